Context: an optimization exercise on an open-source flow, tuned for a short achievable clock period and few clock cycles. The choices shown serve that exercise and are no tape-out recipe.
RTL that was checked went through simulation tests only; none was proved equivalent to the original.
The runs stand in the order in which they began. Some may have run side by side, so a run need not build on the results above it, and the first need not be the original design.
The series may have gaps, and a smaller design here may also do less where the tests do not look.
For run 2, only the layout was checked, not whether the RTL still works.
Power figures rest on the tool's default switching activity, not on a simulated workload.

<file path="design/flow/config.mk">
export PLATFORM = sky130hd
export DESIGN_NAME = RV32I
export DESIGN_NICKNAME = RV32I
export VERILOG_FILES = /design/flow/design.v
export SDC_FILE = /design/flow/constraint.sdc
export NUM_CORES = 4
export LEC_CHECK = 0
export CAP_MARGIN = 20
export CORE_MARGIN = 2
export CORE_UTILIZATION = 40
export SLEW_MARGIN = 20
</file>
<file path="design/flow/constraint.sdc">
create_clock -name core_clock -period 9.0 [get_ports {clk}]
set_input_delay 1.8000 -clock core_clock [delete_from_list [all_inputs] [get_ports {clk}]]
set_output_delay 1.8000 -clock core_clock [all_outputs]
set_load 0.01 [all_outputs]
</file>
<file path="design/flow/design.v">
module addr(in_a,in_b,out);
input[31:0] in_a,in_b;
output[31:0] out;
assign out = in_a+in_b;
endmodule
module alu(SrcA,SrcB,ALUResult,zero,ALUControl);
input[31:0] SrcA,SrcB;
input[3:0] ALUControl;
output zero;
output reg[31:0] ALUResult;
always @(*) begin
	case(ALUControl)
	0: ALUResult = SrcA+SrcB;
	1: ALUResult = SrcA-SrcB;
	2: ALUResult = SrcA&SrcB;
	3: ALUResult = SrcA|SrcB;
	4: ALUResult = SrcA<<SrcB[4:0];
	5: ALUResult = ($signed(SrcA)<$signed(SrcB));
	6: ALUResult = SrcA>>SrcB[4:0];
	7: ALUResult = SrcA>>>SrcB[4:0];
	8: ALUResult = SrcA^SrcB;
    9: ALUResult = (SrcB<SrcA)?1:0;
    10: ALUResult = SrcB<<12;
    default: ALUResult = 0;
    endcase
end
assign zero = ((SrcA-SrcB)==0)?1:0;
endmodule
module alu_decoder(ALUOp,funct,ALUControl);
input[1:0] ALUOp;
input[4:0] funct;  
output reg[3:0] ALUControl;
always @(*) begin
	case(ALUOp)
	0: ALUControl = 4'b0000;  
	1: ALUControl = 4'b0001;  
	2: begin
		case(funct[2:0]) 
		0:ALUControl=(funct[4]&funct[3])?4'b0001:4'b0000;  
		1:ALUControl=4'b0100;
		2:ALUControl=4'b0101;
		3:ALUControl=4'b1001;
		4:ALUControl=4'b1000;
		5:ALUControl=funct[4]?4'b0111:4'b0110;
		6:ALUControl=4'b0011;
		7:ALUControl=4'b0010;
		default:ALUControl=0;
		endcase
	end
	3: ALUControl = 4'b1010;
	default:ALUControl=0;
	endcase
end
endmodule
module main_decoder(opcode,funct3,Branch,Jump,ResultSrc,MemWrite,ALUSrc,ImmSrc,MemStrobe,RegWrite,ALUOp,transEn,lui_en,store_done);
input[6:0] opcode;
input[2:0] funct3;
output reg Branch,Jump,MemWrite,ALUSrc,RegWrite,transEn,lui_en,store_done;
output reg[1:0] ResultSrc,ALUOp,MemStrobe;
output reg[2:0] ImmSrc;
always @(*) begin
    MemStrobe = 0;
    transEn = 0;
    lui_en = 0;
    store_done = 0;
	case(opcode)
    7'b0000011:begin
        {RegWrite,ImmSrc,ALUSrc,MemWrite,ResultSrc,Branch,ALUOp,Jump} = 12'b1_000_1_0_01_0_00_0;  
        case(funct3)
        0: MemStrobe = 2'b01;
        1: MemStrobe = 2'b10;
        default: MemStrobe = 2'b11;
        endcase
        transEn = 1;
    end
    7'b0100011:begin
        {RegWrite,ImmSrc,ALUSrc,MemWrite,ResultSrc,Branch,ALUOp,Jump} = 12'b0_001_1_1_00_0_00_0;  
         case(funct3)
        0: MemStrobe = 2'b01;
        1: MemStrobe = 2'b10;
        default: MemStrobe = 2'b11;
        endcase
        transEn = 1;
        store_done = 1;
    end
    7'b0110011:{RegWrite,ImmSrc,ALUSrc,MemWrite,ResultSrc,Branch,ALUOp,Jump} = 12'b1_000_0_0_00_0_10_0;  
    7'b1100011:{RegWrite,ImmSrc,ALUSrc,MemWrite,ResultSrc,Branch,ALUOp,Jump} = 12'b0_010_0_0_00_1_01_0;  
    7'b0010011:{RegWrite,ImmSrc,ALUSrc,MemWrite,ResultSrc,Branch,ALUOp,Jump} = 12'b1_000_1_0_00_0_10_0;  
    7'b1101111:{RegWrite,ImmSrc,ALUSrc,MemWrite,ResultSrc,Branch,ALUOp,Jump} = 12'b1_011_0_0_10_0_00_1;  
    7'b0110111:{RegWrite,ImmSrc,ALUSrc,MemWrite,ResultSrc,Branch,ALUOp,Jump,lui_en} = 13'b1_100_1_0_00_0_11_0_1;  
    default:{RegWrite,ImmSrc,ALUSrc,MemWrite,ResultSrc,Branch,ALUOp,Jump} = 0;
    endcase
end
endmodule
module control_unit(opcode,funct,RegWrite,ResultSrc,MemWrite,Jump,Branch,ALUControl,ALUSrc,ImmSrc,MemStrobe,transEn,lui_en,store_done);
input[6:0] opcode;
input[4:0] funct;
output RegWrite,MemWrite,Jump,Branch,ALUSrc,transEn,lui_en,store_done;
output[1:0] ResultSrc,MemStrobe;
output[2:0] ImmSrc;
output[3:0] ALUControl;
wire[1:0] ALUOp;
main_decoder main_dec(opcode,funct[2:0],Branch,Jump,ResultSrc,MemWrite,ALUSrc,ImmSrc,MemStrobe,RegWrite,ALUOp,transEn,lui_en,store_done);
alu_decoder alu_dec(ALUOp,funct,ALUControl);
endmodule
module hazard_unit(Rs1E,Rs2E,Rs1D,Rs2D,RdE,RdM,RdW,RegWriteM,RegWriteW,ResultSrc0,PCSrcE,FlushE,FlushD,StallD,StallF,ForwardAE,ForwardBE);
input[4:0] Rs1E,Rs2E,Rs1D,Rs2D,RdE,RdM,RdW;
input RegWriteM,RegWriteW,ResultSrc0,PCSrcE;
output reg[1:0] ForwardAE,ForwardBE;
output reg FlushE,FlushD,StallD,StallF;
reg lwStall;
always @(*) begin
	if((Rs1E==RdM) && RegWriteM && (Rs1E!=0)) ForwardAE=2'b10;
	else if((Rs1E==RdW) && RegWriteW && (Rs1E!=0)) ForwardAE=2'b01;
	else ForwardAE=2'b00;
	if((Rs2E==RdM) && RegWriteM && (Rs2E!=0)) ForwardBE=2'b10;
	else if((Rs2E==RdW) && RegWriteW && (Rs2E!=0)) ForwardBE=2'b01;
	else ForwardBE=2'b00;
	lwStall = ((Rs1D==RdE)||(Rs2D==RdE)) && ResultSrc0;
    {FlushE,FlushD,StallD,StallF} = {lwStall|PCSrcE,
    	                             PCSrcE,
    	                             lwStall,
    	                             lwStall};
end
endmodule
module imm_extend(imm,ImmSrc,ImmExt);
input[24:0] imm;
input[2:0] ImmSrc;
output reg[31:0] ImmExt;
always @(*) begin
	case(ImmSrc)
	0: ImmExt = {{20{imm[24]}},imm[24:13]};  
	1: ImmExt = {{20{imm[24]}},imm[24:18],imm[4:0]};  
	2: ImmExt = {{20{imm[24]}},imm[0],imm[23:18],imm[4:1],1'b0};  
	3: ImmExt = {{12{imm[24]}},imm[12:5],imm[13],imm[23:14],1'b0};  
	4: ImmExt = {{7{1'b0}},imm[24:0]};  
	default: ImmExt=0;
	endcase
end
endmodule
module pc(pc_current,pc_nxt,clk,rst,StallF);
input clk,rst,StallF;
input[31:0] pc_current;
output reg[31:0] pc_nxt;
always @(posedge clk or posedge rst) begin
	if (rst) pc_nxt<=0;
	else if(StallF==0) pc_nxt<=pc_current;	
end
endmodule
module register_file(clk,A1,A2,A3,WD3,RD1,RD2,rst,WE1);
input clk,rst,WE1;
input[4:0] A1,A2,A3;
input[31:0] WD3;
output[31:0] RD1,RD2;
reg[31:0] reg_file[1:31];
always @(negedge clk) begin
	if(WE1 && (A3!=0)) reg_file[A3]<=WD3;
end
assign RD1 = (A1==0) ? 32'd0 : reg_file[A1];
assign RD2 = (A2==0) ? 32'd0 : reg_file[A2];
endmodule
module IF_DEC_Reg(InstrF,InstrD,PCF,PCD,PCPlus4F,PCPlus4D,clk,rst,StallD,FlushD);
input[31:0] InstrF,PCF,PCPlus4F;
input clk,rst,StallD,FlushD;
output reg[31:0] InstrD,PCD,PCPlus4D;
always @(posedge clk or posedge rst) begin
	if (rst) begin
        InstrD<=0;
        PCD<=0;
        PCPlus4D<=0;
	end
	else if (FlushD) begin
        InstrD<=0;
        PCD<=0;
        PCPlus4D<=0;
	end
	else if(StallD==0) begin
		InstrD<=InstrF;
		PCD<=PCF;
		PCPlus4D<=PCPlus4F;
	end
end
endmodule
module DEC_EX_Reg(
	input clk,rst,RegWriteD,MemWriteD,JumpD,BranchD,ALUSrcD,FlushE,transEnD,StallE,lui_enD,store_doneD,
    input[1:0] ResultSrcD,ImmSrcD,MemStrobeD,
    input[3:0] ALUControlD,
    input[31:0] RD1D,RD2D,PCD,ImmExtD,PCPlus4D,
    input[4:0] RdD,Rs1D,Rs2D,
    output reg RegWriteE,MemWriteE,JumpE,BranchE,ALUSrcE,transEnE,lui_enE,store_doneE,
    output reg[1:0] ResultSrcE,ImmSrcE,MemStrobeE,
    output reg[3:0] ALUControlE,
    output reg[31:0] RD1E,RD2E,PCE,ImmExtE,PCPlus4E,
	output reg[4:0] RdE,Rs1E,Rs2E
	);
always @(posedge clk or posedge rst) begin
	if (rst) begin
		RegWriteE<=0;
		MemWriteE<=0;
		transEnE<=0;
		JumpE<=0;
		BranchE<=0;
		ALUSrcE<=0;
		ResultSrcE<=0;
		ImmSrcE<=0;
		lui_enE<=0;
		store_doneE<=0;
		MemStrobeE<=0;
		ALUControlE<=0;
		RD1E<=0;
		RD2E<=0;
		PCE<=0;
		ImmExtE<=0;
		PCPlus4E<=0;
		RdE<=0;
		Rs1E<=0;
		Rs2E<=0;
	end
	else if (FlushE) begin
		RegWriteE<=0;
		MemWriteE<=0;
		transEnE<=0;
		JumpE<=0;
		BranchE<=0;
		ALUSrcE<=0;
		ResultSrcE<=0;
		ImmSrcE<=0;
		lui_enE<=0;
		store_doneE<=0;
		MemStrobeE<=0;
		ALUControlE<=0;
		RD1E<=0;
		RD2E<=0;
		PCE<=0;
		ImmExtE<=0;
		PCPlus4E<=0;
		RdE<=0;
		Rs1E<=0;
		Rs2E<=0;
	end
	else if(StallE==0) begin
		RegWriteE<=RegWriteD;
		MemWriteE<=MemWriteD;
		transEnE<=transEnD;
		JumpE<=JumpD;
		BranchE<=BranchD;
		ALUSrcE<=ALUSrcD;
		ResultSrcE<=ResultSrcD;
		ImmSrcE<=ImmSrcD;
		lui_enE<=lui_enD;
		store_doneE<=store_doneD;
		MemStrobeE<=MemStrobeD;
		ALUControlE<=ALUControlD;
		RD1E<=RD1D;
		RD2E<=RD2D;
		PCE<=PCD;
		ImmExtE<=ImmExtD;
		PCPlus4E<=PCPlus4D;
		RdE<=RdD;
		Rs1E<=Rs1D;
		Rs2E<=Rs2D;
	end
end
endmodule
module EX_MEM_Reg(
	input clk,rst,RegWriteE,MemWriteE,transEnE,StallM,lui_enE,store_doneE,
	input[1:0] ResultSrcE,MemStrobeE,
	input[31:0] ALUResultE,WriteDataE,
	input[4:0] RdE,
	input[31:0] PCPlus4E,
	output reg RegWriteM,MemWriteM,transEnM,lui_enM,store_doneM,
	output reg[1:0] ResultSrcM,MemStrobeM,
	output reg[31:0] ALUResultM,WriteDataM,PCPlus4M,
	output reg[4:0] RdM
	);
always @(posedge clk or posedge rst) begin
	if (rst) begin
		RegWriteM<=0;
		MemWriteM<=0;
		transEnM<=0;
		ResultSrcM<=0;
		MemStrobeM<=0;
		ALUResultM<=0;
		lui_enM<=0;
		store_doneM<=0;
		WriteDataM<=0;
		RdM<=0;
		PCPlus4M<=0;
	end
	else if(StallM==0) begin
		RegWriteM<=RegWriteE;
		MemWriteM<=MemWriteE;
		transEnM<=transEnE;
		lui_enM<=lui_enE;
		store_doneM<=store_doneE;
		ResultSrcM<=ResultSrcE;
		MemStrobeM<=MemStrobeE;
		ALUResultM<=ALUResultE;
		WriteDataM<=WriteDataE;
		RdM<=RdE;
		PCPlus4M<=PCPlus4E;
	end
end
endmodule
module MEM_WB_Reg(
	input clk,rst,RegWriteM,MemWriteM,transEnM,StallW,lui_enM,store_doneM,
	input[1:0] ResultSrcM,MemStrobeM,
	input[3:0] peripheral_load,
	input[4:0] RdM,
	input[31:0] ALUResultM,ReadDataM,PCPlus4M,WriteDataM,
	output reg RegWriteW,Wr_En,transEn,lui_enW,store_doneW,
	output reg[1:0] ResultSrcW,MemStrobeW,
	output reg[4:0] RdW,
	output reg[31:0] ALUResultW,ReadDataW,PCPlus4W,WriteDataW
	);
always @(posedge clk or posedge rst) begin
	if (rst) begin
		RegWriteW<=0;
		Wr_En<=0;
		transEn<=0;
		ResultSrcW<=0;
		MemStrobeW<=0;
		lui_enW<=0;
		store_doneW<=0;
		RdW<=0;
		ALUResultW<=0;
		WriteDataW<=0;
		ReadDataW<=0;
		PCPlus4W<=0;
	end
	else if(StallW==0) begin
		RegWriteW<=RegWriteM;
		Wr_En<=MemWriteM;
		if(peripheral_load==2) transEn<=transEnM;
		else transEn<=0;
		ResultSrcW<=ResultSrcM;
		lui_enW<=lui_enM;
		store_doneW<=store_doneM;
		MemStrobeW<=MemStrobeM;
		RdW<=RdM;
		ALUResultW<=ALUResultM;
		WriteDataW<=WriteDataM;
		ReadDataW<=ReadDataM;
		PCPlus4W<=PCPlus4M;
	end
end
endmodule
module RV32I(clk,rst,imem_addr,imem_rdata,dmem_addr,dmem_wdata,dmem_size,dmem_we,dmem_rdata);
input clk,rst;
input[31:0] imem_rdata,dmem_rdata;
output[31:0] imem_addr,dmem_addr,dmem_wdata;
output[1:0] dmem_size;
output dmem_we;
wire[31:0] pc_current,pc_nxt,ImmExtD,ImmExtE,ALUResultE,ALUResultM,ALUResultW,PCTargetE,WriteDataM,ReadDataM,ReadDataW;
wire[31:0] PCPlus4F,InstF,InstD,PCD,PCPlus4D,RD1D,RD2D,RD1E,RD2E,PCE,PCPlus4E,PCPlus4M,PCPlus4W,SrcBE1,SrcBE2,SrcAE,ResultW;
wire[31:0] WriteDataW;
wire[24:0] instDImm_out;
wire ZeroE,PCSrcE,BranchCond,FlushE,FlushD,StallD,StallF;
wire RegWriteD,MemWriteD,JumpD,BranchD,ALUSrcD,transEnD,lui_enD,store_doneD;
wire RegWriteE,MemWriteE,JumpE,BranchE,ALUSrcE,transEnE,store_doneE,opcode5E,opcode5M;
wire RegWriteM,MemWriteM,transEnM,store_doneM;
wire RegWriteW,Wr_EnW,transEnW,opcode5W,store_doneW;
wire[4:0] RdE,RdM,RdW,Rs1E,Rs2E;
wire[1:0] ResultSrcD,MemStrobeD,ResultSrcE,ResultSrcM,ResultSrcW,ImmSrcE,MemStrobeE,MemStrobeM,MemStrobeW,ForwardAE,ForwardBE;
wire[2:0] ImmSrcD;
wire[3:0] ALUControlD,ALUControlE;
hazard_unit HU(
	Rs1E,Rs2E,InstD[19:15],InstD[24:20],
	RdE,RdM,RdW,RegWriteM,RegWriteW,ResultSrcE[0],
	PCSrcE,FlushE,FlushD,StallD,StallF,ForwardAE,ForwardBE);
pc PC(pc_current,pc_nxt,clk,rst,StallF);
assign imem_addr = pc_nxt;
assign InstF = imem_rdata;
IF_DEC_Reg FD_Reg(InstF,InstD,pc_nxt,PCD,PCPlus4F,PCPlus4D,clk,rst,StallD,FlushD);
addr PCPlus4(pc_nxt,4,PCPlus4F);
control_unit CU(
	InstD[6:0],{InstD[30],InstD[5],InstD[14:12]},
	RegWriteD,ResultSrcD,MemWriteD,JumpD,BranchD,ALUControlD,ALUSrcD,ImmSrcD,MemStrobeD,transEnD,lui_enD,store_doneD
	);
register_file RF(clk,InstD[19:15],InstD[24:20],RdW,ResultW,RD1D,RD2D,rst,RegWriteW);
assign instDImm_out = lui_enD?{{5{1'b0}},InstD[31:12]}:InstD[31:7];
imm_extend ImmExt(instDImm_out,ImmSrcD,ImmExtD);
DEC_EX_Reg DE_Reg(
	 clk,rst,RegWriteD,MemWriteD,JumpD,BranchD,ALUSrcD,FlushE,transEnD,1'b0,InstD[5],store_doneD,
     ResultSrcD,ImmSrcD[1:0],MemStrobeD,
     ALUControlD,
     RD1D,RD2D,PCD,ImmExtD,PCPlus4D,
     InstD[11:7],InstD[19:15],InstD[24:20],
     RegWriteE,MemWriteE,JumpE,BranchE,ALUSrcE,transEnE,opcode5E,store_doneE,
     ResultSrcE,ImmSrcE,MemStrobeE,
     ALUControlE,
     RD1E,RD2E,PCE,ImmExtE,PCPlus4E,
	 RdE,Rs1E,Rs2E
	);
assign SrcBE1 = (ForwardBE==2)?ALUResultM:(ForwardBE==1)?ResultW:RD2E;
assign SrcBE2 = ALUSrcE?ImmExtE:SrcBE1;
assign SrcAE = (ForwardAE==2)?ALUResultM:(ForwardAE==1)?ResultW:RD1E;
alu ALU(SrcAE,SrcBE2,ALUResultE,ZeroE,ALUControlE);
addr JMPADDER(PCE,ImmExtE,PCTargetE);
and(BranchCond,ZeroE,BranchE);
or(PCSrcE,JumpE,BranchCond);
assign pc_current = PCSrcE?PCTargetE:PCPlus4F;
EX_MEM_Reg EM_Reg(
	 clk,rst,RegWriteE,MemWriteE,transEnE,1'b0,opcode5E,store_doneE,
	 ResultSrcE,MemStrobeE,
	 ALUResultE,SrcBE1,RdE,PCPlus4E,
     RegWriteM,MemWriteM,transEnM,opcode5M,store_doneM,
	 ResultSrcM,MemStrobeM,
	 ALUResultM,WriteDataM,PCPlus4M,
	 RdM
	);
assign dmem_addr  = ALUResultM;
assign dmem_wdata = WriteDataM;
assign dmem_size  = MemStrobeM;
assign dmem_we    = MemWriteM;
assign ReadDataM = (MemStrobeM == 2'b01) ? {{24{dmem_rdata[7]}}, dmem_rdata[7:0]} :
                   (MemStrobeM == 2'b10) ? {{16{dmem_rdata[15]}}, dmem_rdata[15:0]} :
                   dmem_rdata;
MEM_WB_Reg MW_Reg(
	clk,rst,RegWriteM,MemWriteM,transEnM,1'b0,opcode5M,store_doneM,
	ResultSrcM,MemStrobeM,
	ALUResultM[31:28],
	RdM,
	ALUResultM,ReadDataM,PCPlus4M,WriteDataM,
	RegWriteW,Wr_EnW,transEnW,opcode5W,store_doneW,
	ResultSrcW,MemStrobeW,
	RdW,
	ALUResultW,ReadDataW,PCPlus4W,WriteDataW
	);
assign ResultW = (ResultSrcW==0)?ALUResultW:(ResultSrcW==1)?ReadDataW:(ResultSrcW==2)?PCPlus4W:0;
endmodule
</file>
<file path="design/flow/run.sh">
#!/bin/bash
# synth_recipe.tcl (not shown) runs the flow's synth.tcl, then flattens the netlist and writes it again
# the make line also repeats each setting of config.mk as NAME=value (left out here)
make -C /OpenROAD-flow-scripts/flow DESIGN_CONFIG=/design/flow/config.mk WORK_HOME=/design/flow/orfs CLKGATE_MAP_FILE= SYNTH_SCRIPT=/design/flow/synth_recipe.tcl finish
</file>
==> results of run 1 <==
## worst max-delay path: stages (launching register included)
cell and delay (ns):
dfrtp_2 0.59, nor2b_4 0.52, nand2_1 0.44, o21ai_2 0.18, buf_4 0.35, mux2i_1 0.15, o21ai_1 0.68, mux2i_1 0.36
inv_1 0.13, ha_1 0.36, clkinv_1 0.25, nand4_1 0.19, a21boi_0 0.66, o32ai_1 0.23, xnor2_1 0.23, nor4_1 0.46
nand4_1 0.36, nor4_4 0.49, or2_4 0.46, buf_4 0.28, a21oi_1 0.07, a221o_1 0.26
## metrics by stage
stage	power, mW	cells	hold WS (ns)	setup slack (ns)
floorplan	12.2	5382	0.331	0.206
finish	22.5	9175	0.345	1.15
detailed placement	14.3	7859	0.335	1.40
global placement	14.3	7859	0.333	1.04
global route	23.6	9172	0.351	0.946
CTS	22.6	9158	0.345	1.36
## layer usage
layer	GRT usage (%)	wire, um
met3	6.10	20800
met1	34.6	102000
met2	43.4	129000
met5	0	11
met4	17.7	16200
## synthesized netlist by cell type (all sizes together) (7+ instances only)
cell | n | share of area (%)
nand2 | 402 | 2.0
a22oi | 91 | 0.90
o21a | 22 | 0.22
a221o | 18 | 0.24
a211o | 7 | 0.081
a21o | 44 | 0.43
mux4 | 581 | 17
edfxtp | 992 | 39
and3 | 15 | 0.12
a21oi | 283 | 1.9
xnor2 | 73 | 0.84
o21bai | 18 | 0.18
o22ai | 28 | 0.23
nand3 | 61 | 0.40
xor2 | 39 | 0.45
clkbuf | 269 | 1.3
nor2b | 26 | 0.21
o31ai | 13 | 0.13
nor3 | 88 | 0.59
a31oi | 24 | 0.20
o2111ai | 8 | 0.092
ha | 129 | 2.1
o221ai | 31 | 0.37
nand4 | 30 | 0.25
nand2b | 27 | 0.22
nand3b | 7 | 0.069
or4 | 7 | 0.069
o21ai | 204 | 1.3
or2 | 13 | 0.11
a211oi | 57 | 0.56
dfrtp | 515 | 17
mux2i | 324 | 4.3
nor2 | 372 | 1.9
and2 | 90 | 0.74
a221oi | 35 | 0.41
o211ai | 33 | 0.33
mux2 | 38 | 0.56
buf | 118 | 0.76
or3 | 19 | 0.16
nor4 | 25 | 0.24
inv | 118 | 0.58
## cell families (layout without fill, tap and decap cells)
family / Yosys count / after routing / synth area share (%)
other: 0 / 17 / 0
buffers and inverters: 509 / 1790 / 2.69
flip-flops: 1507 / 1507 / 56.2
AND/OR/NAND/NOR: 1203 / 1203 / 7.27
XOR/XNOR: 112 / 112 / 1.29
AO/OA/AOI/OAI: 976 / 976 / 8.32
multiplexers: 943 / 943 / 22.1
adder cells (fa/ha/maj): 132 / 132 / 2.20
## cell type report
cell class,instances,area [um^2],share of cell area [%]
diodes,17,42.5,0.0468
clock buffers,181,4270,4.70
flip-flops and latches,1507,42700,47.0
multi-input cells,3366,31700,34.9
repair buffers,369,3460,3.80
inverters,121,458,0.504
clock inverters,1119,5120,5.63
well taps,2495,3120,3.43
## worst min-delay path by stage
stage                    startpoint                   end  slack [ns]  cells after the start
2_1_floorplan  DE_Reg.MemStrobeE[0]  EM_Reg.MemStrobeM[0]        0.33                      0
3_3_place_gp    EM_Reg.PCPlus4M[23]   MW_Reg.PCPlus4W[23]        0.33                      0
3_5_place_dp     DE_Reg.PCPlus4E[7]    EM_Reg.PCPlus4M[7]        0.33                      0
4_1_cts        EM_Reg.ResultSrcM[1]  MW_Reg.ResultSrcW[1]        0.34                      0
5_1_grt         EM_Reg.PCPlus4M[28]   MW_Reg.PCPlus4W[28]        0.35                      0
6_report        DE_Reg.PCPlus4E[16]   EM_Reg.PCPlus4M[16]        0.34                      0
## report_power, final
part           internal, mW  leakage, nW  switching (mW)
clock network          4.71         8.08            4.12
logic                  1.63         13.1            2.96
registers              8.52         15.3           0.581
total                  14.9         36.5            7.66
==> summary.txt, run 1 <==
Timing
  – Final Slew Violations: 0
  – Final Hold Vio Count: 0
  – Final setup vio count: 0
  – Max Freq: 127 MHz
  – RSZ-0062 raised after global routing: false
  – Max_slew headroom: 26.9%
  – Slew @ Worst Pin: about 1.1 ns
  – Tcrit/Tclk final: 87.2%
  – Setup TNS: 0 ns
  – Clock Skew: 0.0543 ns
  – Tmin final: 7.85 ns

Layout
  – Layout fillers: 16,700
  – Register with the most flip-flops: RF.reg_file
  – Final net count: 6,721
  – Share of layout cells above drive strength 1: 18.3%
  – Final Cell Area: 90,900 um^2
  – Most common cell after layout, fill and taps aside: inv_1
  – Area grow syn2layout: 19.7%
  – Commonest non-fill, non-tap cells in the layout: inv_1 (1,130), edfxtp_1 (992), mux4_2 (581)
  – Final core utilization: 48.3%
  – Max reg flops: 992

Setup path
  – R2R Setup Slk: between 1 and 1.5 ns
  – Setup crit start: MW_Reg.ResultSrcW[1]
  – Reg2reg start: MW_Reg.ResultSrcW[1]
  – Worst endpoint data arrival time: ~8.6 ns
  – Worst Setup End Kind: flip-flop
  – Reg2Reg Depth: 21
  – Worst path required time: 9.70 ns
  – Critical path launch point type: flip-flop
  – R2R Path End: PC.pc_nxt[31]
  – Setup CP Type: reg -> reg
  – Critical path endpoint: PC.pc_nxt[31]
  – Max FO, Critical Path: 33

Global routing
  – Total gr overflow: 0
  – First-pass GRT wire length: 383,000 um
  – Largest net degree at the start of global routing: approximately 160
  – Vias in the first global route: 56,000
  – Total Routing Usage GR: 27.6%
  – Initial antenna violation count: 7

Synth
  – Seq cells post-synth: 1,507
  – Post-synth EDFFs: 992
  – Synth Instances: 5,382
  – Yosys warnings: 11
  – Synth cell types: 92
  – Prevailing post-synth register cell: edfxtp_1
  – Avg Inst Size Synth: 14.1 um^2
  – Synthesized Nets: 5,580
  – Synth async-reset ratio: about a third
  – Cell Area, Synth: ~76,000 um^2
  – Sequential area share after synthesis: between 50% and 60%

Floorplan
  – Die Width: 440 um
  – Initial Utilization: roughly two fifths
  – DIE AREA: 193,000 um^2
  – Rows: between 150 and 200
  – Core Footprint: 188,000 um^2
  – I/O pin count: 165
  – Die extent in y: 440 um

Route
  – DRC: 0
  – Vias per inst: 5.93
  – Vias: between 50,000 and 60,000
  – Avg WL per Cell: about 29 um
  – Routed WL: 268,000 um
  – Initial DRC count: roughly 6,600
  – 1st-pass router iterations: 7
  – Routed Antenna Nets: 0

Clocking
  – CTS tree: done
  – CTS Hold Bufs: 0
  – Clk sinks: 1,507
  – Clock root buffer: clkbuf_16
  – Inserted Clock Buffers: 166
  – Post-CTS resize count: 0
  – Post-CTS Setup Bufs: 0
  – Clock Latency Late Sink: 0.82 ns
  – Worst-case clock buffer depth: 3
  – H-tree level count: 4
  – Clk pin slew, worst setup/hold paths: 0.06 ns

Flow run
  – Maxcap violations: 0

Place
  – Final GP Congestion: 1.02
  – Placed Instance Area: 81,500 um^2
  – DPL Wire Length: 177,000 um
  – IO buf count: 164

Pwr
  – PD cells: 248 nW/um^2
  – Max VDD drop: 0.000207 V
  – Static Leak: 36.5 nW

Outcome
  – Status: timing/DRC/antenna clean

Worst hold path
  – Hold Path Class: reg -> reg
Testbench counts, summed over its fixed seeds: cycles 29,373.
==> inputs of run 2 (changes only) <==
==> design/flow/design.v (replaced) <==
module RV32I(clk,rst,imem_addr,imem_rdata,dmem_addr,dmem_wdata,dmem_size,dmem_we,dmem_rdata);
input clk,rst;
input[31:0] imem_rdata,dmem_rdata;
output[31:0] imem_addr,dmem_addr,dmem_wdata;
output[1:0] dmem_size;
output dmem_we;
reg [31:0] pc_f;
reg        v_d;
reg [31:0] ir_d, pc_d;
reg        rw_e, st_e, ld_e, br_e;
reg [4:0]  rd_e;
reg [2:0]  f3_e;
reg [31:0] opa_e, opb_e, sd_e, tgt_e;
reg        fa_m, fa_w, fb_m, fb_w, fs_m, fs_w;
reg        s_add, s_sub, s_sll, s_slt, s_sltu, s_xor, s_srl, s_or, s_and;
reg        rw_m, ld_m, we_m;
reg [4:0]  rd_m;
reg [2:0]  f3_m;
reg [1:0]  size_m;
reg [31:0] res_m, sd_m;
reg        rw_w;
reg [4:0]  rd_w;
reg [31:0] res_w;
reg [31:0] rf [1:31];
wire [6:0] op  = ir_d[6:0];
wire [2:0] f3  = ir_d[14:12];
wire [4:0] rs1 = ir_d[19:15];
wire [4:0] rs2 = ir_d[24:20];
wire [4:0] rd  = ir_d[11:7];
wire is_r   = op == 7'b0110011;
wire is_i   = op == 7'b0010011;
wire is_ld  = op == 7'b0000011;
wire is_st  = op == 7'b0100011;
wire is_br  = op == 7'b1100011;
wire is_jal = op == 7'b1101111;
wire is_lui = op == 7'b0110111;
wire br_same = is_br & (rs1 == rs2);
wire br_cond = is_br & ~br_same;
wire use1 = is_r | is_i | is_ld | is_st | br_cond;
wire use2 = is_r | br_cond;
wire rw_d = (is_r | is_i | is_ld | is_jal | is_lui) & (rd != 5'd0);
wire [31:0] imm_i = {{20{ir_d[31]}}, ir_d[31:20]};
wire [31:0] imm_s = {{20{ir_d[31]}}, ir_d[31:25], ir_d[11:7]};
wire [31:0] imm_b = {{19{ir_d[31]}}, ir_d[31], ir_d[7], ir_d[30:25], ir_d[11:8], 1'b0};
wire [31:0] imm_j = {{11{ir_d[31]}}, ir_d[31], ir_d[19:12], ir_d[20], ir_d[30:21], 1'b0};
wire [31:0] imm_u = {ir_d[31:12], 12'b0};
wire [31:0] tgt_d = pc_d + (is_jal ? imm_j : imm_b);
wire [31:0] rf1 = (rs1 == 5'd0) ? 32'd0 : rf[rs1];
wire [31:0] rf2 = (rs2 == 5'd0) ? 32'd0 : rf[rs2];
wire [31:0] rv1 = (rw_w && rd_w == rs1) ? res_w : rf1;
wire [31:0] rv2 = (rw_w && rd_w == rs2) ? res_w : rf2;
wire [31:0] opa_d = is_jal ? pc_d : is_lui ? 32'd0 : rv1;
wire [31:0] opb_d = is_jal ? 32'd4 : is_lui ? imm_u : is_st ? imm_s :
                    (is_i | is_ld) ? imm_i : rv2;
wire alu_rr = is_r | is_i;
wire d_add  = is_ld | is_st | is_jal | is_lui | (alu_rr & f3 == 3'd0 & ~(is_r & ir_d[30]));
wire d_sub  = is_r & f3 == 3'd0 & ir_d[30];
wire d_fa_m = use1 & rw_e & (rd_e == rs1);
wire d_fa_w = use1 & rw_m & (rd_m == rs1);
wire d_fb_m = use2 & rw_e & (rd_e == rs2);
wire d_fb_w = use2 & rw_m & (rd_m == rs2);
wire d_fs_m = is_st & rw_e & (rd_e == rs2);
wire d_fs_w = is_st & rw_m & (rd_m == rs2);
wire redir_e;
wire stall   = v_d & ld_e & rw_e & ((use1 & rd_e == rs1) | (use2 & rd_e == rs2));
wire redir_d = v_d & (is_jal | br_same) & ~redir_e;
wire bubble  = redir_e | stall | ~v_d;
assign imem_addr = pc_f;
always @(posedge clk or posedge rst) begin
	if (rst) begin
		pc_f <= 32'd0;
		v_d  <= 1'b0;
	end else if (redir_e) begin
		pc_f <= tgt_e;
		v_d  <= 1'b0;
	end else if (!stall) begin
		pc_f <= redir_d ? tgt_d : pc_f + 32'd4;
		v_d  <= ~redir_d;
	end
end
always @(posedge clk) begin
	if (!stall) begin
		ir_d <= imem_rdata;
		pc_d <= pc_f;
	end
end
always @(posedge clk or posedge rst) begin
	if (rst) begin
		rw_e <= 1'b0; st_e <= 1'b0; ld_e <= 1'b0; br_e <= 1'b0;
	end else begin
		rw_e <= ~bubble & rw_d;
		st_e <= ~bubble & is_st;
		ld_e <= ~bubble & is_ld;
		br_e <= ~bubble & br_cond;
	end
end
always @(posedge clk) begin
	rd_e  <= rd;
	f3_e  <= f3;
	opa_e <= opa_d;
	opb_e <= opb_d;
	sd_e  <= rv2;
	tgt_e <= tgt_d;
	fa_m  <= d_fa_m;
	fa_w  <= ~d_fa_m & d_fa_w;
	fb_m  <= d_fb_m;
	fb_w  <= ~d_fb_m & d_fb_w;
	fs_m  <= d_fs_m;
	fs_w  <= ~d_fs_m & d_fs_w;
	s_add  <= d_add;
	s_sub  <= d_sub;
	s_sll  <= alu_rr & f3 == 3'd1;
	s_slt  <= alu_rr & f3 == 3'd2;
	s_sltu <= alu_rr & f3 == 3'd3;
	s_xor  <= alu_rr & f3 == 3'd4;
	s_srl  <= alu_rr & f3 == 3'd5;
	s_or   <= alu_rr & f3 == 3'd6;
	s_and  <= alu_rr & f3 == 3'd7;
end
wire [31:0] resm_fin;
wire [31:0] A  = fa_m ? res_m : fa_w ? res_w : opa_e;
wire [31:0] B  = fb_m ? res_m : fb_w ? res_w : opb_e;
wire [31:0] SD = fs_m ? resm_fin : fs_w ? res_w : sd_e;
assign redir_e = br_e & (A == B);
wire [31:0] sum  = A + B;
wire [31:0] diff = A - B;
wire        lt   = $signed(A) < $signed(B);
wire        ltu  = B < A;
wire [31:0] shl  = A << B[4:0];
wire [31:0] shr  = A >> B[4:0];
wire [31:0] res_e = ({32{s_add}}  & sum)  |
                    ({32{s_sub}}  & diff) |
                    ({32{s_sll}}  & shl)  |
                    ({32{s_slt}}  & {31'd0, lt})  |
                    ({32{s_sltu}} & {31'd0, ltu}) |
                    ({32{s_xor}}  & (A ^ B)) |
                    ({32{s_srl}}  & shr)  |
                    ({32{s_or}}   & (A | B)) |
                    ({32{s_and}}  & (A & B));
always @(posedge clk or posedge rst) begin
	if (rst) begin
		rw_m <= 1'b0; ld_m <= 1'b0; we_m <= 1'b0;
	end else begin
		rw_m <= rw_e;
		ld_m <= ld_e;
		we_m <= st_e;
	end
end
always @(posedge clk) begin
	rd_m  <= rd_e;
	f3_m  <= f3_e;
	size_m <= (f3_e == 3'd0) ? 2'd1 : (f3_e == 3'd1) ? 2'd2 : 2'd3;
	res_m <= res_e;
	sd_m  <= SD;
end
assign dmem_addr  = res_m;
assign dmem_wdata = sd_m;
assign dmem_size  = size_m;
assign dmem_we    = we_m;
wire [31:0] ldv = (f3_m == 3'd0) ? {{24{dmem_rdata[7]}}, dmem_rdata[7:0]} :
                  (f3_m == 3'd1) ? {{16{dmem_rdata[15]}}, dmem_rdata[15:0]} :
                  dmem_rdata;
assign resm_fin = ld_m ? ldv : res_m;
always @(posedge clk or posedge rst) begin
	if (rst) rw_w <= 1'b0;
	else     rw_w <= rw_m;
end
always @(posedge clk) begin
	rd_w  <= rd_m;
	res_w <= resm_fin;
end
always @(posedge clk) begin
	if (rw_w) rf[rd_w] <= res_w;
end
endmodule
--- a/design/flow/config.mk
+++ b/design/flow/config.mk
@@ -5,7 +5,9 @@
 export SDC_FILE = /design/flow/constraint.sdc
 export NUM_CORES = 4
 export LEC_CHECK = 0
+export ABC_CLOCK_PERIOD_IN_PS = 2500
 export CAP_MARGIN = 20
 export CORE_MARGIN = 2
 export CORE_UTILIZATION = 40
+export SETUP_SLACK_MARGIN = 5
 export SLEW_MARGIN = 20
==> run 2 against run 1 <==
  * Still clean on timing, DRC and antenna
  * Non-clock buffer count is 39 higher
  * Sequential power down 14%
  * Routed wire length shrank 6.3%
  * Final cell count down 16%
  * Global-route usage down 0.19 points
  * Register-to-register slack improved by 3.8 ns
  * Synthesized cell count shrank 5.6%
  * Die area shrank 7.7%
  * Via count decreased by 10%
  * Largest power group unchanged
==> summary.txt, run 2 <==
Route
  – 1st-pass router iterations: 6
  – Vias per inst: 6.34
  – Initial DRC count: between 6,000 and 7,000
  – Vias: 48,900
  – Routed Antenna Nets: 0
  – Routed WL: 251,000 um
  – Avg WL per Cell: 32.5 um
  – DRC: 0

Pwr
  – Static Leak: 28.0 nW
  – PD cells: 216 nW/um^2
  – Max VDD drop: 0.000144 V

Synth
  – Sequential area share after synthesis: 54.5%
  – Synth async-reset ratio: 2.99%
  – Top cells by count, synth: edfxtp_1 (1,056), mux4_2 (559), nand2_1 (409), nor2_1 (371), a21oi_1 (327)
  – Seq cells post-synth: roughly 1,400
  – Synth cell types: 107
  – Most common cell in the netlist: edfxtp_1
  – Largest area contributor in the netlist: edfxtp_1
  – Leading post-synthesis cells by cell area: edfxtp_1 (45%), mux4_2 (18%), dfxtp_1 (7.8%), mux2i_1 (4.3%), ha_1 (2.5%)
  – Synthesized Nets: 5,288
  – Avg Inst Size Synth: 13.8 um^2
  – Synth Instances: 5,079
  – Prevailing post-synth register cell: edfxtp_1
  – Yosys warnings: 1
  – Post-synth EDFFs: around 1,100
  – Cell Area, Synth: 70,100 um^2
  – Area share of the largest cell type after synthesis: 45.2%

Floorplan
  – DIE AREA: 179,000 um^2
  – I/O pin count: 165
  – Die Width: about 420 um
  – Initial Utilization: 40.3%
  – Rows: 153
  – Core Footprint: 174,000 um^2
  – Die extent in y: 423 um

Place
  – Final GP Congestion: 0.970
  – IO buf count: 164
  – Placement Setup Slack: 3.76 ns
  – DPL Wire Length: 159,000 um
  – Placed Instance Area: 74,400 um^2

Clocking
  – CTS Hold Bufs: 0
  – Clock root buffer: clkbuf_16
  – H-tree level count: 4
  – Worst-case clock buffer depth: 3
  – CTS tree: done
  – Inserted Clock Buffers: 151
  – Clk pin slew, worst setup/hold paths: approximately 0.06 ns
  – Clk sinks: 1,369
  – Clock Latency Late Sink: 0.82 ns

Timing
  – Tcrit/Tclk final: 45.4%
  – Tmin final: 4.08 ns
  – Final Slew Violations: 0
  – Worst setup margin: 4.92 ns
  – Clock Skew: 0.0442 ns
  – Final setup vio count: 0
  – Setup TNS: 0 ns
  – Max Freq: 245 MHz
  – Slew @ Worst Pin: 1.13 ns
  – Max_slew headroom: 25.0%
  – RSZ-0062 raised after global routing: true
  – Hold slack: between 0.3 and 0.4 ns
  – Final Hold Vio Count: 0

Layout
  – Most common cell after layout, fill and taps aside: edfxtp_1
  – Share of layout cells above drive strength 1: 24.2%
  – Final Cell Area: 81,400 um^2
  – Max reg flops: 992
  – Area grow syn2layout: 16.2%
  – Register with the most flip-flops: rf
  – Final core utilization: 46.8%
  – Final net count: 5,482
  – Commonest non-fill, non-tap cells in the layout: edfxtp_1 (1,056), mux4_2 (559), nand2_1 (405)

Setup path
  – Reg2reg start: ir_d[4]
  – Slowest cell on crit path: edfxtp_1
  – Worst Setup End Kind: flip-flop
  – CP max stage delay: 0.46 ns
  – Critical-path cell list: nor2b_2 -> nand4_1 -> nor2_4 -> buf_8 -> mux2_4 -> ha_4 -> fa_2 -> a21oi_2 -> o211ai_1 -> o2111ai_2 -> a31o_4 -> a211oi_4 -> o41ai_4 -> buf_6 -> o21ai_2 -> or3_1 -> a21oi_2 -> o32a_1
  – Setup crit start: ir_d[4]
  – Max FO, Critical Path: 5
  – Setup CP Type: reg -> reg
  – Critical path launch point type: flip-flop
  – Worst path required time: around 10 ns
  – Worst endpoint data arrival time: just under 5 ns
  – CP dominant cell by count: a21oi_2

Worst hold path
  – Hold Path Class: reg -> reg
  – HP Start: st_e

Flow run
  – Maxcap violations: 0

Global routing
  – First-pass GRT wire length: roughly 350,000 um
  – Total gr overflow: 0
  – Total Routing Usage GR: 27.4%
  – Initial antenna violation count: 12
  – Vias in the first global route: roughly 48,000
  – Largest net degree at the start of global routing: 127

Outcome
  – Status: timing/DRC/antenna clean
-- run 2: cell count changes after synthesis, moves of 64 or more --
cell | previous run | this run
edfxtp_1 | 992 | 1056
and2_1 | 90 | 14
a22oi_1 | 91 | 12
clkbuf_1 | 269 | 190
dfxtp_1 | 0 | 272
buf_2 | 40 | 113
dfrtp_1 | 515 | 41
-- run 2: worst paths after layout --
kind | endpoint | slack [ns] | cells after the start
worst max-delay path | pc_f[31] | 4.92 | 18
worst min-delay path | we_m | 0.34 | 0
worst max register to register | pc_f[31] | 4.92 | 18
worst min register to register | we_m | 0.34 | 0
max in group asynchronous | rw_m | 7.06 | 3
min in group asynchronous | pc_f[1] | 1.48 | 3
-- run 2: power breakdown --
group          internal (mW)  total, mW  leakage (nW)  switching (mW)
sequential              7.38       7.83          12.5           0.451
combinational           1.40       3.62          13.1            2.22
clock                   3.47       6.10          2.37            2.63
total                   12.2       17.6          28.0            5.30
-- run 2: cell families after synthesis --
group           count (synthesis)  share of synthesized area, %
buf+inv                       502                          3.10
xor+xnor                       69                         0.862
flops                        1369                          54.5
compound gates               1096                          9.99
fa+ha+maj                     143                          2.59
mux                           884                          22.7
simple gates                 1016                          6.28
-- run 2: layout make-up --
| type | count | area (um^2) |
|---|---|---|
| Clock inverter | 75 | 726 |
| Clock buffer | 196 | 4100 |
| Antenna cell | 3 | 7.51 |
| Sequential cell | 1369 | 38300 |
| Fill cell | 15100 | 92600 |
| Timing Repair inverter | 2 | 17.5 |
| Tap cell | 2325 | 2910 |
| Multi-Input combinational cell | 3211 | 30900 |
| Timing Repair Buffer | 408 | 4010 |
| Inverter | 130 | 517 |
-- run 2: repair_timing --
action                                  4_1_cts  5_1_grt
buffers inserted                             65       41
pin swaps                                    42       49
gates resized for setup                     132      101
endpoints found under the setup margin      129       56
gates cloned                                  9        2
-- run 2: metal layers --
layer,vias up,share of wire [%],global-route usage [%]
met2,2767,47,44.1
met4,8,6.0,14.1
met1,25200,38,35.5
li1,20300,-,-
met5,-,0.023,0
met3,608,8.9,5.05
-- run 2: per-stage QoR --
stage / power, mW / cells
6_report: 17.6 / 7719
5_1_grt: 18.1 / 7717
4_1_cts: 17.4 / 7673
3_3_place_gp: 11.1 / 7327
3_5_place_dp: 11.1 / 7328
2_1_floorplan: 9.72 / 5079
-- run 2: worst max-delay path: cells and delay by family, from the launching register on --
kind                     cells  cell delay, ns
AND/OR/NAND/NOR              4            0.84
adder cells (fa/ha/maj)      2            0.53
multiplexers                 1            0.32
flip-flops                   1            0.46
AO/OA/AOI/OAI                9            1.51
buffers and inverters        2            0.34
==> inputs of run 3 (changes only) <==
--- a/design/flow/design.v
+++ b/design/flow/design.v
@@ -5,8 +5,13 @@
 output[1:0] dmem_size;
 output dmem_we;
 reg [31:0] pc_f;
-reg        v_d;
+reg        v_d, p_d;
 reg [31:0] ir_d, pc_d;
+localparam NB = 8;
+reg [NB-1:0] bv;
+reg [29:0]   btag [0:NB-1];
+reg [31:0]   btgt [0:NB-1];
+reg [2:0]    bptr;
 reg        rw_e, st_e, ld_e, br_e;
 reg [4:0]  rd_e;
 reg [2:0]  f3_e;
@@ -63,19 +68,50 @@
 wire d_fs_w = is_st & rw_m & (rd_m == rs2);
 wire redir_e;
 wire stall   = v_d & ld_e & rw_e & ((use1 & rd_e == rs1) | (use2 & rd_e == rs2));
-wire redir_d = v_d & (is_jal | br_same) & ~redir_e;
+wire jmp_d   = is_jal | br_same;
+wire redir_d = v_d & (jmp_d ^ p_d) & ~redir_e;
+wire learn_d = v_d & jmp_d & ~p_d & ~redir_e;
 wire bubble  = redir_e | stall | ~v_d;
 assign imem_addr = pc_f;
+reg [NB-1:0] bhit;
+reg [31:0]   bt_f;
+integer k;
+always @(*) begin
+	bt_f = 32'd0;
+	for (k = 0; k < NB; k = k + 1) begin
+		bhit[k] = bv[k] & (btag[k] == pc_f[31:2]);
+		bt_f = bt_f | ({32{bhit[k]}} & btgt[k]);
+	end
+end
+wire hit_f = |bhit;
 always @(posedge clk or posedge rst) begin
 	if (rst) begin
 		pc_f <= 32'd0;
 		v_d  <= 1'b0;
+		p_d  <= 1'b0;
 	end else if (redir_e) begin
 		pc_f <= tgt_e;
 		v_d  <= 1'b0;
+		p_d  <= 1'b0;
 	end else if (!stall) begin
-		pc_f <= redir_d ? tgt_d : pc_f + 32'd4;
+		pc_f <= redir_d ? (jmp_d ? tgt_d : pc_d + 32'd4) : hit_f ? bt_f : pc_f + 32'd4;
 		v_d  <= ~redir_d;
+		p_d  <= ~redir_d & hit_f;
+	end
+end
+always @(posedge clk or posedge rst) begin
+	if (rst) begin
+		bv   <= {NB{1'b0}};
+		bptr <= 3'd0;
+	end else if (learn_d) begin
+		bv[bptr] <= 1'b1;
+		bptr     <= bptr + 3'd1;
+	end
+end
+always @(posedge clk) begin
+	if (learn_d) begin
+		btag[bptr] <= pc_d[31:2];
+		btgt[bptr] <= tgt_d;
 	end
 end
 always @(posedge clk) begin
==> run 3 against run 2 <==
  * Synthesized cell count rose by 25%
  * First-iteration DRC count rose by 34%
  * Sequential share of layout area rose by 3.3 points
  * Core utilization rose by 0.69 points
  * Critical path type unchanged
  * Global-route usage rose by 0.79 points
  * Routed wire length rose by 32%
  * Register-to-register slack got worse by 0.31 ns
==> summary.txt, run 3 <==
Setup path
  – R2R Setup Slk: 4.60 ns
  – CP max stage delay: 0.41 ns
  – Reg2Reg Depth: 17
  – Worst Setup End Kind: flip-flop
  – Worst path required time: 9.53 ns
  – Reg2reg start: ir_d[4]
  – CP top delay family: compound AO/OA/AOI/OAI gates
  – R2R Path End: btgt[3][31]
  – Max FO, Critical Path: 5
  – Worst endpoint data arrival time: 4.92 ns
  – Worst path bufs/invs: 1
  – Slowest cell on crit path: edfxtp_1
  – Critical path launch point type: flip-flop
  – Critical-path cell list: nand2b_4 -> or2_4 -> nor2_4 -> mux2_4 -> ha_4 -> fa_2 -> a211oi_2 -> o21a_1 -> nor2_2 -> a221o_1 -> a211oi_4 -> buf_6 -> o31ai_4 -> a211o_1 -> a21oi_2 -> xor2_2 -> xnor2_2
  – Setup CP Type: reg -> reg

Floorplan
  – Die extent in y: 479 um
  – Rows: ~170
  – I/O pin count: 165
  – Core Footprint: 224,000 um^2
  – DIE AREA: 229,000 um^2
  – Die Width: 479 um
  – Initial Utilization: between 40% and 50%

Layout
  – FF+latch area: 53,600 um^2
  – Area grow syn2layout: 18.1%
  – Share of layout cells above drive strength 1: 23.8%
  – Commonest non-fill, non-tap cells in the layout: edfxtp_1 (1,552), mux4_2 (555), nand2_1 (417)
  – Layout fillers: 19,200
  – Max reg flops: 992
  – Register with the most flip-flops: rf
  – Multi-input combinational cell area: approximately 36,000 um^2
  – Final net count: around 6,900
  – Most common cell after layout, fill and taps aside: edfxtp_1
  – Largest regs: rf: 992 flops, btgt: 256 flops, btag: 240 flops

Place
  – Final GP Congestion: a little under 1
  – IO buf count: approximately 160
  – DPL Wire Length: 203,000 um

Clocking
  – CTS tree: done
  – H-tree level count: 4
  – Worst-case clock buffer depth: 3
  – Inserted Clock Buffers: 193
  – Clk pin slew, worst setup/hold paths: ~0.06 ns
  – CTS Hold Bufs: 0
  – Clock Latency Late Sink: roughly 0.86 ns
  – Clk sinks: 1,877
  – Clock root buffer: clkbuf_16

Timing
  – Slew @ Worst Pin: 1.24 ns
  – Final Hold Vio Count: 0
  – RSZ-0062 raised after global routing: true
  – Final setup vio count: 0
  – Max Freq: 227 MHz
  – Tmin final: roughly 4.4 ns
  – Final Slew Violations: 0
  – Hold slack: 0.355 ns
  – Max_slew headroom: 17.3%
  – Setup TNS: 0 ns
  – Tcrit/Tclk final: 48.9%
  – Clock Skew: 0.0869 ns

Synth
  – Area share of the largest cell type after synthesis: 51.6%
  – Synth Instances: 6,343
  – Sequential area share after synthesis: 59.1%
  – Seq cells post-synth: 1,877
  – Cell Area, Synth: 90,200 um^2
  – Synth async-reset ratio: 2.82%
  – Synthesized Nets: approximately 6,600
  – Avg Inst Size Synth: 14.2 um^2
  – Synth cell types: 92
  – Leading post-synthesis cells by cell area: edfxtp_1 (52%), mux4_2 (14%), dfxtp_1 (6.0%), mux2i_1 (3.4%), xnor2_1 (2.4%)
  – Top cells by count, synth: edfxtp_1 (1,552), mux4_2 (555), nor2_1 (428), nand2_1 (422), a21oi_1 (347)
  – Most common cell in the netlist: edfxtp_1
  – Post-synth EDFFs: between 1,500 and 2,000
  – Prevailing post-synth register cell: edfxtp_1
  – Yosys warnings: 1
  – Largest area contributor in the netlist: edfxtp_1

Route
  – Initial DRC count: about 8,800
  – Routed Antenna Nets: 0
  – Vias per inst: 6.33
  – Vias: between 60,000 and 70,000
  – Avg WL per Cell: 33.8 um
  – DRC: 0
  – Routed WL: 332,000 um
  – 1st-pass router iterations: 9

Global routing
  – Initial antenna violation count: 28
  – Largest net degree at the start of global routing: 122
  – First-pass GRT wire length: 460,000 um
  – Total gr overflow: 0
  – Vias in the first global route: approximately 60,000
  – Total Routing Usage GR: 28.2%

Worst hold path
  – Worst Hold Depth: 0
  – HP Start: st_e
  – Worst hold endpoint: we_m
  – Hold Path Class: reg -> reg

Pwr
  – Max VDD drop: 0.000184 V
  – Static Leak: 36.5 nW
  – PD cells: roughly 220 nW/um^2

Flow run
  – Maxcap violations: 0

Outcome
  – Status: timing/DRC/antenna clean
[run 3: cell types whose count changed after synthesis, moves of 57 or more]
| cell | change |
|---|---|
| edfxtp_1 | +496 |
| xnor2_1 | +218 |
| clkbuf_1 | +91 |
| xor2_1 | +83 |
| a222oi_1 | +64 |
| nand4_1 | +60 |
| nor2_1 | +57 |
[run 3: worst reg2reg max path, cell delays in order, from the launching register on]
cell,delay (ns)
edfxtp_1,0.41
nand2b_4,0.18
or2_4,0.25
nor2_4,0.14
mux2_4,0.33
ha_4,0.17
fa_2,0.37
a211oi_2,0.23
o21a_1,0.19
nor2_2,0.06
a221o_1,0.40
a211oi_4,0.22
buf_6,0.17
o31ai_4,0.07
a211o_1,0.25
a21oi_2,0.17
xor2_2,0.29
xnor2_2,0.17
[run 3: layout make-up]
| type | count | share of cell area, % |
|---|---|---|
| Antenna cell | 2 | 0.00470 |
| Clock inverter | 112 | 0.984 |
| Clock buffer | 248 | 4.96 |
| Timing Repair inverter | 1 | 0.00822 |
| Sequential cell | 1877 | 50.3 |
| Tap cell | 2992 | 3.51 |
| Multi-Input combinational cell | 3891 | 34.2 |
| Timing Repair Buffer | 568 | 5.56 |
| Inverter | 130 | 0.481 |
[run 3: worst max-delay path by stage]
stage	from	end	slack (ns)	cells past startpoint
floorplan	fb_w	btag[5][0]	4.40	17
global placement	fa_w	btgt[3][0]	3.23	12
detailed placement	fa_w	btgt[3][0]	3.13	12
CTS	ir_d[4]	btgt[7][31]	4.56	17
global route	ir_d[4]	btgt[2][31]	4.50	17
finish	ir_d[4]	btgt[3][31]	4.60	17
[run 3: per-stage QoR]
step           power (mW)  setup slack, ns  area (um^2)  cells  util, %
2_1_floorplan        12.7             4.40        90800   6343        -
4_1_cts              22.8             4.56       105000   9743     46.9
6_report             23.0             4.60       107000   9821     47.5
5_1_grt              23.7             4.50       107000   9819     47.5
3_5_place_dp         14.4             3.13        96000   9237     42.8
3_3_place_gp         14.4             3.23        95900   9236     42.7
[run 3: routing by layer]
metal  GRT usage (%)  wire [um]  vias up  share of wire (%)
met2            43.9     150000     3846                 45
met3            6.42      36500      814                 11
met5               0         34        -              0.010
li1                -          -    25500                  -
met1            37.9     127000    32000                 38
met4            12.4      17700        6                5.3
[run 3: power by group]
group | internal, mW | total, mW | leakage (nW) | switching [mW]
sequential | 10.0 | 10.6 | 17.5 | 0.516
clock | 4.47 | 8.01 | 3.07 | 3.55
combinational | 1.68 | 4.45 | 16.0 | 2.77
[run 3: kinds of logic (layout without fill, tap and decap cells)]
kind of cell             Yosys count  after routing  synth area share [%]
flip-flops                      1877           1877                  59.1
AO/OA/AOI/OAI                   1213           1213                  8.68
adder cells (fa/ha/maj)          147            147                  2.06
buffers and inverters            581           1059                  2.60
XOR/XNOR                         370            372                  3.59
other                              0              2                     0
AND/OR/NAND/NOR                 1271           1275                  6.39
multiplexers                     884            884                  17.5
[run 3: repair_timing]
| action | CTS | global route |
|---|---|---|
| cloned | 21 | 3 |
| endpoints found under the setup margin | 788 | 467 |
| pin swaps | 60 | 80 |
| resized for setup | 314 | 115 |
| buffers inserted | 125 | 72 |
Testbench counts for the RTL of run 3, summed over its fixed seeds: cycles 26,761.
==> inputs of run 4 (changes only) <==
--- a/design/flow/design.v
+++ b/design/flow/design.v
@@ -16,7 +16,7 @@
 reg [4:0]  rd_e;
 reg [2:0]  f3_e;
 reg [31:0] opa_e, opb_e, sd_e, tgt_e;
-reg        fa_m, fa_w, fb_m, fb_w, fs_m, fs_w;
+reg        fs_e;
 reg        s_add, s_sub, s_sll, s_slt, s_sltu, s_xor, s_srl, s_or, s_and;
 reg        rw_m, ld_m, we_m;
 reg [4:0]  rd_m;
@@ -49,28 +49,32 @@
 wire [31:0] imm_b = {{19{ir_d[31]}}, ir_d[31], ir_d[7], ir_d[30:25], ir_d[11:8], 1'b0};
 wire [31:0] imm_j = {{11{ir_d[31]}}, ir_d[31], ir_d[19:12], ir_d[20], ir_d[30:21], 1'b0};
 wire [31:0] imm_u = {ir_d[31:12], 12'b0};
-wire [31:0] tgt_d = pc_d + (is_jal ? imm_j : imm_b);
+wire [31:0] tgt_j = pc_d + imm_j;
+wire [31:0] tgt_b = pc_d + imm_b;
+wire [31:0] tgt_d = is_jal ? tgt_j : tgt_b;
 wire [31:0] rf1 = (rs1 == 5'd0) ? 32'd0 : rf[rs1];
 wire [31:0] rf2 = (rs2 == 5'd0) ? 32'd0 : rf[rs2];
 wire [31:0] rv1 = (rw_w && rd_w == rs1) ? res_w : rf1;
 wire [31:0] rv2 = (rw_w && rd_w == rs2) ? res_w : rf2;
-wire [31:0] opa_d = is_jal ? pc_d : is_lui ? 32'd0 : rv1;
+wire [31:0] res_e, resm_fin;
+wire f1e = rw_e & (rd_e == rs1);
+wire f1m = ~f1e & rw_m & (rd_m == rs1);
+wire f2e = rw_e & (rd_e == rs2);
+wire f2m = ~f2e & rw_m & (rd_m == rs2);
+wire [31:0] src1 = f1e ? res_e : f1m ? resm_fin : rv1;
+wire [31:0] src2 = f2e ? res_e : f2m ? resm_fin : rv2;
+wire [31:0] opa_d = is_jal ? pc_d : is_lui ? 32'd0 : src1;
 wire [31:0] opb_d = is_jal ? 32'd4 : is_lui ? imm_u : is_st ? imm_s :
-                    (is_i | is_ld) ? imm_i : rv2;
+                    (is_i | is_ld) ? imm_i : src2;
 wire alu_rr = is_r | is_i;
 wire d_add  = is_ld | is_st | is_jal | is_lui | (alu_rr & f3 == 3'd0 & ~(is_r & ir_d[30]));
 wire d_sub  = is_r & f3 == 3'd0 & ir_d[30];
-wire d_fa_m = use1 & rw_e & (rd_e == rs1);
-wire d_fa_w = use1 & rw_m & (rd_m == rs1);
-wire d_fb_m = use2 & rw_e & (rd_e == rs2);
-wire d_fb_w = use2 & rw_m & (rd_m == rs2);
-wire d_fs_m = is_st & rw_e & (rd_e == rs2);
-wire d_fs_w = is_st & rw_m & (rd_m == rs2);
+wire d_fs = is_st & ld_e & rw_e & (rd_e == rs2);
 wire redir_e;
 wire stall   = v_d & ld_e & rw_e & ((use1 & rd_e == rs1) | (use2 & rd_e == rs2));
 wire jmp_d   = is_jal | br_same;
 wire redir_d = v_d & (jmp_d ^ p_d) & ~redir_e;
-wire learn_d = v_d & jmp_d & ~p_d & ~redir_e;
+wire learn_d = v_d & jmp_d & ~p_d;
 wire bubble  = redir_e | stall | ~v_d;
 assign imem_addr = pc_f;
 reg [NB-1:0] bhit;
@@ -135,14 +139,9 @@
 	f3_e  <= f3;
 	opa_e <= opa_d;
 	opb_e <= opb_d;
-	sd_e  <= rv2;
-	tgt_e <= tgt_d;
-	fa_m  <= d_fa_m;
-	fa_w  <= ~d_fa_m & d_fa_w;
-	fb_m  <= d_fb_m;
-	fb_w  <= ~d_fb_m & d_fb_w;
-	fs_m  <= d_fs_m;
-	fs_w  <= ~d_fs_m & d_fs_w;
+	sd_e  <= src2;
+	tgt_e <= tgt_b;
+	fs_e  <= d_fs;
 	s_add  <= d_add;
 	s_sub  <= d_sub;
 	s_sll  <= alu_rr & f3 == 3'd1;
@@ -153,10 +152,8 @@
 	s_or   <= alu_rr & f3 == 3'd6;
 	s_and  <= alu_rr & f3 == 3'd7;
 end
-wire [31:0] resm_fin;
-wire [31:0] A  = fa_m ? res_m : fa_w ? res_w : opa_e;
-wire [31:0] B  = fb_m ? res_m : fb_w ? res_w : opb_e;
-wire [31:0] SD = fs_m ? resm_fin : fs_w ? res_w : sd_e;
+wire [31:0] A  = opa_e;
+wire [31:0] B  = opb_e;
 assign redir_e = br_e & (A == B);
 wire [31:0] sum  = A + B;
 wire [31:0] diff = A - B;
@@ -164,7 +161,7 @@
 wire        ltu  = B < A;
 wire [31:0] shl  = A << B[4:0];
 wire [31:0] shr  = A >> B[4:0];
-wire [31:0] res_e = ({32{s_add}}  & sum)  |
+assign res_e = ({32{s_add}}  & sum)  |
                     ({32{s_sub}}  & diff) |
                     ({32{s_sll}}  & shl)  |
                     ({32{s_slt}}  & {31'd0, lt})  |
@@ -187,7 +184,6 @@
 	f3_m  <= f3_e;
 	size_m <= (f3_e == 3'd0) ? 2'd1 : (f3_e == 3'd1) ? 2'd2 : 2'd3;
 	res_m <= res_e;
-	sd_m  <= SD;
 end
 assign dmem_addr  = res_m;
 assign dmem_wdata = sd_m;
@@ -197,6 +193,10 @@
                   (f3_m == 3'd1) ? {{16{dmem_rdata[15]}}, dmem_rdata[15:0]} :
                   dmem_rdata;
 assign resm_fin = ld_m ? ldv : res_m;
+always @(posedge clk) begin
+	if (fs_e) sd_m <= resm_fin;
+	else      sd_m <= sd_e;
+end
 always @(posedge clk or posedge rst) begin
 	if (rst) rw_w <= 1'b0;
 	else     rw_w <= rw_m;
==> design/flow/flow/run.sh (new file) <==
#!/bin/bash
set -euo pipefail
bash standard.sh SETUP_SLACK_MARGIN=6 finish > make_finish.log 2>&1
==> design/flow/standard.sh (new file) <==
#!/bin/bash
# synth_recipe.tcl (not shown) runs the flow's synth.tcl, then flattens the netlist and writes it again
# the make line also repeats each setting of config.mk as NAME=value (left out here)
make -C /OpenROAD-flow-scripts/flow DESIGN_CONFIG=/design/flow/config.mk WORK_HOME=/design/flow/orfs CLKGATE_MAP_FILE= SYNTH_SCRIPT=/design/flow/synth_recipe.tcl "${@:-finish}"
--- a/design/flow/config.mk
+++ b/design/flow/config.mk
@@ -9,5 +9,4 @@
 export CAP_MARGIN = 20
 export CORE_MARGIN = 2
 export CORE_UTILIZATION = 40
-export SETUP_SLACK_MARGIN = 5
 export SLEW_MARGIN = 20
removed: design/flow/run.sh
==> run 4 against run 3 <==
  * Register-to-register slack gained 0.81 ns
  * First-iteration DRC count rose by 18%
  * Critical path depth decreased by 4
  * Synthesized cell count grew 0.35%
  * Cell area increased by 11%
  * Fmax grew 23%
  * Clock power grew 2.6%
  * Clock skew fell by 0.0085 ns
  * Largest power group unchanged
==> summary.txt, run 4 <==
Timing
  – Final setup vio count: 0
  – Final Slew Violations: 0
  – Tmin final: approximately 3.6 ns
  – Max_slew headroom: 19.4%
  – Setup TNS: 0 ns
  – Clock Skew: about 0.08 ns
  – Slew @ Worst Pin: 1.20 ns
  – Hold slack: 0.346 ns
  – RSZ-0062 raised after global routing: true
  – Max Freq: ~280 MHz
  – Tcrit/Tclk final: 39.9%
  – Final Hold Vio Count: 0

Global routing
  – Vias in the first global route: 64,600
  – First-pass GRT wire length: 505,000 um
  – Total gr overflow: 0
  – Initial antenna violation count: 28
  – Total Routing Usage GR: 30.9%
  – Largest net degree at the start of global routing: 57

Floorplan
  – Die extent in y: 482 um
  – Initial Utilization: 40.2%
  – Die Width: 482 um
  – I/O pin count: 165
  – DIE AREA: 233,000 um^2
  – Core Footprint: approximately 230,000 um^2
  – Rows: 175

Setup path
  – Max FO, Critical Path: 6
  – CP max stage delay: about 0.55 ns
  – Reg2Reg Depth: 13
  – CP top delay family: multiplexers
  – Critical path launch point type: flip-flop
  – Worst path required time: 9.72 ns
  – Worst endpoint data arrival time: 4.31 ns
  – Worst Setup End Kind: flip-flop
  – Crit path depth: 13
  – Slowest cell on crit path: mux4_2
  – Critical-path cell list: buf_12 -> buf_8 -> buf_16 -> buf_4 -> mux4_2 -> mux2i_2 -> mux2i_2 -> mux2_4 -> a221o_1 -> a22o_1 -> mux2_4 -> a21oi_2 -> o21ai_2
  – Worst path bufs/invs: 4
  – Setup CP Type: reg -> reg

Synth
  – Avg Inst Size Synth: 14.4 um^2
  – Sequential area share after synthesis: 58.2%
  – Area share of the largest cell type after synthesis: between 50% and 60%
  – Largest area contributor in the netlist: edfxtp_1
  – Seq cells post-synth: 1,872
  – Synthesized Nets: 6,591
  – Prevailing post-synth register cell: edfxtp_1
  – Most common cell in the netlist: edfxtp_1
  – Top cells by count, synth: edfxtp_1 (1,552), mux4_2 (618), a21oi_1 (430), nor2_1 (407), nand2_1 (300)
  – Leading post-synthesis cells by cell area: edfxtp_1 (51%), mux4_2 (15%), dfxtp_1 (5.8%), xnor2_1 (2.7%), a21oi_1 (2.4%)
  – Cell Area, Synth: 91,500 um^2
  – Post-synth EDFFs: 1,552
  – Synth Instances: around 6,400
  – Synth cell types: between 90 and 100
  – Synth async-reset ratio: 2.83%
  – Yosys warnings: 1

Route
  – Avg WL per Cell: about 36 um
  – 1st-pass router iterations: 7
  – DRC: 0
  – Routed WL: 374,000 um
  – Vias per inst: 6.51
  – Vias: 67,700
  – Initial DRC count: 10,400
  – Routed Antenna Nets: 0

Clocking
  – Clk sinks: 1,872
  – Inserted Clock Buffers: 201
  – Clk pin slew, worst setup/hold paths: about 0.070 ns
  – H-tree level count: 4
  – Clock root buffer: clkbuf_16
  – Worst-case clock buffer depth: 3
  – CTS tree: done
  – Clock Latency Late Sink: 0.89 ns

Pwr
  – PD cells: 214 nW/um^2
  – Clk pwr share: 32.4%
  – Comb pwr share: 26.0%
  – Max VDD drop: 0.000259 V
  – Sequential share of power: 41.6%
  – Sw Share: 31.2%
  – Static Leak: 41.3 nW
  – Cell Int Power: 17.4 mW
  – P_sw: between 7 and 8 mW

Layout
  – Final Cell Area: between 100,000 and 150,000 um^2
  – Layout fillers: 18,300
  – Max reg flops: 992
  – Area grow syn2layout: 29.2%
  – Final net count: 7,431
  – Commonest non-fill, non-tap cells in the layout: edfxtp_1 (1,552), mux4_2 (618), buf_4 (524)
  – Final std cells w/o fill: 10,400
  – Most common cell after layout, fill and taps aside: edfxtp_1
  – Multi-input combinational cell area: approximately 40,000 um^2
  – FF+latch area: 53,600 um^2
  – Largest regs: rf: 992 flops, btgt: 256 flops, btag: 240 flops
  – Share of layout cells above drive strength 1: 37.7%
  – Register with the most flip-flops: rf

Worst hold path
  – Worst Hold Depth: 0
  – Hold Path Class: reg -> reg

Outcome
  – Status: timing/DRC/antenna clean

Place
  – Final GP Congestion: 0.972
  – IO buf count: 164
  – Placed cells: 9,280
  – Placed Instance Area: approximately 98,000 um^2
  – DPL Wire Length: between 200,000 and 250,000 um

Flow run
  – Maxcap violations: 0
[run 4: cell types whose count changed after synthesis, moves of 25 or more]
cell	before	now
inv_1	127	158
nand2_1	422	300
o21ai_1	39	14
mux4_2	555	618
xnor2_1	248	286
mux2i_1	308	180
o22ai_1	44	13
a21oi_1	347	430
[run 4: worst paths after layout]
| check | end | startpoint | slack, ns |
|---|---|---|---|
| worst max-delay path | opb_e[2] | opb_e[0] | 5.41 |
| min in group asynchronous | bv[6] | rst | 1.56 |
| max in group asynchronous | pc_f[19] | rst | 6.69 |
| worst min register to register | f3_m[0] | f3_e[0] | 0.35 |
| worst min-delay path | f3_m[0] | f3_e[0] | 0.35 |
| worst max register to register | opb_e[2] | opb_e[0] | 5.41 |
[run 4: final cells by class]
class / count / share of cell area, %
clock inverter: 115 / 0.980
clock buffer: 260 / 4.50
timing repair buffer: 1079 / 10.9
tap: 3009 / 3.18
timing repair inverter: 3 / 0.0286
antenna: 14 / 0.0296
inverter: 161 / 0.602
multi-input combinational: 3887 / 34.4
sequential: 1872 / 45.3
[run 4: per-layer routing]
layer / part of all wire (%) / GRT usage (%)
met4: 8.4 / 19.2
met5: 0.015 / 0
met2: 45 / 48.1
met3: 11 / 7.47
met1: 35 / 38.8
[run 4: kinds of logic (layout without fill, tap and decap cells)]
group,count (synthesis),after routing,synth area share [%]
buffers and inverters,610,1618,2.73
muxes,828,829,17.5
DFF,1872,1872,58.2
AOI/OAI and AO/OA,1320,1321,9.48
adders and majority gates,160,160,2.22
xor gates and xnor gates,407,407,3.89
and+or+nand+nor,1168,1170,5.92
other,0,14,0
[run 4: timing repair]
action,in CTS,in global routing
resized for setup,1535,452
hold buffers,0,0
endpoints found under the setup margin,1069,901
buffers inserted,454,184
pin swaps,170,256
cloned,62,31
[run 4: worst reg2reg max path, stage by stage (launching register included)]
cell and delay (ns):
dfxtp_4 0.46, buf_12 0.15, buf_8 0.12, buf_16 0.12, buf_4 0.11, mux4_2 0.55
mux2i_2 0.25, mux2i_2 0.13, mux2_4 0.29, a221o_1 0.42, a22o_1 0.33, mux2_4 0.28
a21oi_2 0.13, o21ai_2 0.10
[run 4: metrics by stage]
step | setup slack, ns | utilization (%) | power (mW)
2_1_floorplan | 5.12 | - | 13.2
3_3_place_gp | 4.09 | 42.8 | 15.1
3_5_place_dp | 4.14 | 42.9 | 15.1
4_1_cts | 5.49 | 50.2 | 24.6
5_1_grt | 5.38 | 52.0 | 25.9
6_report | 5.41 | 52.0 | 25.3
[run 4: power by group through the flow]
stage,Sequential (mW),Clock [mW],Combinational (mW)
global route,10.5,8.63,6.76
CTS,10.5,8.26,5.83
finish,10.5,8.22,6.58
global placement,10.8,0,4.27
detailed placement,10.8,0,4.28
floorplan,10.5,0,2.70
Testbench counts for the RTL of run 4, summed over its fixed seeds: cycles 26,761.
==> inputs of run 5 (changes only) <==
==> design/flow/design.v (replaced) <==
module ks_add32(a, b, cin, s, cout);
input [31:0] a, b;
input cin;
output [31:0] s;
output cout;
wire [31:0] g [0:5];
wire [31:0] p [0:5];
wire [31:0] p0 = a ^ b;
assign g[0] = {a[31:1] & b[31:1], (a[0] & b[0]) | (p0[0] & cin)};
assign p[0] = p0;
genvar l, i;
generate
	for (l = 0; l < 5; l = l + 1) begin : lvl
		for (i = 0; i < 32; i = i + 1) begin : bt
			if (i >= (1 << l)) begin : m
				assign g[l+1][i] = g[l][i] | (p[l][i] & g[l][i - (1 << l)]);
				assign p[l+1][i] = p[l][i] & p[l][i - (1 << l)];
			end else begin : k
				assign g[l+1][i] = g[l][i];
				assign p[l+1][i] = p[l][i];
			end
		end
	end
endgenerate
assign s = p0 ^ {g[5][30:0], cin};
assign cout = g[5][31];
endmodule
module RV32I(clk,rst,imem_addr,imem_rdata,dmem_addr,dmem_wdata,dmem_size,dmem_we,dmem_rdata);
input clk,rst;
input[31:0] imem_rdata,dmem_rdata;
output[31:0] imem_addr,dmem_addr,dmem_wdata;
output[1:0] dmem_size;
output dmem_we;
reg [31:0] pc_f;
reg        v_d, t_d;    
reg        x_d;         
reg [31:0] ir_d, pc_d;
reg [31:13] hi_inc_b, hi_dec_b;    
reg [31:21] hi_inc_j, hi_dec_j;    
reg        rw_e, st_e, ld_e, br_e, jmp_e;
reg [4:0]  rd_e;
reg [2:0]  f3_e;
reg [31:0] opa_e, opb_e, sd_e, tgt_e;
reg        fs_e;
reg        s_add, s_sub, s_sll, s_slt, s_sltu, s_xor, s_srl, s_or, s_and;
reg        rw_m, ld_m, we_m;
reg [4:0]  rd_m;
reg        lb_m, lh_m;    
reg [1:0]  size_m;
reg [31:0] res_m, sd_m;
reg        rw_w;
reg [4:0]  rd_w;
reg [31:0] res_w;
reg [31:0] rf [1:31];
wire [6:0] op  = ir_d[6:0];
wire [2:0] f3  = ir_d[14:12];
wire [4:0] rs1 = ir_d[19:15];
wire [4:0] rs2 = ir_d[24:20];
wire [4:0] rd  = ir_d[11:7];
wire is_r   = op == 7'b0110011;
wire is_i   = op == 7'b0010011;
wire is_ld  = op == 7'b0000011;
wire is_st  = op == 7'b0100011;
wire is_br  = op == 7'b1100011;
wire is_jal = op == 7'b1101111;
wire is_lui = op == 7'b0110111;
wire br_same = is_br & (rs1 == rs2);
wire br_cond = is_br & ~br_same;
wire use1 = is_r | is_i | is_ld | is_st | br_cond;
wire use2 = is_r | br_cond;
wire rw_d = (is_r | is_i | is_ld | is_jal | is_lui) & (rd != 5'd0);
wire [31:0] imm_i = {{20{ir_d[31]}}, ir_d[31:20]};
wire [31:0] imm_s = {{20{ir_d[31]}}, ir_d[31:25], ir_d[11:7]};
wire [31:0] imm_b = {{19{ir_d[31]}}, ir_d[31], ir_d[7], ir_d[30:25], ir_d[11:8], 1'b0};
wire [31:0] imm_j = {{11{ir_d[31]}}, ir_d[31], ir_d[19:12], ir_d[20], ir_d[30:21], 1'b0};
wire [31:0] imm_u = {ir_d[31:12], 12'b0};
wire [13:0] lo_b = {1'b0, pc_d[12:0]} + {1'b0, imm_b[12:0]};
wire [21:0] lo_j = {1'b0, pc_d[20:0]} + {1'b0, imm_j[20:0]};
wire [31:13] hi_b = (lo_b[13] == ir_d[31]) ? pc_d[31:13] : lo_b[13] ? hi_inc_b : hi_dec_b;
wire [31:21] hi_j = (lo_j[21] == ir_d[31]) ? pc_d[31:21] : lo_j[21] ? hi_inc_j : hi_dec_j;
wire [31:0] tgt_b = {hi_b, lo_b[12:0]};
wire [31:0] tgt_j = {hi_j, lo_j[20:0]};
wire [31:0] tgt_d = is_jal ? tgt_j : tgt_b;
wire [31:0] rf1 = (rs1 == 5'd0) ? 32'd0 : rf[rs1];
wire [31:0] rf2 = (rs2 == 5'd0) ? 32'd0 : rf[rs2];
wire [31:0] rv1 = (rw_w && rd_w == rs1) ? res_w : rf1;
wire [31:0] rv2 = (rw_w && rd_w == rs2) ? res_w : rf2;
wire [31:0] res_e, ldv;
wire f1e = rw_e & (rd_e == rs1);
wire f1m = rw_m & (rd_m == rs1);
wire f2e = rw_e & (rd_e == rs2);
wire f2m = rw_m & (rd_m == rs2);
wire a_reg = ~(is_jal | is_lui);
wire b_reg = ~(is_jal | is_lui | is_st | is_i | is_ld);
wire [31:0] opa_r = is_jal ? pc_d : is_lui ? 32'd0 : rv1;
wire [31:0] opb_r = is_jal ? 32'd4 : is_lui ? imm_u : is_st ? imm_s :
                    (is_i | is_ld) ? imm_i : rv2;
wire ae = a_reg & f1e;
wire al = a_reg & ~f1e & f1m & ld_m;
wire am = a_reg & ~f1e & f1m & ~ld_m;
wire ar = ~(ae | al | am);
wire be = b_reg & f2e;
wire bl = b_reg & ~f2e & f2m & ld_m;
wire bm = b_reg & ~f2e & f2m & ~ld_m;
wire br = ~(be | bl | bm);
wire se = f2e;
wire sl = ~f2e & f2m & ld_m;
wire sm = ~f2e & f2m & ~ld_m;
wire sr = ~(se | sl | sm);
wire [31:0] opa_d = ({32{ae}} & res_e) | ({32{al}} & ldv) | ({32{am}} & res_m) | ({32{ar}} & opa_r);
wire [31:0] opb_d = ({32{be}} & res_e) | ({32{bl}} & ldv) | ({32{bm}} & res_m) | ({32{br}} & opb_r);
wire [31:0] sd_d  = ({32{se}} & res_e) | ({32{sl}} & ldv) | ({32{sm}} & res_m) | ({32{sr}} & rv2);
wire alu_rr = is_r | is_i;
wire d_add  = is_ld | is_st | is_jal | is_lui | (alu_rr & f3 == 3'd0 & ~(is_r & ir_d[30]));
wire d_sub  = is_r & f3 == 3'd0 & ir_d[30];
wire d_fs = is_st & ld_e & rw_e & (rd_e == rs2);
wire redir_e;
wire stall   = v_d & ld_e & rw_e & ((use1 & rd_e == rs1) | (use2 & rd_e == rs2));
wire jmp_d   = is_jal | br_same;
wire jfix_d  = jmp_d & (~t_d | x_d);    
wire bubble  = redir_e | stall | ~v_d;
assign imem_addr = pc_f;
wire [31:0] ins    = imem_rdata;
wire        f_jal  = ins[6:0] == 7'b1101111;
wire        take_f = f_jal | (ins[6:0] == 7'b1100011 & ins[19:15] == ins[24:20]);
wire [12:0] lo_jf  = {1'b0, pc_f[11:0]} + {1'b0, ins[20], ins[30:21], 1'b0};
wire [12:0] lo_bf  = {1'b0, pc_f[11:0]} + {1'b0, ins[7], ins[30:25], ins[11:8], 1'b0};
wire        far_f  = f_jal ? (lo_jf[12] != ins[31]) | (ins[19:12] != {8{ins[31]}})
                           : (lo_bf[12] != ins[31]);
wire [31:0] tgt_f  = {pc_f[31:12], f_jal ? lo_jf[11:0] : lo_bf[11:0]};
always @(posedge clk or posedge rst) begin
	if (rst) begin
		pc_f <= 32'd0;
		v_d  <= 1'b0;
		t_d  <= 1'b0;
		x_d  <= 1'b0;
	end else if (redir_e) begin
		pc_f <= tgt_e;
		v_d  <= 1'b0;
		t_d  <= 1'b0;
		x_d  <= 1'b0;
	end else if (!stall) begin
		pc_f <= take_f ? tgt_f : pc_f + 32'd4;
		v_d  <= 1'b1;
		t_d  <= take_f;
		x_d  <= far_f;
	end
end
always @(posedge clk) begin
	if (!stall) begin
		ir_d <= imem_rdata;
		pc_d <= pc_f;
		hi_inc_b <= pc_f[31:13] + 19'd1;
		hi_dec_b <= pc_f[31:13] - 19'd1;
		hi_inc_j <= pc_f[31:21] + 11'd1;
		hi_dec_j <= pc_f[31:21] - 11'd1;
	end
end
always @(posedge clk or posedge rst) begin
	if (rst) begin
		rw_e <= 1'b0; st_e <= 1'b0; ld_e <= 1'b0; br_e <= 1'b0; jmp_e <= 1'b0;
	end else begin
		rw_e <= ~bubble & rw_d;
		st_e <= ~bubble & is_st;
		ld_e <= ~bubble & is_ld;
		br_e <= ~bubble & br_cond;
		jmp_e <= ~bubble & jfix_d;
	end
end
always @(posedge clk) begin
	rd_e  <= rd;
	f3_e  <= f3;
	opa_e <= opa_d;
	opb_e <= opb_d;
	sd_e  <= sd_d;
	tgt_e <= tgt_d;
	fs_e  <= d_fs;
	s_add  <= d_add;
	s_sub  <= d_sub;
	s_sll  <= alu_rr & f3 == 3'd1;
	s_slt  <= alu_rr & f3 == 3'd2;
	s_sltu <= alu_rr & f3 == 3'd3;
	s_xor  <= alu_rr & f3 == 3'd4;
	s_srl  <= alu_rr & f3 == 3'd5;
	s_or   <= alu_rr & f3 == 3'd6;
	s_and  <= alu_rr & f3 == 3'd7;
end
wire [31:0] A  = opa_e;
wire [31:0] B  = opb_e;
wire        eq   = A == B;
assign redir_e = (br_e & eq) | jmp_e;
wire [31:0] sum, diff;
wire        c_sum, c_diff;
ks_add32 ADD(A, B, 1'b0, sum, c_sum);
ks_add32 SUB(A, ~B, 1'b1, diff, c_diff);
wire        lt   = (A[31] ^ B[31]) ? A[31] : ~c_diff;
wire        ltu  = c_diff & ~eq;
wire [31:0] shl  = A << B[4:0];
wire [31:0] shr  = A >> B[4:0];
assign res_e = ({32{s_add}}  & sum)  |
                    ({32{s_sub}}  & diff) |
                    ({32{s_sll}}  & shl)  |
                    ({32{s_slt}}  & {31'd0, lt})  |
                    ({32{s_sltu}} & {31'd0, ltu}) |
                    ({32{s_xor}}  & (A ^ B)) |
                    ({32{s_srl}}  & shr)  |
                    ({32{s_or}}   & (A | B)) |
                    ({32{s_and}}  & (A & B));
always @(posedge clk or posedge rst) begin
	if (rst) begin
		rw_m <= 1'b0; ld_m <= 1'b0; we_m <= 1'b0;
	end else begin
		rw_m <= rw_e;
		ld_m <= ld_e;
		we_m <= st_e;
	end
end
always @(posedge clk) begin
	rd_m  <= rd_e;
	lb_m  <= f3_e == 3'd0;
	lh_m  <= f3_e == 3'd1;
	size_m <= (f3_e == 3'd0) ? 2'd1 : (f3_e == 3'd1) ? 2'd2 : 2'd3;
	res_m <= res_e;
end
assign dmem_addr  = res_m;
assign dmem_wdata = sd_m;
assign dmem_size  = size_m;
assign dmem_we    = we_m;
assign ldv[7:0]   = dmem_rdata[7:0];
assign ldv[15:8]  = lb_m ? {8{dmem_rdata[7]}} : dmem_rdata[15:8];
assign ldv[31:16] = lb_m ? {16{dmem_rdata[7]}} : lh_m ? {16{dmem_rdata[15]}} : dmem_rdata[31:16];
wire [31:0] resm_fin = ld_m ? ldv : res_m;
always @(posedge clk) begin
	if (fs_e) sd_m <= ldv;
	else      sd_m <= sd_e;
end
always @(posedge clk or posedge rst) begin
	if (rst) rw_w <= 1'b0;
	else     rw_w <= rw_m;
end
always @(posedge clk) begin
	rd_w  <= rd_m;
	res_w <= resm_fin;
end
always @(posedge clk) begin
	if (rw_w) rf[rd_w] <= res_w;
end
endmodule
==> design/flow/flow/run.sh (replaced) <==
#!/bin/bash
set -euo pipefail
bash standard.sh SETUP_SLACK_MARGIN=6 "BUFFER_PORTS_ARGS=-buffer_cell sky130_fd_sc_hd__buf_8" finish > make_finish.log 2>&1
==> run 5 against run 4 <==
  * Power down 21%
  * Clock skew down 0.043 ns
  * Core utilization down 1.6 points
  * Register-to-register slack better by 0.15 ns
  * Sequential share of layout area down 2.2 points
  * Critical path depth unchanged
  * Synthesized cell count down 15%
  * Still clean on timing, DRC and antenna
  * Routed wire length down 22%
  * Final cell count down 19%
==> summary.txt, run 5 <==
Setup path
  – Reg2reg start: opa_e[10]
  – R2R Setup Slk: approximately 5.6 ns
  – Max FO, Critical Path: 7
  – Worst endpoint data arrival time: 4.12 ns
  – R2R Path End: opb_e[21]
  – Critical-path cell list: buf_4 -> ha_1 -> nor2_1 -> a221oi_1 -> nor3_1 -> o22ai_4 -> buf_12 -> o311a_4 -> buf_6 -> nor3_2 -> a21oi_2 -> o221a_4 -> o211ai_1
  – Critical path launch point type: flip-flop
  – CP max stage delay: between 0.5 and 0.6 ns
  – Reg2Reg Depth: 13
  – Setup CP Type: reg -> reg
  – Worst path required time: 9.69 ns
  – Worst Setup End Kind: flip-flop
  – Slowest cell on crit path: nor3_1

Clocking
  – CTS Hold Bufs: 0
  – CTS tree: done
  – Worst-case clock buffer depth: 3
  – Clk sinks: 1,424
  – Inserted Clock Buffers: 152
  – Clock Latency Late Sink: 0.82 ns
  – Clock root buffer: clkbuf_16
  – H-tree level count: 4
  – Clk pin slew, worst setup/hold paths: 0.07 ns

Route
  – Avg WL per Cell: around 34 um
  – Routed Antenna Nets: 0
  – 1st-pass router iterations: 9
  – DRC: 0
  – Highest metal used: met5
  – Metal-1 WL: 108,000 um
  – Met3 wire len: 28,100 um
  – Routed WL: 291,000 um
  – Initial DRC count: between 7,000 and 8,000
  – Routed met2 length: between 100,000 and 150,000 um
  – Vias: 54,500
  – Vias per inst: 6.45

Synth
  – Top cells by count, synth: edfxtp_1 (1,114), mux4_2 (604), nand2_1 (400), a21oi_1 (315), nor2_1 (315)
  – Post-synth EDFFs: around 1,100
  – Synth cell types: 97
  – Yosys warnings: 2
  – Cell Area, Synth: between 70,000 and 80,000 um^2
  – Avg Inst Size Synth: 13.8 um^2
  – Seq cells post-synth: 1,424
  – Synth async-reset ratio: under 10%
  – Most common cell in the netlist: edfxtp_1
  – Leading post-synthesis cells by cell area: edfxtp_1 (45%), mux4_2 (18%), dfxtp_1 (7.2%), mux2i_1 (3.0%), ha_1 (2.4%)
  – Area share of the largest cell type after synthesis: 45.0%
  – Sequential area share after synthesis: a little over half
  – Synthesized Nets: 5,597
  – Synth Instances: between 5,000 and 6,000
  – Prevailing post-synth register cell: edfxtp_1
  – Largest area contributor in the netlist: edfxtp_1

Global routing
  – Total Routing Usage GR: 29.6%
  – First-pass GRT wire length: 400,000 um
  – Largest net degree at the start of global routing: 80
  – Initial antenna violation count: 13
  – Total gr overflow: 0
  – Vias in the first global route: 52,500

Floorplan
  – DIE AREA: 189,000 um^2
  – I/O pin count: around 170
  – Initial Utilization: 40.2%
  – Core Footprint: 185,000 um^2
  – Rows: 158
  – Die extent in y: ~440 um
  – Die Width: around 440 um

Place
  – Final GP Congestion: between 0.9 and 1
  – IO buf count: 164
  – DPL Wire Length: roughly 170,000 um

Timing
  – Setup TNS: 0 ns
  – Tmin final: 3.43 ns
  – Tcrit/Tclk final: 38.2%
  – Max_slew headroom: 24.7%
  – Final Slew Violations: 0
  – Slew @ Worst Pin: around 1.1 ns
  – RSZ-0062 raised after global routing: true
  – Max Freq: roughly 290 MHz
  – Clock Skew: 0.0356 ns
  – Final Hold Vio Count: 0
  – Final setup vio count: 0

Layout
  – Layout fillers: 15,600
  – Final core utilization: 50.4%
  – Max reg flops: 992
  – Final net count: around 6,100
  – Area grow syn2layout: 25.4%
  – Share of layout cells above drive strength 1: 38.6%
  – Most common cell after layout, fill and taps aside: edfxtp_1
  – Commonest non-fill, non-tap cells in the layout: edfxtp_1 (1,114), mux4_2 (604), nand2_1 (370)
  – Register with the most flip-flops: rf

Worst hold path
  – Hold Path Class: reg -> reg
  – HP Start: rd_e[3]
  – Worst Hold Depth: 0
  – Worst hold endpoint: rd_m[3]

Pwr
  – PD cells: 213 nW/um^2
  – Static Leak: 32.9 nW
  – Max VDD drop: 0.000151 V

Outcome
  – Status: timing/DRC/antenna clean

Flow run
  – Maxcap violations: 0
[run 5: cell count changes after synthesis, sizes merged, moves of 36 or more]
cell    change
a21oi     -113
xor2       -36
mux2       +60
nand4      -68
mux2i      +42
a222oi     -36
edfxtp    -438
a211oi     -71
nor2       -90
xnor2     -224
nand2     +100
[run 5: worst max path at each step]
stage | cells after the start | to | from
finish | 13 | opb_e[21] | opa_e[10]
global route | 13 | opb_e[21] | opa_e[10]
CTS | 12 | opa_e[27] | opb_e[9]
detailed placement | 12 | pc_f[4] | opa_e[17]
global placement | 12 | pc_f[4] | opa_e[17]
floorplan | 9 | pc_f[6] | ir_d[15]
[run 5: repair_timing]
action                                  CTS  global route
pin swaps                               121           135
gates resized for setup                 648           316
cloned                                   37            19
buffers inserted                        226           141
endpoints found under the setup margin  486           341
[run 5: worst max-delay path, delay by kind of cell, from the launching register on]
kind,cells,cell delay (ns)
flip-flops,1,0.37
buffers and inverters,3,0.50
AND/OR/NAND/NOR,3,0.79
AO/OA/AOI/OAI,6,1.38
adder cells (fa/ha/maj),1,0.27
[run 5: logic make-up (layout without fill, tap and decap cells)]
logic type / after synthesis / in the layout / synth area share [%]
flip-flops: 1424 / 1424 / 53.6
other: 0 / 5 / 0
adder cells (fa/ha/maj): 150 / 150 / 2.58
AO/OA/AOI/OAI: 1088 / 1088 / 9.64
buffers and inverters: 567 / 1155 / 3.10
XOR/XNOR: 147 / 147 / 1.73
multiplexers: 916 / 916 / 22.6
AND/OR/NAND/NOR: 1089 / 1092 / 6.68
[run 5: through the flow]
| stage | hold WS, ns | total power [mW] | setup WS (ns) | std cells | area, um^2 |
|---|---|---|---|---|---|
| after floorplan | 0.331 | 10.7 | 5.32 | 5381 | 75200 |
| after detailed placement | 0.381 | 12.3 | 3.83 | 7753 | 80200 |
| after CTS | 0.394 | 19.4 | 5.58 | 8292 | 90400 |
| after global routing | 0.400 | 20.5 | 5.50 | 8454 | 93200 |
| after global placement | 0.381 | 12.3 | 3.84 | 7753 | 80200 |
| final | 0.397 | 19.9 | 5.57 | 8457 | 93200 |
[run 5: metal layers]
layer / vias to the layer above / GRT usage [%]
met5: - / 0
met4: 2 / 16.5
met3: 775 / 5.17
met2: 3395 / 47.0
met1: 28000 / 38.5
li1: 22300 / -
[run 5: report_power, final]
| part | total [mW] | internal, mW | switching (mW) | leakage [nW] |
|---|---|---|---|---|
| Combinational | 5.29 | 2.40 | 2.90 | 17.4 |
| Sequential | 8.28 | 7.66 | 0.617 | 13.1 |
| Clock | 6.31 | 3.57 | 2.74 | 2.38 |
[run 5: cell type report]
type	count	area (um^2)	share of cell area (%)
Timing Repair Buffer	708	8630	9.25
Clock buffer	212	4200	4.50
Sequential cell	1424	40200	43.2
Clock inverter	64	723	0.776
Timing Repair inverter	4	35.0	0.0376
Inverter	167	698	0.749
Tap cell	2480	3100	3.33
Antenna cell	5	12.5	0.0134
Multi-Input combinational cell	3393	35600	38.2
Testbench counts for the RTL of run 5, summed over its fixed seeds: cycles 26,042.
==> inputs of run 6 (changes only) <==
--- a/design/flow/config.mk
+++ b/design/flow/config.mk
@@ -8,5 +8,5 @@
 export ABC_CLOCK_PERIOD_IN_PS = 2500
 export CAP_MARGIN = 20
 export CORE_MARGIN = 2
-export CORE_UTILIZATION = 40
+export CORE_UTILIZATION = 65
 export SLEW_MARGIN = 20
==> run 6 against run 5 <==
  * Still clean
  * Global-route usage increased by 23 points
  * Combinational power increased by 7.9%
  * Final cell count decreased by 11%
  * Cell area increased by 0.29%
  * Critical path type unchanged
  * Highest routed layer unchanged
==> summary.txt, run 6 <==
Synth
  – Area share of the largest cell type after synthesis: approximately 45%
  – Synth Instances: 5,381
  – Largest area contributor in the netlist: edfxtp_1
  – Yosys warnings: 2
  – Prevailing post-synth register cell: edfxtp_1
  – Cell Area, Synth: around 74,000 um^2
  – Sequential area share after synthesis: 53.6%
  – Synthesized Nets: between 5,000 and 6,000
  – Synth async-reset ratio: 3.09%
  – Synth cell types: 97
  – Post-synth EDFFs: 1,114
  – Avg Inst Size Synth: 13.8 um^2
  – Leading post-synthesis cells by cell area: edfxtp_1 (45%), mux4_2 (18%), dfxtp_1 (7.2%), mux2i_1 (3.0%), ha_1 (2.4%)
  – Seq cells post-synth: about 1,400
  – Top cells by count, synth: edfxtp_1 (1,114), mux4_2 (604), nand2_1 (400), a21oi_1 (315), nor2_1 (315)
  – Most common cell in the netlist: edfxtp_1

Layout
  – Register with the most flip-flops: rf
  – Most common cell after layout, fill and taps aside: edfxtp_1
  – Commonest non-fill, non-tap cells in the layout: edfxtp_1 (1,114), mux4_2 (604), buf_4 (411)
  – Final net count: ~6,100
  – Max reg flops: 992
  – FF+latch area: 40,200 um^2
  – Area grow syn2layout: 25.7%
  – Multi-input combinational cell area: 35,900 um^2
  – Final std cells w/o fill: 7,565
  – Layout fillers: 5,651
  – Share of layout cells above drive strength 1: 40.3%

Global routing
  – Largest net degree at the start of global routing: 71
  – Total Routing Usage GR: a little over half
  – First-pass GRT wire length: 430,000 um
  – Initial antenna violation count: 24
  – Total gr overflow: 0
  – Vias in the first global route: about 58,000

Floorplan
  – Rows: 124
  – Core Footprint: 114,000 um^2
  – I/O pin count: 165
  – Die Width: 342 um
  – Initial Utilization: 65.3%
  – DIE AREA: 117,000 um^2
  – Die extent in y: 342 um

Worst hold path
  – HP Start: st_e
  – Worst Hold Depth: 0
  – Worst hold endpoint: we_m
  – Hold Path Class: reg -> reg

Setup path
  – Critical-path cell list: buf_12 -> bufbuf_16 -> mux4_2 -> mux4_2 -> mux2_2 -> a222oi_1 -> o221ai_1
  – Worst path required time: 9.61 ns
  – CP top delay family: multiplexers
  – Worst Setup End Kind: flip-flop
  – CP max stage delay: between 1 and 1.5 ns
  – Worst endpoint data arrival time: approximately 4.4 ns
  – Setup CP Type: reg -> reg
  – CP dominant cell by count: mux4_2
  – R2R Path End: opa_e[23]
  – Reg2Reg Depth: 7
  – Max FO, Critical Path: 6
  – Worst path bufs/invs: 2
  – Critical path launch point type: flip-flop
  – Slowest cell on crit path: a222oi_1
  – R2R Setup Slk: 5.23 ns

Clocking
  – Clk pin slew, worst setup/hold paths: about 0.070 ns
  – CTS Hold Bufs: 0
  – Inserted Clock Buffers: 146
  – Clock Latency Late Sink: 0.85 ns
  – Clk sinks: 1,424
  – Worst-case clock buffer depth: 3
  – Clock root buffer: clkbuf_16
  – H-tree level count: 4
  – CTS tree: done

Pwr
  – Final Power: between 20 and 25 mW
  – Max VDD drop: 0.000218 V
  – Static Leak: 33.5 nW
  – PD cells: 220 nW/um^2

Timing
  – Slew @ Worst Pin: ~1.4 ns
  – Max Freq: between 200 and 300 MHz
  – Tmin final: about 3.8 ns
  – Max_slew headroom: 8.64%
  – Final Hold Vio Count: 0
  – Clock Skew: 0.0904 ns
  – RSZ-0062 raised after global routing: true
  – Final Slew Violations: 0
  – Setup TNS: 0 ns
  – Final setup vio count: 0
  – Tcrit/Tclk final: 41.9%

Route
  – DRC: 0
  – Routed WL: 329,000 um
  – Vias: approximately 63,000
  – Avg WL per Cell: 43.5 um
  – Initial DRC count: between 10,000 and 15,000
  – Vias per inst: 8.32
  – 1st-pass router iterations: 15
  – Routed Antenna Nets: 0

Place
  – DPL Wire Length: 168,000 um
  – IO buf count: 164
  – Placed cells: 6,770
  – Final GP Congestion: 1.05

Outcome
  – Status: timing/DRC/antenna clean

Flow run
  – Maxcap violations: 0
run 6: cell counts after synthesis:
No cell type changed its count.
run 6: where the power goes:
group | total [mW] | leakage (nW) | switching (mW) | internal, mW
Sequential | 8.35 | 13.1 | 0.691 | 7.66
Clock | 6.48 | 2.34 | 2.92 | 3.56
Combinational | 5.71 | 18.1 | 3.17 | 2.54
Total | 20.5 | 33.5 | 6.78 | 13.8
run 6: cell families after synthesis:
logic type                 count (synthesis)  share of synthesized area [%]
xor gates and xnor gates                 147                           1.73
DFF                                     1424                           53.6
buffers and inverters                    567                           3.10
AOI/OAI and AO/OA                       1088                           9.64
and+or+nand+nor                         1089                           6.68
muxes                                    916                           22.6
adders and majority gates                150                           2.58
run 6: timing repair:
item,in CTS,in global routing
cloned,49,21
gates resized for setup,679,347
pin swaps,109,175
endpoints found under the setup margin,407,488
setup buffers,239,213
run 6: worst max-delay path by stage:
stage | endpoint | slack [ns] | cells after the start
2_1_floorplan | pc_f[6] | 5.32 | 9
3_3_place_gp | opb_e[5] | 4.07 | 12
3_5_place_dp | opa_e[27] | 3.99 | 12
4_1_cts | opa_e[27] | 5.55 | 15
5_1_grt | opa_e[6] | 5.32 | 11
6_report | opa_e[23] | 5.23 | 7
run 6: per-layer routing:
layer / vias to the layer above / part of all wire [%] / track usage (%)
li1: 22400 / - / -
met1: 30000 / 29 / 61.0
met2: 7835 / 42 / 75.9
met3: 2664 / 18 / 24.9
met4: 36 / 12 / 40.1
met5: - / 0.15 / 0.858
run 6: layout make-up:
type	count	area share, %
clock buffer	187	4.21
timing repair buffer	789	10.4
multi-input combinational	3395	38.4
clock inverter	75	1.01
sequential	1424	43.0
timing repair inverter	5	0.0522
tap	1512	2.02
antenna	11	0.0294
inverter	167	0.752
run 6: through the flow:
stage | hold WS (ns) | setup slack [ns] | utilization [%] | cell area (um^2)
CTS | 0.372 | 5.55 | 78.8 | 89800
detailed placement | 0.346 | 3.99 | 69.3 | 78900
global placement | 0.360 | 4.07 | 69.3 | 78900
finish | 0.372 | 5.23 | 82.1 | 93500
floorplan | 0.331 | 5.32 | - | 75200
global route | 0.397 | 5.32 | 82.1 | 93500
==> inputs of run 7 (changes only) <==
--- a/design/flow/design.v
+++ b/design/flow/design.v
@@ -24,6 +24,24 @@
 endgenerate
 assign s = p0 ^ {g[5][30:0], cin};
 assign cout = g[5][31];
+endmodule
+module alu_pick(sel, sum, diff, shl, lt, ltu, x, shr, o, n, s1, v1, s2, v2, s3, v3, y);
+input [8:0] sel;
+input [31:0] sum, diff, shl, x, shr, o, n;
+input lt, ltu;
+input s1, s2, s3;
+input [31:0] v1, v2, v3;
+output [31:0] y;
+assign y = ({32{sel[0]}} & sum)  |
+           ({32{sel[1]}} & diff) |
+           ({32{sel[2]}} & shl)  |
+           ({32{sel[3]}} & {31'd0, lt})  |
+           ({32{sel[4]}} & {31'd0, ltu}) |
+           ({32{sel[5]}} & x)    |
+           ({32{sel[6]}} & shr)  |
+           ({32{sel[7]}} & o)    |
+           ({32{sel[8]}} & n)    |
+           ({32{s1}} & v1) | ({32{s2}} & v2) | ({32{s3}} & v3);
 endmodule
 module RV32I(clk,rst,imem_addr,imem_rdata,dmem_addr,dmem_wdata,dmem_size,dmem_we,dmem_rdata);
 input clk,rst;
@@ -80,7 +98,7 @@
 wire [31:21] hi_j = (lo_j[21] == ir_d[31]) ? pc_d[31:21] : lo_j[21] ? hi_inc_j : hi_dec_j;
 wire [31:0] tgt_b = {hi_b, lo_b[12:0]};
 wire [31:0] tgt_j = {hi_j, lo_j[20:0]};
-wire [31:0] tgt_d = is_jal ? tgt_j : tgt_b;
+wire [31:0] tgt_d = ({32{is_jal}} & tgt_j) | ({32{~is_jal}} & tgt_b);
 wire [31:0] rf1 = (rs1 == 5'd0) ? 32'd0 : rf[rs1];
 wire [31:0] rf2 = (rs2 == 5'd0) ? 32'd0 : rf[rs2];
 wire [31:0] rv1 = (rw_w && rd_w == rs1) ? res_w : rf1;
@@ -107,9 +125,13 @@
 wire sl = ~f2e & f2m & ld_m;
 wire sm = ~f2e & f2m & ~ld_m;
 wire sr = ~(se | sl | sm);
-wire [31:0] opa_d = ({32{ae}} & res_e) | ({32{al}} & ldv) | ({32{am}} & res_m) | ({32{ar}} & opa_r);
-wire [31:0] opb_d = ({32{be}} & res_e) | ({32{bl}} & ldv) | ({32{bm}} & res_m) | ({32{br}} & opb_r);
-wire [31:0] sd_d  = ({32{se}} & res_e) | ({32{sl}} & ldv) | ({32{sm}} & res_m) | ({32{sr}} & rv2);
+wire [8:0]  s_vec;
+wire [31:0] sum, diff, shl, shr, u_x, u_o, u_n;
+wire        lt, ltu;
+wire [31:0] opa_d, opb_d, sd_d;
+alu_pick PA({9{ae}} & s_vec, sum, diff, shl, lt, ltu, u_x, shr, u_o, u_n, al, ldv, am, res_m, ar, opa_r, opa_d);
+alu_pick PB({9{be}} & s_vec, sum, diff, shl, lt, ltu, u_x, shr, u_o, u_n, bl, ldv, bm, res_m, br, opb_r, opb_d);
+alu_pick PS({9{se}} & s_vec, sum, diff, shl, lt, ltu, u_x, shr, u_o, u_n, sl, ldv, sm, res_m, sr, rv2, sd_d);
 wire alu_rr = is_r | is_i;
 wire d_add  = is_ld | is_st | is_jal | is_lui | (alu_rr & f3 == 3'd0 & ~(is_r & ir_d[30]));
 wire d_sub  = is_r & f3 == 3'd0 & ir_d[30];
@@ -127,7 +149,9 @@
 wire [12:0] lo_bf  = {1'b0, pc_f[11:0]} + {1'b0, ins[7], ins[30:25], ins[11:8], 1'b0};
 wire        far_f  = f_jal ? (lo_jf[12] != ins[31]) | (ins[19:12] != {8{ins[31]}})
                            : (lo_bf[12] != ins[31]);
-wire [31:0] tgt_f  = {pc_f[31:12], f_jal ? lo_jf[11:0] : lo_bf[11:0]};
+wire [31:0] tgt_f  = {pc_f[31:12], ({12{f_jal}} & lo_jf[11:0]) | ({12{~f_jal}} & lo_bf[11:0])};
+wire [31:0] pc4_f  = pc_f + 32'd4;
+wire [31:0] npc_f  = ({32{take_f}} & tgt_f) | ({32{~take_f}} & pc4_f);
 always @(posedge clk or posedge rst) begin
 	if (rst) begin
 		pc_f <= 32'd0;
@@ -140,7 +164,7 @@
 		t_d  <= 1'b0;
 		x_d  <= 1'b0;
 	end else if (!stall) begin
-		pc_f <= take_f ? tgt_f : pc_f + 32'd4;
+		pc_f <= npc_f;
 		v_d  <= 1'b1;
 		t_d  <= take_f;
 		x_d  <= far_f;
@@ -189,23 +213,18 @@
 wire [31:0] B  = opb_e;
 wire        eq   = A == B;
 assign redir_e = (br_e & eq) | jmp_e;
-wire [31:0] sum, diff;
 wire        c_sum, c_diff;
 ks_add32 ADD(A, B, 1'b0, sum, c_sum);
 ks_add32 SUB(A, ~B, 1'b1, diff, c_diff);
-wire        lt   = (A[31] ^ B[31]) ? A[31] : ~c_diff;
-wire        ltu  = c_diff & ~eq;
-wire [31:0] shl  = A << B[4:0];
-wire [31:0] shr  = A >> B[4:0];
-assign res_e = ({32{s_add}}  & sum)  |
-                    ({32{s_sub}}  & diff) |
-                    ({32{s_sll}}  & shl)  |
-                    ({32{s_slt}}  & {31'd0, lt})  |
-                    ({32{s_sltu}} & {31'd0, ltu}) |
-                    ({32{s_xor}}  & (A ^ B)) |
-                    ({32{s_srl}}  & shr)  |
-                    ({32{s_or}}   & (A | B)) |
-                    ({32{s_and}}  & (A & B));
+assign lt   = (A[31] ^ B[31]) ? A[31] : ~c_diff;
+assign ltu  = c_diff & ~eq;
+assign shl  = A << B[4:0];
+assign shr  = A >> B[4:0];
+assign u_x  = A ^ B;
+assign u_o  = A | B;
+assign u_n  = A & B;
+assign s_vec = {s_and, s_or, s_srl, s_xor, s_sltu, s_slt, s_sll, s_sub, s_add};
+alu_pick PR(s_vec, sum, diff, shl, lt, ltu, u_x, shr, u_o, u_n, 1'b0, 32'd0, 1'b0, 32'd0, 1'b0, 32'd0, res_e);
 always @(posedge clk or posedge rst) begin
 	if (rst) begin
 		rw_m <= 1'b0; ld_m <= 1'b0; we_m <= 1'b0;
--- a/design/flow/config.mk
+++ b/design/flow/config.mk
@@ -8,5 +8,5 @@
 export ABC_CLOCK_PERIOD_IN_PS = 2500
 export CAP_MARGIN = 20
 export CORE_MARGIN = 2
-export CORE_UTILIZATION = 65
+export CORE_UTILIZATION = 40
 export SLEW_MARGIN = 20
==> run 7 against run 6 <==
  * Still clean on timing, DRC and antenna
  * Clock skew fell by 0.041 ns
  * Cell area rose by 4.6%
  * Hold slack improved by 0.027 ns
  * Core utilization fell by 29 points
  * Final cell count rose by 16%
  * Register-to-register slack improved by 0.33 ns
  * Count of clock-buffer cells in the layout rose by 23
  * Sequential share of layout area fell by 1.9 points
  * Area after synthesis rose by 0.87%
  * Sequential power fell by 6.0%
  * Largest cell class unchanged
  * Largest power group unchanged
  * Highest routed layer unchanged
==> summary.txt, run 7 <==
Outcome
  – Status: timing/DRC/antenna clean

Layout
  – Commonest non-fill, non-tap cells in the layout: edfxtp_1 (1,114), mux4_2 (599), buf_4 (476)
  – Layout fillers: between 15,000 and 20,000
  – Max reg flops: 992
  – Register with the most flip-flops: rf
  – Final std cells w/o fill: 8,757
  – Share of layout cells above drive strength 1: between 40% and 50%
  – Most common cell after layout, fill and taps aside: edfxtp_1
  – Final net count: 6,359
  – Area grow syn2layout: 30.4%
  – Final core utilization: 52.7%

Synth
  – Seq cells post-synth: 1,424
  – Synthesized Nets: 5,693
  – Post-synth EDFFs: 1,114
  – Top cells by count, synth: edfxtp_1 (1,114), mux4_2 (598), nor2_1 (351), nand2_1 (344), a21oi_1 (343)
  – Yosys warnings: 2
  – Largest area contributor in the netlist: edfxtp_1
  – Synth async-reset ratio: just over 3%
  – Prevailing post-synth register cell: edfxtp_1
  – Avg Inst Size Synth: approximately 14 um^2
  – Most common cell in the netlist: edfxtp_1
  – Synth Instances: 5,476
  – Sequential area share after synthesis: 53.2%
  – Synth cell types: 97
  – Area share of the largest cell type after synthesis: between 40% and 50%
  – Cell Area, Synth: between 70,000 and 80,000 um^2
  – Leading post-synthesis cells by cell area: edfxtp_1 (45%), mux4_2 (18%), dfxtp_1 (7.1%), mux2i_1 (2.6%), ha_1 (2.4%)

Setup path
  – Worst path required time: ~9.6 ns
  – Max FO, Critical Path: 10
  – R2R Path End: opa_e[16]
  – Setup CP Type: reg -> reg
  – Reg2Reg Depth: 9
  – Worst Setup End Kind: flip-flop
  – CP max stage delay: about 0.76 ns
  – R2R Setup Slk: between 5 and 6 ns
  – Worst endpoint data arrival time: 4.06 ns
  – Critical path launch point type: flip-flop
  – Critical-path cell list: buf_12 -> buf_12 -> buf_16 -> buf_12 -> mux4_2 -> mux4_2 -> mux2_4 -> a222oi_1 -> o221ai_1
  – Slowest cell on crit path: a222oi_1
  – CP dominant cell by count: buf_12

Global routing
  – Total gr overflow: 0
  – Total Routing Usage GR: 31.8%
  – Vias in the first global route: 55,600
  – First-pass GRT wire length: 430,000 um
  – Initial antenna violation count: 18
  – Largest net degree at the start of global routing: 83

Floorplan
  – Initial Utilization: 40.4%
  – Die Width: 437 um
  – DIE AREA: 191,000 um^2
  – I/O pin count: 165
  – Core Footprint: ~190,000 um^2
  – Die extent in y: 437 um
  – Rows: 158

Route
  – Vias per inst: 6.59
  – 1st-pass router iterations: 9
  – Avg WL per Cell: around 36 um
  – Routed WL: between 300,000 and 400,000 um
  – Routed Antenna Nets: 0
  – Initial DRC count: around 8,400
  – Vias: 57,700
  – DRC: 0

Clocking
  – Clk pin slew, worst setup/hold paths: ~0.060 ns
  – Clock root buffer: clkbuf_16
  – Worst-case clock buffer depth: 3
  – Clock Latency Late Sink: 0.83 ns
  – Clk sinks: between 1,000 and 1,500
  – Inserted Clock Buffers: 157
  – H-tree level count: 4
  – CTS tree: done

Pwr
  – Final Power: roughly 20 mW
  – Max VDD drop: around 0.00019 V
  – Static Leak: 34.9 nW
  – PD cells: 207 nW/um^2

Place
  – Final GP Congestion: 1.06
  – Placed cells: 7,835
  – IO buf count: 164
  – DPL Wire Length: 184,000 um

Worst hold path
  – HP Start: rd_e[2]
  – Hold Path Class: reg -> reg
  – Worst Hold Depth: 0
  – Worst hold endpoint: rd_m[2]

Timing
  – Final Hold Vio Count: 0
  – Tmin final: 3.44 ns
  – Final setup vio count: 0
  – Max Freq: 291 MHz
  – Hold slack: 0.399 ns
  – Slew @ Worst Pin: 1.13 ns
  – Final Slew Violations: 0
  – Tcrit/Tclk final: 38.2%
  – RSZ-0062 raised after global routing: true
  – Max_slew headroom: 24.6%
  – Setup TNS: 0 ns
  – Clock Skew: 0.0491 ns

Flow run
  – Maxcap violations: 0
-- run 7: cell count changes after synthesis, moves of 14 or more --
cell / previous run / this run
a211oi_1: 39 / 71
a21oi_1: 315 / 343
a31oi_1: 32 / 49
mux2_2: 87 / 130
mux2i_1: 222 / 195
nand2_1: 400 / 344
nand3_1: 72 / 90
nand3b_1: 8 / 22
nor2_1: 315 / 351
o21ai_0: 253 / 233
xnor2_1: 62 / 125
xor2_1: 85 / 56
-- run 7: cell type report --
class	instances	area [um^2]	area share (%)
clock inverter	78	843	0.862
timing repair buffer	922	11500	11.7
tap	2480	3100	3.17
sequential	1424	40200	41.1
inverter	161	712	0.728
clock buffer	210	4280	4.37
timing repair inverter	3	28.8	0.0294
multi-input combinational	3473	37100	38.0
antenna	6	15.0	0.0153
-- run 7: metal layers --
layer  up-vias  part of all wire (%)  global-route usage (%)
met2      3914                    46                    49.7
met4        10                   8.1                    20.3
li1      23100                     -                       -
met3      1046                    11                    8.51
met5         -                 0.022                       0
met1     29700                    35                    39.0
-- run 7: power breakdown --
| group | leakage, nW | internal (mW) | total (mW) | switching, mW |
|---|---|---|---|---|
| sequential | 13.2 | 7.42 | 7.85 | 0.426 |
| combinational | 19.2 | 2.74 | 5.95 | 3.20 |
| clock | 2.50 | 3.69 | 6.49 | 2.80 |
| total | 34.9 | 13.9 | 20.3 | 6.43 |
-- run 7: cells by family after synthesis --
group | after synthesis | share of synthesized area (%)
flip-flops | 1424 | 53.2
AO/OA/AOI/OAI | 1132 | 9.82
AND/OR/NAND/NOR | 1080 | 6.60
multiplexers | 926 | 22.6
buffers and inverters | 582 | 3.14
XOR/XNOR | 181 | 2.11
adder cells (fa/ha/maj) | 151 | 2.58
-- run 7: repair_timing --
item / in CTS / in global routing
pin swaps: 182 / 203
buffers inserted: 392 / 159
gates cloned: 61 / 16
hold buffers: 0 / 0
resized for setup: 913 / 355
setup endpoints to repair: 615 / 548
-- run 7: worst max-delay path by stage --
stage                    from  depth (start not counted)        end
3_5_place_dp        opa_e[25]                         12  flip-flop
4_1_cts             opa_e[11]                         12  opa_e[28]
3_3_place_gp        opa_e[12]                         12  flip-flop
5_1_grt             opa_e[11]                         17  flip-flop
2_1_floorplan  imem_rdata[22]                         11  flip-flop
6_report            flip-flop                          9  opa_e[16]
-- run 7: metrics by stage --
stage	area [um^2]	worst slack, ns
global placement	80700	3.81
global route	97800	5.54
floorplan	75600	5.37
CTS	94600	5.61
detailed placement	80700	3.89
finish	97800	5.56
-- run 7: worst max-delay path, delay by kind of cell (launching register included) --
kind,cells,cell delay [ns]
muxes,3,1.37
DFF,1,0.38
buffers and inverters,4,0.53
AOI/OAI and AO/OA,2,0.96
Testbench counts for the RTL of run 7, summed over its fixed seeds: cycles 26,042.
==> inputs of run 8 (changes only) <==
--- a/design/flow/design.v
+++ b/design/flow/design.v
@@ -24,6 +24,33 @@
 endgenerate
 assign s = p0 ^ {g[5][30:0], cin};
 assign cout = g[5][31];
+endmodule
+module ks_addw(a, b, s, cout);
+parameter W = 12;
+parameter L = 4;    
+input [W-1:0] a, b;
+output [W-1:0] s;
+output cout;
+wire [W-1:0] g [0:L];
+wire [W-1:0] p [0:L];
+assign g[0] = a & b;
+assign p[0] = a ^ b;
+genvar l, i;
+generate
+	for (l = 0; l < L; l = l + 1) begin : lvl
+		for (i = 0; i < W; i = i + 1) begin : bt
+			if (i >= (1 << l)) begin : m
+				assign g[l+1][i] = g[l][i] | (p[l][i] & g[l][i - (1 << l)]);
+				assign p[l+1][i] = p[l][i] & p[l][i - (1 << l)];
+			end else begin : k
+				assign g[l+1][i] = g[l][i];
+				assign p[l+1][i] = p[l][i];
+			end
+		end
+	end
+endgenerate
+assign s = p[0] ^ {g[L][W-2:0], 1'b0};
+assign cout = g[L][W-1];
 endmodule
 module alu_pick(sel, sum, diff, shl, lt, ltu, x, shr, o, n, s1, v1, s2, v2, s3, v3, y);
 input [8:0] sel;
@@ -92,8 +119,10 @@
 wire [31:0] imm_b = {{19{ir_d[31]}}, ir_d[31], ir_d[7], ir_d[30:25], ir_d[11:8], 1'b0};
 wire [31:0] imm_j = {{11{ir_d[31]}}, ir_d[31], ir_d[19:12], ir_d[20], ir_d[30:21], 1'b0};
 wire [31:0] imm_u = {ir_d[31:12], 12'b0};
-wire [13:0] lo_b = {1'b0, pc_d[12:0]} + {1'b0, imm_b[12:0]};
-wire [21:0] lo_j = {1'b0, pc_d[20:0]} + {1'b0, imm_j[20:0]};
+wire [13:0] lo_b;
+wire [21:0] lo_j;
+ks_addw #(13, 4) KB(pc_d[12:0], imm_b[12:0], lo_b[12:0], lo_b[13]);
+ks_addw #(21, 5) KJ(pc_d[20:0], imm_j[20:0], lo_j[20:0], lo_j[21]);
 wire [31:13] hi_b = (lo_b[13] == ir_d[31]) ? pc_d[31:13] : lo_b[13] ? hi_inc_b : hi_dec_b;
 wire [31:21] hi_j = (lo_j[21] == ir_d[31]) ? pc_d[31:21] : lo_j[21] ? hi_inc_j : hi_dec_j;
 wire [31:0] tgt_b = {hi_b, lo_b[12:0]};
@@ -145,8 +174,9 @@
 wire [31:0] ins    = imem_rdata;
 wire        f_jal  = ins[6:0] == 7'b1101111;
 wire        take_f = f_jal | (ins[6:0] == 7'b1100011 & ins[19:15] == ins[24:20]);
-wire [12:0] lo_jf  = {1'b0, pc_f[11:0]} + {1'b0, ins[20], ins[30:21], 1'b0};
-wire [12:0] lo_bf  = {1'b0, pc_f[11:0]} + {1'b0, ins[7], ins[30:25], ins[11:8], 1'b0};
+wire [12:0] lo_jf, lo_bf;
+ks_addw #(12, 4) KJF(pc_f[11:0], {ins[20], ins[30:21], 1'b0}, lo_jf[11:0], lo_jf[12]);
+ks_addw #(12, 4) KBF(pc_f[11:0], {ins[7], ins[30:25], ins[11:8], 1'b0}, lo_bf[11:0], lo_bf[12]);
 wire        far_f  = f_jal ? (lo_jf[12] != ins[31]) | (ins[19:12] != {8{ins[31]}})
                            : (lo_bf[12] != ins[31]);
 wire [31:0] tgt_f  = {pc_f[31:12], ({12{f_jal}} & lo_jf[11:0]) | ({12{~f_jal}} & lo_bf[11:0])};
==> run 8 against run 7 <==
  * Still clean
  * Fmax is 2.7% higher
  * Global-route usage is 1.3 points lower
  * Register-to-register slack better by 0.09 ns
  * Non-clock buffer count is 201 lower
  * Highest routed layer unchanged
==> summary.txt, run 8 <==
Timing
  – Setup TNS: 0 ns
  – Max Freq: 299 MHz
  – Final Hold Vio Count: 0
  – Slew @ Worst Pin: 1.17 ns
  – Hold slack: 0.404 ns
  – Tcrit/Tclk final: 37.2%
  – Final Slew Violations: 0
  – Final setup vio count: 0
  – Tmin final: 3.35 ns
  – Clock Skew: 0.0432 ns
  – Max_slew headroom: 22.2%
  – RSZ-0062 raised after global routing: true

Pwr
  – Final Power: 19.4 mW
  – Static Leak: 33.0 nW
  – PD cells: about 210 nW/um^2
  – Max VDD drop: approximately 0.00015 V

Synth
  – Largest area contributor in the netlist: edfxtp_1
  – Sequential area share after synthesis: 53.7%
  – Post-synth EDFFs: around 1,100
  – Area share of the largest cell type after synthesis: a little under half
  – Synth async-reset ratio: 3.09%
  – Leading post-synthesis cells by cell area: edfxtp_1 (45%), mux4_2 (18%), dfxtp_1 (7.2%), mux2i_1 (2.8%), ha_1 (2.4%)
  – Synthesized Nets: 5,604
  – Top cells by count, synth: edfxtp_1 (1,114), mux4_2 (592), nor2_1 (380), nand2_1 (331), a21oi_1 (319)
  – Avg Inst Size Synth: 13.8 um^2
  – Seq cells post-synth: 1,424
  – Yosys warnings: 5
  – Most common cell in the netlist: edfxtp_1
  – Cell Area, Synth: 74,200 um^2
  – Synth Instances: 5,387
  – Prevailing post-synth register cell: edfxtp_1
  – Synth cell types: 91

Setup path
  – Worst Setup End Kind: flip-flop
  – Max FO, Critical Path: 11
  – Setup CP Type: reg -> reg
  – Worst endpoint data arrival time: ~4 ns
  – Critical path launch point type: flip-flop
  – Worst path required time: 9.64 ns

Floorplan
  – Initial Utilization: between 40 and 50%
  – Die Width: roughly 430 um
  – I/O pin count: 165
  – Die extent in y: 435 um
  – Rows: about 160
  – Core Footprint: 185,000 um^2
  – DIE AREA: 189,000 um^2

Route
  – Avg WL per Cell: around 35 um
  – DRC: 0
  – Met3 wire len: 28,900 um
  – Routed Antenna Nets: 0
  – Highest metal used: met5
  – Routed met2 length: 140,000 um
  – Vias: 55,000
  – Routed WL: ~300,000 um
  – Initial DRC count: around 7,300
  – Metal-1 WL: 109,000 um
  – Vias per inst: 6.47
  – 1st-pass router iterations: 7

Layout
  – Most common cell after layout, fill and taps aside: edfxtp_1
  – Register with the most flip-flops: rf
  – Final Cell Area: a little over 90,000 um^2
  – Max reg flops: 992
  – Share of layout cells above drive strength 1: 37.6%
  – Commonest non-fill, non-tap cells in the layout: edfxtp_1 (1,114), mux4_2 (592), buf_4 (373)
  – Area grow syn2layout: 25.7%
  – Final net count: 6,096

Clocking
  – Clock Latency Late Sink: 0.83 ns
  – Clk pin slew, worst setup/hold paths: 0.06 ns
  – H-tree level count: 4
  – Inserted Clock Buffers: 155
  – Worst-case clock buffer depth: 3
  – CTS tree: done
  – Clk sinks: about 1,400
  – Clock root buffer: clkbuf_16

Place
  – DPL Wire Length: 176,000 um
  – IO buf count: 164
  – Placed Instance Area: 79,700 um^2
  – Final GP Congestion: 0.987

Global routing
  – Largest net degree at the start of global routing: 56
  – Initial antenna violation count: 20
  – First-pass GRT wire length: ~410,000 um
  – Vias in the first global route: around 53,000
  – Total gr overflow: 0
  – Total Routing Usage GR: 30.5%

Worst hold path
  – Hold Path Class: reg -> reg

Outcome
  – Status: timing/DRC/antenna clean

Flow run
  – Maxcap violations: 0
## run 8: cell types whose count changed in the layout (fill, tap and decap cells not counted), sizes merged, moves of 15 or more
cell	previous run	this run
a21oi	344	321
a31oi	49	32
buf	888	688
clkbuf	224	209
inv	157	180
mux2	132	98
nand2b	39	61
nand3	90	66
nor2	352	380
or3	12	31
xnor2	126	96
xor2	56	81
## run 8: per-layer routing
layer  vias to the layer above  GRT usage, %
met2                      3409          48.7
met1                     28500          38.6
met3                       785          6.88
met5                         -             0
met4                         4          16.9
li1                      22300             -
## run 8: power by group
| part | switching, mW | internal, mW |
|---|---|---|
| clock | 2.80 | 3.70 |
| sequential | 0.459 | 7.44 |
| combinational | 2.73 | 2.27 |
## run 8: path summary, 6_finish.rpt
| check | startpoint | to | slack [ns] | depth (start not counted) |
|---|---|---|---|---|
| max | opb_e[11] | opa_e[26] | 5.65 | 14 |
| min | rd_e[4] | rd_m[4] | 0.40 | 0 |
| max reg2reg | opb_e[11] | opa_e[26] | 5.65 | 14 |
| min reg2reg | rd_e[4] | rd_m[4] | 0.40 | 0 |
| max in group asynchronous | rst | asynchronous set/reset pin | 7.24 | 3 |
| min in group asynchronous | rst | t_d | 1.20 | 3 |
## run 8: per-stage QoR
step / cells / setup WS [ns] / utilization, %
finish: 8505 / 5.65 / 50.5
global route: 8492 / 5.59 / 50.5
CTS: 8343 / 5.71 / 49.1
detailed placement: 7760 / 4.19 / 43.1
global placement: 7760 / 4.19 / 43.1
floorplan: 5387 / 5.46 / -
## run 8: layout make-up
class                      count  area [um^2]
antenna                       14         35.0
sequential                  1424        40200
tap                         2480         3100
clock inverter                93          965
timing repair inverter         3         33.8
timing repair buffer         721         8940
fill                       15400        91500
multi-input combinational   3397        35000
inverter                     177          762
clock buffer                 196         4180
## run 8: cells by family (layout without fill, tap and decap cells)
logic type                 after synthesis  count (layout)  synth area share (%)
adders and majority gates              151             151                  2.61
buffers and inverters                  572            1190                  3.20
other                                    0              14                     0
xor gates and xnor gates               177             177                  2.09
muxes                                  898             898                  22.3
AOI/OAI and AO/OA                     1075            1076                  9.42
and+or+nand+nor                       1090            1095                  6.68
DFF                                   1424            1424                  53.7
## run 8: repair_timing
action / in CTS / in global routing
gates resized for setup: 696 / 219
setup buffers: 252 / 132
cloned: 42 / 16
endpoints found under the setup margin: 417 / 398
hold buffers: 0 / 0
pin swaps: 116 / 132
## run 8: critical path, cell delays in order, from the launching register on
cell,delay [ns]
dfxtp_1,0.52
inv_1,0.16
ha_4,0.40
nand4_1,0.16
nor2_2,0.17
o211ai_1,0.11
buf_4,0.19
buf_4,0.14
buf_4,0.13
a31oi_4,0.20
nor2_2,0.06
o41ai_2,0.33
o211ai_1,0.21
a21oi_4,0.25
o221ai_1,0.16
Testbench counts for the RTL of run 8, summed over its fixed seeds: cycles 26,042.
==> inputs of run 9 (changes only) <==
--- a/design/flow/design.v
+++ b/design/flow/design.v
@@ -80,12 +80,14 @@
 reg        v_d, t_d;    
 reg        x_d;         
 reg [31:0] ir_d, pc_d;
+reg [31:1] oh1_d, oh2_d;    
 reg [31:13] hi_inc_b, hi_dec_b;    
 reg [31:21] hi_inc_j, hi_dec_j;    
 reg        rw_e, st_e, ld_e, br_e, jmp_e;
 reg [4:0]  rd_e;
 reg [2:0]  f3_e;
 reg [31:0] opa_e, opb_e, sd_e, tgt_e;
+reg [31:0] an_e, bn_e;      
 reg        fs_e;
 reg        s_add, s_sub, s_sll, s_slt, s_sltu, s_xor, s_srl, s_or, s_and;
 reg        rw_m, ld_m, we_m;
@@ -128,8 +130,16 @@
 wire [31:0] tgt_b = {hi_b, lo_b[12:0]};
 wire [31:0] tgt_j = {hi_j, lo_j[20:0]};
 wire [31:0] tgt_d = ({32{is_jal}} & tgt_j) | ({32{~is_jal}} & tgt_b);
-wire [31:0] rf1 = (rs1 == 5'd0) ? 32'd0 : rf[rs1];
-wire [31:0] rf2 = (rs2 == 5'd0) ? 32'd0 : rf[rs2];
+reg [31:0] rf1, rf2;
+integer q;
+always @(*) begin
+	rf1 = 32'd0;
+	rf2 = 32'd0;
+	for (q = 1; q < 32; q = q + 1) begin
+		rf1 = rf1 | ({32{oh1_d[q]}} & rf[q]);
+		rf2 = rf2 | ({32{oh2_d[q]}} & rf[q]);
+	end
+end
 wire [31:0] rv1 = (rw_w && rd_w == rs1) ? res_w : rf1;
 wire [31:0] rv2 = (rw_w && rd_w == rs2) ? res_w : rf2;
 wire [31:0] res_e, ldv;
@@ -172,6 +182,8 @@
 wire bubble  = redir_e | stall | ~v_d;
 assign imem_addr = pc_f;
 wire [31:0] ins    = imem_rdata;
+wire [31:0] oh1_f  = 32'd1 << ins[19:15];
+wire [31:0] oh2_f  = 32'd1 << ins[24:20];
 wire        f_jal  = ins[6:0] == 7'b1101111;
 wire        take_f = f_jal | (ins[6:0] == 7'b1100011 & ins[19:15] == ins[24:20]);
 wire [12:0] lo_jf, lo_bf;
@@ -203,6 +215,8 @@
 always @(posedge clk) begin
 	if (!stall) begin
 		ir_d <= imem_rdata;
+		oh1_d <= oh1_f[31:1];
+		oh2_d <= oh2_f[31:1];
 		pc_d <= pc_f;
 		hi_inc_b <= pc_f[31:13] + 19'd1;
 		hi_dec_b <= pc_f[31:13] - 19'd1;
@@ -226,6 +240,8 @@
 	f3_e  <= f3;
 	opa_e <= opa_d;
 	opb_e <= opb_d;
+	an_e  <= ~opa_d;
+	bn_e  <= ~opb_d;
 	sd_e  <= sd_d;
 	tgt_e <= tgt_d;
 	fs_e  <= d_fs;
@@ -242,7 +258,8 @@
 wire [31:0] A  = opa_e;
 wire [31:0] B  = opb_e;
 wire        eq   = A == B;
-assign redir_e = (br_e & eq) | jmp_e;
+wire        beq  = ~|(an_e ^ bn_e);    
+assign redir_e = (br_e & beq) | jmp_e;
 wire        c_sum, c_diff;
 ks_add32 ADD(A, B, 1'b0, sum, c_sum);
 ks_add32 SUB(A, ~B, 1'b1, diff, c_diff);
==> run 9 against run 8 <==
  * Still clean on timing, DRC and antenna
  * Clock power up 5.5%
  * Via count rose by 22%
  * Flip-flop and latch count is 116 higher
  * Critical path type unchanged
==> summary.txt, run 9 <==
Timing
  – Worst setup margin: 5.51 ns
  – Setup TNS: 0 ns
  – Final Slew Violations: 0
  – Max Freq: 287 MHz
  – Final setup vio count: 0
  – Hold slack: 0.350 ns
  – Tmin final: 3.49 ns
  – Max_slew headroom: 14.3%
  – RSZ-0062 raised after global routing: true
  – Final Hold Vio Count: 0
  – Tcrit/Tclk final: 38.7%
  – Clock Skew: between 0.05 and 0.06 ns
  – Slew @ Worst Pin: 1.29 ns

Layout
  – Multi-input combinational cell area: 32,400 um^2
  – Final std cells w/o fill: 9,212
  – Register with the most flip-flops: rf
  – Most common cell after layout, fill and taps aside: edfxtp_1
  – Area grow syn2layout: 26.9%
  – Share of layout cells above drive strength 1: between 20% and 30%
  – FF+latch area: 43,100 um^2
  – Commonest non-fill, non-tap cells in the layout: edfxtp_1 (1,176), buf_4 (448), a22oi_1 (368)
  – Final net count: between 6,000 and 7,000
  – Max reg flops: 992
  – Layout fillers: 15,600

Setup path
  – Worst endpoint data arrival time: 4.20 ns
  – Max FO, Critical Path: 20
  – Worst Setup End Kind: flip-flop
  – Worst path required time: between 9 and 10 ns
  – Setup CP Type: reg -> reg
  – Critical path launch point type: flip-flop

Route
  – Routed Antenna Nets: 0
  – Initial DRC count: roughly 16,000
  – Routed WL: ~380,000 um
  – Vias: 67,200
  – Avg WL per Cell: 41.2 um
  – DRC: 0
  – 1st-pass router iterations: 12
  – Vias per inst: 7.30

Synth
  – Area share of the largest cell type after synthesis: 48.0%
  – Avg Inst Size Synth: 12.1 um^2
  – Seq cells post-synth: 1,540
  – Synth async-reset ratio: under 10%
  – Synth Instances: 6,059
  – Yosys warnings: 5
  – Synthesized Nets: 6,275
  – Top cells by count, synth: edfxtp_1 (1,176), nor2_1 (393), a22oi_1 (371), nand2_1 (352), clkbuf_1 (334)
  – Leading post-synthesis cells by cell area: edfxtp_1 (48%), dfxtp_1 (8.7%), a22oi_1 (3.8%), a221oi_1 (3.6%), a22o_1 (3.4%)
  – Prevailing post-synth register cell: edfxtp_1
  – Post-synth EDFFs: 1,176
  – Synth cell types: 103
  – Sequential area share after synthesis: 58.2%
  – Most common cell in the netlist: edfxtp_1
  – Cell Area, Synth: 73,500 um^2
  – Largest area contributor in the netlist: edfxtp_1

Clocking
  – Clock root buffer: clkbuf_16
  – Worst-case clock buffer depth: 3
  – Clk pin slew, worst setup/hold paths: roughly 0.060 ns
  – Clock Latency Late Sink: ~0.87 ns
  – CTS tree: done
  – H-tree level count: 4
  – Inserted Clock Buffers: between 150 and 200
  – Clk sinks: 1,540

Flow run
  – Maxcap violations: 0

Global routing
  – Total gr overflow: 0
  – Initial antenna violation count: 18
  – First-pass GRT wire length: 509,000 um
  – Total Routing Usage GR: 39.1%
  – Vias in the first global route: between 60,000 and 70,000
  – Largest net degree at the start of global routing: 77

Place
  – Placement Setup Slack: 4.33 ns
  – Final GP Congestion: ~1.0
  – IO buf count: around 160
  – DPL Wire Length: 218,000 um
  – Placed cells: 8,444

Floorplan
  – DIE AREA: 187,000 um^2
  – Die Width: 433 um
  – Core Footprint: 183,000 um^2
  – I/O pin count: approximately 170
  – Initial Utilization: 40.2%
  – Die extent in y: 433 um
  – Rows: 157

Pwr
  – Max VDD drop: 0.000157 V
  – P_sw: just over 7 mW
  – Comb pwr share: 29.0%
  – Final Power: 21.8 mW
  – Clk pwr share: 31.4%
  – Sequential share of power: 39.6%
  – Cell Int Power: 14.8 mW
  – Static Leak: 33.5 nW
  – Sw Share: 32.3%
  – PD cells: 234 nW/um^2

Outcome
  – Status: timing/DRC/antenna clean

Worst hold path
  – Hold Path Class: reg -> reg
[run 9: cell count changes after synthesis, moves of 58 or more]
cell,change
nand3_1,+67
mux2i_1,-122
buf_2,-59
edfxtp_1,+62
a22o_1,+279
nand4_1,+127
a22oi_1,+339
a221oi_1,+283
mux4_2,-525
a211oi_1,-58
clkbuf_1,+101
[run 9: final cells by class]
cell class,instances,share of cell area [%]
repair buffers,797,9.19
well taps,2464,3.30
diodes,21,0.0563
clock inverters,69,0.688
multi-input cells,3909,34.7
clock buffers,233,5.05
flip-flops and latches,1540,46.2
repair inverters,4,0.0375
inverters,175,0.800
[run 9: cells by family after synthesis]
| kind of cell | Yosys count | synth area share, % |
|---|---|---|
| AOI/OAI and AO/OA | 1923 | 19.8 |
| DFF | 1540 | 58.2 |
| and+or+nand+nor | 1395 | 9.18 |
| buffers and inverters | 614 | 3.30 |
| muxes | 225 | 4.41 |
| xor gates and xnor gates | 212 | 2.52 |
| adders and majority gates | 150 | 2.61 |
[run 9: metrics by stage]
stage / utilization [%] / cell area [um^2]
6_report: 51.0 / 93400
5_1_grt: 51.0 / 93300
4_1_cts: 49.6 / 90800
3_5_place_dp: 43.5 / 79600
3_3_place_gp: 43.5 / 79600
2_1_floorplan: - / 74100
[run 9: power by group through the flow]
| stage | sequential (mW) | combinational [mW] | clock [mW] |
|---|---|---|---|
| finish | 8.65 | 6.33 | 6.86 |
| global route | 8.67 | 6.56 | 7.13 |
| CTS | 8.63 | 5.54 | 6.83 |
| detailed placement | 8.92 | 4.31 | 0 |
| global placement | 8.90 | 4.31 | 0 |
| floorplan | 8.62 | 2.80 | 0 |
[run 9: repair_timing]
action                                  CTS  global route
endpoints found under the setup margin  430           977
gates cloned                             20             7
hold buffers                              0             0
setup buffers                           305           113
pin swaps                               169           187
gates resized for setup                 714           360
[run 9: worst paths after layout]
kind	startpoint	to	slack (ns)	cells past startpoint
max	oh2_d[27]	opb_e[20]	5.51	11
min	st_e	we_m	0.35	0
max reg2reg	oh2_d[27]	opb_e[20]	5.51	11
min reg2reg	st_e	we_m	0.35	0
max in group asynchronous	rst	pc_f[6]	7.29	3
min in group asynchronous	rst	asynchronous set/reset pin	1.14	3
[run 9: per-layer routing]
metal	part of all wire [%]	GRT usage, %	vias to the layer above
li1	-	-	25300
met4	9.6	29.3	10
met5	0.026	0.364	-
met1	34	49.9	32700
met2	39	52.6	7202
met3	17	16.1	1959
[run 9: worst max-delay path, stage by stage (launching register included)]
cell	delay [ns]
edfxtp_1	0.37
buf_4	0.28
buf_6	0.29
a22o_1	0.28
a221oi_1	0.32
nand4_1	0.14
or4b_2	0.74
o21ai_2	0.17
o211ai_1	0.16
o21ai_2	0.15
nor2_1	0.13
a221o_1	0.28
Testbench counts for the RTL of run 9, summed over its fixed seeds: cycles 26,042.
==> inputs of run 10 (changes only) <==
--- a/design/flow/design.v
+++ b/design/flow/design.v
@@ -87,7 +87,6 @@
 reg [4:0]  rd_e;
 reg [2:0]  f3_e;
 reg [31:0] opa_e, opb_e, sd_e, tgt_e;
-reg [31:0] an_e, bn_e;      
 reg        fs_e;
 reg        s_add, s_sub, s_sll, s_slt, s_sltu, s_xor, s_srl, s_or, s_and;
 reg        rw_m, ld_m, we_m;
@@ -240,8 +239,6 @@
 	f3_e  <= f3;
 	opa_e <= opa_d;
 	opb_e <= opb_d;
-	an_e  <= ~opa_d;
-	bn_e  <= ~opb_d;
 	sd_e  <= sd_d;
 	tgt_e <= tgt_d;
 	fs_e  <= d_fs;
@@ -258,8 +255,7 @@
 wire [31:0] A  = opa_e;
 wire [31:0] B  = opb_e;
 wire        eq   = A == B;
-wire        beq  = ~|(an_e ^ bn_e);    
-assign redir_e = (br_e & beq) | jmp_e;
+assign redir_e = (br_e & eq) | jmp_e;
 wire        c_sum, c_diff;
 ks_add32 ADD(A, B, 1'b0, sum, c_sum);
 ks_add32 SUB(A, ~B, 1'b1, diff, c_diff);
==> run 10 against run 9 <==
  * Critical path depth decreased by 1
  * Clock power decreased by 2%
  * Non-clock buffer count decreased by 38
  * Setup slack improved by 0.011 ns
  * Still clean
  * Largest power group unchanged
  * Count of clock-buffer cells in the layout decreased by 45
  * Core utilization increased by 0.089 points
  * Hold slack improved by 0.016 ns
  * Fmax increased by 0.32%
==> summary.txt, run 10 <==
Timing
  – Setup TNS: 0 ns
  – Final Slew Violations: 0
  – Max Freq: 288 MHz
  – Worst setup margin: 5.52 ns
  – Tmin final: 3.48 ns
  – Clock Skew: ~0.039 ns
  – RSZ-0062 raised after global routing: true
  – Final setup vio count: 0
  – Max_slew headroom: 19.9%
  – Final Hold Vio Count: 0
  – Slew @ Worst Pin: about 1.2 ns
  – Tcrit/Tclk final: between 30% and 40%

Synth
  – Synthesized Nets: just over 6,000
  – Avg Inst Size Synth: 12.0 um^2
  – Area share of the largest cell type after synthesis: 49.4%
  – Synth cell types: 91
  – Seq cells post-synth: 1,476
  – Sequential area share after synthesis: 58.1%
  – Synth async-reset ratio: 2.98%
  – Yosys warnings: 5
  – Largest area contributor in the netlist: edfxtp_1
  – Top cells by count, synth: edfxtp_1 (1,176), nand2_1 (363), nor2_1 (349), clkbuf_1 (332), a221oi_1 (314)
  – Prevailing post-synth register cell: edfxtp_1
  – Synth Instances: 5,961
  – Post-synth EDFFs: ~1,200
  – Cell Area, Synth: 71,500 um^2
  – Leading post-synthesis cells by cell area: edfxtp_1 (49%), dfxtp_1 (7.2%), a221oi_1 (3.8%), a22o_1 (3.7%), a22oi_1 (3.3%)
  – Most common cell in the netlist: edfxtp_1

Setup path
  – Worst Setup End Kind: flip-flop
  – Slowest cell on crit path: nor3_4
  – Worst path bufs/invs: 2
  – Max FO, Critical Path: 20
  – CP top delay family: compound AO/OA/AOI/OAI gates
  – Critical path launch point type: flip-flop
  – Worst endpoint data arrival time: 4.19 ns
  – CP max stage delay: 0.58 ns
  – Worst path required time: 9.71 ns
  – Setup CP Type: reg -> reg
  – Critical-path cell list: buf_4 -> buf_4 -> a22o_1 -> a221oi_1 -> nand4_1 -> nor3_4 -> a21oi_1 -> a21oi_1 -> nor3_1 -> a221o_1

Clocking
  – Clk sinks: 1,476
  – Inserted Clock Buffers: about 160
  – H-tree level count: 4
  – Clock root buffer: clkbuf_16
  – Clock Latency Late Sink: 0.84 ns
  – Clk pin slew, worst setup/hold paths: 0.06 ns
  – CTS Hold Bufs: 0
  – Worst-case clock buffer depth: 3
  – CTS tree: done

Layout
  – Max reg flops: between 900 and 1,000
  – Area grow syn2layout: 27.2%
  – Register with the most flip-flops: rf
  – Final net count: 6,657
  – Commonest non-fill, non-tap cells in the layout: edfxtp_1 (1,176), buf_4 (425), nand2_1 (345)
  – Most common cell after layout, fill and taps aside: edfxtp_1
  – Layout fillers: 15,200
  – Share of layout cells above drive strength 1: 28.9%

Place
  – DPL Wire Length: 210,000 um
  – Placement Setup Slack: 3.66 ns
  – IO buf count: 164
  – Final GP Congestion: 1.02

Route
  – Vias: 65,300
  – Initial DRC count: 14,000
  – Avg WL per Cell: about 40 um
  – Routed Antenna Nets: 0
  – DRC: 0
  – Routed WL: between 300,000 and 400,000 um
  – Vias per inst: 7.30
  – 1st-pass router iterations: 11

Floorplan
  – Die Width: ~430 um
  – Core Footprint: ~180,000 um^2
  – Initial Utilization: 40.2%
  – DIE AREA: 182,000 um^2
  – Rows: 155
  – I/O pin count: 165
  – Die extent in y: between 400 and 500 um

Global routing
  – Vias in the first global route: between 50,000 and 60,000
  – Largest net degree at the start of global routing: 79
  – Total Routing Usage GR: between 30% and 40%
  – Total gr overflow: 0
  – First-pass GRT wire length: 485,000 um
  – Initial antenna violation count: 16

Outcome
  – Status: timing/DRC/antenna clean

Flow run
  – Maxcap violations: 0

Worst hold path
  – Hold Path Class: reg -> reg

Pwr
  – Max VDD drop: about 0.00018 V
  – PD cells: between 200 and 250 nW/um^2
  – Final Power: 21.2 mW
  – Static Leak: 32.4 nW
-- run 10: kinds of logic after synthesis --
group,count (synthesis),share of synthesized area [%]
flops,1476,58.1
buf+inv,594,3.27
fa+ha+maj,150,2.69
simple gates,1391,9.32
compound gates,1928,20.3
xor+xnor,166,2.03
mux,256,4.38
-- run 10: per-layer routing --
layer / track usage [%] / up-vias / part of all wire, %
met2: 53.5 / 6760 / 40
met3: 15.6 / 1936 / 16
met4: 24.4 / 19 / 9.1
met1: 48.7 / 31800 / 34
met5: 0.476 / - / 0.047
li1: - / 24800 / -
-- run 10: path summary, 6_finish.rpt --
| check | start | end | slack [ns] | cells after the start |
|---|---|---|---|---|
| max in group asynchronous | rst | asynchronous set/reset pin | 7.31 | 2 |
| max | oh2_d[8] | opb_e[21] | 5.52 | 10 |
| min reg2reg | pc_d[0] | tgt_e[0] | 0.37 | 0 |
| min in group asynchronous | rst | asynchronous set/reset pin | 1.10 | 2 |
| min | pc_d[0] | tgt_e[0] | 0.37 | 0 |
| max reg2reg | oh2_d[8] | opb_e[21] | 5.52 | 10 |
-- run 10: through the flow --
stage	utilization [%]	cells	area [um^2]	hold WS, ns
finish	51.1	8945	91000	0.366
global route	51.1	8930	91000	0.378
CTS	49.0	8734	87200	0.374
detailed placement	43.4	8220	77300	0.355
global placement	43.4	8219	77300	0.361
floorplan	-	5961	72100	0.331
-- run 10: repair_timing --
action | CTS | global route
cloned | 18 | 18
resized for setup | 660 | 460
buffers inserted | 204 | 176
pin swaps | 139 | 183
setup endpoints to repair | 400 | 347
-- run 10: final cells by class --
cell class | instances | area [um^2] | share of cell area, %
clock buffer | 188 | 4170 | 4.58
inverter | 147 | 676 | 0.742
tap | 2355 | 2950 | 3.24
antenna | 16 | 40.0 | 0.0440
timing repair inverter | 3 | 28.8 | 0.0316
sequential | 1476 | 41800 | 46.0
timing repair buffer | 759 | 8510 | 9.35
clock inverter | 104 | 1060 | 1.17
multi-input combinational | 3897 | 31800 | 34.9
-- run 10: worst reg2reg max path: cells and delay by family (launching register included) --
family,cells,cell delay [ns]
flops,1,0.36
simple gates,3,0.90
compound gates,5,1.44
buf+inv,2,0.68
-- run 10: where the power goes --
group | internal (mW) | switching (mW) | total [mW]
Combinational | 2.66 | 3.57 | 6.23
Sequential | 7.82 | 0.461 | 8.28
Clock | 3.80 | 2.93 | 6.72
Testbench counts for the RTL of run 10, summed over its fixed seeds: cycles 26,042.
==> inputs of run 11 (changes only) <==
--- a/design/flow/design.v
+++ b/design/flow/design.v
@@ -89,6 +89,7 @@
 reg [31:0] opa_e, opb_e, sd_e, tgt_e;
 reg        fs_e;
 reg        s_add, s_sub, s_sll, s_slt, s_sltu, s_xor, s_srl, s_or, s_and;
+reg [4:0]  sh_e;    
 reg        rw_m, ld_m, we_m;
 reg [4:0]  rd_m;
 reg        lb_m, lh_m;    
@@ -249,6 +250,7 @@
 	s_sltu <= alu_rr & f3 == 3'd3;
 	s_xor  <= alu_rr & f3 == 3'd4;
 	s_srl  <= alu_rr & f3 == 3'd5;
+	sh_e   <= (alu_rr & (f3 == 3'd1 | f3 == 3'd5)) ? opb_d[4:0] : 5'd0;
 	s_or   <= alu_rr & f3 == 3'd6;
 	s_and  <= alu_rr & f3 == 3'd7;
 end
@@ -261,8 +263,8 @@
 ks_add32 SUB(A, ~B, 1'b1, diff, c_diff);
 assign lt   = (A[31] ^ B[31]) ? A[31] : ~c_diff;
 assign ltu  = c_diff & ~eq;
-assign shl  = A << B[4:0];
-assign shr  = A >> B[4:0];
+assign shl  = A << sh_e;
+assign shr  = A >> sh_e;
 assign u_x  = A ^ B;
 assign u_o  = A | B;
 assign u_n  = A & B;
==> run 11 against run 10 <==
  * Hold slack gained 0.0029 ns
  * Cell area is 0.54% lower
  * Final cell count grew 0.15%
  * Sequential power about the same
  * Still clean on timing, DRC and antenna
  * Critical endpoint is now opb_e[14]
  * Count of clock-buffer cells in the layout rose by 18
  * First-iteration DRC count increased by 4.7%
==> summary.txt, run 11 <==
Place
  – IO buf count: roughly 160
  – Placed cells: 8,216
  – Placement Setup Slack: 4.08 ns
  – Final GP Congestion: 1.03
  – DPL Wire Length: 214,000 um

Synth
  – Post-synth EDFFs: 1,176
  – Most common cell in the netlist: edfxtp_1
  – Synth async-reset ratio: 2.97%
  – Area share of the largest cell type after synthesis: 49.4%
  – Largest area contributor in the netlist: edfxtp_1
  – Synth cell types: between 90 and 100
  – Prevailing post-synth register cell: edfxtp_1
  – Seq cells post-synth: ~1,500
  – Cell Area, Synth: 71,500 um^2
  – Synth Instances: ~5,900
  – Synthesized Nets: 6,151
  – Leading post-synthesis cells by cell area: edfxtp_1 (49%), dfxtp_1 (7.3%), a22oi_1 (3.9%), a221oi_1 (3.6%), a22o_1 (3.4%)
  – Avg Inst Size Synth: 12.0 um^2
  – Yosys warnings: 5
  – Sequential area share after synthesis: 58.2%
  – Top cells by count, synth: edfxtp_1 (1,176), nor2_1 (375), a22oi_1 (374), nand2_1 (347), clkbuf_1 (316)

Timing
  – Max_slew headroom: 20.4%
  – Tcrit/Tclk final: a little under 40%
  – Tmin final: approximately 3.5 ns
  – Final Hold Vio Count: 0
  – RSZ-0062 raised after global routing: true
  – Worst setup margin: 5.54 ns
  – Max Freq: 289 MHz
  – Final setup vio count: 0
  – Setup TNS: 0 ns
  – Final Slew Violations: 0
  – Clock Skew: 0.0307 ns
  – Slew @ Worst Pin: 1.19 ns

Setup path
  – Reg2reg start: sh_e[0]
  – Worst endpoint data arrival time: 4.12 ns
  – Reg2Reg Depth: 12
  – Worst Setup End Kind: flip-flop
  – Worst path required time: 9.66 ns
  – Setup CP Type: reg -> reg
  – Critical path launch point type: flip-flop
  – R2R Path End: opb_e[14]
  – R2R Setup Slk: between 5 and 6 ns
  – Max FO, Critical Path: 8

Route
  – Vias per inst: 7.28
  – Routed WL: 363,000 um
  – Initial DRC count: 14,700
  – 1st-pass router iterations: 11
  – Avg WL per Cell: 40.5 um
  – DRC: 0
  – Vias: 65,200
  – Routed Antenna Nets: 0

Floorplan
  – Die extent in y: around 430 um
  – Core Footprint: ~180,000 um^2
  – Initial Utilization: 40.2%
  – Rows: 155
  – Die Width: roughly 430 um
  – I/O pin count: around 170
  – DIE AREA: 182,000 um^2

Global routing
  – Vias in the first global route: 60,000
  – Total gr overflow: 0
  – First-pass GRT wire length: 486,000 um
  – Initial antenna violation count: 22
  – Largest net degree at the start of global routing: 67
  – Total Routing Usage GR: 38.3%

Layout
  – Area grow syn2layout: 26.6%
  – Register with the most flip-flops: rf
  – Final std cells w/o fill: about 9,000
  – Share of layout cells above drive strength 1: 29.2%
  – Layout fillers: 15,200
  – Most common cell after layout, fill and taps aside: edfxtp_1
  – Final net count: ~6,700
  – Final core utilization: 50.9%
  – Max reg flops: 992
  – Commonest non-fill, non-tap cells in the layout: edfxtp_1 (1,176), buf_4 (476), a22oi_1 (365)

Clocking
  – H-tree level count: 4
  – Inserted Clock Buffers: 158
  – Clock Latency Late Sink: 0.85 ns
  – Worst-case clock buffer depth: 3
  – CTS tree: done
  – Clk pin slew, worst setup/hold paths: 0.07 ns
  – Clock root buffer: clkbuf_16
  – Clk sinks: 1,481

Flow run
  – Maxcap violations: 0

Worst hold path
  – Worst hold endpoint: we_m
  – Worst Hold Depth: 0
  – Hold Path Class: reg -> reg
  – HP Start: st_e

Pwr
  – Static Leak: 32.0 nW
  – Max VDD drop: between 0.0002 and 0.00025 V
  – PD cells: approximately 220 nW/um^2
  – Final Power: 19.9 mW

Outcome
  – Status: timing/DRC/antenna clean
[run 11: area by class of cell]
class | instances | area [um^2] | share of cell area, %
Multi-Input combinational cell | 3846 | 31200 | 34.5
Clock inverter | 87 | 898 | 0.992
Inverter | 165 | 701 | 0.774
Timing Repair Buffer | 801 | 8420 | 9.29
Timing Repair inverter | 3 | 31.3 | 0.0345
Clock buffer | 206 | 4350 | 4.80
Antenna cell | 14 | 35.0 | 0.0387
Sequential cell | 1481 | 42000 | 46.3
Tap cell | 2355 | 2950 | 3.25
[run 11: worst max-delay path by stage]
stage / from / end / slack (ns)
2_1_floorplan: imem_rdata[17] / pc_f[11] / 5.39
3_3_place_gp: opa_e[23] / flip-flop / 4.11
3_5_place_dp: opa_e[22] / flip-flop / 4.08
4_1_cts: opa_e[0] / opb_e[14] / 5.61
5_1_grt: opa_e[0] / opb_e[14] / 5.57
6_report: sh_e[0] / opb_e[14] / 5.54
[run 11: repair_timing]
action	4_1_cts	5_1_grt
cloned	11	7
hold buffers	0	0
pin swaps	148	186
setup endpoints to repair	510	420
gates resized for setup	742	335
buffers inserted	273	144
[run 11: stage by stage]
step / cell area (um^2) / hold WS [ns]
after floorplan: 71900 / 0.331
after global placement: 77200 / 0.359
after detailed placement: 77200 / 0.361
after CTS: 87800 / 0.374
after global routing: 90500 / 0.370
final: 90500 / 0.369
[run 11: report_power, final]
| group | internal, mW | total [mW] | leakage, nW | switching (mW) |
|---|---|---|---|---|
| sequential | 7.83 | 8.27 | 14.0 | 0.435 |
| combinational | 2.14 | 4.94 | 15.5 | 2.80 |
| clock | 3.81 | 6.72 | 2.54 | 2.92 |
| total | 13.8 | 19.9 | 32.0 | 6.15 |
[run 11: worst max-delay path, cell delays in order (launching register included)]
cell and delay (ns):
dfxtp_4 0.44, buf_12 0.17, buf_4 0.12, mux4_2 0.55, mux2i_1 0.20, nor2_1 0.07, o311ai_2 0.44, o2111ai_1 0.21
a31oi_1 0.21, o211ai_1 0.11, buf_4 0.19, buf_6 0.12, a221o_1 0.43
[run 11: metal layers]
metal / track usage, % / wire (um) / up-vias
met1: 48.9 / 124000 / 31600
met3: 16.0 / 60800 / 1903
li1: - / - / 24800
met5: 0.344 / 266 / -
met4: 25.2 / 32800 / 26
met2: 53.0 / 144000 / 6888
[run 11: cell families after synthesis]
kind of cell | synth area share [%]
AOI/OAI and AO/OA | 20.3
xor gates and xnor gates | 2.14
adders and majority gates | 2.67
buffers and inverters | 3.38
DFF | 58.2
muxes | 4.24
and+or+nand+nor | 9.09
Testbench counts for the RTL of run 11, summed over its fixed seeds: cycles 26,042.
==> inputs of run 12 (changes only) <==
--- a/design/flow/design.v
+++ b/design/flow/design.v
@@ -80,7 +80,6 @@
 reg        v_d, t_d;    
 reg        x_d;         
 reg [31:0] ir_d, pc_d;
-reg [31:1] oh1_d, oh2_d;    
 reg [31:13] hi_inc_b, hi_dec_b;    
 reg [31:21] hi_inc_j, hi_dec_j;    
 reg        rw_e, st_e, ld_e, br_e, jmp_e;
@@ -89,7 +88,6 @@
 reg [31:0] opa_e, opb_e, sd_e, tgt_e;
 reg        fs_e;
 reg        s_add, s_sub, s_sll, s_slt, s_sltu, s_xor, s_srl, s_or, s_and;
-reg [4:0]  sh_e;    
 reg        rw_m, ld_m, we_m;
 reg [4:0]  rd_m;
 reg        lb_m, lh_m;    
@@ -130,16 +128,8 @@
 wire [31:0] tgt_b = {hi_b, lo_b[12:0]};
 wire [31:0] tgt_j = {hi_j, lo_j[20:0]};
 wire [31:0] tgt_d = ({32{is_jal}} & tgt_j) | ({32{~is_jal}} & tgt_b);
-reg [31:0] rf1, rf2;
-integer q;
-always @(*) begin
-	rf1 = 32'd0;
-	rf2 = 32'd0;
-	for (q = 1; q < 32; q = q + 1) begin
-		rf1 = rf1 | ({32{oh1_d[q]}} & rf[q]);
-		rf2 = rf2 | ({32{oh2_d[q]}} & rf[q]);
-	end
-end
+wire [31:0] rf1 = (rs1 == 5'd0) ? 32'd0 : rf[rs1];
+wire [31:0] rf2 = (rs2 == 5'd0) ? 32'd0 : rf[rs2];
 wire [31:0] rv1 = (rw_w && rd_w == rs1) ? res_w : rf1;
 wire [31:0] rv2 = (rw_w && rd_w == rs2) ? res_w : rf2;
 wire [31:0] res_e, ldv;
@@ -182,8 +172,6 @@
 wire bubble  = redir_e | stall | ~v_d;
 assign imem_addr = pc_f;
 wire [31:0] ins    = imem_rdata;
-wire [31:0] oh1_f  = 32'd1 << ins[19:15];
-wire [31:0] oh2_f  = 32'd1 << ins[24:20];
 wire        f_jal  = ins[6:0] == 7'b1101111;
 wire        take_f = f_jal | (ins[6:0] == 7'b1100011 & ins[19:15] == ins[24:20]);
 wire [12:0] lo_jf, lo_bf;
@@ -215,8 +203,6 @@
 always @(posedge clk) begin
 	if (!stall) begin
 		ir_d <= imem_rdata;
-		oh1_d <= oh1_f[31:1];
-		oh2_d <= oh2_f[31:1];
 		pc_d <= pc_f;
 		hi_inc_b <= pc_f[31:13] + 19'd1;
 		hi_dec_b <= pc_f[31:13] - 19'd1;
@@ -250,7 +236,6 @@
 	s_sltu <= alu_rr & f3 == 3'd3;
 	s_xor  <= alu_rr & f3 == 3'd4;
 	s_srl  <= alu_rr & f3 == 3'd5;
-	sh_e   <= (alu_rr & (f3 == 3'd1 | f3 == 3'd5)) ? opb_d[4:0] : 5'd0;
 	s_or   <= alu_rr & f3 == 3'd6;
 	s_and  <= alu_rr & f3 == 3'd7;
 end
@@ -263,8 +248,8 @@
 ks_add32 SUB(A, ~B, 1'b1, diff, c_diff);
 assign lt   = (A[31] ^ B[31]) ? A[31] : ~c_diff;
 assign ltu  = c_diff & ~eq;
-assign shl  = A << sh_e;
-assign shr  = A >> sh_e;
+assign shl  = A << B[4:0];
+assign shr  = A >> B[4:0];
 assign u_x  = A ^ B;
 assign u_o  = A | B;
 assign u_n  = A & B;
--- a/design/flow/config.mk
+++ b/design/flow/config.mk
@@ -8,5 +8,5 @@
 export ABC_CLOCK_PERIOD_IN_PS = 2500
 export CAP_MARGIN = 20
 export CORE_MARGIN = 2
-export CORE_UTILIZATION = 40
+export CORE_UTILIZATION = 35
 export SLEW_MARGIN = 20
==> run 12 against run 11 <==
  * Still clean
  * Synthesized cell count decreased by 9.2%
  * Count of clock-buffer cells in the layout down 18
  * Die area increased by 18%
  * Clock skew rose by 0.046 ns
  * Combinational power is 5.7% higher
  * Register-to-register slack lost 0.08 ns
  * Critical path depth decreased by 1
  * Setup slack worse by 0.080 ns
  * Core utilization is 6.0 points lower
  * Largest cell class unchanged
==> summary.txt, run 12 <==
Pwr
  – Clk pwr share: around a third
  – Max VDD drop: roughly 0.00021 V
  – Cell Int Power: 13.5 mW
  – Comb pwr share: 26.5%
  – P_sw: 6.21 mW
  – Sw Share: approximately a third
  – PD cells: 207 nW/um^2
  – Static Leak: 33.4 nW
  – Sequential share of power: 40.2%

Route
  – 1st-pass router iterations: 8
  – Routed WL: 310,000 um
  – DRC: 0
  – Vias: 55,700
  – Initial DRC count: 7,984
  – Avg WL per Cell: 34.9 um
  – Vias per inst: between 6 and 7
  – Routed Antenna Nets: 0

Clocking
  – Clk pin slew, worst setup/hold paths: about 0.06 ns
  – CTS Hold Bufs: 0
  – Clock root buffer: clkbuf_16
  – Clk sinks: 1,424
  – H-tree level count: 4
  – CTS tree: done
  – Inserted Clock Buffers: 155
  – Clock Latency Late Sink: 0.85 ns
  – Worst-case clock buffer depth: 3

Synth
  – Cell Area, Synth: 74,200 um^2
  – Prevailing post-synth register cell: edfxtp_1
  – Synth cell types: 91
  – Synthesized Nets: 5,604
  – Most common cell in the netlist: edfxtp_1
  – Leading post-synthesis cells by cell area: edfxtp_1 (45%), mux4_2 (18%), dfxtp_1 (7.2%), mux2i_1 (2.8%), ha_1 (2.4%)
  – Yosys warnings: 5
  – Avg Inst Size Synth: 13.8 um^2
  – Seq cells post-synth: between 1,000 and 1,500
  – Synth Instances: 5,387
  – Post-synth EDFFs: between 1,000 and 1,500
  – Synth async-reset ratio: 3.09%
  – Top cells by count, synth: edfxtp_1 (1,114), mux4_2 (592), nor2_1 (380), nand2_1 (331), a21oi_1 (319)
  – Area share of the largest cell type after synthesis: about 45%
  – Largest area contributor in the netlist: edfxtp_1
  – Sequential area share after synthesis: between 50% and 60%

Global routing
  – Vias in the first global route: 53,600
  – First-pass GRT wire length: around 420,000 um
  – Total gr overflow: 0
  – Initial antenna violation count: 18
  – Total Routing Usage GR: 27.5%
  – Largest net degree at the start of global routing: 74

Setup path
  – Setup CP Type: reg -> reg
  – Reg2Reg Depth: 11
  – R2R Path End: opb_e[14]
  – Worst endpoint data arrival time: 4.19 ns
  – R2R Setup Slk: 5.46 ns
  – Max FO, Critical Path: 10
  – Worst Setup End Kind: flip-flop
  – Reg2reg start: opb_e[1]
  – Worst path required time: between 9 and 10 ns
  – Critical path launch point type: flip-flop

Timing
  – Final Hold Vio Count: 0
  – RSZ-0062 raised after global routing: true
  – Slew @ Worst Pin: 1.21 ns
  – Tmin final: 3.54 ns
  – Clock Skew: 0.0764 ns
  – Max_slew headroom: 19.6%
  – Tcrit/Tclk final: 39.4%
  – Final Slew Violations: 0
  – Final setup vio count: 0
  – Max Freq: around 280 MHz
  – Setup TNS: 0 ns

Layout
  – Register with the most flip-flops: rf
  – Area grow syn2layout: 27.9%
  – FF+latch area: 40,200 um^2
  – Final std cells w/o fill: 8,882
  – Multi-input combinational cell area: 35,400 um^2
  – Share of layout cells above drive strength 1: 38.7%
  – Layout fillers: 18,600
  – Most common cell after layout, fill and taps aside: edfxtp_1
  – Max reg flops: 992
  – Final net count: approximately 6,100
  – Commonest non-fill, non-tap cells in the layout: edfxtp_1 (1,114), mux4_2 (592), buf_4 (367)

Floorplan
  – Rows: 169
  – Die extent in y: 464 um
  – I/O pin count: 165
  – DIE AREA: 216,000 um^2
  – Core Footprint: 211,000 um^2
  – Initial Utilization: 35.1%
  – Die Width: ~460 um

Worst hold path
  – Worst hold endpoint: we_m
  – Worst Hold Depth: 0
  – HP Start: st_e
  – Hold Path Class: reg -> reg

Flow run
  – Maxcap violations: 0

Place
  – Placed cells: roughly 8,100
  – IO buf count: 164
  – Final GP Congestion: 0.989
  – DPL Wire Length: about 180,000 um

Outcome
  – Status: timing/DRC/antenna clean
-- run 12: cell families after synthesis --
| group | Yosys count | share of synthesized area [%] |
|---|---|---|
| flops | 1424 | 53.7 |
| simple gates | 1090 | 6.68 |
| compound gates | 1075 | 9.42 |
| mux | 898 | 22.3 |
| buf+inv | 572 | 3.20 |
| xor+xnor | 177 | 2.09 |
| fa+ha+maj | 151 | 2.61 |
-- run 12: power groups by stage --
stage,Combinational [mW],Sequential (mW),Clock (mW)
floorplan,2.46,7.79,0
global placement,3.61,8.15,0
detailed placement,3.60,8.15,0
CTS,4.52,7.90,6.59
global route,5.45,7.92,6.84
finish,5.22,7.90,6.54
-- run 12: final cells by class --
cell class	instances	share of cell area, %
Tap cell	2821	3.72
Timing Repair Buffer	763	10.3
Timing Repair inverter	3	0.0382
Clock inverter	101	1.18
Sequential cell	1424	42.4
Clock buffer	188	4.28
Inverter	177	0.812
Antenna cell	12	0.0316
Multi-Input combinational cell	3393	37.3
-- run 12: timing repair --
item,CTS,global route
setup buffers,248,149
cloned,47,25
setup endpoints to repair,490,283
pin swaps,104,195
resized for setup,679,353
-- run 12: per-stage QoR --
stage | utilization, % | instance area, um^2 | worst slack (ns) | power (mW) | hold slack, ns
CTS | 43.3 | 91600 | 5.62 | 19.0 | 0.360
global route | 44.9 | 94900 | 5.51 | 20.2 | 0.374
floorplan | - | 74500 | 5.46 | 10.2 | 0.331
global placement | 37.9 | 80200 | 3.83 | 11.8 | 0.343
finish | 44.9 | 94900 | 5.46 | 19.7 | 0.359
detailed placement | 37.9 | 80200 | 4.00 | 11.8 | 0.348
-- run 12: how the worst max path moves through the flow --
stage	start	endpoint	slack (ns)
CTS	opb_e[0]	opb_e[14]	5.62
global route	opb_e[2]	opb_e[14]	5.51
detailed placement	opb_e[3]	opb_e[14]	4.00
finish	opb_e[1]	opb_e[14]	5.46
floorplan	imem_rdata[21]	pc_f[6]	5.46
global placement	opb_e[3]	opb_e[14]	3.83
-- run 12: metal layers --
| layer | GRT usage [%] | vias up | wire [um] |
|---|---|---|---|
| li1 | - | 22400 | - |
| met1 | 34.5 | 28700 | 112000 |
| met2 | 43.2 | 3700 | 142000 |
| met3 | 6.10 | 942 | 32100 |
| met4 | 17.1 | 4 | 23700 |
| met5 | 0 | - | 31 |
-- run 12: critical path, cell delays in order, from the launching register on --
cell,delay (ns)
dfxtp_4,0.48
buf_4,0.17
buf_6,0.19
mux2i_1,0.12
mux2i_1,0.68
mux2i_1,0.21
mux2i_1,0.40
a21oi_1,0.15
o211ai_1,0.22
a211oi_4,0.07
buf_12,0.17
o211ai_1,0.49
Testbench counts for the RTL of run 12, summed over its fixed seeds: cycles 26,042.

-- what the ideal ports hide --
The results above use ideal ports. As a check the final layouts listed here were re-extracted and re-timed, cells and wires unchanged.
Step 1, drivers: a clkbuf_16 drives clk and a buf_2 each remaining input, both assumed.
Step 2 times the ports against the registers' clock, not the clock port: input delays grow and output delays shrink by t, the midpoint of the rising clock arrivals with the driver on.
Three values: ideal, step 1, step 2; two values: the first two.
run | shift t [ns] | setup WS [ns] | worst setup path at the end | slew at the worst register clock pin (ns) | pins driven straight from the clock port
run 2 | 0.879 | 4.915 / 4.915 / 4.915 | register to register | 0.07 / 0.07 | 1
run 3 | 0.915 | 4.601 / 4.601 / 4.601 | register to register | 0.07 / 0.07 | 1
run 4 | 0.952 | 5.411 / 5.411 / 4.849 | input to register | 0.07 / 0.07 | 1
run 5 | 0.896 | 5.565 / 5.565 / 4.757 | input to register | 0.07 / 0.07 | 1
run 6 | 0.887 | 5.232 / 5.232 / 4.603 | input to register | 0.09 / 0.09 | 1
run 7 | 0.883 | 5.561 / 5.561 / 4.883 | input to register | 0.07 / 0.07 | 1
run 8 | 0.885 | 5.651 / 5.651 / 4.966 | input to register | 0.07 / 0.07 | 1
run 9 | 0.923 | 5.513 / 5.513 / 4.829 | input to register | 0.07 / 0.07 | 1
run 10 | 0.914 | 5.524 / 5.524 / 4.912 | input to register | 0.07 / 0.07 | 1
run 11 | 0.922 | 5.538 / 5.538 / 4.943 | input to register | 0.07 / 0.07 | 1
run 12 | 0.898 | 5.458 / 5.458 / 4.993 | input to register | 0.07 / 0.07 | 1
After both steps setup and hold are still met in every run listed. For run 5, which loses most, drivers alone change the setup slack by 0.000 ns; drivers and shift together by -0.808 ns.
